From an optimization exercise on the open Yosys and OpenROAD flow, aimed at small area, a short achievable clock period and few clock cycles per item; shortcuts taken in it are not production practice.
RTL that was checked went through simulation tests only; none was proved equivalent to the original.
Order is by start time. A run may have started before the one above it ended, and the first run may already hold edits.
Not every run is shown, and edits may drop behaviour that the tests do not exercise.
Only the layout flow was run in runs 2 to 11, 14 to 16, 18 to 20, 27 to 30, 32 and 33; the RTL was not checked for function there.

==> design.v <==
module ysyx_23060136_EXU_DIV(
        input                                                       clk	           ,   
        input                                                       rst 	       ,    
        input         [  64-1:0 ]                dividend       ,    
        input         [  64-1:0 ]                divisor	       ,              
        input                                                       div_valid      ,      
        input                                                       divw	       ,      
        input                                                       div_signed     ,   
        output                                                      div_ready      ,  
        output                                                      div_out_valid  ,   
        output        [  64-1:0 ]                quotient       , 
        output        [  64-1:0 ]                remainder  
 );
    wire [63 : 0]  dividend_amend  = divw ? ((div_signed && dividend[31]) ? {32'b0, -dividend[31:0]} : {32'b0, dividend[31:0]}) : 
                                            ((div_signed && dividend[63]) ? -dividend : dividend);
    wire [63 : 0]  divisor_amend   = divw ? ((div_signed && divisor[31])  ? {32'b0, -divisor[31:0]}  : {32'b0, divisor[31:0]}) : 
                                            ((div_signed && divisor[63])  ? -divisor  : divisor);
    logic                                     quotient_signed_amend      ;
    logic                                     remainder_signed_amend     ;
    always_comb begin
        if(divw) begin
            quotient_signed_amend  = div_signed && (dividend[31] ^ divisor[31]) ? 1'b1 : 1'b0   ;
            remainder_signed_amend = div_signed &&  dividend[31] ? 1'b1 : 1'b0                  ;
        end
        else begin
            quotient_signed_amend  = div_signed && (dividend[63] ^ divisor[63]) ? 1'b1 : 1'b0   ;
            remainder_signed_amend = div_signed &&  dividend[63] ? 1'b1 : 1'b0                  ;
        end
    end
    logic                 [ 63:0]          dividend_s                 ;
    logic                 [  127:0]        divisor_s                  ;
    logic                 [   8:0]         shift_times                ;
    logic                                  divider_working            ;
    logic                 [  63:0]         quotient_s                 ;
    always_ff @(posedge clk) begin
        if(rst || div_out_valid) begin
            dividend_s      <= 64'b0    ;
            divisor_s       <= 128'b0   ;
            shift_times     <= 9'b0     ;
            divider_working <= 1'b0     ;
            quotient_s      <= 64'b0    ;
        end
        else if(div_valid && div_ready) begin
            divisor_s       <= divw ? {33'b0, divisor_amend, 31'b0} : {1'b0, divisor_amend, 63'b0} ;
            dividend_s      <= dividend_amend            ;
            shift_times     <= 9'b0                      ;
            divider_working <= 1'b1                      ;
            quotient_s      <= 64'b0                     ;
        end
        else if(divider_working) begin
            if({64'b0, dividend_s} < divisor_s) begin
                divisor_s   <= {1'b0, divisor_s[127 : 1]};
                quotient_s  <= {quotient_s[62 : 0], 1'b0};
            end
            else begin
                dividend_s  <= part_sub[63 : 0]          ;
                divisor_s   <= {1'b0, divisor_s[127 : 1]};
                quotient_s  <= {quotient_s[62:0], 1'b1}  ;
            end
            shift_times     <= shift_times + 1           ;
        end
    end
    wire  [  63:0]   part_sub    =  dividend_s - divisor_s[63 : 0]                                          ;
    assign div_ready              =  ~divider_working                                                       ;
    assign div_out_valid          =  divw      ? (shift_times == 9'd32) : (shift_times == 9'd64)            ;
    assign quotient               =  quotient_signed_amend  ? -quotient_s : quotient_s                      ;
    assign remainder              =  remainder_signed_amend ? -dividend_s : dividend_s                      ;
endmodule
==> run.sh <==
#!/bin/bash
# synth_recipe.tcl (not shown) runs the flow's synth.tcl, then flattens the netlist and writes it again
# the make line also repeats each setting of config.mk as NAME=value (left out here)
make -C /OpenROAD-flow-scripts/flow DESIGN_CONFIG=/design/flow/config.mk WORK_HOME=/design/flow/orfs CLKGATE_MAP_FILE= SYNTH_SCRIPT=/design/flow/synth_recipe.tcl finish
==> config.mk <==
export PLATFORM = sky130hd
export DESIGN_NAME = ysyx_23060136_EXU_DIV
export DESIGN_NICKNAME = ysyx_23060136_EXU_DIV
export VERILOG_FILES = /design/flow/design.v
export SDC_FILE = /design/flow/constraint.sdc
export NUM_CORES = 4
export LEC_CHECK = 0
export CAP_MARGIN = 20
export CORE_MARGIN = 2
export CORE_UTILIZATION = 40
export SLEW_MARGIN = 20
==> constraint.sdc <==
create_clock -name core_clock -period 6.5 [get_ports {clk}]
set_input_delay 1.3000 -clock core_clock [delete_from_list [all_inputs] [get_ports {clk}]]
set_output_delay 1.3000 -clock core_clock [all_outputs]
set_load 0.01 [all_outputs]
==> flow_metrics.env, run 1 <==
export IMPL_drc=0
export IMPL_antenna_cells=0
export IMPL_fin_crit_sh=0.943
export IMPL_clock_fmax_ghz=0.163
export IMPL_die_area_um2=52800
export IMPL_crit_buf_inv=1
export IMPL_drt_initial_drc_count=1932
export IMPL_fin_cells=3574
export IMPL_crit_start="quotient_s[2]$_SDFFE_PP0P_"
export IMPL_ys_flop_type="dfxtp_1"
export IMPL_clk_latency_ns=0.56
export IMPL_required_ns=5.20
export IMPL_hold_start="divisor_s[22]$_SDFFE_PP0P_"
export IMPL_use_met1=0.379
export IMPL_crit_slowest_cell="nor4_1"
export IMPL_vias=21300
export IMPL_synthCells=2734
export IMPL_grt_max_degree=183
export IMPL_avgSynthCellArea_um2=7.46
export IMPL_hold_viol_final=0
export IMPL_final_common_cell="nor2_1"
export IMPL_viasPerCell=5.97
export IMPL_grt_pass1_vias=20000
export IMPL_die_y_um=230
export IMPL_drt_first_pass_iters=6
export IMPL_worstHoldPathType="flop to flop"
export IMPL_synth_seq_area_share=0.260
export IMPL_clkTransAtPathRegs_ns=0.06
export IMPL_grtUsageMet3=0.0538
export IMPL_finish_utilization=0.489
export IMPL_cts_buffers=35
export IMPL_tightest_slew_ns=1.13
export IMPL_path_max_fanout=7
export IMPL_wirelength_um=74800
export IMPL_hold_worst_slack_ns=0.482
export IMPL_ys_seq_elements=265
export IMPL_rsz0062_at_grt="no"
export IMPL_status="complete, no violations"
export IMPL_gr_total_overflow=0
export IMPL_area_growth_pct=20.5
export IMPL_async_flop_share=0
export IMPL_cts_tree="built"
export IMPL_cts_resized_gates=0
export IMPL_finClkSkew_ns=0.0134
export IMPL_yosysWarnings=1
export IMPL_start_kind="flop"
export IMPL_initial_core_util=0.406
export IMPL_synth_edf_count=0
export IMPL_portBuffers=262
export IMPL_pin_count=263
export IMPL_drv_slew=0
export IMPL_cts_hold_buf=0
export IMPL_cp_arrival_ns=4.83
export IMPL_timing_worst_setup_path_type="flop to output pin"
export IMPL_gp_congestion=0.923
export IMPL_antenna_found_initial=0
export IMPL_nNetsFinal=3079
export IMPL_use_met2=0.420
export IMPL_final_cell_mix="nor2_1, dfxtp_1, clkdlybuf4s50_1"
export IMPL_fp_row_count=82
export IMPL_grt_use_total=0.273
export IMPL_fin_tns_setup_ns=0
export IMPL_numClockSinks=265
export IMPL_grt_busiest_layer="met2"
export IMPL_syn_nets=2938
export IMPL_relSlewSlack=0.248
export IMPL_rr_startpoint="dividend_s[0]$_SDFFE_PP0P_"
export IMPL_period_needed_ns=6.13
export IMPL_cts_max_path_buffers=3
export IMPL_cap_violations=0
export IMPL_post_dp_hpwl_um=55800
export IMPL_placed_cells=3510
export IMPL_synth_cell_types=75
export IMPL_htree_num_levels=2
export IMPL_coreArea_um2=50300
export IMPL_grt_pass1_wl_um=116000
export IMPL_netlist_area_um2=20400
export IMPL_root_buffer="clkbuf_16"
export IMPL_cp_end_kind="output pin"
export IMPL_max_stage_delay_ns=0.96
export IMPL_cp_top_family="simple AND/OR/NAND/NOR gates"
export IMPL_setup_viol=0
export IMPL_detail_route_wl_per_cell_um=20.9
export IMPL_layout_drive_gt1_share=0.0427
export IMPL_path_cells="nor4_1 > nand4_1 > or4_1 > nor2_1 > nand3_1 > o21ai_1 > o21ai_0 > xor2_1 > clkdlybuf4s50_1"
export IMPL_die_w_um=230
export IMPL_detail_route_antenna_nets=0
export IMPL_postCtsSetupRepairBufs=0
[registers in the layout, indices dropped and copies added (netlist names)]
signal           flops
divisor_s          127
dividend_s          64
divider_working      1
shift_times          9
quotient_s          64
[metal layers]
metal  part of all wire  vias up
met5                  0        -
met4              0.031        0
met3              0.080      141
met2               0.43      866
met1               0.46    10100
li1                   -    10300
[path summary, 6_finish.rpt]
kind         cells after the start                          end  slack [ns]
max reg2reg                     12  dividend_s[61]$_SDFFE_PP0P_        1.68
max                              9                 quotient[48]        0.37
min reg2reg                      2   divisor_s[21]$_SDFFE_PP0P_        0.48
min                              2   divisor_s[21]$_SDFFE_PP0P_        0.48
[cells in the mapped netlist (all sizes together), types with 78 or more instances]
library cell | n | area (um2)
nand2 | 149 | 559
dfxtp | 265 | 5310
inv | 109 | 409
a221oi | 78 | 689
xor2 | 139 | 1220
xnor2 | 167 | 1460
a21oi | 235 | 1180
nor3 | 127 | 636
o21ai | 148 | 741
nor2 | 351 | 1320
clkbuf | 176 | 661
mux2i | 88 | 881
[worst reg2reg max path: stages, from the launching register on]
cell and delay [ns]:
dfxtp_1 0.40, inv_1 0.10, ha_1 0.24, fa_1 0.39, nand2b_1 0.22, a21oi_1 0.43
o211ai_1 0.25, a211oi_1 0.68, o21ai_0 0.35, a31o_2 0.34, a21oi_4 0.79, a31oi_1 0.23
o221a_2 0.29
[kinds of logic after synthesis]
kind of cell | count (synthesis) | synth area share
xor gates and xnor gates | 306 | 0.131
DFF | 265 | 0.260
buffers and inverters | 297 | 0.0550
muxes | 90 | 0.0443
adders and majority gates | 71 | 0.0439
AOI/OAI and AO/OA | 766 | 0.243
and+or+nand+nor | 939 | 0.222
[final cells by class]
class / instances / area (um2)
fill: 4963 / 25700
inverter: 110 / 413
tap: 672 / 841
clock buffer: 53 / 1030
clock inverter: 11 / 103
multi-input combinational: 2172 / 14000
timing repair buffer: 291 / 2860
sequential: 265 / 5310
[per-stage QoR]
stage	worst slack, ns	cell area (um2)
final	0.371	24600
after global routing	0.0225	24600
after CTS	0.369	24600
after detailed placement	1.01	23400
after global placement	1.00	23400
after floorplan	2.06	20400
Testbench counts, summed over its fixed seeds: cycles 48,288, items 960.
Power of run 1 is not shown: the default activity estimate is doubtful for this run.
==> run 2, diff against run 1 <==
==> design.v (replaced) <==
module ysyx_23060136_EXU_DIV(
        input                 clk           ,
        input                 rst           ,
        input         [63:0]  dividend      ,
        input         [63:0]  divisor       ,
        input                 div_valid     ,
        input                 divw          ,
        input                 div_signed    ,
        output                div_ready     ,
        output                div_out_valid ,
        output        [63:0]  quotient      ,
        output        [63:0]  remainder
 );
    localparam [2:0] S_IDLE  = 3'd0,
                     S_PREP  = 3'd1,
                     S_ALIGN = 3'd2,
                     S_ITER  = 3'd3,
                     S_FIX   = 3'd4,
                     S_DONE  = 3'd5;
    function automatic [6:0] lzc64(input [63:0] x);
        integer i;
        begin
            lzc64 = 7'd64;
            for (i = 0; i < 64; i = i + 1)
                if (x[i]) lzc64 = 7'd63 - i[6:0];
        end
    endfunction
    wire        sa   = div_signed & (divw ? dividend[31] : dividend[63]);
    wire        sb   = div_signed & (divw ? divisor[31]  : divisor[63]);
    wire        qneg = sa ^ sb;
    wire        rneg = sa;
    wire [63:0] a_x  = divw ? {32'b0, dividend[31:0]} : dividend;
    wire [63:0] b_x  = divw ? {32'b0, divisor[31:0]}  : divisor;
    wire [63:0] a_n  = (a_x ^ {64{sa}}) + {63'b0, sa};
    wire [63:0] b_n  = (b_x ^ {64{sb}}) + {63'b0, sb};
    wire [63:0] a_abs = divw ? {32'b0, a_n[31:0]} : a_n;
    wire [63:0] b_abs = divw ? {32'b0, b_n[31:0]} : b_n;
    wire [63:0] a_ext = divw ? {{32{sa}}, dividend[31:0]} : dividend;
    logic [2:0]  state;
    logic [63:0] R, D, Q;
    logic [5:0]  cnt;
    wire [64:0] sub  = {1'b0, R} - {1'b0, D};
    wire        ge   = ~sub[64];
    wire [63:0] r_it = ge ? sub[63:0] : R;
    wire [6:0]  lza  = lzc64(R);
    wire [6:0]  lzb  = lzc64(D);
    wire [6:0]  dd   = lzb - lza;
    wire [63:0] q_ones = divw ? (qneg ? 64'hffffffff00000001 : 64'h00000000ffffffff)
                              : (qneg ? 64'h0000000000000001 : 64'hffffffffffffffff);
    always_ff @(posedge clk) begin
        if (rst) begin
            state <= S_IDLE;
        end
        else begin
            case (state)
            S_IDLE: if (div_valid) begin
                R     <= a_abs;
                D     <= b_abs;
                state <= S_PREP;
            end
            S_PREP: begin
                cnt <= dd[5:0];
                if (lzb[6] || !ge) begin
                    R     <= a_ext;
                    Q     <= lzb[6] ? q_ones : 64'b0;
                    state <= S_DONE;
                end
                else begin
                    if (qneg) R <= sub[63:0];
                    Q     <= {64{qneg}};
                    state <= S_ALIGN;
                end
            end
            S_ALIGN: begin
                D     <= D << cnt;
                state <= S_ITER;
            end
            S_ITER: begin
                Q   <= {Q[62:0], ge ^ qneg};
                cnt <= cnt - 6'd1;
                if (cnt == 6'd0) begin
                    if (rneg) begin
                        R     <= 64'b0;
                        D     <= r_it;
                        state <= S_FIX;
                    end
                    else begin
                        R     <= r_it;
                        state <= S_DONE;
                    end
                end
                else begin
                    R <= r_it;
                    D <= {1'b0, D[63:1]};
                end
            end
            S_FIX: begin
                R     <= sub[63:0];
                state <= S_DONE;
            end
            default: state <= S_IDLE;
            endcase
        end
    end
    assign div_ready     = (state == S_IDLE);
    assign div_out_valid = (state == S_DONE);
    assign quotient      = Q;
    assign remainder     = R;
endmodule
==> flow_metrics.env, run 2 <==
export IMPL_rr_startpoint="D[0]$_DFFE_PP_"
export IMPL_die_w_um=248
export IMPL_synth_top_area_cell="edfxtp_1"
export IMPL_antenna_found_initial=4
export IMPL_die_y_um=248
export IMPL_root_buffer="clkbuf_16"
export IMPL_die_area_um2=61700
export IMPL_crit_slowest_cell="nand2_2"
export IMPL_synthCells=2982
export IMPL_coreArea_um2=59000
export IMPL_netlist_area_um2=23900
export IMPL_postCtsSetupRepairBufs=0
export IMPL_finClkSkew_ns=0.0139
export IMPL_vias=26300
export IMPL_fp_row_count=89
export IMPL_setup_viol=0
export IMPL_worstRegToRegCells=15
export IMPL_cp_arrival_ns=6.05
export IMPL_r2r_slack_ns=0.77
export IMPL_syn_nets=3193
export IMPL_initial_core_util=0.405
export IMPL_wirelength_um=115000
export IMPL_drt_first_pass_iters=9
export IMPL_cts_buffers=27
export IMPL_relSlewSlack=0.278
export IMPL_cts_resized_gates=0
export IMPL_synth_most_common_cell="nand2_1"
export IMPL_yosysWarnings=1
export IMPL_netlist_top_cells_area="edfxtp_1, o21ai_0, xnor2_1"
export IMPL_avgSynthCellArea_um2=8.01
export IMPL_path_max_fanout=35
export IMPL_viasPerCell=6.66
export IMPL_drc=0
export IMPL_clkTransAtPathRegs_ns=0.06
export IMPL_pre_cts_slack_ns=0.542
export IMPL_pin_count=263
export IMPL_ys_seq_elements=201
export IMPL_min_path_cells=1
export IMPL_synth_cell_types=102
export IMPL_final_common_cell="nand2_1"
export IMPL_cts_tree="built"
export IMPL_hold_end="Q[54]$_DFFE_PP_"
export IMPL_reg2reg_to="R[16]$_DFFE_PP_"
export IMPL_ys_flop_type="edfxtp_1"
export IMPL_finalWorstSetupSlack_ns=0.770
export IMPL_post_dp_hpwl_um=89100
export IMPL_numClockSinks=201
export IMPL_hold_worst_slack_ns=0.543
export IMPL_cap_violations=0
export IMPL_worstHoldPathType="flop to flop"
export IMPL_antenna_cells=0
export IMPL_status="complete, no violations"
export IMPL_gp_congestion=1.07
export IMPL_fin_crit_sh=0.882
export IMPL_max_stage_delay_ns=0.62
export IMPL_hold_start="Q[53]$_DFFE_PP_"
export IMPL_cp_end_kind="flop"
export IMPL_cts_max_path_buffers=3
export IMPL_cts_hold_buf=0
export IMPL_drt_initial_drc_count=3671
export IMPL_clock_fmax_ghz=0.175
export IMPL_nNetsFinal=3373
export IMPL_area_growth_pct=18.5
export IMPL_synth_seq_area_share=0.251
export IMPL_synth_edf_count=198
export IMPL_grt_pass1_wl_um=167000
export IMPL_yosysTopAreaCellShare=0.249
export IMPL_final_cell_mix="nand2_1, o21ai_0, nor2_1"
export IMPL_ys_top_cells_by_count="nand2_1, o21ai_0, nor2_1"
export IMPL_htree_num_levels=1
export IMPL_grt_max_degree=77
export IMPL_portBuffers=262
export IMPL_rsz0062_at_grt="no"
export IMPL_timing_worst_setup_path_type="flop to flop"
export IMPL_fin_tns_setup_ns=0
export IMPL_period_needed_ns=5.73
export IMPL_async_flop_share=0
export IMPL_largestRegisters="D x64, Q x64, R x64"
export IMPL_path_cells="ha_1 > inv_1 > fa_1 > a211o_1 > a2111oi_4 > o21bai_2 > o41a_4 > o21a_1 > o2111a_2 > o21ai_2 > nand2_2 > buf_4 > mux2i_1 > a2bb2oi_1 > o21ai_0"
export IMPL_clk_latency_ns=0.60
export IMPL_layout_drive_gt1_share=0.0792
export IMPL_required_ns=6.82
export IMPL_grt_pass1_vias=24700
export IMPL_gr_total_overflow=0
export IMPL_detail_route_wl_per_cell_um=29.2
export IMPL_detail_route_antenna_nets=0
export IMPL_hold_viol_final=0
export IMPL_start_kind="flop"
export IMPL_tightest_slew_ns=1.08
export IMPL_grt_use_total=0.356
export IMPL_drv_slew=0
run 2: worst max-delay path by stage:
stage / slack [ns] / endpoint / from
floorplan: 0.86 / R[0]$_DFFE_PP_ / R[0]$_DFFE_PP_
CTS: 0.80 / R[3]$_DFFE_PP_ / D[0]$_DFFE_PP_
detailed placement: 0.54 / D[60]$_DFFE_PP_ / div_signed
finish: 0.77 / R[16]$_DFFE_PP_ / D[0]$_DFFE_PP_
global route: 0.55 / R[3]$_DFFE_PP_ / D[0]$_DFFE_PP_
global placement: 0.61 / D[60]$_DFFE_PP_ / div_signed
run 2: final cells by class:
class / count / area (um2)
Inverter: 143 / 537
Clock inverter: 17 / 225
Tap cell: 773 / 967
Clock buffer: 30 / 687
Timing Repair Buffer: 338 / 3210
Sequential cell: 201 / 6010
Fill cell: 5863 / 30700
Multi-Input combinational cell: 2451 / 16700
run 2: metrics by stage:
step                utilization  cells  cell area [um2]
global route              0.480   3953            28300
floorplan                     -   2982            23900
detailed placement        0.464   3906            27400
finish                    0.480   3953            28300
CTS                       0.480   3953            28300
global placement          0.464   3906            27400
run 2: critical path, delay by kind of cell, from the launching register on:
kind | cells | cell delay, ns
muxes | 1 | 0.49
buffers and inverters | 2 | 0.57
adders and majority gates | 2 | 0.65
DFF | 1 | 0.57
and+or+nand+nor | 1 | 0.62
AOI/OAI and AO/OA | 9 | 2.50
run 2: cells by family after synthesis:
group,share of synthesized area
AOI/OAI and AO/OA,0.287
xor gates and xnor gates,0.0722
adders and majority gates,0.0415
buffers and inverters,0.0539
DFF,0.251
muxes,0.107
and+or+nand+nor,0.187
run 2: metal layers:
| layer | up-vias | share of wire | track usage |
|---|---|---|---|
| met5 | - | 0.00011 | 0 |
| met4 | 2 | 0.040 | 0.122 |
| met3 | 222 | 0.10 | 0.0731 |
| met2 | 1512 | 0.43 | 0.541 |
| met1 | 12900 | 0.43 | 0.503 |
| li1 | 11700 | - | - |
Power of run 2 is not shown: the default activity estimate is doubtful for this run.
==> run 3, diff against run 2 <==
--- a/config.mk
+++ b/config.mk
@@ -5,7 +5,9 @@
 export SDC_FILE = /design/flow/constraint.sdc
 export NUM_CORES = 4
 export LEC_CHECK = 0
+export ABC_CLOCK_PERIOD_IN_PS = 2000
 export CAP_MARGIN = 20
 export CORE_MARGIN = 2
 export CORE_UTILIZATION = 40
+export SETUP_SLACK_MARGIN = 4.0
 export SLEW_MARGIN = 20
==> flow_metrics.env, run 3 <==
export IMPL_grt_pass1_vias=27300
export IMPL_yosysWarnings=1
export IMPL_viasPerCell=6.76
export IMPL_cap_violations=0
export IMPL_worstRegToRegCells=18
export IMPL_ys_seq_elements=201
export IMPL_die_w_um=248
export IMPL_fin_tns_setup_ns=0
export IMPL_numClockSinks=201
export IMPL_min_path_cells=1
export IMPL_synth_most_common_cell="nand2_1"
export IMPL_ys_flop_type="edfxtp_1"
export IMPL_cts_buffers=27
export IMPL_initial_core_util=0.405
export IMPL_vias=29300
export IMPL_timing_worst_setup_path_type="flop to flop"
export IMPL_fin_crit_sh=0.712
export IMPL_drv_slew=0
export IMPL_cts_max_path_buffers=3
export IMPL_die_y_um=248
export IMPL_htree_num_levels=1
export IMPL_path_max_fanout=8
export IMPL_post_dp_hpwl_um=86500
export IMPL_grt_pass1_wl_um=183000
export IMPL_yosysTopAreaCellShare=0.249
export IMPL_largestRegisters="D x64, Q x64, R x64"
export IMPL_fp_row_count=89
export IMPL_path_cells="buf_6 > inv_4 > ha_4 > inv_2 > fa_2 > a211o_1 > a2111oi_4 > o21bai_2 > o41a_4 > o21a_1 > o2111a_2 > o21a_4 > o21ai_4 > buf_6 > nor2_4 > a221oi_4 > buf_12 > clkbuf_16"
export IMPL_avgSynthCellArea_um2=8.01
export IMPL_hold_viol_final=0
export IMPL_gp_congestion=1.01
export IMPL_status="complete, no violations"
export IMPL_crit_slowest_cell="a2111oi_4"
export IMPL_final_common_cell="nand2_1"
export IMPL_synthCells=2982
export IMPL_grt_use_total=0.390
export IMPL_antenna_found_initial=5
export IMPL_async_flop_share=0
export IMPL_detail_route_antenna_nets=0
export IMPL_cts_tree="built"
export IMPL_period_needed_ns=4.63
export IMPL_finClkSkew_ns=0.0150
export IMPL_tightest_slew_ns=1.18
export IMPL_syn_nets=3193
export IMPL_cp_end_kind="flop"
export IMPL_critPathMostFrequentCell="buf_6"
export IMPL_finalWorstSetupSlack_ns=1.87
export IMPL_pin_count=263
export IMPL_drt_first_pass_iters=11
export IMPL_final_cell_mix="nand2_1, nor2_1, buf_6"
export IMPL_required_ns=6.80
export IMPL_synth_top_area_cell="edfxtp_1"
export IMPL_netlist_area_um2=23900
export IMPL_ys_top_cells_by_count="nand2_1, o21ai_0, nor2_1"
export IMPL_pre_cts_slack_ns=0.777
export IMPL_drc=0
export IMPL_grt_max_degree=77
export IMPL_synth_cell_types=102
export IMPL_coreArea_um2=59000
export IMPL_die_area_um2=61700
export IMPL_max_stage_delay_ns=0.42
export IMPL_clkTransAtPathRegs_ns=0.06
export IMPL_synth_edf_count=198
export IMPL_rsz0062_at_grt="yes"
export IMPL_clk_latency_ns=0.59
export IMPL_nNetsFinal=3746
export IMPL_r2r_slack_ns=1.87
export IMPL_portBuffers=262
export IMPL_netlist_top_cells_area="edfxtp_1, o21ai_0, xnor2_1"
export IMPL_detail_route_wl_per_cell_um=29.6
export IMPL_setup_viol=0
export IMPL_drt_initial_drc_count=4287
export IMPL_area_growth_pct=46.2
export IMPL_clock_fmax_ghz=0.216
export IMPL_cp_arrival_ns=4.93
export IMPL_gr_total_overflow=0
export IMPL_start_kind="flop"
export IMPL_layout_drive_gt1_share=0.290
export IMPL_fill_cells=5179
export IMPL_relSlewSlack=0.209
export IMPL_worstHoldPathType="flop to flop"
export IMPL_synth_seq_area_share=0.251
export IMPL_wirelength_um=128000
export IMPL_root_buffer="clkbuf_16"
-- run 3: per-stage QoR --
step / cells / utilization / hold slack [ns] / area [um2]
global placement: 3892 / 0.466 / 0.524 / 27500
finish: 4332 / 0.592 / 0.541 / 34900
floorplan: 2982 / - / 0.594 / 24300
global route: 4331 / 0.592 / 0.554 / 34900
detailed placement: 3892 / 0.466 / 0.537 / 27500
CTS: 4277 / 0.572 / 0.543 / 33800
-- run 3: logic make-up (layout without fill, tap and decap cells) --
| group | after synthesis | in the layout | synth area share |
|---|---|---|---|
| other cells | 0 | 3 | 0 |
| compound gates | 1027 | 1027 | 0.287 |
| xor+xnor | 197 | 197 | 0.0722 |
| simple gates | 967 | 974 | 0.187 |
| flops | 201 | 201 | 0.251 |
| mux | 182 | 182 | 0.107 |
| fa+ha+maj | 78 | 78 | 0.0415 |
| buf+inv | 330 | 897 | 0.0539 |
-- run 3: layer usage --
layer / wire (um) / vias to the layer above / GRT usage
met3: 15900 / 428 / 0.0959
met4: 7620 / 6 / 0.180
met5: 33 / - / 0
met1: 49600 / 14200 / 0.526
met2: 55100 / 2121 / 0.586
li1: - / 12500 / -
-- run 3: area by class of cell --
| cell class | instances | area [um2] | share of cell area |
|---|---|---|---|
| inverter | 143 | 561 | 0.0160 |
| timing repair buffer | 704 | 7620 | 0.218 |
| sequential | 201 | 6010 | 0.172 |
| tap | 773 | 967 | 0.0277 |
| clock buffer | 36 | 729 | 0.0209 |
| multi-input combinational | 2458 | 18900 | 0.541 |
| clock inverter | 14 | 148 | 0.00423 |
| antenna | 3 | 7.51 | 0.000215 |
-- run 3: worst paths after layout --
kind,startpoint,endpoint
max,R[0]$_DFFE_PP_,R[52]$_DFFE_PP_
min reg2reg,Q[11]$_DFFE_PP_,Q[12]$_DFFE_PP_
max reg2reg,R[0]$_DFFE_PP_,R[52]$_DFFE_PP_
min,Q[11]$_DFFE_PP_,Q[12]$_DFFE_PP_
-- run 3: timing repair --
action                     4_1_cts  5_1_grt
hold buffers                     0        0
setup endpoints to repair      529      397
gates resized for setup       1140      164
pin swaps                       90       78
buffers inserted               302       46
cloned                          33        6
-- run 3: worst max-delay path: cells and delay by family (launching register included) --
kind	cells	cell delay (ns)
buf+inv	6	0.79
flops	1	0.37
compound gates	9	2.65
simple gates	1	0.05
fa+ha+maj	2	0.46
Power of run 3 is not shown: the default activity estimate is doubtful for this run.
==> run 4, diff against run 3 <==
==> design.v (replaced) <==
module ysyx_23060136_EXU_DIV(
        input                 clk           ,
        input                 rst           ,
        input         [63:0]  dividend      ,
        input         [63:0]  divisor       ,
        input                 div_valid     ,
        input                 divw          ,
        input                 div_signed    ,
        output                div_ready     ,
        output                div_out_valid ,
        output        [63:0]  quotient      ,
        output        [63:0]  remainder
 );
    localparam [1:0] S_IDLE  = 2'd0,
                     S_PREP  = 2'd1,
                     S_ITER  = 2'd2,
                     S_DONE  = 2'd3;
    wire        sa_in = div_signed & (divw ? dividend[31] : dividend[63]);
    wire        sb_in = div_signed & (divw ? divisor[31]  : divisor[63]);
    wire        qn_in = sa_in ^ sb_in;
    wire [64:0] a_ext = divw ? {{33{sa_in}}, dividend[31:0]} : {sa_in, dividend};
    wire [65:0] b_ext = divw ? {{34{sb_in}}, divisor[31:0]}  : {{2{sb_in}}, divisor};
    wire [6:0]  lza, lzb;
    ysyx_23060136_EXU_DIV_lzc u_lza (.x(a_ext[63:0] ^ {64{sa_in}}), .z(lza));
    ysyx_23060136_EXU_DIV_lzc u_lzb (.x(b_ext[63:0] ^ {64{sb_in}}), .z(lzb));
    wire [5:0]  lzbc  = lzb[5:0] | {6{lzb[6]}};
    wire        dz_in = lzb[6] & ~sb_in;                     
    wire        a_lt_b = ({1'b0, lzbc} + {6'b0, sa_in}) < lza;    
    wire [5:0]  dd    = lzbc - lza[5:0] + {5'b0, sa_in};
    wire [63:0] q_ones = divw ? (qn_in ? 64'hffffffff00000001 : 64'h00000000ffffffff)
                              : (qn_in ? 64'h0000000000000001 : 64'hffffffffffffffff);
    logic [1:0]  state;
    logic [64:0] R;          
    logic [65:0] D;          
    logic [63:0] Q;
    logic [5:0]  cnt;
    logic        sa, qneg;
    wire        sub  = ~qneg;                
    wire [65:0] x    = {R[64], R};
    wire [65:0] sum;
    ysyx_23060136_EXU_DIV_add u_add (.a(x), .b(D), .cin(sub), .s(sum));
    wire [65:0] cpre = {x[64:0] | D[64:0], sub};
    wire        zero = &(~(x ^ D ^ cpre));
    wire        acc  = sa ? (sum[65] | zero) : ~sum[65];
    wire [65:0] d_sh = (D << cnt) | ({66{sub}} & ~({66{1'b1}} << cnt));
    always_ff @(posedge clk) begin
        if (rst) begin
            state <= S_IDLE;
        end
        else begin
            case (state)
            S_IDLE: if (div_valid) begin
                R     <= a_ext;
                D     <= b_ext ^ {66{~qn_in}};
                Q     <= dz_in ? q_ones : 64'b0;
                cnt   <= dd;
                sa    <= sa_in;
                qneg  <= qn_in;
                state <= (dz_in | a_lt_b) ? S_DONE : S_PREP;
            end
            S_PREP: begin
                D <= d_sh;
                if (acc) begin
                    if (qneg) R <= sum[64:0];
                    Q     <= {64{qneg}};
                    state <= S_ITER;
                end
                else begin
                    state <= S_DONE;
                end
            end
            S_ITER: begin
                if (acc) R <= sum[64:0];
                Q   <= {Q[62:0], acc ^ qneg};
                D   <= {D[65], D[65:1]};
                cnt <= cnt - 6'd1;
                if (cnt == 6'd0) state <= S_DONE;
            end
            default: state <= S_IDLE;
            endcase
        end
    end
    assign div_ready     = (state == S_IDLE);
    assign div_out_valid = (state == S_DONE);
    assign quotient      = Q;
    assign remainder     = R[63:0];
endmodule
module ysyx_23060136_EXU_DIV_add(
        input         [65:0]  a,
        input         [65:0]  b,
        input                 cin,
        output        [65:0]  s
 );
    localparam N = 67;
    wire [N-1:0] g [0:7];
    wire [N-1:0] p [0:7];
    assign g[0] = {a & b, cin};
    assign p[0] = {a ^ b, 1'b0};
    genvar l, i;
    generate
        for (l = 0; l < 7; l = l + 1) begin : lv
            for (i = 0; i < N; i = i + 1) begin : bt
                if ((i >> l) & 1) begin : m
                    localparam integer J = ((i >> l) << l) - 1;
                    assign g[l+1][i] = g[l][i] | (p[l][i] & g[l][J]);
                    assign p[l+1][i] = p[l][i] & p[l][J];
                end
                else begin : t
                    assign g[l+1][i] = g[l][i];
                    assign p[l+1][i] = p[l][i];
                end
            end
        end
    endgenerate
    assign s = p[0][66:1] ^ g[7][65:0];
endmodule
module ysyx_23060136_EXU_DIV_lzc(
        input         [63:0]  x,
        output        [6:0]   z
 );
    wire [31:0]     v1;
    wire [31:0]     c1;
    wire [15:0]     v2;
    wire [15:0][1:0] c2;
    wire [7:0]      v3;
    wire [7:0][2:0] c3;
    wire [3:0]      v4;
    wire [3:0][3:0] c4;
    wire [1:0]      v5;
    wire [1:0][4:0] c5;
    genvar i;
    generate
        for (i = 0; i < 32; i = i + 1) begin : g1
            assign v1[i] = x[2*i+1] | x[2*i];
            assign c1[i] = ~x[2*i+1];
        end
        for (i = 0; i < 16; i = i + 1) begin : g2
            assign v2[i] = v1[2*i+1] | v1[2*i];
            assign c2[i] = v1[2*i+1] ? {1'b0, c1[2*i+1]} : {1'b1, c1[2*i]};
        end
        for (i = 0; i < 8; i = i + 1) begin : g3
            assign v3[i] = v2[2*i+1] | v2[2*i];
            assign c3[i] = v2[2*i+1] ? {1'b0, c2[2*i+1]} : {1'b1, c2[2*i]};
        end
        for (i = 0; i < 4; i = i + 1) begin : g4
            assign v4[i] = v3[2*i+1] | v3[2*i];
            assign c4[i] = v3[2*i+1] ? {1'b0, c3[2*i+1]} : {1'b1, c3[2*i]};
        end
        for (i = 0; i < 2; i = i + 1) begin : g5
            assign v5[i] = v4[2*i+1] | v4[2*i];
            assign c5[i] = v4[2*i+1] ? {1'b0, c4[2*i+1]} : {1'b1, c4[2*i]};
        end
    endgenerate
    assign z = (v5[1] | v5[0]) ? (v5[1] ? {2'b00, c5[1]} : {2'b01, c5[0]}) : 7'd64;
endmodule
--- a/config.mk
+++ b/config.mk
@@ -5,9 +5,8 @@
 export SDC_FILE = /design/flow/constraint.sdc
 export NUM_CORES = 4
 export LEC_CHECK = 0
-export ABC_CLOCK_PERIOD_IN_PS = 2000
 export CAP_MARGIN = 20
 export CORE_MARGIN = 2
 export CORE_UTILIZATION = 40
-export SETUP_SLACK_MARGIN = 4.0
+export SETUP_SLACK_MARGIN = 2.0
 export SLEW_MARGIN = 20
==> flow_metrics.env, run 4 <==
export IMPL_fin_tns_setup_ns=0
export IMPL_detail_route_antenna_nets=0
export IMPL_clock_fmax_ghz=0.211
export IMPL_top_register="D"
export IMPL_synth_edf_count=203
export IMPL_ys_top_cells_by_count="nand2_1, o21ai_0, edfxtp_1"
export IMPL_wirelength_um=106000
export IMPL_layout_drive_gt1_share=0.193
export IMPL_drt_initial_drc_count=3236
export IMPL_path_max_fanout=7
export IMPL_synth_seq_area_share=0.265
export IMPL_netlist_area_um2=23100
export IMPL_async_flop_share=0
export IMPL_yosysTopAreaCellShare=0.264
export IMPL_cts_max_path_buffers=3
export IMPL_cp_end_kind="flop"
export IMPL_grt_use_total=0.340
export IMPL_cts_tree="built"
export IMPL_die_area_um2=59700
export IMPL_post_dp_hpwl_um=78700
export IMPL_die_w_um=244
export IMPL_required_ns=6.81
export IMPL_synth_cell_types=92
export IMPL_hold_viol_final=0
export IMPL_antenna_found_initial=1
export IMPL_area_growth_pct=27.5
export IMPL_rsz0062_at_grt="yes"
export IMPL_numClockSinks=205
export IMPL_drv_slew=0
export IMPL_initial_core_util=0.403
export IMPL_timing_worst_setup_path_type="input pin to flop"
export IMPL_grt_pass1_wl_um=152000
export IMPL_largest_reg_flops=66
export IMPL_clkTransAtPathRegs_ns=0.06
export IMPL_grt_pass1_vias=22400
export IMPL_detail_route_wl_per_cell_um=28.1
export IMPL_finClkSkew_ns=0.0245
export IMPL_status="complete, no violations"
export IMPL_cap_violations=0
export IMPL_synth_top_area_cell="edfxtp_1"
export IMPL_tightest_slew_ns=1.01
export IMPL_gp_congestion=0.998
export IMPL_netlist_top_cells_area="edfxtp_1, ha_1, nand2_1"
export IMPL_finish_utilization=0.514
export IMPL_root_buffer="clkbuf_16"
export IMPL_rr_startpoint="D[39]$_DFFE_PP_"
export IMPL_grt_max_degree=101
export IMPL_r2r_slack_ns=2.09
export IMPL_drc=0
export IMPL_start_kind="input pin"
export IMPL_fin_crit_sh=0.728
export IMPL_cp_arrival_ns=5.04
export IMPL_crit_start="divw"
export IMPL_final_cell_mix="nand2_1, o21ai_0, edfxtp_1"
export IMPL_worstHoldPathType="flop to flop"
export IMPL_viasPerCell=6.37
export IMPL_nNetsFinal=3302
export IMPL_period_needed_ns=4.73
export IMPL_synthCells=2770
export IMPL_avgSynthCellArea_um2=8.34
export IMPL_crit_path_end="cnt[5]$_DFFE_PP_"
export IMPL_largestRegisters="D x66, R x65, Q x64"
export IMPL_coreArea_um2=57400
export IMPL_hold_worst_slack_ns=0.539
export IMPL_drt_first_pass_iters=8
export IMPL_worstRegToRegCells=15
export IMPL_yosysWarnings=2
export IMPL_reg2reg_to="R[47]$_DFFE_PP_"
export IMPL_pin_count=263
export IMPL_portBuffers=262
export IMPL_clk_latency_ns=0.59
export IMPL_ys_flop_type="edfxtp_1"
export IMPL_cts_hold_buf=0
export IMPL_synth_most_common_cell="nand2_1"
export IMPL_die_y_um=244
export IMPL_placed_cells=3620
export IMPL_vias=24100
export IMPL_fin_cells=3787
export IMPL_syn_nets=3068
export IMPL_ys_seq_elements=205
export IMPL_gr_total_overflow=0
export IMPL_fp_row_count=88
export IMPL_relSlewSlack=0.319
export IMPL_htree_num_levels=1
export IMPL_final_common_cell="nand2_1"
export IMPL_cts_buffers=28
export IMPL_setup_viol=0
## run 4: cell types whose count changed in the layout (fill, tap and decap cells not counted), sizes merged, moves of 55 or more
| cell | change |
|---|---|
| buf | -366 |
| ha | +81 |
| nor2 | -84 |
| clkdlybuf4s50 | +55 |
| a21oi | -56 |
## run 4: layout make-up
| class | instances | area [um2] |
|---|---|---|
| fillers | 5397 | 27900 |
| multi-input cells | 2132 | 16600 |
| flip-flops and latches | 205 | 6140 |
| repair buffers | 447 | 4210 |
| well taps | 765 | 957 |
| clock buffers | 31 | 733 |
| inverters | 190 | 724 |
| clock inverters | 16 | 135 |
| diodes | 1 | 2.50 |
## run 4: worst max-delay path, cell delays in order
cell and delay, ns:
buf_12 0.11, mux2_4 0.40, nand2_8 0.16, buf_12 0.11
mux2i_4 0.22, o21ai_2 0.10, buf_4 0.18, o311ai_4 0.33
nand2b_4 0.15, a31oi_4 0.24, nor2_1 0.08, ha_2 0.33
inv_2 0.04, ha_4 0.15, a21o_1 0.19, a21oi_2 0.14
o21bai_1 0.09, a21oi_2 0.19, xnor2_2 0.14, xnor2_1 0.15
xnor2_1 0.14, o21ai_1 0.07
## run 4: timing repair
item	CTS	global route
resized for setup	239	180
cloned	3	0
buffers inserted	57	58
pin swaps	53	81
setup endpoints to repair	199	70
## run 4: how the worst min path moves through the flow
stage,startpoint,cells after the start,to
CTS,Q[51]$_DFFE_PP_,1,Q[52]$_DFFE_PP_
detailed placement,Q[33]$_DFFE_PP_,1,Q[34]$_DFFE_PP_
floorplan,state[1]$_SDFFE_PP0P_,2,state[1]$_SDFFE_PP0P_
global route,Q[51]$_DFFE_PP_,1,Q[52]$_DFFE_PP_
global placement,Q[45]$_DFFE_PP_,1,Q[46]$_DFFE_PP_
finish,Q[51]$_DFFE_PP_,1,Q[52]$_DFFE_PP_
## run 4: metrics by stage
| stage | setup slack, ns | cell area, um2 |
|---|---|---|
| detailed placement | 0.273 | 26200 |
| CTS | 1.68 | 28200 |
| floorplan | 1.46 | 23400 |
| global route | 1.64 | 29500 |
| finish | 1.77 | 29500 |
| global placement | 0.335 | 26200 |
## run 4: kinds of logic (layout without fill, tap and decap cells)
| kind of cell | after synthesis | count (layout) | synth area share |
|---|---|---|---|
| AO/OA/AOI/OAI | 849 | 849 | 0.240 |
| XOR/XNOR | 164 | 164 | 0.0625 |
| adder cells (fa/ha/maj) | 165 | 165 | 0.0919 |
| buffers and inverters | 433 | 684 | 0.0849 |
| flip-flops | 205 | 205 | 0.265 |
| multiplexers | 146 | 146 | 0.0938 |
| other | 0 | 1 | 0 |
| AND/OR/NAND/NOR | 808 | 808 | 0.161 |
## run 4: per-layer routing
metal,track usage,vias up,wire [um]
met1,0.454,11700,42600
met3,0.0735,296,11500
met2,0.519,1548,45600
met5,0.00817,-,64
li1,-,10600,-
met4,0.170,2,6650
Power of run 4 is not shown: the default activity estimate is doubtful for this run.
==> run 5, diff against run 4 <==
--- a/config.mk
+++ b/config.mk
@@ -8,5 +8,4 @@
 export CAP_MARGIN = 20
 export CORE_MARGIN = 2
 export CORE_UTILIZATION = 40
-export SETUP_SLACK_MARGIN = 2.0
 export SLEW_MARGIN = 20
==> flow_metrics.env, run 5 <==
export IMPL_status="complete, no violations"
export IMPL_period_needed_ns=5.89
export IMPL_viasPerCell=6.31
export IMPL_synth_edf_count=203
export IMPL_start_kind="input pin"
export IMPL_die_y_um=244
export IMPL_hold_viol_final=0
export IMPL_reg2reg_to="R[28]$_DFFE_PP_"
export IMPL_gr_total_overflow=0
export IMPL_postCtsSetupRepairBufs=0
export IMPL_antenna_found_initial=0
export IMPL_largestRegisters="D x66, R x65, Q x64"
export IMPL_cts_hold_buf=0
export IMPL_syn_nets=3068
export IMPL_largest_reg_flops=66
export IMPL_ys_seq_elements=205
export IMPL_drt_initial_drc_count=3127
export IMPL_cts_max_path_buffers=3
export IMPL_ys_top_cells_by_count="nand2_1, o21ai_0, edfxtp_1"
export IMPL_drv_slew=0
export IMPL_fp_row_count=88
export IMPL_dpl_cell_area_um2=26200
export IMPL_final_common_cell="nand2_1"
export IMPL_ys_flop_type="edfxtp_1"
export IMPL_nNetsFinal=3202
export IMPL_numClockSinks=205
export IMPL_clkTransAtPathRegs_ns=0.06
export IMPL_portBuffers=262
export IMPL_cts_buffers=27
export IMPL_cts_resized_gates=0
export IMPL_fin_area_um2=27100
export IMPL_yosysWarnings=2
export IMPL_grt_use_total=0.323
export IMPL_final_cell_mix="nand2_1, clkdlybuf4s50_1, o21ai_0"
export IMPL_synthCells=2770
export IMPL_rr_startpoint="D[37]$_DFFE_PP_"
export IMPL_r2r_slack_ns=0.89
export IMPL_root_buffer="clkbuf_16"
export IMPL_fin_crit_sh=0.907
export IMPL_htree_num_levels=1
export IMPL_timing_worst_setup_path_type="input pin to flop"
export IMPL_grt_max_degree=104
export IMPL_synth_cell_types=92
export IMPL_cap_violations=0
export IMPL_grt_pass1_vias=22000
export IMPL_detail_route_antenna_nets=0
export IMPL_drt_first_pass_iters=6
export IMPL_worstRegToRegCells=13
export IMPL_relSlewSlack=0.232
export IMPL_vias=23300
export IMPL_hold_end="Q[29]$_DFFE_PP_"
export IMPL_die_area_um2=59700
export IMPL_synth_top_area_cell="edfxtp_1"
export IMPL_pin_count=263
export IMPL_antenna_cells=0
export IMPL_coreArea_um2=57400
export IMPL_hold_start="Q[28]$_DFFE_PP_"
export IMPL_finClkSkew_ns=0.0453
export IMPL_layout_drive_gt1_share=0.0940
export IMPL_worstHoldPathType="flop to flop"
export IMPL_cp_arrival_ns=6.18
export IMPL_path_max_fanout=12
export IMPL_area_growth_pct=17.1
export IMPL_top_register="D"
export IMPL_wirelength_um=99000
export IMPL_die_w_um=244
export IMPL_netlist_top_cells_area="edfxtp_1, ha_1, nand2_1"
export IMPL_clock_fmax_ghz=0.170
export IMPL_synth_seq_area_share=0.265
export IMPL_detail_route_wl_per_cell_um=26.8
export IMPL_drc=0
export IMPL_tightest_slew_ns=1.14
export IMPL_yosysTopAreaCellShare=0.264
export IMPL_fin_tns_setup_ns=0
export IMPL_avgSynthCellArea_um2=8.34
export IMPL_post_dp_hpwl_um=76600
export IMPL_synth_most_common_cell="nand2_1"
export IMPL_required_ns=6.79
export IMPL_setup_viol=0
export IMPL_rsz0062_at_grt="no"
export IMPL_gp_congestion=1.01
export IMPL_min_path_cells=1
export IMPL_async_flop_share=0
export IMPL_grt_pass1_wl_um=146000
export IMPL_cts_tree="built"
export IMPL_clk_latency_ns=0.60
export IMPL_cp_end_kind="flop"
export IMPL_initial_core_util=0.403
export IMPL_netlist_area_um2=23100
run 5: cell counts after synthesis:
Identical to the previous run, type by type.
run 5: critical path, stage by stage:
cell	delay, ns
clkdlybuf4s50_1	0.44
mux2_2	0.29
nand2_1	0.37
inv_2	0.08
buf_4	0.19
o41ai_1	0.33
o32a_1	0.25
o21ai_1	0.09
a21boi_0	0.71
o31ai_1	0.16
o21ai_1	0.17
ha_1	0.30
ha_1	0.32
a21o_1	0.18
a21oi_1	0.21
o21bai_1	0.09
a21oi_1	0.17
xnor2_1	0.17
xnor2_1	0.16
xnor2_1	0.14
o21ai_1	0.07
run 5: per-stage QoR:
step	util	std cells	setup slack (ns)	hold slack [ns]
floorplan	-	2770	0.344	0.537
global placement	0.456	3640	0.290	0.529
detailed placement	0.456	3640	0.223	0.531
CTS	0.472	3690	0.791	0.546
global route	0.472	3690	0.444	0.561
finish	0.472	3690	0.607	0.546
run 5: area by class of cell:
class	count	area, um2
Tap cell	765	957
Timing Repair Buffer	348	3300
Inverter	190	713
Sequential cell	205	6140
Fill cell	5627	30300
Clock buffer	30	687
Clock inverter	20	205
Multi-Input combinational cell	2132	15100
run 5: worst max-delay path by stage:
stage                    startpoint          endpoint  slack (ns)  depth (start not counted)
detailed placement     dividend[63]  cnt[5]$_DFFE_PP_        0.22                         21
finish                 dividend[63]  cnt[5]$_DFFE_PP_        0.61                         21
global route           dividend[63]  cnt[5]$_DFFE_PP_        0.44                         22
global placement       dividend[31]  cnt[5]$_DFFE_PP_        0.29                         21
CTS                    dividend[31]  cnt[5]$_DFFE_PP_        0.79                         21
floorplan           D[52]$_DFFE_PP_    Q[0]$_DFFE_PP_        0.34                         13
run 5: routing by layer:
metal	routed length (um)	up-vias	global-route usage
met1	41100	11200	0.447
met2	43000	1418	0.495
li1	-	10400	-
met5	0	-	0
met3	10700	230	0.0669
met4	4270	0	0.121
run 5: cells by family (layout without fill, tap and decap cells):
kind of cell | count (synthesis) | after routing | synth area share
compound gates | 849 | 849 | 0.240
simple gates | 808 | 808 | 0.161
buf+inv | 433 | 588 | 0.0849
flops | 205 | 205 | 0.265
fa+ha+maj | 165 | 165 | 0.0919
xor+xnor | 164 | 164 | 0.0625
mux | 146 | 146 | 0.0938
Power of run 5 is not shown: the default activity estimate is doubtful for this run.
==> run 6, diff against run 5 <==
--- a/design.v
+++ b/design.v
@@ -11,10 +11,12 @@
         output        [63:0]  quotient      ,
         output        [63:0]  remainder
  );
-    localparam [1:0] S_IDLE  = 2'd0,
-                     S_PREP  = 2'd1,
-                     S_ITER  = 2'd2,
-                     S_DONE  = 2'd3;
+    localparam [2:0] S_IDLE  = 3'd0,
+                     S_PREP  = 3'd1,
+                     S_ITER  = 3'd2,
+                     S_CORR  = 3'd3,
+                     S_REST  = 3'd4,
+                     S_DONE  = 3'd5;
     wire        sa_in = div_signed & (divw ? dividend[31] : dividend[63]);
     wire        sb_in = div_signed & (divw ? divisor[31]  : divisor[63]);
     wire        qn_in = sa_in ^ sb_in;
@@ -26,59 +28,76 @@
     wire [5:0]  lzbc  = lzb[5:0] | {6{lzb[6]}};
     wire        dz_in = lzb[6] & ~sb_in;                     
     wire        a_lt_b = ({1'b0, lzbc} + {6'b0, sa_in}) < lza;    
-    wire [5:0]  dd    = lzbc - lza[5:0] + {5'b0, sa_in};
     wire [63:0] q_ones = divw ? (qn_in ? 64'hffffffff00000001 : 64'h00000000ffffffff)
                               : (qn_in ? 64'h0000000000000001 : 64'hffffffffffffffff);
-    logic [1:0]  state;
-    logic [64:0] R;          
+    logic [2:0]  state;
+    logic [65:0] R;          
     logic [65:0] D;          
     logic [63:0] Q;
     logic [5:0]  cnt;
+    logic [5:0]  lza_r, lzb_r;
     logic        sa, qneg;
+    logic        ind;        
     wire        sub  = ~qneg;                
-    wire [65:0] x    = {R[64], R};
+    wire [65:0] y    = D ^ {66{~ind}};
+    wire        cin  = sub ^ ~ind;
     wire [65:0] sum;
-    ysyx_23060136_EXU_DIV_add u_add (.a(x), .b(D), .cin(sub), .s(sum));
-    wire [65:0] cpre = {x[64:0] | D[64:0], sub};
-    wire        zero = &(~(x ^ D ^ cpre));
+    ysyx_23060136_EXU_DIV_add u_add (.a(R), .b(y), .cin(cin), .s(sum));
+    wire [65:0] cpre = {R[64:0] | y[64:0], cin};
+    wire        zero = &(~(R ^ y ^ cpre));
     wire        acc  = sa ? (sum[65] | zero) : ~sum[65];
-    wire [65:0] d_sh = (D << cnt) | ({66{sub}} & ~({66{1'b1}} << cnt));
+    wire [5:0]  dd   = lzb_r - lza_r + {5'b0, sa};
+    wire [65:0] d_sh = (D << dd) | ({66{sub}} & ~({66{1'b1}} << dd));
+    wire        last = (cnt == 6'd0);
     always_ff @(posedge clk) begin
         if (rst) begin
             state <= S_IDLE;
         end
         else begin
             case (state)
-            S_IDLE: if (div_valid) begin
-                R     <= a_ext;
-                D     <= b_ext ^ {66{~qn_in}};
-                Q     <= dz_in ? q_ones : 64'b0;
-                cnt   <= dd;
-                sa    <= sa_in;
-                qneg  <= qn_in;
-                state <= (dz_in | a_lt_b) ? S_DONE : S_PREP;
-            end
-            S_PREP: begin
-                D <= d_sh;
-                if (acc) begin
-                    if (qneg) R <= sum[64:0];
-                    Q     <= {64{qneg}};
-                    state <= S_ITER;
-                end
-                else begin
-                    state <= S_DONE;
-                end
-            end
-            S_ITER: begin
-                if (acc) R <= sum[64:0];
-                Q   <= {Q[62:0], acc ^ qneg};
-                D   <= {D[65], D[65:1]};
-                cnt <= cnt - 6'd1;
-                if (cnt == 6'd0) state <= S_DONE;
-            end
+            S_IDLE:  if (div_valid) state <= (dz_in | a_lt_b) ? S_DONE : S_PREP;
+            S_PREP:  state <= acc ? S_ITER : (qneg ? S_REST : S_DONE);
+            S_ITER:  if (last) state <= acc ? S_DONE : S_CORR;
+            S_CORR:  state <= S_DONE;
+            S_REST:  state <= S_DONE;
             default: state <= S_IDLE;
             endcase
         end
+    end
+    always_ff @(posedge clk) begin
+        case (state)
+        S_IDLE: begin
+            R    <= {a_ext[64], a_ext};
+            D    <= b_ext ^ {66{~qn_in}};
+            Q    <= dz_in ? q_ones : 64'b0;
+            lza_r <= lza[5:0];
+            lzb_r <= lzbc;
+            sa   <= sa_in;
+            qneg <= qn_in;
+            ind  <= 1'b1;
+        end
+        S_PREP: begin
+            R <= qneg ? sum : {a_ext[64], a_ext};
+            D   <= d_sh;
+            cnt <= dd;
+            Q   <= {64{qneg}};
+        end
+        S_ITER: begin
+            R   <= sum;
+            ind <= acc;
+            Q   <= {Q[62:0], acc ^ qneg};
+            cnt <= cnt - 6'd1;
+            if (!last) D <= {D[65], D[65:1]};
+        end
+        S_CORR: begin
+            R <= sum;
+        end
+        S_REST: begin
+            R <= {a_ext[64], a_ext};
+            Q <= 64'b0;
+        end
+        default: ;
+        endcase
     end
     assign div_ready     = (state == S_IDLE);
     assign div_out_valid = (state == S_DONE);
--- a/config.mk
+++ b/config.mk
@@ -8,4 +8,5 @@
 export CAP_MARGIN = 20
 export CORE_MARGIN = 2
 export CORE_UTILIZATION = 40
+export SETUP_SLACK_MARGIN = 2.0
 export SLEW_MARGIN = 20
==> flow_metrics.env, run 6 <==
export IMPL_status="complete, no violations"
export IMPL_fill_cells=5702
export IMPL_drv_slew=0
export IMPL_finClkSkew_ns=0.0273
export IMPL_cp_end_kind="flop"
export IMPL_detail_route_wl_per_cell_um=26.8
export IMPL_final_common_cell="nand2_1"
export IMPL_worstHoldPathType="flop to flop"
export IMPL_portBuffers=262
export IMPL_detail_route_antenna_nets=0
export IMPL_grt_max_degree=80
export IMPL_largestRegisters="D x66, R x66, Q x64"
export IMPL_area_growth_pct=22.4
export IMPL_clk_latency_ns=0.62
export IMPL_syn_nets=3234
export IMPL_numClockSinks=220
export IMPL_final_cell_mix="nand2_1, o21ai_0, edfxtp_1"
export IMPL_fin_tns_setup_ns=0
export IMPL_regArea_um2=6580
export IMPL_cts_tree="built"
export IMPL_setup_viol=0
export IMPL_cp_arrival_ns=5.09
export IMPL_netlist_top_cells_area="edfxtp_1, ha_1, o21ai_0"
export IMPL_root_buffer="clkbuf_16"
export IMPL_wirelength_um=104000
export IMPL_die_y_um=249
export IMPL_gr_total_overflow=0
export IMPL_fp_row_count=89
export IMPL_rsz0062_at_grt="yes"
export IMPL_placed_cells=3770
export IMPL_clock_fmax_ghz=0.217
export IMPL_crit_slowest_cell="or3_4"
export IMPL_multi_input_area_um2=16700
export IMPL_drt_initial_drc_count=2962
export IMPL_yosysTopAreaCellShare=0.270
export IMPL_avgSynthCellArea_um2=8.20
export IMPL_post_dp_hpwl_um=79700
export IMPL_path_cells="buf_16 > mux2_4 > buf_6 > a211oi_4 > o22ai_2 > or3_4 > o2111a_2 > buf_4 > o31ai_4 > o211a_1 > ha_4 > nand3_2 > xnor2_1 > ha_1 > a21oi_1 > nor2b_1 > o21ai_1 > a31o_2 > o311a_1 > a211o_1"
export IMPL_ys_seq_elements=220
export IMPL_drt_first_pass_iters=9
export IMPL_grt_use_total=0.318
export IMPL_grt_pass1_vias=22900
export IMPL_vias=24100
export IMPL_synth_edf_count=217
export IMPL_finish_utilization=0.497
export IMPL_drc=0
export IMPL_start_kind="input pin"
export IMPL_synth_seq_area_share=0.273
export IMPL_pin_count=263
export IMPL_period_needed_ns=4.60
export IMPL_synth_cell_types=84
export IMPL_async_flop_share=0
export IMPL_htree_num_levels=1
export IMPL_hold_worst_slack_ns=0.549
export IMPL_cap_violations=0
export IMPL_relSlewSlack=0.206
export IMPL_die_w_um=249
export IMPL_die_area_um2=62200
export IMPL_hold_viol_final=0
export IMPL_initial_core_util=0.406
export IMPL_gp_congestion=1.02
export IMPL_netlist_area_um2=24100
export IMPL_layout_drive_gt1_share=0.130
export IMPL_tightest_slew_ns=1.18
export IMPL_fin_cells=3879
export IMPL_coreArea_um2=59400
export IMPL_synth_top_area_cell="edfxtp_1"
export IMPL_clkTransAtPathRegs_ns=0.06
export IMPL_synth_most_common_cell="nand2_1"
export IMPL_yosysWarnings=2
export IMPL_timing_worst_setup_path_type="input pin to flop"
export IMPL_cts_max_path_buffers=3
export IMPL_antenna_found_initial=5
export IMPL_required_ns=6.99
export IMPL_grt_pass1_wl_um=150000
export IMPL_viasPerCell=6.21
export IMPL_synthCells=2941
export IMPL_max_stage_delay_ns=0.43
export IMPL_cts_buffers=30
export IMPL_ys_flop_type="edfxtp_1"
export IMPL_path_max_fanout=8
export IMPL_ys_top_cells_by_count="nand2_1, o21ai_0, edfxtp_1"
export IMPL_fin_crit_sh=0.708
export IMPL_nNetsFinal=3373
==> run 6: logic make-up (layout without fill, tap and decap cells) <==
logic type | count (synthesis) | count (layout) | share of synthesized area
adder cells (fa/ha/maj) | 160 | 160 | 0.0855
other | 0 | 3 | 0
AND/OR/NAND/NOR | 796 | 796 | 0.153
flip-flops | 220 | 220 | 0.273
buffers and inverters | 460 | 621 | 0.0850
XOR/XNOR | 246 | 247 | 0.0894
AO/OA/AOI/OAI | 926 | 926 | 0.249
multiplexers | 133 | 133 | 0.0656
==> run 6: critical path, delay by kind of cell <==
family / cells / cell delay [ns]
adders and majority gates: 2 / 0.47
AOI/OAI and AO/OA: 10 / 1.76
muxes: 1 / 0.35
and+or+nand+nor: 3 / 0.66
buffers and inverters: 3 / 0.41
xor gates and xnor gates: 1 / 0.14
==> run 6: worst paths after layout <==
path | to | depth (start not counted) | start | slack [ns]
worst max register to register | D[54]$_DFFE_PP_ | 13 | sa$_DFFE_PP_ | 2.03
worst min register to register | Q[9]$_DFFE_PP_ | 1 | Q[8]$_DFFE_PP_ | 0.55
worst min-delay path | Q[9]$_DFFE_PP_ | 1 | Q[8]$_DFFE_PP_ | 0.55
worst max-delay path | state[2]$_SDFFE_PP0P_ | 20 | divw | 1.90
==> run 6: routing by layer <==
metal / part of all wire / vias up / track usage / wire, um
li1: - / 10900 / - / -
met1: 0.41 / 11600 / 0.423 / 42500
met2: 0.45 / 1327 / 0.516 / 47200
met3: 0.098 / 231 / 0.0617 / 10200
met4: 0.039 / 0 / 0.105 / 4040
met5: 0 / - / 0 / 0
==> run 6: repair_timing <==
action | CTS | global route
resized for setup | 160 | 132
pin swaps | 30 | 36
setup endpoints to repair | 126 | 35
hold buffers | 0 | 0
gates cloned | 0 | 3
buffers inserted | 17 | 31
==> run 6: cell type report <==
class / instances / share of cell area
clock inverters: 19 / 0.00678
diodes: 3 / 0.000254
well taps: 773 / 0.0328
repair buffers: 368 / 0.121
clock buffers: 36 / 0.0262
flip-flops and latches: 220 / 0.223
multi-input cells: 2262 / 0.565
inverters: 198 / 0.0253
==> run 6: per-stage QoR <==
step	instance area [um2]	worst slack [ns]
2_1_floorplan	24200	1.72
3_3_place_gp	27000	0.457
3_5_place_dp	27000	0.384
4_1_cts	28500	1.96
5_1_grt	29500	1.80
6_report	29500	1.90
Power of run 6 is left out: the tool's default activity adds up to more than one toggle a clock period on the data nets, which glitch-free logic cannot reach.
==> run 7, diff against run 6 <==
--- a/config.mk
+++ b/config.mk
@@ -8,5 +8,5 @@
 export CAP_MARGIN = 20
 export CORE_MARGIN = 2
 export CORE_UTILIZATION = 40
-export SETUP_SLACK_MARGIN = 2.0
+export SETUP_SLACK_MARGIN = 2.8
 export SLEW_MARGIN = 20
==> flow_metrics.env, run 7 <==
export IMPL_status="complete, no violations"
export IMPL_yosysWarnings=2
export IMPL_yosysTopAreaCellShare=0.270
export IMPL_fin_crit_sh=0.693
export IMPL_gr_total_overflow=0
export IMPL_cts_max_path_buffers=3
export IMPL_detail_route_wl_per_cell_um=27.2
export IMPL_finalWorstSetupSlack_ns=2.00
export IMPL_synth_cell_types=84
export IMPL_wirelength_um=110000
export IMPL_rsz0062_at_grt="yes"
export IMPL_crit_slowest_cell="a2111oi_2"
export IMPL_portBuffers=262
export IMPL_cts_tree="built"
export IMPL_drt_first_pass_iters=6
export IMPL_vias=25400
export IMPL_initial_core_util=0.406
export IMPL_crit_buf_inv=3
export IMPL_drc=0
export IMPL_cp_end_kind="flop"
export IMPL_clkTransAtPathRegs_ns=0.06
export IMPL_cp_arrival_ns=5.03
export IMPL_die_area_um2=62200
export IMPL_syn_nets=3234
export IMPL_synth_seq_area_share=0.273
export IMPL_root_buffer="clkbuf_16"
export IMPL_die_w_um=249
export IMPL_r2r_slack_ns=2.29
export IMPL_pre_cts_slack_ns=0.361
export IMPL_ys_flop_type="edfxtp_1"
export IMPL_timing_worst_setup_path_type="input pin to flop"
export IMPL_netlist_top_cells_area="edfxtp_1, ha_1, o21ai_0"
export IMPL_final_cell_mix="nand2_1, edfxtp_1, clkdlybuf4s50_1"
export IMPL_critPathMostFrequentCell="o31ai_1"
export IMPL_post_dp_hpwl_um=78200
export IMPL_clk_latency_ns=0.60
export IMPL_numClockSinks=220
export IMPL_cp_top_family="compound AO/OA/AOI/OAI gates"
export IMPL_grt_pass1_wl_um=158000
export IMPL_grt_use_total=0.331
export IMPL_drv_slew=0
export IMPL_clock_fmax_ghz=0.222
export IMPL_detail_route_antenna_nets=0
export IMPL_cap_violations=0
export IMPL_start_kind="input pin"
export IMPL_htree_num_levels=1
export IMPL_synth_edf_count=217
export IMPL_cts_buffers=29
export IMPL_relSlewSlack=0.321
export IMPL_synth_most_common_cell="nand2_1"
export IMPL_path_cells="buf_12 > mux2_4 > buf_6 > a2111o_1 > a32oi_1 > o31ai_1 > a2111oi_2 > o31ai_1 > o211a_2 > ha_4 > buf_4 > xor2_1 > ha_1 > or3_1 > a211oi_2 > o311a_1 > a211o_1"
export IMPL_worstHoldPathType="flop to flop"
export IMPL_hold_end="Q[45]$_DFFE_PP_"
export IMPL_path_max_fanout=6
export IMPL_required_ns=7.03
export IMPL_grt_max_degree=79
export IMPL_largestRegisters="D x66, R x66, Q x64"
export IMPL_hold_viol_final=0
export IMPL_synthCells=2941
export IMPL_tightest_slew_ns=1.02
export IMPL_ys_top_cells_by_count="nand2_1, o21ai_0, edfxtp_1"
export IMPL_avgSynthCellArea_um2=8.20
export IMPL_area_growth_pct=43.0
export IMPL_synth_top_area_cell="edfxtp_1"
export IMPL_final_common_cell="nand2_1"
export IMPL_max_stage_delay_ns=0.45
export IMPL_drt_initial_drc_count=3055
export IMPL_pin_count=263
export IMPL_nNetsFinal=3537
export IMPL_grt_pass1_vias=24400
export IMPL_reg2reg_to="Q[0]$_DFFE_PP_"
export IMPL_die_y_um=249
export IMPL_gp_congestion=1.01
export IMPL_coreArea_um2=59400
export IMPL_rr_startpoint="ind$_SDFFCE_PN1P_"
export IMPL_finClkSkew_ns=0.0170
export IMPL_worstRegToRegCells=19
export IMPL_hold_start="Q[44]$_DFFE_PP_"
export IMPL_setup_viol=0
export IMPL_layout_drive_gt1_share=0.299
export IMPL_cts_hold_buf=0
export IMPL_fp_row_count=89
export IMPL_min_path_cells=1
export IMPL_antenna_found_initial=5
export IMPL_period_needed_ns=4.50
export IMPL_netlist_area_um2=24100
export IMPL_async_flop_share=0
export IMPL_viasPerCell=6.30
export IMPL_fin_tns_setup_ns=0
export IMPL_ys_seq_elements=220
run 7: stage by stage:
step	instances	hold slack, ns	cell area [um2]	utilization
2_1_floorplan	2941	0.565	24300	-
3_3_place_gp	3766	0.530	27100	0.456
3_5_place_dp	3766	0.533	27100	0.456
4_1_cts	3962	0.553	32300	0.544
5_1_grt	4037	0.566	34500	0.581
6_report	4037	0.549	34500	0.581
run 7: worst max-delay path by stage:
stage,startpoint,endpoint,slack [ns],depth (start not counted)
after floorplan,divisor[27],state[2]$_SDFFE_PP0P_,1.72,20
after global placement,divisor[31],state[2]$_SDFFE_PP0P_,0.44,20
after detailed placement,divisor[31],state[2]$_SDFFE_PP0P_,0.36,18
after CTS,divisor[25],state[2]$_SDFFE_PP0P_,1.97,18
after global routing,divw,state[2]$_SDFFE_PP0P_,1.85,20
final,divw,state[2]$_SDFFE_PP0P_,2.00,17
run 7: logic make-up after synthesis:
| logic type | share of synthesized area |
|---|---|
| xor+xnor | 0.0894 |
| fa+ha+maj | 0.0855 |
| compound gates | 0.249 |
| buf+inv | 0.0850 |
| flops | 0.273 |
| simple gates | 0.153 |
| mux | 0.0656 |
run 7: layer usage:
| metal | share of wire | track usage |
|---|---|---|
| met1 | 0.40 | 0.442 |
| met5 | 0.00055 | 0 |
| met2 | 0.45 | 0.525 |
| met3 | 0.097 | 0.0669 |
| met4 | 0.046 | 0.133 |
run 7: layout make-up:
cell class,instances,area (um2)
Antenna cell,1,2.50
Clock buffer,36,752
Fill cell,5163,24900
Timing Repair Buffer,531,5460
Clock inverter,14,105
Tap cell,773,967
Sequential cell,220,6580
Inverter,198,764
Multi-Input combinational cell,2264,19900
run 7: timing repair:
| item | in CTS | in global routing |
|---|---|---|
| buffers inserted | 135 | 72 |
| endpoints found under the setup margin | 203 | 184 |
| cloned | 11 | 2 |
| pin swaps | 179 | 234 |
| gates resized for setup | 737 | 409 |
| endpoints found under the hold margin | 0 | 0 |
Power of run 7 is left out for the same reason.
==> run 8, diff against run 7 <==
--- a/design.v
+++ b/design.v
@@ -38,16 +38,16 @@
     logic [5:0]  lza_r, lzb_r;
     logic        sa, qneg;
     logic        ind;        
-    wire        sub  = ~qneg;                
-    wire [65:0] y    = D ^ {66{~ind}};
-    wire        cin  = sub ^ ~ind;
+    wire        sub  = ind ^ qneg;
+    wire [65:0] y    = D ^ {66{sub}};
+    wire        cin  = sub;
     wire [65:0] sum;
     ysyx_23060136_EXU_DIV_add u_add (.a(R), .b(y), .cin(cin), .s(sum));
     wire [65:0] cpre = {R[64:0] | y[64:0], cin};
     wire        zero = &(~(R ^ y ^ cpre));
     wire        acc  = sa ? (sum[65] | zero) : ~sum[65];
     wire [5:0]  dd   = lzb_r - lza_r + {5'b0, sa};
-    wire [65:0] d_sh = (D << dd) | ({66{sub}} & ~({66{1'b1}} << dd));
+    wire [65:0] d_sh = D << dd;
     wire        last = (cnt == 6'd0);
     always_ff @(posedge clk) begin
         if (rst) begin
@@ -68,7 +68,7 @@
         case (state)
         S_IDLE: begin
             R    <= {a_ext[64], a_ext};
-            D    <= b_ext ^ {66{~qn_in}};
+            D    <= b_ext;
             Q    <= dz_in ? q_ones : 64'b0;
             lza_r <= lza[5:0];
             lzb_r <= lzbc;
--- a/config.mk
+++ b/config.mk
@@ -8,5 +8,5 @@
 export CAP_MARGIN = 20
 export CORE_MARGIN = 2
 export CORE_UTILIZATION = 40
-export SETUP_SLACK_MARGIN = 2.8
+export SETUP_SLACK_MARGIN = 2.0
 export SLEW_MARGIN = 20
==> flow_metrics.env, run 8 <==
export IMPL_status="complete, no violations"
export IMPL_critPathMostFrequentCell="ha_4"
export IMPL_final_common_cell="nand2_1"
export IMPL_path_cells="buf_16 > mux2_4 > and2_4 > or3_4 > o31a_1 > nor4_4 > buf_4 > a21boi_4 > o21a_1 > a32oi_4 > ha_4 > ha_4 > nand3_4 > xnor2_2 > ha_1 > nand3_1 > nor2_1 > o21ai_0 > nand3b_1 > a2111o_1 > a21oi_2 > or3_1"
export IMPL_worstHoldPathType="flop to flop"
export IMPL_pin_count=263
export IMPL_die_area_um2=58500
export IMPL_cp_end_kind="flop"
export IMPL_gr_total_overflow=0
export IMPL_netlist_top_cells_area="edfxtp_1, ha_1, xor2_1"
export IMPL_cp_arrival_ns=5.49
export IMPL_fp_row_count=87
export IMPL_numClockSinks=220
export IMPL_clock_fmax_ghz=0.201
export IMPL_largestRegisters="D x66, R x66, Q x64"
export IMPL_coreArea_um2=56200
export IMPL_synth_cell_types=85
export IMPL_reg2reg_to="state[2]$_SDFFE_PP0P_"
export IMPL_synthCells=2719
export IMPL_vias=21900
export IMPL_netlist_area_um2=22600
export IMPL_grt_pass1_wl_um=132000
export IMPL_period_needed_ns=4.97
export IMPL_tightest_slew_ns=1.03
export IMPL_synth_edf_count=217
export IMPL_r2r_slack_ns=2.09
export IMPL_wirelength_um=89800
export IMPL_synth_most_common_cell="nand2_1"
export IMPL_antenna_cells=0
export IMPL_max_stage_delay_ns=0.38
export IMPL_die_y_um=242
export IMPL_final_cell_mix="nand2_1, clkdlybuf4s50_1, o21ai_0"
export IMPL_antenna_found_initial=0
export IMPL_worstRegToRegCells=16
export IMPL_portBuffers=262
export IMPL_timing_worst_setup_path_type="input pin to flop"
export IMPL_post_dp_hpwl_um=67300
export IMPL_area_growth_pct=25.2
export IMPL_crit_slowest_cell="or3_1"
export IMPL_nNetsFinal=3185
export IMPL_rsz0062_at_grt="yes"
export IMPL_synth_top_area_cell="edfxtp_1"
export IMPL_ys_top_cells_by_count="nand2_1, o21ai_0, edfxtp_1"
export IMPL_ys_flop_type="edfxtp_1"
export IMPL_hold_end="Q[31]$_DFFE_PP_"
export IMPL_finClkSkew_ns=0.0533
export IMPL_detail_route_antenna_nets=0
export IMPL_cts_max_path_buffers=3
export IMPL_fin_crit_sh=0.765
export IMPL_hold_start="Q[30]$_DFFE_PP_"
export IMPL_relSlewSlack=0.316
export IMPL_yosysWarnings=2
export IMPL_drc=0
export IMPL_yosysTopAreaCellShare=0.288
export IMPL_drt_initial_drc_count=2316
export IMPL_cts_buffers=30
export IMPL_grt_use_total=0.292
export IMPL_htree_num_levels=1
export IMPL_initial_core_util=0.403
export IMPL_grt_max_degree=84
export IMPL_ys_seq_elements=220
export IMPL_viasPerCell=5.95
export IMPL_min_path_cells=1
export IMPL_syn_nets=3010
export IMPL_clkTransAtPathRegs_ns=0.06
export IMPL_start_kind="input pin"
export IMPL_layout_drive_gt1_share=0.130
export IMPL_drt_first_pass_iters=5
export IMPL_setup_viol=0
export IMPL_hold_viol_final=0
export IMPL_avgSynthCellArea_um2=8.32
export IMPL_cap_violations=0
export IMPL_root_buffer="clkbuf_16"
export IMPL_path_max_fanout=4
export IMPL_clk_latency_ns=0.63
export IMPL_detail_route_wl_per_cell_um=24.4
export IMPL_grt_pass1_vias=20900
export IMPL_cts_tree="built"
export IMPL_fin_tns_setup_ns=0
export IMPL_async_flop_share=0
export IMPL_gp_congestion=0.967
export IMPL_die_w_um=242
export IMPL_rr_startpoint="qneg$_DFFE_PP_"
export IMPL_required_ns=7.02
export IMPL_drv_slew=0
export IMPL_synth_seq_area_share=0.291
==> run 8: changes by cell type in the layout (fill, tap and decap cells not counted), sizes merged, moves of 9 or more <==
cell           before  now
buf               281  106
xnor2             144   56
xor2              103  144
o21ai             280  240
a21oi             188  151
nand2             280  310
a221o              35    7
clkdlybuf4s50     198  222
o221ai              5   25
nor3               69   50
nand3              70   53
a211oi             50   36
o22ai              25   14
o21a               10   19
==> run 8: final cells by class <==
cell class              instances  area (um2)
multi-input cells            2074       15400
inverters                     199         747
flip-flops and latches        220        6580
well taps                     756         946
clock inverters                21         260
fillers                      5458       27800
clock buffers                  35         769
repair buffers                369        3630
==> run 8: kinds of logic (layout without fill, tap and decap cells) <==
logic type      count (synthesis)  count (layout)  share of synthesized area
buf+inv                       426             624                     0.0831
compound gates                803             803                      0.229
fa+ha+maj                     158             158                     0.0897
simple gates                  780             780                      0.158
flops                         220             220                      0.291
mux                           133             133                     0.0728
xor+xnor                      199             200                     0.0770
==> run 8: repair_timing <==
item / 4_1_cts / 5_1_grt
hold buffers: 0 / 0
cloned: 4 / 3
pin swaps: 33 / 30
gates resized for setup: 162 / 99
setup buffers: 30 / 13
endpoints found under the setup margin: 45 / 40
==> run 8: how the worst max path moves through the flow <==
| stage | endpoint | cells past startpoint | startpoint | slack, ns |
|---|---|---|---|---|
| 5_1_grt | state[2]$_SDFFE_PP0P_ | 22 | divw | 1.45 |
| 3_3_place_gp | state[2]$_SDFFE_PP0P_ | 23 | divisor[63] | 0.26 |
| 6_report | state[2]$_SDFFE_PP0P_ | 22 | divw | 1.53 |
| 2_1_floorplan | state[2]$_SDFFE_PP0P_ | 22 | divw | 1.18 |
| 4_1_cts | state[2]$_SDFFE_PP0P_ | 21 | divw | 1.69 |
| 3_5_place_dp | state[2]$_SDFFE_PP0P_ | 22 | div_signed | 0.16 |
==> run 8: metal layers <==
metal	share of wire	global-route usage	vias to the layer above
li1	-	-	10100
met1	0.42	0.393	10600
met2	0.47	0.480	957
met3	0.071	0.0395	178
met4	0.044	0.108	0
met5	0	0	-
==> run 8: worst max-delay path: cells and delay by family <==
kind                     cells  cell delay [ns]
adder cells (fa/ha/maj)      3             0.72
XOR/XNOR                     1             0.15
AND/OR/NAND/NOR              8             1.49
buffers and inverters        2             0.29
multiplexers                 1             0.31
AO/OA/AOI/OAI                7             1.22
==> run 8: through the flow <==
stage | utilization | instances | hold WS [ns] | cell area (um2) | setup slack [ns]
3_5_place_dp | 0.457 | 3568 | 0.536 | 25700 | 0.165
3_3_place_gp | 0.457 | 3568 | 0.527 | 25700 | 0.264
5_1_grt | 0.505 | 3674 | 0.559 | 28300 | 1.45
4_1_cts | 0.492 | 3658 | 0.543 | 27600 | 1.69
6_report | 0.505 | 3674 | 0.539 | 28300 | 1.53
2_1_floorplan | - | 2719 | 0.589 | 22700 | 1.18
Power of run 8 is left out for the same reason.
==> run 9, diff against run 8 <==
--- a/config.mk
+++ b/config.mk
@@ -5,6 +5,7 @@
 export SDC_FILE = /design/flow/constraint.sdc
 export NUM_CORES = 4
 export LEC_CHECK = 0
+export ABC_AREA = 1
 export CAP_MARGIN = 20
 export CORE_MARGIN = 2
 export CORE_UTILIZATION = 40
==> flow_metrics.env, run 9 <==
export IMPL_status="complete, no violations"
export IMPL_grt_pass1_wl_um=136000
export IMPL_die_y_um=246
export IMPL_synthSimpleGateAreaFrac=0.263
export IMPL_largestRegisters="D x66, R x66, Q x64"
export IMPL_timing_worst_setup_path_type="input pin to flop"
export IMPL_synth_adder_area_share=0.0865
export IMPL_hold_start="Q[62]$_DFFE_PP_"
export IMPL_synth_top_area_cell="edfxtp_1"
export IMPL_cap_violations=0
export IMPL_max_stage_delay_ns=0.33
export IMPL_rsz0062_at_grt="yes"
export IMPL_synth_edf_count=217
export IMPL_portBuffers=262
export IMPL_gp_congestion=0.970
export IMPL_antenna_found_initial=2
export IMPL_crit_start="divisor[31]"
export IMPL_grt_use_total=0.295
export IMPL_start_kind="input pin"
export IMPL_cts_buffers=30
export IMPL_vias=24100
export IMPL_rr_startpoint="sa$_DFFE_PP_"
export IMPL_r2r_slack_ns=2.11
export IMPL_netlist_top_cells_area="edfxtp_1, nand2_1, ha_1"
export IMPL_async_flop_share=0
export IMPL_viasPerCell=5.51
export IMPL_synth_compound_area_frac=0.171
export IMPL_area_growth_pct=23.5
export IMPL_synth_most_common_cell="nand2_1"
export IMPL_synthCells=3397
export IMPL_grt_max_degree=83
export IMPL_coreArea_um2=57800
export IMPL_post_dp_hpwl_um=69700
export IMPL_drt_initial_drc_count=2660
export IMPL_clock_fmax_ghz=0.220
export IMPL_crit_slowest_cell="ha_1"
export IMPL_wirelength_um=92800
export IMPL_die_w_um=246
export IMPL_layout_drive_gt1_share=0.120
export IMPL_ys_flop_type="edfxtp_1"
export IMPL_fp_row_count=88
export IMPL_tightest_slew_ns=1.08
export IMPL_hold_viol_final=0
export IMPL_final_common_cell="nand2_1"
export IMPL_htree_num_levels=1
export IMPL_avgSynthCellArea_um2=6.90
export IMPL_die_area_um2=60600
export IMPL_crit_path_end="state[2]$_SDFFE_PP0P_"
export IMPL_path_max_fanout=6
export IMPL_reg2reg_to="D[49]$_DFFE_PP_"
export IMPL_fin_crit_sh=0.701
export IMPL_detail_route_wl_per_cell_um=21.2
export IMPL_netlist_area_um2=23500
export IMPL_setup_viol=0
export IMPL_clk_latency_ns=0.62
export IMPL_numClockSinks=220
export IMPL_relSlewSlack=0.283
export IMPL_crit_buf_inv=6
export IMPL_cp_top_family="simple AND/OR/NAND/NOR gates"
export IMPL_ys_seq_elements=220
export IMPL_crit_cells=32
export IMPL_synth_seq_area_share=0.280
export IMPL_root_buffer="clkbuf_16"
export IMPL_worstRegToRegCells=15
export IMPL_ys_top_cells_by_count="nand2_1, inv_1, o21ai_0"
export IMPL_fin_tns_setup_ns=0
export IMPL_gr_total_overflow=0
export IMPL_cp_end_kind="flop"
export IMPL_grt_pass1_vias=22100
export IMPL_cts_max_path_buffers=3
export IMPL_period_needed_ns=4.55
export IMPL_drc=0
export IMPL_synth_mux_area_frac=0.0166
export IMPL_final_cell_mix="nand2_1, inv_1, o21ai_0"
export IMPL_synth_cell_types=61
export IMPL_cts_tree="built"
export IMPL_yosysTopAreaCellShare=0.278
export IMPL_cp_arrival_ns=5.11
export IMPL_pin_count=263
export IMPL_synth_top_family_by_area="simple AND/OR/NAND/NOR gates"
export IMPL_initial_core_util=0.406
export IMPL_clkTransAtPathRegs_ns=0.06
export IMPL_fill_cells=5784
export IMPL_syn_nets=3688
export IMPL_drt_first_pass_iters=5
export IMPL_nNetsFinal=3873
export IMPL_finClkSkew_ns=0.0365
export IMPL_yosysWarnings=2
export IMPL_hold_worst_slack_ns=0.565
export IMPL_synthXorXnorAreaFrac=0.0534
export IMPL_detail_route_antenna_nets=0
export IMPL_worstHoldPathType="flop to flop"
export IMPL_critPathMostFrequentCell="nand2_1"
export IMPL_required_ns=7.06
export IMPL_antenna_cells=0
export IMPL_drv_slew=0
run 9: cell count changes in the layout (fill, tap and decap cells not counted), moves of 56 or more:
| cell | delta |
|---|---|
| o21ai_0 | +110 |
| a21oi_1 | -56 |
| a21o_1 | -75 |
| inv_1 | +260 |
| nand3_1 | +89 |
| nand2_1 | +581 |
run 9: how the worst min path moves through the flow:
| stage | to | depth (start not counted) |
|---|---|---|
| global route | Q[44]$_DFFE_PP_ | 2 |
| floorplan | D[34]$_DFFE_PP_ | 2 |
| detailed placement | Q[31]$_DFFE_PP_ | 2 |
| global placement | Q[20]$_DFFE_PP_ | 2 |
| CTS | Q[20]$_DFFE_PP_ | 2 |
| finish | Q[63]$_DFFE_PP_ | 2 |
run 9: cell families after synthesis:
| group | after synthesis |
|---|---|
| simple gates | 1448 |
| buf+inv | 715 |
| mux | 39 |
| compound gates | 674 |
| flops | 220 |
| fa+ha+maj | 158 |
| xor+xnor | 143 |
run 9: per-stage QoR:
stage	area [um2]	setup slack (ns)	util	std cells
3_5_place_dp	26300	0.428	0.455	4238
4_1_cts	28000	1.95	0.485	4337
5_1_grt	29000	1.70	0.501	4370
3_3_place_gp	26300	0.384	0.455	4238
6_report	29000	1.95	0.501	4370
2_1_floorplan	23500	1.83	-	3397
run 9: repair_timing:
item | in CTS | in global routing
gates resized for setup | 93 | 143
pin swaps | 33 | 50
buffers inserted | 38 | 31
cloned | 6 | 2
hold buffers | 0 | 0
endpoints found under the setup margin | 24 | 30
run 9: cell type report:
| type | instances | area [um2] | share of cell area |
|---|---|---|---|
| inverter | 484 | 1850 | 0.0639 |
| multi-input combinational | 2464 | 14800 | 0.511 |
| sequential | 220 | 6580 | 0.227 |
| clock inverter | 16 | 179 | 0.00618 |
| timing repair buffer | 379 | 3780 | 0.130 |
| clock buffer | 39 | 805 | 0.0278 |
| tap | 765 | 957 | 0.0330 |
| timing repair inverter | 3 | 27.5 | 0.000950 |
run 9: routing by layer:
layer | track usage | share of wire | vias to the layer above
li1 | - | - | 11500
met1 | 0.410 | 0.42 | 11200
met2 | 0.467 | 0.45 | 1105
met3 | 0.0352 | 0.083 | 224
met4 | 0.113 | 0.044 | 2
met5 | 0 | 0.00016 | -
run 9: worst min-delay path, cell delays in order, from the launching register on:
cell      delay [ns]
edfxtp_1        0.34
nand2_1         0.05
nand3_1         0.07
Power of run 9 is left out for the same reason.
==> run 10, diff against run 9 <==
--- a/design.v
+++ b/design.v
@@ -37,8 +37,8 @@
     logic [5:0]  cnt;
     logic [5:0]  lza_r, lzb_r;
     logic        sa, qneg;
-    logic        ind;        
-    wire        sub  = ind ^ qneg;
+    logic        sub;        
+    logic        early;      
     wire [65:0] y    = D ^ {66{sub}};
     wire        cin  = sub;
     wire [65:0] sum;
@@ -46,6 +46,7 @@
     wire [65:0] cpre = {R[64:0] | y[64:0], cin};
     wire        zero = &(~(R ^ y ^ cpre));
     wire        acc  = sa ? (sum[65] | zero) : ~sum[65];
+    wire        sub_n = acc ^ qneg;
     wire [5:0]  dd   = lzb_r - lza_r + {5'b0, sa};
     wire [65:0] d_sh = D << dd;
     wire        last = (cnt == 6'd0);
@@ -55,8 +56,8 @@
         end
         else begin
             case (state)
-            S_IDLE:  if (div_valid) state <= (dz_in | a_lt_b) ? S_DONE : S_PREP;
-            S_PREP:  state <= acc ? S_ITER : (qneg ? S_REST : S_DONE);
+            S_IDLE:  if (div_valid) state <= S_PREP;
+            S_PREP:  state <= early ? S_IDLE : (acc ? S_ITER : (qneg ? S_REST : S_DONE));
             S_ITER:  if (last) state <= acc ? S_DONE : S_CORR;
             S_CORR:  state <= S_DONE;
             S_REST:  state <= S_DONE;
@@ -74,7 +75,8 @@
             lzb_r <= lzbc;
             sa   <= sa_in;
             qneg <= qn_in;
-            ind  <= 1'b1;
+            sub  <= ~qn_in;
+            early <= dz_in | a_lt_b;
         end
         S_PREP: begin
             R <= qneg ? sum : {a_ext[64], a_ext};
@@ -84,8 +86,8 @@
         end
         S_ITER: begin
             R   <= sum;
-            ind <= acc;
-            Q   <= {Q[62:0], acc ^ qneg};
+            sub <= sub_n;
+            Q   <= {Q[62:0], sub_n};
             cnt <= cnt - 6'd1;
             if (!last) D <= {D[65], D[65:1]};
         end
@@ -100,7 +102,7 @@
         endcase
     end
     assign div_ready     = (state == S_IDLE);
-    assign div_out_valid = (state == S_DONE);
+    assign div_out_valid = (state == S_DONE) | ((state == S_PREP) & early);
     assign quotient      = Q;
     assign remainder     = R[63:0];
 endmodule
--- a/config.mk
+++ b/config.mk
@@ -5,7 +5,6 @@
 export SDC_FILE = /design/flow/constraint.sdc
 export NUM_CORES = 4
 export LEC_CHECK = 0
-export ABC_AREA = 1
 export CAP_MARGIN = 20
 export CORE_MARGIN = 2
 export CORE_UTILIZATION = 40
==> flow_metrics.env, run 10 <==
export IMPL_synth_top_area_cell="edfxtp_1"
export IMPL_ys_top_cells_by_count="nand2_1, edfxtp_1, inv_1"
export IMPL_drv_slew=0
export IMPL_nNetsFinal=3226
export IMPL_gp_congestion=0.972
export IMPL_detail_route_wl_per_cell_um=25.7
export IMPL_synth_adder_area_share=0.0881
export IMPL_die_w_um=245
export IMPL_rsz0062_at_grt="yes"
export IMPL_detail_route_antenna_nets=0
export IMPL_final_common_cell="nand2_1"
export IMPL_viasPerCell=6.11
export IMPL_root_buffer="clkbuf_16"
export IMPL_synthCells=2747
export IMPL_netlist_area_um2=23200
export IMPL_layout_drive_gt1_share=0.150
export IMPL_wirelength_um=95800
export IMPL_netlist_top_cells_area="edfxtp_1, ha_1, mux2i_1"
export IMPL_htree_num_levels=1
export IMPL_cp_arrival_ns=5.11
export IMPL_drt_first_pass_iters=6
export IMPL_path_max_fanout=5
export IMPL_cts_tree="built"
export IMPL_setup_viol=0
export IMPL_vias=22700
export IMPL_cap_violations=0
export IMPL_synthSimpleGateAreaFrac=0.170
export IMPL_largestRegisters="D x66, R x66, Q x64"
export IMPL_numClockSinks=221
export IMPL_fin_crit_sh=0.717
export IMPL_yosysWarnings=2
export IMPL_synth_seq_area_share=0.285
export IMPL_portBuffers=262
export IMPL_tightest_slew_ns=1.08
export IMPL_antenna_cells=0
export IMPL_initial_core_util=0.403
export IMPL_avgSynthCellArea_um2=8.43
export IMPL_start_kind="input pin"
export IMPL_ys_flop_type="edfxtp_1"
export IMPL_fp_row_count=88
export IMPL_synth_compound_area_frac=0.224
export IMPL_cts_max_path_buffers=3
export IMPL_cts_buffers=31
export IMPL_synth_mux_area_frac=0.0793
export IMPL_multi_input_area_um2=16400
export IMPL_grt_pass1_vias=22000
export IMPL_coreArea_um2=57500
export IMPL_final_cell_mix="nand2_1, edfxtp_1, clkdlybuf4s50_1"
export IMPL_synth_top_family_by_area="compound AO/OA/AOI/OAI gates"
export IMPL_relSlewSlack=0.279
export IMPL_grt_max_degree=89
export IMPL_finClkSkew_ns=0.0154
export IMPL_ys_seq_elements=221
export IMPL_pin_count=263
export IMPL_async_flop_share=0
export IMPL_die_y_um=245
export IMPL_grt_pass1_wl_um=141000
export IMPL_yosysTopAreaCellShare=0.283
export IMPL_worstHoldPathType="flop to flop"
export IMPL_die_area_um2=59900
export IMPL_fill_cells=5396
export IMPL_synth_edf_count=218
export IMPL_hold_viol_final=0
export IMPL_fin_tns_setup_ns=0
export IMPL_synth_most_common_cell="nand2_1"
export IMPL_clock_fmax_ghz=0.215
export IMPL_status="complete, no violations"
export IMPL_period_needed_ns=4.66
export IMPL_drt_initial_drc_count=2092
export IMPL_clk_latency_ns=0.63
export IMPL_area_growth_pct=27.4
export IMPL_timing_worst_setup_path_type="input pin to flop"
export IMPL_cp_end_kind="flop"
export IMPL_gr_total_overflow=0
export IMPL_drc=0
export IMPL_regArea_um2=6610
export IMPL_cts_hold_buf=0
export IMPL_synthXorXnorAreaFrac=0.0699
export IMPL_clkTransAtPathRegs_ns=0.06
export IMPL_post_dp_hpwl_um=71400
export IMPL_antenna_found_initial=1
export IMPL_grt_use_total=0.310
export IMPL_synth_cell_types=92
export IMPL_syn_nets=3039
export IMPL_required_ns=6.95
## run 10: final cells by class
| class | instances | area share |
|---|---|---|
| Clock buffer | 36 | 0.0269 |
| Timing Repair Buffer | 373 | 0.125 |
| Sequential cell | 221 | 0.224 |
| Inverter | 206 | 0.0262 |
| Multi-Input combinational cell | 2101 | 0.557 |
| Tap cell | 765 | 0.0324 |
| Clock inverter | 22 | 0.00776 |
## run 10: per-stage QoR
stage	setup slack (ns)	instance area [um2]	utilization	instances	hold WS, ns
after floorplan	1.61	23200	-	2747	0.562
after global placement	0.337	26200	0.456	3606	0.524
after detailed placement	0.242	26200	0.456	3606	0.530
after CTS	1.88	28900	0.503	3702	0.554
after global routing	1.70	29500	0.513	3724	0.572
final	1.84	29500	0.513	3724	0.549
## run 10: final timing paths
path | start | to | slack (ns) | cells after the start
max reg2reg | sub$_DFFE_PP_ | Q[0]$_DFFE_PP_ | 2.10 | 19
max | divisor[49] | early$_DFFE_PP_ | 1.84 | 19
min reg2reg | Q[29]$_DFFE_PP_ | Q[30]$_DFFE_PP_ | 0.55 | 1
min | Q[29]$_DFFE_PP_ | Q[30]$_DFFE_PP_ | 0.55 | 1
## run 10: cell families after synthesis
family,count (synthesis)
AO/OA/AOI/OAI,783
XOR/XNOR,185
adder cells (fa/ha/maj),159
buffers and inverters,427
flip-flops,221
multiplexers,151
AND/OR/NAND/NOR,821
## run 10: worst max-delay path: stages
cell and delay, ns:
dlygate4sd2_1 0.28, or4_4 0.50, o22ai_2 0.14, a21oi_2 0.10, nand2b_4 0.19, nor4_4 0.26, buf_4 0.18, o31ai_4 0.08
buf_4 0.15, o41a_1 0.55, ha_4 0.24, nand3_4 0.07, xnor2_2 0.06, ha_1 0.30, buf_4 0.14, a21o_1 0.16
a21oi_2 0.13, nor2b_1 0.06, o31ai_1 0.21
## run 10: repair_timing
action	4_1_cts	5_1_grt
endpoints found under the hold margin	0	0
pin swaps	37	33
gates cloned	8	1
setup endpoints to repair	104	46
gates resized for setup	235	95
setup buffers	30	21
## run 10: metal layers
layer / vias up / wire length [um] / GRT usage
met1: 11200 / 39200 / 0.407
li1: 10300 / - / -
met2: 992 / 45000 / 0.510
met5: - / 13 / 0
met3: 184 / 6850 / 0.0425
met4: 2 / 4750 / 0.129
Power of run 10 is left out for the same reason.
==> run 11, diff against run 10 <==
--- a/design.v
+++ b/design.v
@@ -121,8 +121,8 @@
     generate
         for (l = 0; l < 7; l = l + 1) begin : lv
             for (i = 0; i < N; i = i + 1) begin : bt
-                if ((i >> l) & 1) begin : m
-                    localparam integer J = ((i >> l) << l) - 1;
+                if (i >= (1 << l)) begin : m
+                    localparam integer J = i - (1 << l);
                     assign g[l+1][i] = g[l][i] | (p[l][i] & g[l][J]);
                     assign p[l+1][i] = p[l][i] & p[l][J];
                 end
==> flow_metrics.env, run 11 <==
export IMPL_drv_slew=0
export IMPL_cts_buffers=31
export IMPL_initial_core_util=0.406
export IMPL_synth_most_common_cell="nand2_1"
export IMPL_path_max_fanout=12
export IMPL_clkTransAtPathRegs_ns=0.06
export IMPL_grt_use_total=0.310
export IMPL_rsz0062_at_grt="yes"
export IMPL_gp_congestion=1.01
export IMPL_final_cell_mix="nand2_1, a21oi_1, clkdlybuf4s50_1"
export IMPL_pre_cts_slack_ns=0.653
export IMPL_syn_nets=3281
export IMPL_finClkSkew_ns=0.0245
export IMPL_pin_count=263
export IMPL_max_stage_delay_ns=0.43
export IMPL_required_ns=6.83
export IMPL_fin_crit_sh=0.698
export IMPL_antenna_found_initial=1
export IMPL_root_buffer="clkbuf_16"
export IMPL_gr_total_overflow=0
export IMPL_path_cells="buf_12 > buf_4 > xor2_2 > inv_1 > ha_4 > xor2_4 > nand4_1 > nor4_1 > nand4_1 > nor4_4 > nor4b_1 > a2111oi_2 > buf_4 > nand2_2 > ha_4 > o31ai_1 > a221oi_1"
export IMPL_start_kind="flop"
export IMPL_finish_utilization=0.508
export IMPL_hold_worst_slack_ns=0.551
export IMPL_setup_viol=0
export IMPL_vias=24000
export IMPL_netlist_top_cells_area="edfxtp_1, ha_1, xor2_1"
export IMPL_detail_route_antenna_nets=0
export IMPL_reg2reg_to="Q[0]$_DFFE_PP_"
export IMPL_clock_fmax_ghz=0.220
export IMPL_grt_pass1_vias=22900
export IMPL_hold_start="Q[27]$_DFFE_PP_"
export IMPL_portBuffers=262
export IMPL_fin_tns_setup_ns=0
export IMPL_drt_first_pass_iters=6
export IMPL_ys_flop_type="edfxtp_1"
export IMPL_wirelength_um=102000
export IMPL_area_growth_pct=25.1
export IMPL_hold_viol_final=0
export IMPL_synth_cell_types=87
export IMPL_fp_row_count=89
export IMPL_worstHoldPathType="flop to flop"
export IMPL_cap_violations=0
export IMPL_crit_slowest_cell="edfxtp_1"
export IMPL_numClockSinks=221
export IMPL_detail_route_wl_per_cell_um=26.2
export IMPL_post_dp_hpwl_um=78400
export IMPL_die_area_um2=62100
export IMPL_drt_initial_drc_count=2441
export IMPL_synth_seq_area_share=0.275
export IMPL_cts_tree="built"
export IMPL_hold_end="Q[28]$_DFFE_PP_"
export IMPL_synthCells=2994
export IMPL_status="complete, no violations"
export IMPL_crit_start="sub$_DFFE_PP_"
export IMPL_ys_seq_elements=221
export IMPL_clk_latency_ns=0.64
export IMPL_htree_num_levels=1
export IMPL_layout_drive_gt1_share=0.139
export IMPL_cp_end_kind="flop"
export IMPL_die_y_um=249
export IMPL_coreArea_um2=59200
export IMPL_grt_max_degree=81
export IMPL_rr_startpoint="sub$_DFFE_PP_"
export IMPL_final_common_cell="nand2_1"
export IMPL_yosysTopAreaCellShare=0.272
export IMPL_period_needed_ns=4.54
export IMPL_min_path_cells=1
export IMPL_avgSynthCellArea_um2=8.03
export IMPL_nNetsFinal=3393
export IMPL_relSlewSlack=0.326
export IMPL_antenna_cells=0
export IMPL_netlist_area_um2=24000
export IMPL_finalWorstSetupSlack_ns=1.96
export IMPL_drc=0
export IMPL_die_w_um=249
export IMPL_synth_top_area_cell="edfxtp_1"
export IMPL_cp_arrival_ns=4.87
export IMPL_ys_top_cells_by_count="nand2_1, a21oi_1, nor2_1"
export IMPL_async_flop_share=0
export IMPL_r2r_slack_ns=1.96
export IMPL_worstRegToRegCells=17
export IMPL_tightest_slew_ns=1.00
export IMPL_largestRegisters="D x66, R x66, Q x64"
export IMPL_yosysWarnings=2
export IMPL_synth_edf_count=218
export IMPL_grt_pass1_wl_um=147000
export IMPL_viasPerCell=6.14
export IMPL_timing_worst_setup_path_type="flop to flop"
export IMPL_cts_max_path_buffers=3
[run 11: layout make-up]
type                    instances  area, um2
clock buffers                  35        791
clock inverters                23        249
fillers                      5643      29200
inverters                     198        752
multi-input cells            2303      17200
flip-flops and latches        221       6610
well taps                     773        967
repair buffers                351       3500
[run 11: routing by layer]
| metal | part of all wire | track usage |
|---|---|---|
| met1 | 0.42 | 0.415 |
| met2 | 0.47 | 0.522 |
| met3 | 0.066 | 0.0344 |
| met4 | 0.041 | 0.0997 |
| met5 | 0 | 0 |
[run 11: worst max-delay path, delay by kind of cell, from the launching register on]
family | cells | cell delay (ns)
XOR/XNOR | 2 | 0.47
buffers and inverters | 4 | 0.72
AND/OR/NAND/NOR | 6 | 1.30
adder cells (fa/ha/maj) | 2 | 0.62
AO/OA/AOI/OAI | 3 | 0.66
flip-flops | 1 | 0.43
[run 11: cells by family after synthesis]
kind of cell             count (synthesis)  share of synthesized area
AO/OA/AOI/OAI                          919                      0.244
XOR/XNOR                               216                     0.0787
adder cells (fa/ha/maj)                154                     0.0805
buffers and inverters                  472                     0.0867
flip-flops                             221                      0.275
multiplexers                           136                     0.0674
AND/OR/NAND/NOR                        876                      0.168
[run 11: repair_timing]
action / 4_1_cts / 5_1_grt
buffers inserted: 6 / 22
hold buffers: 0 / 0
pin swaps: 12 / 29
gates resized for setup: 155 / 190
setup endpoints to repair: 105 / 98
gates cloned: 1 / 3
[run 11: worst max path at each step]
stage                      endpoint  slack [ns]  cells after the start
floorplan           early$_DFFE_PP_        1.80                     18
global placement    early$_DFFE_PP_        0.67                     16
detailed placement  early$_DFFE_PP_        0.65                     16
CTS                  Q[0]$_DFFE_PP_        1.86                     18
global route         Q[0]$_DFFE_PP_        1.79                     17
finish               Q[0]$_DFFE_PP_        1.96                     17
[run 11: through the flow]
stage / std cells / area [um2]
after floorplan: 2994 / 24100
after global placement: 3814 / 26900
after detailed placement: 3814 / 26900
after CTS: 3879 / 28800
after global routing: 3904 / 30100
final: 3904 / 30100
Power of run 11 is left out for the same reason.
==> run 12, diff against run 11 <==
--- a/design.v
+++ b/design.v
@@ -27,7 +27,6 @@
     ysyx_23060136_EXU_DIV_lzc u_lzb (.x(b_ext[63:0] ^ {64{sb_in}}), .z(lzb));
     wire [5:0]  lzbc  = lzb[5:0] | {6{lzb[6]}};
     wire        dz_in = lzb[6] & ~sb_in;                     
-    wire        a_lt_b = ({1'b0, lzbc} + {6'b0, sa_in}) < lza;    
     wire [63:0] q_ones = divw ? (qn_in ? 64'hffffffff00000001 : 64'h00000000ffffffff)
                               : (qn_in ? 64'h0000000000000001 : 64'hffffffffffffffff);
     logic [2:0]  state;
@@ -35,10 +34,11 @@
     logic [65:0] D;          
     logic [63:0] Q;
     logic [5:0]  cnt;
-    logic [5:0]  lza_r, lzb_r;
+    logic [6:0]  lza_r;
+    logic [5:0]  lzb_r;
+    logic        dz;         
     logic        sa, qneg;
     logic        sub;        
-    logic        early;      
     wire [65:0] y    = D ^ {66{sub}};
     wire        cin  = sub;
     wire [65:0] sum;
@@ -47,7 +47,8 @@
     wire        zero = &(~(R ^ y ^ cpre));
     wire        acc  = sa ? (sum[65] | zero) : ~sum[65];
     wire        sub_n = acc ^ qneg;
-    wire [5:0]  dd   = lzb_r - lza_r + {5'b0, sa};
+    wire [5:0]  dd   = lzb_r - lza_r[5:0] + {5'b0, sa};
+    wire        early = dz | (({1'b0, lzb_r} + {6'b0, sa}) < lza_r);
     wire [65:0] d_sh = D << dd;
     wire        last = (cnt == 6'd0);
     always_ff @(posedge clk) begin
@@ -65,37 +66,42 @@
             endcase
         end
     end
+    wire [65:0] a_ld = {a_ext[64], a_ext};
+    always_ff @(posedge clk) begin
+        case (state)
+        S_PREP:         R <= qneg ? sum : a_ld;
+        S_ITER, S_CORR: R <= sum;
+        default:        R <= a_ld;
+        endcase
+    end
+    always_ff @(posedge clk) begin
+        case (state)
+        S_PREP:  D <= d_sh;
+        S_ITER:  D <= last ? b_ext : {D[65], D[65:1]};
+        default: D <= b_ext;
+        endcase
+    end
     always_ff @(posedge clk) begin
         case (state)
         S_IDLE: begin
-            R    <= {a_ext[64], a_ext};
-            D    <= b_ext;
-            Q    <= dz_in ? q_ones : 64'b0;
-            lza_r <= lza[5:0];
+            Q     <= dz_in ? q_ones : 64'b0;
+            lza_r <= lza;
+            dz    <= dz_in;
             lzb_r <= lzbc;
-            sa   <= sa_in;
-            qneg <= qn_in;
-            sub  <= ~qn_in;
-            early <= dz_in | a_lt_b;
+            sa    <= sa_in;
+            qneg  <= qn_in;
+            sub   <= ~qn_in;
         end
         S_PREP: begin
-            R <= qneg ? sum : {a_ext[64], a_ext};
-            D   <= d_sh;
             cnt <= dd;
             Q   <= {64{qneg}};
         end
         S_ITER: begin
-            R   <= sum;
             sub <= sub_n;
             Q   <= {Q[62:0], sub_n};
             cnt <= cnt - 6'd1;
-            if (!last) D <= {D[65], D[65:1]};
-        end
-        S_CORR: begin
-            R <= sum;
         end
         S_REST: begin
-            R <= {a_ext[64], a_ext};
             Q <= 64'b0;
         end
         default: ;
@@ -121,8 +127,8 @@
     generate
         for (l = 0; l < 7; l = l + 1) begin : lv
             for (i = 0; i < N; i = i + 1) begin : bt
-                if (i >= (1 << l)) begin : m
-                    localparam integer J = i - (1 << l);
+                if ((i >> l) & 1) begin : m
+                    localparam integer J = ((i >> l) << l) - 1;
                     assign g[l+1][i] = g[l][i] | (p[l][i] & g[l][J]);
                     assign p[l+1][i] = p[l][i] & p[l][J];
                 end
--- a/config.mk
+++ b/config.mk
@@ -8,5 +8,5 @@
 export CAP_MARGIN = 20
 export CORE_MARGIN = 2
 export CORE_UTILIZATION = 40
-export SETUP_SLACK_MARGIN = 2.0
+export SETUP_SLACK_MARGIN = 2.4
 export SLEW_MARGIN = 20
==> flow_metrics.env, run 12 <==
export IMPL_start_kind="flop"
export IMPL_yosysTopAreaCellShare=0.126
export IMPL_final_common_cell="nand2_1"
export IMPL_portBuffers=262
export IMPL_met3WireLength_um=7510
export IMPL_clkTransAtPathRegs_ns=0.07
export IMPL_viasPerCell=6.02
export IMPL_nNetsFinal=3200
export IMPL_cts_tree="built"
export IMPL_detail_route_antenna_nets=0
export IMPL_numClockSinks=222
export IMPL_finalWorstSetupSlack_ns=2.05
export IMPL_die_y_um=235
export IMPL_placed_cells=3503
export IMPL_pre_cts_slack_ns=1.11
export IMPL_final_cell_mix="nand2_1, clkdlybuf4s50_1, a21oi_1"
export IMPL_htree_num_levels=1
export IMPL_largestRegisters="D x66, R x66, Q x64"
export IMPL_cts_buffers=27
export IMPL_yosysWarnings=2
export IMPL_synth_most_common_cell="nand2_1"
export IMPL_die_area_um2=55000
export IMPL_async_flop_share=0
export IMPL_cp_end_kind="output pin"
export IMPL_gp_congestion=0.963
export IMPL_detail_route_wl_per_cell_um=24.4
export IMPL_met2WireLength_um=40300
export IMPL_drv_slew=0
export IMPL_grt_pass1_vias=20500
export IMPL_drt_initial_drc_count=2154
export IMPL_initial_core_util=0.405
export IMPL_wirelength_met1_um=37600
export IMPL_clock_fmax_ghz=0.225
export IMPL_crit_start="lzb_r[0]$_DFFE_PP_"
export IMPL_fin_cells=3618
export IMPL_tightest_slew_ns=1.05
export IMPL_finClkSkew_ns=0.0265
export IMPL_netlist_area_um2=21300
export IMPL_rsz0062_at_grt="yes"
export IMPL_synth_seq_area_share=0.250
export IMPL_vias=21800
export IMPL_period_needed_ns=4.45
export IMPL_grt_pass1_wl_um=129000
export IMPL_antenna_found_initial=2
export IMPL_ys_top_cells_by_count="nand2_1, a21oi_1, o21ai_0"
export IMPL_clk_latency_ns=0.59
export IMPL_regArea_um2=5330
export IMPL_antenna_cells=0
export IMPL_netlist_top_cells_area="dfxtp_1, edfxtp_1, ha_1"
export IMPL_pin_count=263
export IMPL_die_w_um=235
export IMPL_area_growth_pct=26.4
export IMPL_root_buffer="clkbuf_16"
export IMPL_hold_viol_final=0
export IMPL_ys_flop_type="dfxtp_1"
export IMPL_rr_startpoint="sub$_DFFE_PP_"
export IMPL_cap_violations=0
export IMPL_worstHoldPathType="flop to flop"
export IMPL_cp_arrival_ns=3.15
export IMPL_synth_top_area_cell="dfxtp_1"
export IMPL_layout_drive_gt1_share=0.126
export IMPL_ys_seq_elements=222
export IMPL_wirelength_um=88400
export IMPL_fin_crit_sh=0.684
export IMPL_multi_input_area_um2=15400
export IMPL_grt_use_total=0.300
export IMPL_drc=0
export IMPL_required_ns=5.20
export IMPL_min_path_cells=1
export IMPL_post_dp_hpwl_um=68000
export IMPL_hold_start="Q[37]$_DFFE_PP_"
export IMPL_synthCells=2742
export IMPL_status="complete, no violations"
export IMPL_synth_cell_types=88
export IMPL_syn_nets=3033
export IMPL_fin_tns_setup_ns=0
export IMPL_timing_worst_setup_path_type="flop to output pin"
export IMPL_path_max_fanout=3
export IMPL_drt_first_pass_iters=8
export IMPL_fp_row_count=84
export IMPL_coreArea_um2=52600
export IMPL_grt_max_degree=71
export IMPL_cts_max_path_buffers=3
export IMPL_setup_viol=0
export IMPL_top_layer="met5"
export IMPL_avgSynthCellArea_um2=7.76
export IMPL_worstRegToRegCells=18
export IMPL_fill_cells=5068
export IMPL_gr_total_overflow=0
export IMPL_synth_edf_count=88
export IMPL_relSlewSlack=0.300
-- run 12: cell types whose count changed after synthesis, moves of 14 or more --
cell,change
nand4_1,-20
dfxtp_1,+131
xor2_1,-26
o31ai_1,-16
edfxtp_1,-130
nor3_1,+20
mux2i_1,-34
clkbuf_1,-49
a21oi_1,-14
a211oi_1,+35
nor2_1,-46
nand2_1,-30
a21o_1,-24
-- run 12: critical path: stages (launching register included) --
cell and delay [ns]:
edfxtp_1 0.43, ha_2 0.23, ha_4 0.18, xor2_1 0.15, ha_1 0.28, a21o_1 0.18, a21o_1 0.15, a21o_1 0.16
a21o_1 0.18, a21oi_4 0.26, nor3_4 0.09, nor2_4 0.15, buf_6 0.12
-- run 12: metrics by stage --
stage          utilization  hold WS, ns  cell area (um2)
5_1_grt              0.512        0.571            26900
4_1_cts              0.494        0.555            25900
6_report             0.512        0.551            26900
3_3_place_gp         0.457        0.530            24000
2_1_floorplan            -        0.488            21300
3_5_place_dp         0.457        0.538            24000
-- run 12: timing repair --
item / in CTS / in global routing
setup endpoints to repair: 137 / 122
endpoints found under the hold margin: 0 / 0
setup buffers: 26 / 34
hold buffers: 0 / 0
pin swaps: 39 / 40
gates cloned: 1 / 4
resized for setup: 125 / 107
-- run 12: final timing paths --
kind                          end  slack [ns]
hold / removal    Q[38]$_DFFE_PP_        0.55
hold reg to reg   Q[38]$_DFFE_PP_        0.55
setup / recovery    div_out_valid        2.05
setup reg to reg    sub$_DFFE_PP_        2.15
-- run 12: cell families after synthesis --
group                      Yosys count  share of synthesized area
muxes                               99                     0.0573
adders and majority gates          158                     0.0954
and+or+nand+nor                    815                      0.180
xor gates and xnor gates           197                     0.0811
AOI/OAI and AO/OA                  827                      0.246
buffers and inverters              424                     0.0892
DFF                                222                      0.250
-- run 12: area by class of cell --
cell class,count,share of cell area
clock buffer,29,0.0254
multi-input combinational,2099,0.572
timing repair buffer,364,0.135
tap,688,0.0320
sequential,222,0.198
clock inverter,21,0.0106
inverter,195,0.0273
-- run 12: layer usage --
layer	track usage	vias to the layer above
li1	-	10000
met1	0.410	10600
met2	0.484	1017
met3	0.0496	144
met4	0.0896	2
met5	0	-
Testbench counts for the RTL of run 12, summed over its fixed seeds: cycles 10,303, items 960.
Power of run 12 is left out for the same reason.
==> run 13, diff against run 12 <==
--- a/config.mk
+++ b/config.mk
@@ -8,5 +8,5 @@
 export CAP_MARGIN = 20
 export CORE_MARGIN = 2
 export CORE_UTILIZATION = 40
-export SETUP_SLACK_MARGIN = 2.4
+export SETUP_SLACK_MARGIN = 2.0
 export SLEW_MARGIN = 20
==> flow_metrics.env, run 13 <==
export IMPL_netlist_area_um2=21300
export IMPL_hold_viol_final=0
export IMPL_cts_tree="built"
export IMPL_avgSynthCellArea_um2=7.76
export IMPL_synthCells=2742
export IMPL_die_w_um=235
export IMPL_netlist_top_cells_area="dfxtp_1, edfxtp_1, ha_1"
export IMPL_layout_drive_gt1_share=0.0945
export IMPL_hold_worst_slack_ns=0.545
export IMPL_synth_adder_area_share=0.0954
export IMPL_portBuffers=262
export IMPL_r2r_slack_ns=2.07
export IMPL_synth_mux_area_frac=0.0573
export IMPL_rsz0062_at_grt="yes"
export IMPL_synth_compound_area_frac=0.246
export IMPL_tightest_slew_ns=0.931
export IMPL_regArea_um2=5330
export IMPL_post_dp_hpwl_um=67300
export IMPL_relSlewSlack=0.380
export IMPL_die_y_um=235
export IMPL_antenna_found_initial=1
export IMPL_cts_buffers=28
export IMPL_clkTransAtPathRegs_ns=0.06
export IMPL_drv_slew=0
export IMPL_final_common_cell="nand2_1"
export IMPL_pin_count=263
export IMPL_initial_core_util=0.405
export IMPL_synthXorXnorAreaFrac=0.0811
export IMPL_fp_row_count=84
export IMPL_synth_cell_types=88
export IMPL_yosysWarnings=2
export IMPL_wirelength_um=86100
export IMPL_grt_use_total=0.295
export IMPL_ys_flop_type="dfxtp_1"
export IMPL_setup_viol=0
export IMPL_gp_congestion=0.974
export IMPL_synth_top_family_by_area="compound AO/OA/AOI/OAI gates"
export IMPL_met2WireLength_um=38400
export IMPL_worstHoldPathType="flop to flop"
export IMPL_viasPerCell=5.99
export IMPL_met3WireLength_um=6640
export IMPL_finClkSkew_ns=0.0334
export IMPL_cp_arrival_ns=3.21
export IMPL_required_ns=5.20
export IMPL_final_cell_mix="nand2_1, clkdlybuf4s50_1, a21oi_1"
export IMPL_wirelength_met1_um=37900
export IMPL_yosysTopAreaCellShare=0.126
export IMPL_vias=21400
export IMPL_synth_seq_area_share=0.250
export IMPL_fin_crit_sh=0.694
export IMPL_area_growth_pct=21.5
export IMPL_synth_top_area_cell="dfxtp_1"
export IMPL_period_needed_ns=4.51
export IMPL_numClockSinks=222
export IMPL_async_flop_share=0
export IMPL_clock_fmax_ghz=0.222
export IMPL_finalWorstSetupSlack_ns=1.99
export IMPL_status="complete, no violations"
export IMPL_synth_edf_count=88
export IMPL_coreArea_um2=52600
export IMPL_grt_max_degree=74
export IMPL_cp_end_kind="output pin"
export IMPL_pre_cts_slack_ns=1.29
export IMPL_gr_total_overflow=0
export IMPL_timing_worst_setup_path_type="flop to output pin"
export IMPL_path_max_fanout=2
export IMPL_cap_violations=0
export IMPL_root_buffer="clkbuf_16"
export IMPL_clk_latency_ns=0.60
export IMPL_drt_first_pass_iters=6
export IMPL_drc=0
export IMPL_cts_hold_buf=0
export IMPL_fin_tns_setup_ns=0
export IMPL_htree_num_levels=1
export IMPL_detail_route_wl_per_cell_um=24.1
export IMPL_die_area_um2=55000
export IMPL_drt_initial_drc_count=2164
export IMPL_detail_route_antenna_nets=0
export IMPL_grt_pass1_wl_um=126000
export IMPL_start_kind="flop"
export IMPL_ys_seq_elements=222
export IMPL_nNetsFinal=3147
export IMPL_largestRegisters="D x66, R x66, Q x64"
export IMPL_grt_pass1_vias=19900
export IMPL_synthSimpleGateAreaFrac=0.180
export IMPL_top_layer="met4"
export IMPL_synth_most_common_cell="nand2_1"
export IMPL_fill_cells=5162
export IMPL_cts_max_path_buffers=3
export IMPL_ys_top_cells_by_count="nand2_1, a21oi_1, o21ai_0"
export IMPL_syn_nets=3033
export IMPL_multi_input_area_um2=14900
-- run 13: cell families after synthesis --
kind of cell / count (synthesis)
flops: 222
buf+inv: 424
xor+xnor: 197
compound gates: 827
simple gates: 815
fa+ha+maj: 158
mux: 99
-- run 13: worst max-delay path, cell delays in order, from the launching register on --
cell and delay, ns:
edfxtp_1 0.51, ha_4 0.23, ha_4 0.24, ha_4 0.23, a21o_1 0.17, a21o_1 0.18
a21o_1 0.16, a21o_1 0.16, a21o_1 0.18, a21oi_4 0.20, nor3_4 0.07, nor2_1 0.12
buf_2 0.16
-- run 13: path summary, 6_finish.rpt --
check                     start         endpoint  depth (start not counted)
max          lzb_r[0]$_DFFE_PP_    div_out_valid                         12
min reg2reg     Q[58]$_DFFE_PP_  Q[59]$_DFFE_PP_                          1
max reg2reg       sub$_DFFE_PP_    sub$_DFFE_PP_                         18
min             Q[58]$_DFFE_PP_  Q[59]$_DFFE_PP_                          1
-- run 13: layout make-up --
class | count | share of cell area
multi-input combinational | 2097 | 0.577
clock buffer | 34 | 0.0287
timing repair buffer | 312 | 0.120
sequential | 222 | 0.206
antenna | 1 | 0.0000968
inverter | 195 | 0.0283
clock inverter | 18 | 0.00639
tap | 688 | 0.0333
-- run 13: per-stage QoR --
step	area, um2	utilization	instances
after floorplan	21300	-	2742
after global placement	24000	0.457	3498
after detailed placement	24000	0.457	3498
after CTS	25200	0.480	3559
after global routing	25900	0.492	3566
final	25900	0.492	3567
-- run 13: timing repair --
action                                  in CTS  in global routing
endpoints found under the setup margin      69                 86
gates resized for setup                     39                 88
cloned                                       2                  2
pin swaps                                   22                 16
setup buffers                                7                  4
-- run 13: routing by layer --
layer,GRT usage,up-vias
met2,0.463,943
li1,-,9921
met3,0.0492,132
met5,0,-
met4,0.102,0
met1,0.408,10400
Power of run 13 is left out for the same reason.
==> run 14, diff against run 13 <==
--- a/design.v
+++ b/design.v
@@ -35,7 +35,7 @@
     logic [63:0] Q;
     logic [5:0]  cnt;
     logic [6:0]  lza_r;
-    logic [5:0]  lzb_r;
+    logic [6:0]  lzb_r;      
     logic        dz;         
     logic        sa, qneg;
     logic        sub;        
@@ -47,8 +47,8 @@
     wire        zero = &(~(R ^ y ^ cpre));
     wire        acc  = sa ? (sum[65] | zero) : ~sum[65];
     wire        sub_n = acc ^ qneg;
-    wire [5:0]  dd   = lzb_r - lza_r[5:0] + {5'b0, sa};
-    wire        early = dz | (({1'b0, lzb_r} + {6'b0, sa}) < lza_r);
+    wire [5:0]  dd   = lzb_r[5:0] - lza_r[5:0];
+    wire        early = dz | (lzb_r < lza_r);
     wire [65:0] d_sh = D << dd;
     wire        last = (cnt == 6'd0);
     always_ff @(posedge clk) begin
@@ -87,7 +87,7 @@
             Q     <= dz_in ? q_ones : 64'b0;
             lza_r <= lza;
             dz    <= dz_in;
-            lzb_r <= lzbc;
+            lzb_r <= {1'b0, lzbc} + {6'b0, sa_in};
             sa    <= sa_in;
             qneg  <= qn_in;
             sub   <= ~qn_in;
--- a/config.mk
+++ b/config.mk
@@ -8,5 +8,5 @@
 export CAP_MARGIN = 20
 export CORE_MARGIN = 2
 export CORE_UTILIZATION = 40
-export SETUP_SLACK_MARGIN = 2.0
+export SETUP_SLACK_MARGIN = 1.7
 export SLEW_MARGIN = 20
==> flow_metrics.env, run 14 <==
export IMPL_grt_pass1_wl_um=122000
export IMPL_hold_viol_final=0
export IMPL_grt_max_degree=83
export IMPL_netlist_area_um2=21100
export IMPL_worstHoldPathType="flop to flop"
export IMPL_worstRegToRegCells=17
export IMPL_rsz0062_at_grt="no"
export IMPL_r2r_slack_ns=1.88
export IMPL_finClkSkew_ns=0.0218
export IMPL_avgSynthCellArea_um2=7.80
export IMPL_grt_pass1_vias=19300
export IMPL_async_flop_share=0
export IMPL_relSlewSlack=0.187
export IMPL_cp_end_kind="flop"
export IMPL_drv_slew=0
export IMPL_root_buffer="clkbuf_16"
export IMPL_synth_edf_count=89
export IMPL_cts_buffers=28
export IMPL_setup_viol=0
export IMPL_viasPerCell=5.91
export IMPL_path_max_fanout=12
export IMPL_synth_most_common_cell="nand2_1"
export IMPL_coreArea_um2=52300
export IMPL_ys_seq_elements=223
export IMPL_largestRegisters="D x66, R x66, Q x64"
export IMPL_layout_drive_gt1_share=0.0642
export IMPL_synth_cell_types=83
export IMPL_clk_latency_ns=0.60
export IMPL_ys_flop_type="dfxtp_1"
export IMPL_detail_route_antenna_nets=0
export IMPL_drc=0
export IMPL_initial_core_util=0.403
export IMPL_hold_end="D[36]$_DFF_P_"
export IMPL_clock_fmax_ghz=0.212
export IMPL_fin_tns_setup_ns=0
export IMPL_synthCells=2704
export IMPL_start_kind="input pin"
export IMPL_multi_input_area_um2=14100
export IMPL_yosysTopAreaCellShare=0.127
export IMPL_htree_num_levels=1
export IMPL_cp_arrival_ns=5.17
export IMPL_netlist_top_cells_area="dfxtp_1, edfxtp_1, ha_1"
export IMPL_nNetsFinal=3095
export IMPL_grt_use_total=0.296
export IMPL_final_cell_mix="clkdlybuf4s50_1, nand2_1, a21oi_1"
export IMPL_yosysWarnings=2
export IMPL_drt_first_pass_iters=5
export IMPL_period_needed_ns=4.72
export IMPL_antenna_cells=0
export IMPL_post_dp_hpwl_um=65300
export IMPL_die_area_um2=54600
export IMPL_die_w_um=234
export IMPL_regArea_um2=5360
export IMPL_ys_top_cells_by_count="nand2_1, a21oi_1, inv_1, nor2_1, o21ai_0"
export IMPL_syn_nets=2986
export IMPL_rr_startpoint="sub$_DFFE_PP_"
export IMPL_area_growth_pct=18.6
export IMPL_cts_max_path_buffers=3
export IMPL_cap_violations=0
export IMPL_gp_congestion=1.01
export IMPL_wirelength_um=83600
export IMPL_reg2reg_to="sub$_DFFE_PP_"
export IMPL_drt_initial_drc_count=2011
export IMPL_antenna_found_initial=0
export IMPL_cts_tree="built"
export IMPL_status="complete, no violations"
export IMPL_fin_crit_sh=0.727
export IMPL_die_y_um=234
export IMPL_required_ns=6.95
export IMPL_gr_total_overflow=0
export IMPL_hold_start="D[37]$_DFF_P_"
export IMPL_final_common_cell="clkdlybuf4s50_1"
export IMPL_numClockSinks=223
export IMPL_synth_seq_area_share=0.254
export IMPL_fill_cells=5154
export IMPL_tightest_slew_ns=1.21
export IMPL_fp_row_count=84
export IMPL_timing_worst_setup_path_type="input pin to flop"
export IMPL_detail_route_wl_per_cell_um=23.7
export IMPL_clkTransAtPathRegs_ns=0.07
export IMPL_vias=20800
export IMPL_min_path_cells=2
export IMPL_portBuffers=262
export IMPL_synth_top_area_cell="dfxtp_1"
export IMPL_pin_count=263
==> run 14: changes by cell type after synthesis, sizes merged, moves of 9 or more <==
| cell | delta |
|---|---|
| a21o | +12 |
| a21oi | -16 |
| and3 | -9 |
| ha | -9 |
| mux2i | +23 |
| nand2 | -38 |
| nand3 | -17 |
| nor2 | +19 |
| nor3 | -18 |
| o21ai | -25 |
| o22ai | +23 |
| xnor2 | +9 |
==> run 14: layout make-up <==
type | count | area share
clock buffers | 37 | 0.0294
flip-flops and latches | 223 | 0.214
multi-input cells | 2049 | 0.563
repair buffers | 309 | 0.121
inverters | 202 | 0.0303
well taps | 688 | 0.0344
clock inverters | 14 | 0.00805
==> run 14: stage by stage <==
stage | cells | hold WS, ns | setup WS, ns | cell area [um2] | utilization
after global routing | 3522 | 0.563 | 1.69 | 25000 | 0.478
final | 3522 | 0.551 | 1.78 | 25000 | 0.478
after CTS | 3515 | 0.548 | 1.77 | 24800 | 0.475
after detailed placement | 3461 | 0.538 | 1.16 | 23800 | 0.456
after global placement | 3461 | 0.533 | 1.28 | 23800 | 0.456
after floorplan | 2704 | 0.469 | 1.71 | 21100 | -
==> run 14: routing by layer <==
| layer | vias to the layer above | wire (um) | global-route usage |
|---|---|---|---|
| li1 | 9790 | - | - |
| met1 | 10000 | 36900 | 0.412 |
| met2 | 893 | 37200 | 0.465 |
| met3 | 133 | 6630 | 0.0470 |
| met4 | 0 | 2850 | 0.0955 |
| met5 | - | 0 | 0 |
==> run 14: worst max path at each step <==
stage	start	end	slack, ns
final	dividend[31]	lza_r[3]$_SDFFCE_PN0P_	1.78
after global routing	sub$_DFFE_PP_	sub$_DFFE_PP_	1.69
after CTS	divisor[63]	lzb_r[5]$_DFFE_PP_	1.77
after detailed placement	divisor[63]	lzb_r[5]$_DFFE_PP_	1.16
after global placement	divisor[31]	lzb_r[5]$_DFFE_PP_	1.28
after floorplan	sub$_DFFE_PP_	sub$_DFFE_PP_	1.71
==> run 14: critical path, cell delays in order <==
cell and delay [ns]:
clkdlybuf4s50_1 0.63, and2_1 0.28, o21ai_1 0.11, buf_4 0.25, inv_1 0.11, buf_4 0.22
a31oi_1 0.58, nor2_1 0.20, nand3_1 0.13, nor2_1 0.06, buf_4 0.18, nor3_1 0.57
a31oi_1 0.23, nor2_1 0.16, o21a_1 0.13
==> run 14: repair_timing <==
item                       in CTS  in global routing
pin swaps                       0                  5
cloned                          1                  1
buffers inserted                2                  6
hold buffers                    0                  0
resized for setup               6                 21
setup endpoints to repair       3                 72
==> run 14: logic make-up (layout without fill, tap and decap cells) <==
family,after synthesis,after routing,synth area share
simple gates,759,759,0.166
mux,120,120,0.0676
buf+inv,432,562,0.0901
compound gates,822,822,0.249
fa+ha+maj,149,149,0.0909
xor+xnor,199,199,0.0826
flops,223,223,0.254
Power of run 14 is left out for the same reason.
==> run 15, diff against run 14 <==
--- a/config.mk
+++ b/config.mk
@@ -7,6 +7,6 @@
 export LEC_CHECK = 0
 export CAP_MARGIN = 20
 export CORE_MARGIN = 2
-export CORE_UTILIZATION = 40
-export SETUP_SLACK_MARGIN = 1.7
+export CORE_UTILIZATION = 60
+export SETUP_SLACK_MARGIN = 2.0
 export SLEW_MARGIN = 20
==> flow_metrics.env, run 15 <==
export IMPL_rr_startpoint="sub$_DFFE_PP_"
export IMPL_relSlewSlack=0.299
export IMPL_clkTransAtPathRegs_ns=0.07
export IMPL_drt_initial_drc_count=3378
export IMPL_cts_tree="built"
export IMPL_period_needed_ns=4.66
export IMPL_synth_adder_area_share=0.0909
export IMPL_fin_crit_sh=0.716
export IMPL_vias=22200
export IMPL_layout_drive_gt1_share=0.106
export IMPL_yosysWarnings=2
export IMPL_reg2reg_to="sub$_DFFE_PP_"
export IMPL_worstRegToRegCells=18
export IMPL_rsz0062_at_grt="yes"
export IMPL_largestRegisters="D x66, R x66, Q x64"
export IMPL_synth_top_family_by_area="compound AO/OA/AOI/OAI gates"
export IMPL_drc=0
export IMPL_htree_num_levels=1
export IMPL_clock_fmax_ghz=0.215
export IMPL_synth_mux_area_frac=0.0676
export IMPL_min_path_cells=2
export IMPL_required_ns=6.82
export IMPL_coreArea_um2=34500
export IMPL_synth_edf_count=89
export IMPL_initial_core_util=0.611
export IMPL_gr_total_overflow=0
export IMPL_nNetsFinal=3126
export IMPL_timing_worst_setup_path_type="flop to flop"
export IMPL_grt_pass1_vias=20000
export IMPL_synthXorXnorAreaFrac=0.0826
export IMPL_synth_seq_area_share=0.254
export IMPL_pin_count=263
export IMPL_synth_cell_types=83
export IMPL_die_y_um=191
export IMPL_wirelength_um=82300
export IMPL_area_growth_pct=22.6
export IMPL_final_cell_mix="clkdlybuf4s50_1, nand2_1, a21oi_1"
export IMPL_grt_use_total=0.423
export IMPL_status="complete, no violations"
export IMPL_netlist_top_cells_area="dfxtp_1, edfxtp_1, ha_1"
export IMPL_viasPerCell=6.69
export IMPL_path_max_fanout=5
export IMPL_ys_top_cells_by_count="nand2_1, a21oi_1, inv_1, nor2_1, o21ai_0"
export IMPL_avgSynthCellArea_um2=7.80
export IMPL_grt_pass1_wl_um=119000
export IMPL_setup_viol=0
export IMPL_cts_max_path_buffers=3
export IMPL_fin_tns_setup_ns=0
export IMPL_cp_arrival_ns=4.97
export IMPL_cap_violations=0
export IMPL_synthSimpleGateAreaFrac=0.166
export IMPL_die_area_um2=36700
export IMPL_die_w_um=191
export IMPL_syn_nets=2986
export IMPL_detail_route_antenna_nets=0
export IMPL_drv_slew=0
export IMPL_tightest_slew_ns=1.05
export IMPL_gp_congestion=1.07
export IMPL_netlist_area_um2=21100
export IMPL_hold_start="D[37]$_DFF_P_"
export IMPL_hold_viol_final=0
export IMPL_worstHoldPathType="flop to flop"
export IMPL_post_dp_hpwl_um=59000
export IMPL_synthCells=2704
export IMPL_grt_max_degree=83
export IMPL_yosysTopAreaCellShare=0.127
export IMPL_portBuffers=262
export IMPL_async_flop_share=0
export IMPL_detail_route_wl_per_cell_um=24.8
export IMPL_ys_seq_elements=223
export IMPL_clk_latency_ns=0.57
export IMPL_numClockSinks=223
export IMPL_synth_compound_area_frac=0.249
export IMPL_synth_top_area_cell="dfxtp_1"
export IMPL_final_common_cell="clkdlybuf4s50_1"
export IMPL_fill_cells=2494
export IMPL_cp_end_kind="flop"
export IMPL_ys_flop_type="dfxtp_1"
export IMPL_finClkSkew_ns=0.0267
export IMPL_root_buffer="clkbuf_16"
export IMPL_r2r_slack_ns=1.84
export IMPL_antenna_found_initial=1
export IMPL_drt_first_pass_iters=9
export IMPL_fp_row_count=68
export IMPL_synth_most_common_cell="nand2_1"
export IMPL_cts_hold_buf=0
export IMPL_start_kind="flop"
export IMPL_hold_end="D[36]$_DFF_P_"
export IMPL_cts_buffers=26
-- run 15: changes by cell type in the layout (fill, tap and decap cells not counted), moves of 4 or more --
cell	before	now
buf_4	44	69
clkbuf_1	9	2
clkinv_2	4	8
ha_1	136	112
ha_4	1	26
inv_1	199	190
inv_2	1	9
xor2_1	112	80
xor2_2	9	22
xor2_4	2	21
-- run 15: worst max-delay path by stage --
stage	to	start	slack, ns
floorplan	sub$_DFFE_PP_	sub$_DFFE_PP_	2.00
global placement	lzb_r[5]$_DFFE_PP_	divisor[63]	1.24
detailed placement	lzb_r[5]$_DFFE_PP_	divisor[63]	1.14
CTS	sub$_DFFE_PP_	sub$_DFFE_PP_	1.95
global route	sub$_DFFE_PP_	sub$_DFFE_PP_	1.77
finish	sub$_DFFE_PP_	sub$_DFFE_PP_	1.84
-- run 15: per-layer routing --
metal,track usage,part of all wire,vias up
met1,0.565,0.37,10300
met2,0.644,0.42,1723
li1,-,-,9825
met4,0.207,0.070,4
met5,0,0.00098,-
met3,0.0960,0.13,360
-- run 15: critical path: stages (launching register included) --
cell	delay, ns
edfxtp_1	0.46
buf_8	0.20
clkbuf_16	0.20
xor2_4	0.20
inv_1	0.14
ha_4	0.22
and3_1	0.20
nor3_2	0.19
a21bo_2	0.20
a31oi_4	0.11
o211ai_4	0.31
a211oi_4	0.12
a311oi_4	0.41
a311oi_2	0.18
xnor2_1	0.29
mux2_4	0.36
inv_2	0.06
ha_2	0.26
mux2_2	0.26
-- run 15: cells by family (layout without fill, tap and decap cells) --
family          Yosys count  after routing
flops                   223            223
mux                     120            120
fa+ha+maj               149            149
buf+inv                 432            592
compound gates          822            822
other cells               0              1
xor+xnor                199            199
simple gates            759            759
-- run 15: repair_timing --
action,CTS,global route
setup buffers,16,26
gates resized for setup,84,85
pin swaps,16,21
setup endpoints to repair,75,89
cloned,3,4
-- run 15: final cells by class --
type	count	area, um2	share of cell area
inverters	202	762	0.0295
repair buffers	341	3370	0.130
well taps	455	569	0.0220
flip-flops and latches	223	5360	0.207
multi-input cells	2049	15000	0.579
clock buffers	30	697	0.0269
diodes	1	2.50	0.0000967
clock inverters	18	121	0.00469
repair inverters	1	5.00	0.000193
-- run 15: through the flow --
stage          std cells  hold WS, ns  cell area, um2  setup slack (ns)  utilization
6_report            3320        0.549           25900              1.84        0.749
5_1_grt             3319        0.576           25900              1.77        0.749
4_1_cts             3289        0.540           25100              1.95        0.727
3_5_place_dp        3222        0.534           23500              1.14        0.681
3_3_place_gp        3222        0.525           23500              1.24        0.681
2_1_floorplan       2704        0.469           21100              2.00            -
Power of run 15 is left out for the same reason.
==> run 16, diff against run 15 <==
--- a/config.mk
+++ b/config.mk
@@ -7,6 +7,6 @@
 export LEC_CHECK = 0
 export CAP_MARGIN = 20
 export CORE_MARGIN = 2
-export CORE_UTILIZATION = 60
+export CORE_UTILIZATION = 40
 export SETUP_SLACK_MARGIN = 2.0
 export SLEW_MARGIN = 20
==> flow_metrics.env, run 16 <==
export IMPL_fill_cells=4957
export IMPL_fin_crit_sh=0.690
export IMPL_final_common_cell="nand2_1"
export IMPL_grt_max_degree=82
export IMPL_detail_route_wl_per_cell_um=23.9
export IMPL_portBuffers=262
export IMPL_viasPerCell=5.99
export IMPL_root_buffer="clkbuf_16"
export IMPL_htree_num_levels=1
export IMPL_antenna_cells=0
export IMPL_hold_start="Q[47]$_DFFE_PP_"
export IMPL_setup_viol=0
export IMPL_vias=21300
export IMPL_die_w_um=234
export IMPL_r2r_slack_ns=2.01
export IMPL_synth_edf_count=89
export IMPL_required_ns=6.86
export IMPL_status="complete, no violations"
export IMPL_pin_count=263
export IMPL_relSlewSlack=0.318
export IMPL_crit_slowest_cell="a311oi_2"
export IMPL_antenna_found_initial=0
export IMPL_regArea_um2=5360
export IMPL_largestRegisters="D x66, R x66, Q x64"
export IMPL_period_needed_ns=4.49
export IMPL_cts_hold_buf=0
export IMPL_worstHoldPathType="flop to flop"
export IMPL_gr_total_overflow=0
export IMPL_die_area_um2=54600
export IMPL_grt_pass1_vias=19400
export IMPL_avgSynthCellArea_um2=7.80
export IMPL_final_cell_mix="nand2_1, clkdlybuf4s50_1, a21oi_1"
export IMPL_grt_use_total=0.296
export IMPL_drt_initial_drc_count=2335
export IMPL_clk_latency_ns=0.61
export IMPL_gp_congestion=1.02
export IMPL_drv_slew=0
export IMPL_layout_drive_gt1_share=0.110
export IMPL_min_path_cells=1
export IMPL_worstRegToRegCells=19
export IMPL_nNetsFinal=3130
export IMPL_cp_end_kind="flop"
export IMPL_hold_viol_final=0
export IMPL_rr_startpoint="sub$_DFFE_PP_"
export IMPL_clock_fmax_ghz=0.223
export IMPL_synth_most_common_cell="nand2_1"
export IMPL_fp_row_count=84
export IMPL_synth_seq_area_share=0.254
export IMPL_yosysWarnings=2
export IMPL_wirelength_um=85200
export IMPL_netlist_area_um2=21100
export IMPL_rsz0062_at_grt="yes"
export IMPL_area_growth_pct=25.1
export IMPL_cap_violations=0
export IMPL_tightest_slew_ns=1.02
export IMPL_synthCells=2704
export IMPL_die_y_um=234
export IMPL_post_dp_hpwl_um=66000
export IMPL_cts_max_path_buffers=3
export IMPL_cp_arrival_ns=4.85
export IMPL_clkTransAtPathRegs_ns=0.07
export IMPL_async_flop_share=0
export IMPL_multi_input_area_um2=15000
export IMPL_ys_top_cells_by_count="nand2_1, a21oi_1, inv_1, nor2_1, o21ai_0"
export IMPL_netlist_top_cells_area="dfxtp_1, edfxtp_1, ha_1"
export IMPL_initial_core_util=0.403
export IMPL_detail_route_antenna_nets=0
export IMPL_ys_flop_type="dfxtp_1"
export IMPL_coreArea_um2=52300
export IMPL_synth_top_area_cell="dfxtp_1"
export IMPL_reg2reg_to="sub$_DFFE_PP_"
export IMPL_timing_worst_setup_path_type="flop to flop"
export IMPL_cts_buffers=28
export IMPL_path_cells="buf_12 > buf_12 > xor2_4 > inv_2 > ha_4 > buf_4 > a21oi_1 > nand2_1 > a21oi_1 > a31oi_4 > o211ai_2 > a211oi_2 > a311oi_2 > a311oi_2 > xnor2_1 > mux2_4 > inv_2 > ha_4 > mux2_2"
export IMPL_grt_pass1_wl_um=122000
export IMPL_numClockSinks=223
export IMPL_yosysTopAreaCellShare=0.127
export IMPL_drt_first_pass_iters=5
export IMPL_cts_tree="built"
export IMPL_syn_nets=2986
export IMPL_fin_tns_setup_ns=0
export IMPL_max_stage_delay_ns=0.48
export IMPL_drc=0
export IMPL_hold_end="Q[48]$_DFFE_PP_"
export IMPL_finClkSkew_ns=0.0385
export IMPL_hold_worst_slack_ns=0.550
export IMPL_synth_cell_types=83
export IMPL_path_max_fanout=8
export IMPL_start_kind="flop"
export IMPL_ys_seq_elements=223
run 16: cell counts after synthesis:
No cell type changed its count.
run 16: how the worst max path moves through the flow:
| stage | start | slack [ns] | end |
|---|---|---|---|
| finish | sub$_DFFE_PP_ | 2.01 | sub$_DFFE_PP_ |
| global route | sub$_DFFE_PP_ | 1.84 | sub$_DFFE_PP_ |
| CTS | sub$_DFFE_PP_ | 1.90 | sub$_DFFE_PP_ |
| detailed placement | divisor[63] | 0.94 | Q[61]$_DFFE_PP_ |
| global placement | divisor[63] | 0.99 | Q[32]$_DFFE_PP_ |
| floorplan | sub$_DFFE_PP_ | 2.00 | sub$_DFFE_PP_ |
run 16: through the flow:
step	setup slack (ns)	instance area, um2	utilization	std cells
detailed placement	0.937	23900	0.457	3470
global route	1.84	26400	0.504	3558
floorplan	2.00	21100	-	2704
CTS	1.90	25100	0.479	3530
finish	2.01	26400	0.504	3558
global placement	0.991	23900	0.457	3469
run 16: layer usage:
layer / part of all wire / up-vias / wire (um) / track usage
li1: - / 9834 / - / -
met1: 0.43 / 10300 / 36800 / 0.414
met2: 0.45 / 986 / 38200 / 0.464
met3: 0.082 / 136 / 6980 / 0.0350
met4: 0.038 / 0 / 3200 / 0.110
met5: 0 / - / 0 / 0
run 16: cells by family after synthesis:
| logic type | share of synthesized area |
|---|---|
| muxes | 0.0676 |
| AOI/OAI and AO/OA | 0.249 |
| adders and majority gates | 0.0909 |
| and+or+nand+nor | 0.166 |
| DFF | 0.254 |
| buffers and inverters | 0.0901 |
| xor gates and xnor gates | 0.0826 |
run 16: area by class of cell:
cell class | instances | share of cell area
inverter | 202 | 0.0289
clock buffer | 34 | 0.0289
sequential | 223 | 0.203
clock inverter | 18 | 0.00934
multi-input combinational | 2049 | 0.568
tap | 688 | 0.0326
timing repair buffer | 344 | 0.130
run 16: what timing repair did:
action	CTS	global route
setup endpoints to repair	92	82
gates cloned	0	3
pin swaps	3	29
setup buffers	8	25
resized for setup	25	156
run 16: critical path: cells and delay by family, from the launching register on:
| family | cells | cell delay [ns] |
|---|---|---|
| XOR/XNOR | 2 | 0.45 |
| AND/OR/NAND/NOR | 1 | 0.07 |
| adder cells (fa/ha/maj) | 2 | 0.39 |
| buffers and inverters | 5 | 0.69 |
| multiplexers | 2 | 0.62 |
| flip-flops | 1 | 0.44 |
| AO/OA/AOI/OAI | 7 | 1.53 |
Power of run 16 is left out for the same reason.
==> run 17, diff against run 16 <==
--- a/design.v
+++ b/design.v
@@ -35,7 +35,7 @@
     logic [63:0] Q;
     logic [5:0]  cnt;
     logic [6:0]  lza_r;
-    logic [6:0]  lzb_r;      
+    logic [5:0]  lzb_r;
     logic        dz;         
     logic        sa, qneg;
     logic        sub;        
@@ -47,8 +47,8 @@
     wire        zero = &(~(R ^ y ^ cpre));
     wire        acc  = sa ? (sum[65] | zero) : ~sum[65];
     wire        sub_n = acc ^ qneg;
-    wire [5:0]  dd   = lzb_r[5:0] - lza_r[5:0];
-    wire        early = dz | (lzb_r < lza_r);
+    wire [5:0]  dd   = lzb_r - lza_r[5:0] + {5'b0, sa};
+    wire        early = dz | (({1'b0, lzb_r} + {6'b0, sa}) < lza_r);
     wire [65:0] d_sh = D << dd;
     wire        last = (cnt == 6'd0);
     always_ff @(posedge clk) begin
@@ -87,7 +87,7 @@
             Q     <= dz_in ? q_ones : 64'b0;
             lza_r <= lza;
             dz    <= dz_in;
-            lzb_r <= {1'b0, lzbc} + {6'b0, sa_in};
+            lzb_r <= lzbc;
             sa    <= sa_in;
             qneg  <= qn_in;
             sub   <= ~qn_in;
==> flow/run.sh (new file) <==
#!/bin/bash
# Standard layout, with plain buffers (sky130_fd_sc_hd__buf_1) on the ports
# instead of the delay buffers buffer_ports picks by default.
set -euo pipefail
export BUFFER_PORTS_ARGS="-buffer_cell sky130_fd_sc_hd__buf_1"
bash standard.sh > standard_flow.log 2>&1
==> standard.sh (new file) <==
#!/bin/bash
# synth_recipe.tcl (not shown) runs the flow's synth.tcl, then flattens the netlist and writes it again
# the make line also repeats each setting of config.mk as NAME=value (left out here)
make -C /OpenROAD-flow-scripts/flow DESIGN_CONFIG=/design/flow/config.mk WORK_HOME=/design/flow/orfs CLKGATE_MAP_FILE= SYNTH_SCRIPT=/design/flow/synth_recipe.tcl "${@:-finish}"
removed: run.sh
==> flow_metrics.env, run 17 <==
export IMPL_final_cell_mix="nand2_1, buf_1, a21oi_1"
export IMPL_netlist_area_um2=21300
export IMPL_finClkSkew_ns=0.0293
export IMPL_start_kind="flop"
export IMPL_grt_max_degree=69
export IMPL_hold_end="Q[8]$_DFFE_PP_"
export IMPL_cap_violations=0
export IMPL_min_path_cells=1
export IMPL_coreArea_um2=52600
export IMPL_wirelength_um=85600
export IMPL_drv_slew=0
export IMPL_worstRegToRegCells=12
export IMPL_grt_pass1_vias=19800
export IMPL_fin_cells=3566
export IMPL_crit_buf_inv=2
export IMPL_antenna_found_initial=0
export IMPL_max_stage_delay_ns=0.90
export IMPL_netlist_top_cells_area="dfxtp_1, edfxtp_1, ha_1"
export IMPL_async_flop_share=0
export IMPL_synth_most_common_cell="nand2_1"
export IMPL_fp_row_count=84
export IMPL_placed_cells=3494
export IMPL_drc=0
export IMPL_final_common_cell="nand2_1"
export IMPL_viasPerCell=5.99
export IMPL_wirelength_met1_um=36800
export IMPL_die_area_um2=55000
export IMPL_hold_worst_slack_ns=0.550
export IMPL_required_ns=6.96
export IMPL_met2WireLength_um=38500
export IMPL_path_cells="ha_1 > inv_1 > ha_4 > fa_2 > xor2_4 > buf_4 > o21ai_0 > o21ai_0 > nor2_1 > nor3_1 > a21oi_1 > a221o_1"
export IMPL_fill_cells=5338
export IMPL_synth_cell_types=88
export IMPL_pin_count=263
export IMPL_gr_total_overflow=0
export IMPL_detail_route_wl_per_cell_um=24.0
export IMPL_fin_tns_setup_ns=0
export IMPL_clkTransAtPathRegs_ns=0.06
export IMPL_root_buffer="clkbuf_16"
export IMPL_initial_core_util=0.405
export IMPL_top_layer="met4"
export IMPL_setup_viol=0
export IMPL_synth_seq_area_share=0.250
export IMPL_detail_route_antenna_nets=0
export IMPL_clock_fmax_ghz=0.223
export IMPL_clk_latency_ns=0.60
export IMPL_ys_seq_elements=222
export IMPL_cts_buffers=28
export IMPL_synth_edf_count=88
export IMPL_cts_hold_buf=0
export IMPL_portBuffers=262
export IMPL_cp_top_family="compound AO/OA/AOI/OAI gates"
export IMPL_timing_worst_setup_path_type="flop to flop"
export IMPL_synth_top_area_cell="dfxtp_1"
export IMPL_drt_first_pass_iters=6
export IMPL_die_w_um=235
export IMPL_largestRegisters="D x66, R x66, Q x64"
export IMPL_status="complete, no violations"
export IMPL_gp_congestion=0.986
export IMPL_worstHoldPathType="flop to flop"
export IMPL_synthCells=2742
export IMPL_cp_arrival_ns=4.94
export IMPL_period_needed_ns=4.48
export IMPL_antenna_cells=0
export IMPL_hold_start="Q[7]$_DFFE_PP_"
export IMPL_crit_slowest_cell="xor2_4"
export IMPL_r2r_slack_ns=2.02
export IMPL_cts_tree="built"
export IMPL_cts_max_path_buffers=3
export IMPL_rsz0062_at_grt="yes"
export IMPL_relSlewSlack=0.258
export IMPL_area_growth_pct=13.9
export IMPL_tightest_slew_ns=1.11
export IMPL_layout_drive_gt1_share=0.0910
export IMPL_rr_startpoint="lza_r[0]$_SDFFCE_PN0P_"
export IMPL_ys_top_cells_by_count="nand2_1, a21oi_1, o21ai_0"
export IMPL_avgSynthCellArea_um2=7.76
export IMPL_htree_num_levels=1
export IMPL_grt_pass1_wl_um=125000
export IMPL_nNetsFinal=3147
export IMPL_path_max_fanout=38
export IMPL_yosysTopAreaCellShare=0.126
export IMPL_hold_viol_final=0
export IMPL_cp_end_kind="flop"
export IMPL_ys_flop_type="dfxtp_1"
export IMPL_fin_crit_sh=0.690
export IMPL_post_dp_hpwl_um=66500
export IMPL_critPathMostFrequentCell="o21ai_0"
export IMPL_syn_nets=3033
export IMPL_die_y_um=235
export IMPL_vias=21400
export IMPL_drt_initial_drc_count=2070
export IMPL_numClockSinks=222
export IMPL_reg2reg_to="D[54]$_DFF_P_"
export IMPL_grt_use_total=0.290
export IMPL_met3WireLength_um=7420
export IMPL_yosysWarnings=2
## run 17: cell types whose count changed in the layout (fill, tap and decap cells not counted), sizes merged, moves of 12 or more
| cell | change |
|---|---|
| nand2 | +38 |
| buf | +228 |
| a21o | -12 |
| mux2i | -23 |
| o21ai | +25 |
| nor2 | -19 |
| clkdlybuf4s50 | -253 |
| a21oi | +16 |
| nor3 | +18 |
| o22ai | -23 |
| nand3 | +17 |
## run 17: repair_timing
item	4_1_cts	5_1_grt
pin swaps	4	23
buffers inserted	5	9
gates cloned	1	5
resized for setup	18	98
setup endpoints to repair	75	82
## run 17: worst max-delay path by stage
stage                                 startpoint         endpoint  cells past startpoint
after floorplan                    sub$_DFFE_PP_    sub$_DFFE_PP_                     20
after global placement               divisor[63]  Q[20]$_DFFE_PP_                     13
after detailed placement             divisor[63]  Q[20]$_DFFE_PP_                     13
after CTS                           sa$_DFFE_PP_    div_out_valid                     12
after global routing               sub$_DFFE_PP_    sub$_DFFE_PP_                     18
final                     lza_r[0]$_SDFFCE_PN0P_    D[54]$_DFF_P_                     12
## run 17: cells by family (layout without fill, tap and decap cells)
| kind of cell | count (synthesis) | in the layout | synth area share |
|---|---|---|---|
| xor gates and xnor gates | 197 | 198 | 0.0811 |
| buffers and inverters | 424 | 559 | 0.0892 |
| adders and majority gates | 158 | 158 | 0.0954 |
| DFF | 222 | 222 | 0.250 |
| AOI/OAI and AO/OA | 827 | 827 | 0.246 |
| and+or+nand+nor | 815 | 815 | 0.180 |
| muxes | 99 | 99 | 0.0573 |
## run 17: through the flow
step                      setup WS [ns]  instance area [um2]  utilization
after floorplan                    2.09                21300            -
after global placement             1.45                22300        0.425
after detailed placement           1.32                22300        0.425
after CTS                          2.00                23400        0.446
after global routing               1.93                24200        0.461
final                              2.02                24200        0.461
## run 17: cell type report
type / count / area, um2 / area share
Multi-Input combinational cell: 2097 / 14900 / 0.614
Timing Repair Buffer: 312 / 1480 / 0.0612
Clock buffer: 35 / 800 / 0.0330
Tap cell: 688 / 861 / 0.0355
Sequential cell: 222 / 5330 / 0.220
Inverter: 195 / 732 / 0.0302
Clock inverter: 17 / 163 / 0.00671
## run 17: layer usage
layer / vias to the layer above / global-route usage
met5: - / 0
li1: 9910 / -
met3: 150 / 0.0573
met4: 0 / 0.0817
met2: 956 / 0.465
met1: 10400 / 0.396
Testbench counts for the RTL of run 17, summed over its fixed seeds: cycles 10,303, items 960.
Power of run 17 is left out for the same reason.
==> run 18, diff against run 17 <==
--- a/design.v
+++ b/design.v
@@ -35,7 +35,7 @@
     logic [63:0] Q;
     logic [5:0]  cnt;
     logic [6:0]  lza_r;
-    logic [5:0]  lzb_r;
+    logic [6:0]  lzb_r;      
     logic        dz;         
     logic        sa, qneg;
     logic        sub;        
@@ -47,8 +47,8 @@
     wire        zero = &(~(R ^ y ^ cpre));
     wire        acc  = sa ? (sum[65] | zero) : ~sum[65];
     wire        sub_n = acc ^ qneg;
-    wire [5:0]  dd   = lzb_r - lza_r[5:0] + {5'b0, sa};
-    wire        early = dz | (({1'b0, lzb_r} + {6'b0, sa}) < lza_r);
+    wire [5:0]  dd   = lzb_r[5:0] - lza_r[5:0];
+    wire        early = dz | (lzb_r < lza_r);
     wire [65:0] d_sh = D << dd;
     wire        last = (cnt == 6'd0);
     always_ff @(posedge clk) begin
@@ -87,7 +87,7 @@
             Q     <= dz_in ? q_ones : 64'b0;
             lza_r <= lza;
             dz    <= dz_in;
-            lzb_r <= lzbc;
+            lzb_r <= {1'b0, lzbc} + {6'b0, sa_in};
             sa    <= sa_in;
             qneg  <= qn_in;
             sub   <= ~qn_in;
--- a/config.mk
+++ b/config.mk
@@ -8,5 +8,5 @@
 export CAP_MARGIN = 20
 export CORE_MARGIN = 2
 export CORE_UTILIZATION = 40
-export SETUP_SLACK_MARGIN = 2.0
+export SETUP_SLACK_MARGIN = 2.2
 export SLEW_MARGIN = 20
==> flow_metrics.env, run 18 <==
export IMPL_status="complete, no violations"
export IMPL_portBuffers=262
export IMPL_worstHoldPathType="flop to flop"
export IMPL_grt_use_total=0.301
export IMPL_die_w_um=234
export IMPL_met3WireLength_um=7250
export IMPL_relSlewSlack=0.289
export IMPL_fp_row_count=84
export IMPL_layout_drive_gt1_share=0.106
export IMPL_drv_slew=0
export IMPL_gr_total_overflow=0
export IMPL_cts_buffers=28
export IMPL_fin_crit_sh=0.681
export IMPL_die_y_um=234
export IMPL_htree_num_levels=1
export IMPL_coreArea_um2=52300
export IMPL_drt_initial_drc_count=2442
export IMPL_initial_core_util=0.403
export IMPL_synth_edf_count=89
export IMPL_gp_congestion=0.999
export IMPL_synth_cell_types=83
export IMPL_cts_hold_buf=0
export IMPL_drc=0
export IMPL_final_common_cell="buf_1"
export IMPL_drt_first_pass_iters=6
export IMPL_worstRegToRegCells=18
export IMPL_fin_area_um2=24500
export IMPL_netlist_top_cells_area="dfxtp_1, edfxtp_1, ha_1"
export IMPL_yosysWarnings=2
export IMPL_cp_end_kind="flop"
export IMPL_dpl_cell_area_um2=22300
export IMPL_crit_path_end="sub$_DFFE_PP_"
export IMPL_tightest_slew_ns=1.07
export IMPL_grt_pass1_wl_um=124000
export IMPL_syn_nets=2986
export IMPL_finClkSkew_ns=0.0248
export IMPL_hold_viol_final=0
export IMPL_cap_violations=0
export IMPL_synth_seq_area_share=0.254
export IMPL_timing_worst_setup_path_type="flop to flop"
export IMPL_met2WireLength_um=38000
export IMPL_avgSynthCellArea_um2=7.80
export IMPL_grt_pass1_vias=19500
export IMPL_rsz0062_at_grt="yes"
export IMPL_clock_fmax_ghz=0.226
export IMPL_synth_top_area_cell="dfxtp_1"
export IMPL_antenna_found_initial=1
export IMPL_root_buffer="clkbuf_16"
export IMPL_setup_viol=0
export IMPL_detail_route_antenna_nets=0
export IMPL_detail_route_wl_per_cell_um=24.0
export IMPL_viasPerCell=5.96
export IMPL_area_growth_pct=16.3
export IMPL_pin_count=263
export IMPL_netlist_area_um2=21100
export IMPL_final_cell_mix="buf_1, nand2_1, a21oi_1"
export IMPL_cp_arrival_ns=4.77
export IMPL_clk_latency_ns=0.59
export IMPL_period_needed_ns=4.43
export IMPL_ys_seq_elements=223
export IMPL_top_layer="met4"
export IMPL_wirelength_um=85600
export IMPL_synthCells=2704
export IMPL_fin_tns_setup_ns=0
export IMPL_largestRegisters="D x66, R x66, Q x64"
export IMPL_required_ns=6.84
export IMPL_start_kind="flop"
export IMPL_post_dp_hpwl_um=65800
export IMPL_yosysTopAreaCellShare=0.127
export IMPL_reg2reg_to="sub$_DFFE_PP_"
export IMPL_ys_top_cells_by_count="nand2_1, a21oi_1, inv_1, nor2_1, o21ai_0"
export IMPL_nNetsFinal=3138
export IMPL_rr_startpoint="sub$_DFFE_PP_"
export IMPL_grt_max_degree=83
export IMPL_path_max_fanout=6
export IMPL_crit_start="sub$_DFFE_PP_"
export IMPL_numClockSinks=223
export IMPL_min_path_cells=1
export IMPL_vias=21300
export IMPL_synth_most_common_cell="nand2_1"
export IMPL_ys_flop_type="dfxtp_1"
export IMPL_antenna_cells=0
export IMPL_clkTransAtPathRegs_ns=0.06
export IMPL_r2r_slack_ns=2.07
export IMPL_wirelength_met1_um=37200
export IMPL_cts_max_path_buffers=3
export IMPL_die_area_um2=54600
export IMPL_async_flop_share=0
export IMPL_cts_tree="built"
## run 18: worst min-delay path by stage
stage | from | to | slack (ns)
6_report | Q[28]$_DFFE_PP_ | Q[29]$_DFFE_PP_ | 0.54
5_1_grt | Q[62]$_DFFE_PP_ | Q[63]$_DFFE_PP_ | 0.56
4_1_cts | Q[28]$_DFFE_PP_ | Q[29]$_DFFE_PP_ | 0.54
3_5_place_dp | Q[28]$_DFFE_PP_ | Q[29]$_DFFE_PP_ | 0.53
3_3_place_gp | Q[62]$_DFFE_PP_ | Q[63]$_DFFE_PP_ | 0.53
2_1_floorplan | D[37]$_DFF_P_ | D[36]$_DFF_P_ | 0.47
## run 18: kinds of logic after synthesis
logic type / after synthesis / share of synthesized area
AOI/OAI and AO/OA: 822 / 0.249
xor gates and xnor gates: 199 / 0.0826
adders and majority gates: 149 / 0.0909
buffers and inverters: 432 / 0.0901
DFF: 223 / 0.254
muxes: 120 / 0.0676
and+or+nand+nor: 759 / 0.166
## run 18: cell type report
cell class	instances	area [um2]
timing repair buffer	351	1810
tap	688	861
clock inverter	21	219
multi-input combinational	2049	14800
clock buffer	30	708
inverter	202	762
timing repair inverter	1	5.00
fill	5208	27800
sequential	223	5360
## run 18: per-stage QoR
step	cells	setup slack, ns	utilization	hold WS, ns
floorplan	2704	2.23	-	0.469
global placement	3462	0.966	0.425	0.526
detailed placement	3462	0.983	0.425	0.532
CTS	3552	2.13	0.463	0.542
global route	3565	1.95	0.469	0.562
finish	3565	2.07	0.469	0.541
## run 18: metal layers
layer	up-vias	GRT usage
li1	9846	-
met1	10300	0.415
met2	1018	0.478
met3	134	0.0470
met4	0	0.0969
met5	-	0
## run 18: worst max-delay path, stage by stage, from the launching register on
cell      delay, ns
edfxtp_1       0.43
buf_6          0.16
buf_12         0.15
xor2_4         0.19
inv_1          0.09
ha_4           0.28
nand4_1        0.11
a211oi_1       0.21
a21bo_2        0.28
a31oi_4        0.25
o211ai_4       0.15
a211oi_4       0.33
a311oi_4       0.18
a311oi_2       0.30
xnor2_1        0.19
mux2_4         0.35
inv_2          0.07
ha_4           0.19
mux2_4         0.25
## run 18: repair_timing
action                                 4_1_cts  5_1_grt
setup buffers                               35       13
endpoints found under the hold margin        0        0
pin swaps                                   25       15
setup endpoints to repair                   99       86
gates cloned                                 4        0
gates resized for setup                    108       32
Power of run 18 is left out for the same reason.
==> run 19, diff against run 18 <==
--- a/config.mk
+++ b/config.mk
@@ -8,5 +8,5 @@
 export CAP_MARGIN = 20
 export CORE_MARGIN = 2
 export CORE_UTILIZATION = 40
-export SETUP_SLACK_MARGIN = 2.2
+export SETUP_SLACK_MARGIN = 2.0
 export SLEW_MARGIN = 20
==> flow_metrics.env, run 19 <==
export IMPL_status="complete, no violations"
export IMPL_synth_cell_types=83
export IMPL_synth_top_area_cell="dfxtp_1"
export IMPL_cts_max_path_buffers=3
export IMPL_netlist_top_cells_area="dfxtp_1, edfxtp_1, ha_1"
export IMPL_drt_initial_drc_count=2375
export IMPL_use_met2=0.466
export IMPL_root_buffer="clkbuf_16"
export IMPL_antenna_found_initial=0
export IMPL_fin_cells=3533
export IMPL_syn_nets=2986
export IMPL_drc=0
export IMPL_post_dp_hpwl_um=63800
export IMPL_regArea_um2=5360
export IMPL_synth_edf_count=89
export IMPL_portBuffers=262
export IMPL_dpl_cell_area_um2=22300
export IMPL_detail_route_antenna_nets=0
export IMPL_cts_tree="built"
export IMPL_fin_area_um2=23900
export IMPL_clk_latency_ns=0.59
export IMPL_finalWorstSetupSlack_ns=2.03
export IMPL_synthCells=2704
export IMPL_cp_end_kind="flop"
export IMPL_viasPerCell=5.98
export IMPL_multi_input_area_um2=14500
export IMPL_worstHoldPathType="flop to flop"
export IMPL_pre_cts_slack_ns=1.26
export IMPL_hold_viol_final=0
export IMPL_die_w_um=234
export IMPL_die_y_um=234
export IMPL_die_area_um2=54600
export IMPL_start_kind="flop"
export IMPL_finClkSkew_ns=0.0277
export IMPL_cts_buffers=28
export IMPL_fill_cells=5274
export IMPL_path_max_fanout=6
export IMPL_use_met1=0.405
export IMPL_grt_pass1_vias=19400
export IMPL_coreArea_um2=52300
export IMPL_placed_cells=3465
export IMPL_wirelength_um=81300
export IMPL_synth_seq_area_share=0.254
export IMPL_clock_fmax_ghz=0.223
export IMPL_grtUsageMet3=0.0308
export IMPL_netlist_area_um2=21100
export IMPL_clkTransAtPathRegs_ns=0.06
export IMPL_synth_most_common_cell="nand2_1"
export IMPL_antenna_cells=0
export IMPL_cap_violations=0
export IMPL_vias=21100
export IMPL_rsz0062_at_grt="yes"
export IMPL_grt_max_degree=78
export IMPL_layout_drive_gt1_share=0.0840
export IMPL_setup_viol=0
export IMPL_relSlewSlack=0.277
export IMPL_ys_flop_type="dfxtp_1"
export IMPL_period_needed_ns=4.47
export IMPL_timing_worst_setup_path_type="flop to flop"
export IMPL_grt_busiest_layer="met2"
export IMPL_initial_core_util=0.403
export IMPL_ys_seq_elements=223
export IMPL_detail_route_wl_per_cell_um=23.0
export IMPL_area_growth_pct=13.5
export IMPL_cts_hold_buf=0
export IMPL_required_ns=6.84
export IMPL_fin_crit_sh=0.688
export IMPL_grt_use_total=0.287
export IMPL_pin_count=263
export IMPL_cp_arrival_ns=4.81
export IMPL_ys_top_cells_by_count="nand2_1, a21oi_1, inv_1, nor2_1, o21ai_0"
export IMPL_async_flop_share=0
export IMPL_nNetsFinal=3105
export IMPL_gr_total_overflow=0
export IMPL_final_cell_mix="nand2_1, buf_1, a21oi_1"
export IMPL_fin_tns_setup_ns=0
export IMPL_htree_num_levels=1
export IMPL_tightest_slew_ns=1.08
export IMPL_fp_row_count=84
export IMPL_drt_first_pass_iters=6
export IMPL_gp_congestion=1.02
export IMPL_drv_slew=0
export IMPL_numClockSinks=223
export IMPL_yosysTopAreaCellShare=0.127
export IMPL_largestRegisters="D x66, R x66, Q x64"
export IMPL_yosysWarnings=2
export IMPL_grt_pass1_wl_um=119000
export IMPL_avgSynthCellArea_um2=7.80
-- run 19: changes by cell type in the layout (fill, tap and decap cells not counted), moves of 3 or more --
cell / delta
buf_2: -3
buf_4: -25
buf_8: -3
clkbuf_2: +3
clkbuf_8: +3
clkinv_2: -3
ha_1: +13
ha_2: +3
ha_4: -16
inv_1: +7
inv_2: -6
xor2_1: +8
xor2_2: -7
-- run 19: cells by family after synthesis --
| group | Yosys count | synth area share |
|---|---|---|
| AO/OA/AOI/OAI | 822 | 0.249 |
| XOR/XNOR | 199 | 0.0826 |
| adder cells (fa/ha/maj) | 149 | 0.0909 |
| buffers and inverters | 432 | 0.0901 |
| flip-flops | 223 | 0.254 |
| multiplexers | 120 | 0.0676 |
| AND/OR/NAND/NOR | 759 | 0.166 |
-- run 19: final timing paths --
path	from	endpoint	slack [ns]	cells past startpoint
worst max-delay path	sub$_DFFE_PP_	sub$_DFFE_PP_	2.03	18
worst min-delay path	Q[25]$_DFFE_PP_	Q[26]$_DFFE_PP_	0.55	1
worst max register to register	sub$_DFFE_PP_	sub$_DFFE_PP_	2.03	18
worst min register to register	Q[25]$_DFFE_PP_	Q[26]$_DFFE_PP_	0.55	1
-- run 19: final cells by class --
| type | instances | area share |
|---|---|---|
| repair buffers | 319 | 0.0623 |
| clock inverters | 18 | 0.00962 |
| well taps | 688 | 0.0360 |
| inverters | 202 | 0.0318 |
| multi-input cells | 2049 | 0.605 |
| clock buffers | 34 | 0.0319 |
| flip-flops and latches | 223 | 0.224 |
-- run 19: metrics by stage --
step	utilization	hold slack (ns)
5_1_grt	0.457	0.567
2_1_floorplan	-	0.469
6_report	0.457	0.546
4_1_cts	0.451	0.551
3_3_place_gp	0.425	0.525
3_5_place_dp	0.425	0.537
-- run 19: metal layers --
layer / part of all wire / routed length [um]
met1: 0.44 / 35500
met2: 0.45 / 37000
met5: 0 / 0
met4: 0.025 / 2050
met3: 0.084 / 6810
-- run 19: critical path: stages, from the launching register on --
cell,delay [ns]
edfxtp_1,0.41
buf_12,0.17
buf_16,0.15
xor2_4,0.18
inv_2,0.06
ha_4,0.29
nand4_1,0.16
a211oi_2,0.22
a21bo_2,0.28
a31oi_4,0.27
o211ai_4,0.15
a211oi_4,0.31
a311oi_4,0.16
a311oi_2,0.35
xnor2_2,0.17
mux2_4,0.36
inv_2,0.07
ha_4,0.19
mux2_4,0.25
-- run 19: what timing repair did --
item,in CTS,in global routing
gates cloned,0,1
endpoints found under the setup margin,11,90
pin swaps,6,17
buffers inserted,8,7
resized for setup,39,44
Power of run 19 is left out for the same reason.
==> run 20, diff against run 19 <==
--- a/config.mk
+++ b/config.mk
@@ -8,5 +8,5 @@
 export CAP_MARGIN = 20
 export CORE_MARGIN = 2
 export CORE_UTILIZATION = 40
-export SETUP_SLACK_MARGIN = 2.0
+export SETUP_SLACK_MARGIN = 1.8
 export SLEW_MARGIN = 20
==> flow_metrics.env, run 20 <==
export IMPL_cap_violations=0
export IMPL_cts_buffers=27
export IMPL_grt_pass1_vias=19000
export IMPL_nNetsFinal=3096
export IMPL_netlist_area_um2=21100
export IMPL_post_dp_hpwl_um=64100
export IMPL_synth_seq_area_share=0.254
export IMPL_largestRegisters="D x66, R x66, Q x64"
export IMPL_yosysWarnings=2
export IMPL_synth_most_common_cell="nand2_1"
export IMPL_die_w_um=234
export IMPL_yosysTopAreaCellShare=0.127
export IMPL_avgSynthCellArea_um2=7.80
export IMPL_coreArea_um2=52300
export IMPL_cts_tree="built"
export IMPL_async_flop_share=0
export IMPL_detail_route_wl_per_cell_um=23.5
export IMPL_antenna_found_initial=0
export IMPL_final_cell_mix="buf_1, nand2_1, a21oi_1"
export IMPL_grt_max_degree=78
export IMPL_drc=0
export IMPL_netlist_top_cells_area="dfxtp_1, edfxtp_1, ha_1"
export IMPL_hold_viol_final=0
export IMPL_r2r_slack_ns=1.92
export IMPL_detail_route_antenna_nets=0
export IMPL_die_area_um2=54600
export IMPL_area_growth_pct=12.7
export IMPL_clk_latency_ns=0.59
export IMPL_worstHoldPathType="flop to flop"
export IMPL_cp_arrival_ns=4.92
export IMPL_initial_core_util=0.403
export IMPL_cts_max_path_buffers=3
export IMPL_drt_first_pass_iters=5
export IMPL_drv_slew=0
export IMPL_hold_start="Q[27]$_DFFE_PP_"
export IMPL_min_path_cells=1
export IMPL_fin_tns_setup_ns=0
export IMPL_synth_edf_count=89
export IMPL_path_max_fanout=8
export IMPL_worstRegToRegCells=18
export IMPL_viasPerCell=5.99
export IMPL_fin_crit_sh=0.705
export IMPL_final_common_cell="buf_1"
export IMPL_pin_count=263
export IMPL_fp_row_count=84
export IMPL_drt_initial_drc_count=2616
export IMPL_start_kind="flop"
export IMPL_finish_utilization=0.454
export IMPL_status="complete, no violations"
export IMPL_rsz0062_at_grt="yes"
export IMPL_tightest_slew_ns=1.13
export IMPL_wirelength_um=82900
export IMPL_rr_startpoint="sub$_DFFE_PP_"
export IMPL_gr_total_overflow=0
export IMPL_pre_cts_slack_ns=1.19
export IMPL_finClkSkew_ns=0.0258
export IMPL_cp_end_kind="flop"
export IMPL_grt_pass1_wl_um=120000
export IMPL_gp_congestion=1.03
export IMPL_portBuffers=262
export IMPL_root_buffer="clkbuf_16"
export IMPL_required_ns=6.84
export IMPL_synthCells=2704
export IMPL_synth_cell_types=83
export IMPL_clock_fmax_ghz=0.218
export IMPL_cts_hold_buf=0
export IMPL_relSlewSlack=0.236
export IMPL_clkTransAtPathRegs_ns=0.07
export IMPL_numClockSinks=223
export IMPL_syn_nets=2986
export IMPL_setup_viol=0
export IMPL_period_needed_ns=4.58
export IMPL_timing_worst_setup_path_type="flop to flop"
export IMPL_synth_top_area_cell="dfxtp_1"
export IMPL_vias=21100
export IMPL_grt_use_total=0.290
export IMPL_ys_flop_type="dfxtp_1"
export IMPL_htree_num_levels=1
export IMPL_hold_end="Q[28]$_DFFE_PP_"
export IMPL_finalWorstSetupSlack_ns=1.92
export IMPL_layout_drive_gt1_share=0.0737
export IMPL_ys_top_cells_by_count="nand2_1, a21oi_1, inv_1, nor2_1, o21ai_0"
export IMPL_reg2reg_to="sub$_DFFE_PP_"
export IMPL_ys_seq_elements=223
export IMPL_die_y_um=234
[run 20: cell count changes in the layout (fill, tap and decap cells not counted), moves of 3 or more]
cell       change
buf_1          +4
buf_4          -8
bufinv_16      +4
clkbuf_2       -4
clkbuf_8       -4
clkinv_4       +4
ha_1          +12
ha_2           -3
ha_4           -9
inv_1          +3
inv_2          -4
xor2_4         -3
[run 20: worst max-delay path by stage]
stage / start / end / slack (ns)
finish: sub$_DFFE_PP_ / sub$_DFFE_PP_ / 1.92
global route: sub$_DFFE_PP_ / sub$_DFFE_PP_ / 1.76
CTS: sub$_DFFE_PP_ / sub$_DFFE_PP_ / 1.80
detailed placement: dividend[31] / lza_r[3]$_SDFFCE_PN0P_ / 1.19
global placement: dividend[31] / lza_r[3]$_SDFFCE_PN0P_ / 1.31
floorplan: sub$_DFFE_PP_ / sub$_DFFE_PP_ / 1.86
[run 20: cells by family (layout without fill, tap and decap cells)]
| family | count (synthesis) | count (layout) | synth area share |
|---|---|---|---|
| XOR/XNOR | 199 | 199 | 0.0826 |
| flip-flops | 223 | 223 | 0.254 |
| adder cells (fa/ha/maj) | 149 | 149 | 0.0909 |
| multiplexers | 120 | 120 | 0.0676 |
| buffers and inverters | 432 | 563 | 0.0901 |
| AND/OR/NAND/NOR | 759 | 759 | 0.166 |
| other | 0 | 1 | 0 |
| AO/OA/AOI/OAI | 822 | 822 | 0.249 |
[run 20: worst max-delay path, stage by stage, from the launching register on]
cell	delay, ns
edfxtp_1	0.38
buf_6	0.17
clkbuf_16	0.21
xor2_2	0.19
inv_1	0.10
ha_4	0.31
nand4_1	0.14
a211oi_2	0.17
a21bo_2	0.27
a31oi_4	0.31
o211ai_4	0.14
a211oi_4	0.32
a311oi_4	0.17
a311oi_2	0.32
xnor2_1	0.20
mux2_4	0.35
inv_1	0.06
ha_1	0.23
mux2_2	0.27
[run 20: area by class of cell]
cell class / instances / area [um2]
fill: 5317 / 28600
multi-input combinational: 2049 / 14300
sequential: 223 / 5360
timing repair buffer: 310 / 1440
tap: 688 / 861
inverter: 202 / 762
clock buffer: 28 / 679
clock inverter: 22 / 374
timing repair inverter: 1 / 5.00
antenna: 1 / 2.50
[run 20: timing repair]
action,4_1_cts,5_1_grt
pin swaps,2,8
hold endpoints to repair,0,0
setup endpoints to repair,7,77
setup buffers,3,4
cloned,2,3
resized for setup,12,40
[run 20: per-stage QoR]
step | hold WS (ns) | instances | area (um2)
after global placement | 0.526 | 3461 | 22200
after global routing | 0.575 | 3523 | 23800
final | 0.544 | 3524 | 23800
after CTS | 0.547 | 3516 | 23500
after floorplan | 0.469 | 2704 | 21100
after detailed placement | 0.532 | 3461 | 22200
[run 20: per-layer routing]
layer | GRT usage | vias up | share of wire
li1 | - | 9774 | -
met1 | 0.413 | 10200 | 0.44
met2 | 0.452 | 998 | 0.44
met3 | 0.0382 | 139 | 0.092
met4 | 0.0878 | 0 | 0.032
met5 | 0 | - | 0
Power of run 20 is left out for the same reason.
==> run 21, diff against run 20 <==
--- a/design.v
+++ b/design.v
@@ -33,7 +33,6 @@
     logic [65:0] R;          
     logic [65:0] D;          
     logic [63:0] Q;
-    logic [5:0]  cnt;
     logic [6:0]  lza_r;
     logic [6:0]  lzb_r;      
     logic        dz;         
@@ -50,7 +49,7 @@
     wire [5:0]  dd   = lzb_r[5:0] - lza_r[5:0];
     wire        early = dz | (lzb_r < lza_r);
     wire [65:0] d_sh = D << dd;
-    wire        last = (cnt == 6'd0);
+    wire        last = (lzb_r[5:0] == 6'd0);
     always_ff @(posedge clk) begin
         if (rst) begin
             state <= S_IDLE;
@@ -93,13 +92,13 @@
             sub   <= ~qn_in;
         end
         S_PREP: begin
-            cnt <= dd;
+            lzb_r <= {1'b0, dd};
             Q   <= {64{qneg}};
         end
         S_ITER: begin
             sub <= sub_n;
             Q   <= {Q[62:0], sub_n};
-            cnt <= cnt - 6'd1;
+            lzb_r <= lzb_r - 7'd1;
         end
         S_REST: begin
             Q <= 64'b0;
--- a/config.mk
+++ b/config.mk
@@ -8,5 +8,5 @@
 export CAP_MARGIN = 20
 export CORE_MARGIN = 2
 export CORE_UTILIZATION = 40
-export SETUP_SLACK_MARGIN = 1.8
+export SETUP_SLACK_MARGIN = 2.0
 export SLEW_MARGIN = 20
==> flow_metrics.env, run 21 <==
export IMPL_status="complete, no violations"
export IMPL_grt_pass1_wl_um=119000
export IMPL_hold_viol_final=0
export IMPL_top_layer="met5"
export IMPL_htree_num_levels=1
export IMPL_finClkSkew_ns=0.0267
export IMPL_fin_area_um2=23800
export IMPL_die_y_um=234
export IMPL_netlist_area_um2=21100
export IMPL_clk_latency_ns=0.59
export IMPL_worstHoldPathType="flop to flop"
export IMPL_final_cell_mix="buf_1, nand2_1, o21ai_0"
export IMPL_netlist_top_cells_area="dfxtp_1, edfxtp_1, ha_1"
export IMPL_setup_viol=0
export IMPL_die_area_um2=54700
export IMPL_cts_max_path_buffers=3
export IMPL_drt_first_pass_iters=11
export IMPL_timing_worst_setup_path_type="flop to flop"
export IMPL_tightest_slew_ns=0.950
export IMPL_synth_cell_types=94
export IMPL_drv_slew=0
export IMPL_largestRegisters="D x66, R x66, Q x64"
export IMPL_cap_violations=0
export IMPL_crit_slowest_cell="edfxtp_1"
export IMPL_die_w_um=234
export IMPL_max_stage_delay_ns=0.52
export IMPL_vias=20900
export IMPL_path_cells="buf_4 > clkbuf_16 > xor2_4 > inv_1 > ha_2 > nand4_1 > or3_4 > a2111oi_4 > buf_4 > o21ai_2 > and2_4 > a211oi_4 > mux2i_4 > ha_1 > nand2_1 > nand3_1"
export IMPL_viasPerCell=6.07
export IMPL_numClockSinks=217
export IMPL_met3WireLength_um=7380
export IMPL_cts_buffers=27
export IMPL_gr_total_overflow=0
export IMPL_portBuffers=262
export IMPL_grt_pass1_vias=19500
export IMPL_root_buffer="clkbuf_16"
export IMPL_drt_initial_drc_count=2547
export IMPL_min_path_cells=1
export IMPL_synth_edf_count=83
export IMPL_ys_seq_elements=217
export IMPL_clkTransAtPathRegs_ns=0.06
export IMPL_relSlewSlack=0.366
export IMPL_initial_core_util=0.403
export IMPL_pin_count=263
export IMPL_detail_route_antenna_nets=0
export IMPL_fin_crit_sh=0.681
export IMPL_fin_tns_setup_ns=0
export IMPL_clock_fmax_ghz=0.226
export IMPL_wirelength_um=80900
export IMPL_drc=0
export IMPL_coreArea_um2=52400
export IMPL_required_ns=6.79
export IMPL_cp_arrival_ns=4.71
export IMPL_antenna_found_initial=1
export IMPL_critPathMostFrequentCell="buf_4"
export IMPL_antenna_cells=0
export IMPL_cts_tree="built"
export IMPL_synth_top_area_cell="dfxtp_1"
export IMPL_period_needed_ns=4.42
export IMPL_grt_use_total=0.282
export IMPL_final_common_cell="buf_1"
export IMPL_grt_max_degree=71
export IMPL_path_max_fanout=9
export IMPL_dpl_cell_area_um2=22200
export IMPL_synth_seq_area_share=0.245
export IMPL_fp_row_count=84
export IMPL_async_flop_share=0
export IMPL_start_kind="flop"
export IMPL_wirelength_met1_um=34500
export IMPL_detail_route_wl_per_cell_um=23.5
export IMPL_avgSynthCellArea_um2=8.12
export IMPL_synthCells=2603
export IMPL_yosysTopAreaCellShare=0.127
export IMPL_cp_end_kind="flop"
export IMPL_yosysWarnings=2
export IMPL_rsz0062_at_grt="yes"
export IMPL_met2WireLength_um=35900
export IMPL_layout_drive_gt1_share=0.0934
export IMPL_synth_most_common_cell="nand2_1"
export IMPL_area_growth_pct=12.7
export IMPL_worstRegToRegCells=16
export IMPL_gp_congestion=0.993
export IMPL_ys_flop_type="dfxtp_1"
export IMPL_post_dp_hpwl_um=61400
export IMPL_syn_nets=2885
export IMPL_fill_cells=5310
export IMPL_nNetsFinal=3013
export IMPL_ys_top_cells_by_count="nand2_1, o21ai_0, inv_1"
-- run 21: cell families (layout without fill, tap and decap cells) --
family                     after synthesis  after routing  synth area share
AOI/OAI and AO/OA                      796            798             0.245
and+or+nand+nor                        672            672             0.151
buffers and inverters                  437            584            0.0930
DFF                                    217            217             0.245
xor gates and xnor gates               192            192            0.0796
adders and majority gates              149            149            0.0907
muxes                                  140            140            0.0952
-- run 21: final timing paths --
check	startpoint	end	slack, ns
worst max-delay path	sub$_DFFE_PP_	Q[0]$_DFFE_PP_	2.08
worst min-delay path	Q[36]$_DFFE_PP_	Q[37]$_DFFE_PP_	0.55
worst max register to register	sub$_DFFE_PP_	Q[0]$_DFFE_PP_	2.08
worst min register to register	Q[36]$_DFFE_PP_	Q[37]$_DFFE_PP_	0.55
-- run 21: per-stage QoR --
step            util  hold slack, ns  cells  setup WS (ns)
2_1_floorplan      -           0.500   2603           2.08
3_3_place_gp   0.424           0.527   3371           1.08
3_5_place_dp   0.424           0.534   3371           1.05
4_1_cts        0.443           0.549   3426           1.96
5_1_grt        0.454           0.563   3440           1.92
6_report       0.454           0.545   3440           2.08
-- run 21: final cells by class --
cell class	count	area, um2	share of cell area
Clock inverter	13	153	0.00641
Inverter	221	830	0.0348
Clock buffer	37	743	0.0312
Timing Repair Buffer	313	1510	0.0635
Tap cell	688	861	0.0362
Multi-Input combinational cell	1951	14500	0.610
Sequential cell	217	5170	0.217
-- run 21: worst max-delay path, delay by kind of cell, from the launching register on --
family	cells	cell delay, ns
flip-flops	1	0.52
adder cells (fa/ha/maj)	2	0.66
XOR/XNOR	1	0.19
AND/OR/NAND/NOR	5	0.99
buffers and inverters	4	0.69
AO/OA/AOI/OAI	3	0.69
multiplexers	1	0.38
-- run 21: timing repair --
action / in CTS / in global routing
setup endpoints to repair: 84 / 83
hold buffers: 0 / 0
gates resized for setup: 11 / 72
setup buffers: 4 / 9
pin swaps: 3 / 10
gates cloned: 1 / 5
-- run 21: per-layer routing --
layer | vias to the layer above | global-route usage
li1 | 9614 | -
met1 | 10000 | 0.397
met2 | 1069 | 0.442
met3 | 158 | 0.0375
met4 | 2 | 0.102
met5 | - | 0
Testbench counts for the RTL of run 21, summed over its fixed seeds: cycles 10,303, items 960.
Power of run 21 is not shown: the default activity estimate is doubtful for this run.
==> run 22, diff against run 21 <==
--- a/config.mk
+++ b/config.mk
@@ -10,3 +10,4 @@
 export CORE_UTILIZATION = 40
 export SETUP_SLACK_MARGIN = 2.0
 export SLEW_MARGIN = 20
+export TNS_END_PERCENT = 5
==> flow_metrics.env, run 22 <==
export IMPL_status="complete, no violations"
export IMPL_pin_count=263
export IMPL_hold_end="Q[37]$_DFFE_PP_"
export IMPL_drt_first_pass_iters=9
export IMPL_ys_flop_type="dfxtp_1"
export IMPL_reg2reg_to="sub$_DFFE_PP_"
export IMPL_clk_latency_ns=0.59
export IMPL_hold_start="Q[36]$_DFFE_PP_"
export IMPL_synth_most_common_cell="nand2_1"
export IMPL_min_path_cells=1
export IMPL_htree_num_levels=1
export IMPL_netlist_area_um2=21100
export IMPL_cts_buffers=27
export IMPL_cts_tree="built"
export IMPL_netlist_top_cells_area="dfxtp_1, edfxtp_1, ha_1"
export IMPL_coreArea_um2=52400
export IMPL_initial_core_util=0.403
export IMPL_rsz0062_at_grt="yes"
export IMPL_cp_end_kind="flop"
export IMPL_hold_viol_final=0
export IMPL_fin_crit_sh=0.698
export IMPL_die_area_um2=54700
export IMPL_die_w_um=234
export IMPL_required_ns=6.79
export IMPL_post_dp_hpwl_um=61400
export IMPL_die_y_um=234
export IMPL_ys_seq_elements=217
export IMPL_drc=0
export IMPL_cap_violations=0
export IMPL_synth_top_area_cell="dfxtp_1"
export IMPL_synth_seq_area_share=0.245
export IMPL_async_flop_share=0
export IMPL_detail_route_wl_per_cell_um=23.4
export IMPL_timing_worst_setup_path_type="flop to flop"
export IMPL_syn_nets=2885
export IMPL_fin_tns_setup_ns=0
export IMPL_tightest_slew_ns=0.944
export IMPL_detail_route_antenna_nets=0
export IMPL_synthCells=2603
export IMPL_wirelength_um=80300
export IMPL_portBuffers=262
export IMPL_drv_slew=0
export IMPL_path_max_fanout=17
export IMPL_vias=20900
export IMPL_numClockSinks=217
export IMPL_worstHoldPathType="flop to flop"
export IMPL_r2r_slack_ns=1.96
export IMPL_start_kind="flop"
export IMPL_final_cell_mix="buf_1, nand2_1, o21ai_0"
export IMPL_clkTransAtPathRegs_ns=0.06
export IMPL_cts_max_path_buffers=3
export IMPL_grt_pass1_vias=19500
export IMPL_final_common_cell="buf_1"
export IMPL_worstRegToRegCells=16
export IMPL_grt_pass1_wl_um=119000
export IMPL_area_growth_pct=10.7
export IMPL_ys_top_cells_by_count="nand2_1, o21ai_0, inv_1"
export IMPL_gp_congestion=0.993
export IMPL_synth_edf_count=83
export IMPL_grt_max_degree=71
export IMPL_root_buffer="clkbuf_16"
export IMPL_largestRegisters="D x66, R x66, Q x64"
export IMPL_finClkSkew_ns=0.0250
export IMPL_yosysWarnings=2
export IMPL_viasPerCell=6.08
export IMPL_relSlewSlack=0.369
export IMPL_finalWorstSetupSlack_ns=1.96
export IMPL_pre_cts_slack_ns=1.05
export IMPL_avgSynthCellArea_um2=8.12
export IMPL_antenna_cells=0
export IMPL_period_needed_ns=4.54
export IMPL_antenna_found_initial=1
export IMPL_clock_fmax_ghz=0.220
export IMPL_fp_row_count=84
export IMPL_layout_drive_gt1_share=0.0736
export IMPL_gr_total_overflow=0
export IMPL_grt_use_total=0.282
export IMPL_drt_initial_drc_count=2536
export IMPL_synth_cell_types=94
export IMPL_cp_arrival_ns=4.83
export IMPL_yosysTopAreaCellShare=0.127
export IMPL_setup_viol=0
export IMPL_nNetsFinal=3006
export IMPL_rr_startpoint="sub$_DFFE_PP_"
-- run 22: changes by cell type in the layout (fill, tap and decap cells not counted), moves of 4 or more --
cell / change
buf_4: -4
xor2_2: -21
xor2_1: +25
ha_2: -12
xor2_4: -4
ha_1: +15
-- run 22: worst max-delay path by stage --
stage / startpoint / to / slack (ns)
final: sub$_DFFE_PP_ / sub$_DFFE_PP_ / 1.96
after global routing: sub$_DFFE_PP_ / sub$_DFFE_PP_ / 1.82
after CTS: divw / Q[27]$_DFFE_PP_ / 1.95
after detailed placement: divw / lzb_r[4]$_DFFE_PP_ / 1.05
after global placement: divw / lzb_r[5]$_DFFE_PP_ / 1.08
after floorplan: sub$_DFFE_PP_ / Q[0]$_DFFE_PP_ / 2.08
-- run 22: repair_timing --
action	4_1_cts	5_1_grt
hold buffers	0	0
cloned	1	3
endpoints found under the setup margin	84	83
gates resized for setup	11	10
buffers inserted	4	4
pin swaps	2	3
-- run 22: final cells by class --
class / count / area, um2
Clock buffer: 37 / 743
Timing Repair Buffer: 306 / 1430
Tap cell: 688 / 861
Clock inverter: 13 / 153
Inverter: 221 / 830
Sequential cell: 217 / 5170
Fill cell: 5347 / 29100
Multi-Input combinational cell: 1951 / 14200
-- run 22: kinds of logic after synthesis --
group	count (synthesis)	share of synthesized area
buffers and inverters	437	0.0930
multiplexers	140	0.0952
AND/OR/NAND/NOR	672	0.151
flip-flops	217	0.245
XOR/XNOR	192	0.0796
AO/OA/AOI/OAI	796	0.245
adder cells (fa/ha/maj)	149	0.0907
-- run 22: critical path: stages (launching register included) --
cell	delay (ns)
edfxtp_1	0.52
buf_4	0.21
clkbuf_16	0.19
xor2_1	0.25
inv_1	0.07
ha_1	0.38
nand4_1	0.21
or3_1	0.45
a2111oi_4	0.32
buf_4	0.20
o21ai_2	0.07
and2_4	0.18
a211oi_2	0.34
mux2i_4	0.38
ha_1	0.28
nand2_1	0.09
o21ai_0	0.10
-- run 22: metrics by stage --
step	util	area, um2	std cells	hold WS, ns
floorplan	-	21100	2603	0.500
global placement	0.424	22200	3371	0.527
detailed placement	0.424	22200	3371	0.534
CTS	0.443	23200	3426	0.549
global route	0.446	23400	3433	0.563
finish	0.446	23400	3433	0.547
-- run 22: per-layer routing --
metal	track usage	wire, um
met4	0.102	3220
met1	0.397	34700
met2	0.442	35400
met3	0.0375	6940
met5	0	15
Power of run 22 is not shown: the default activity estimate is doubtful for this run.
==> run 23, diff against run 22 <==
--- a/config.mk
+++ b/config.mk
@@ -8,6 +8,6 @@
 export CAP_MARGIN = 20
 export CORE_MARGIN = 2
 export CORE_UTILIZATION = 40
+export CTS_BUF_LIST = sky130_fd_sc_hd__clkbuf_4 sky130_fd_sc_hd__clkbuf_8
 export SETUP_SLACK_MARGIN = 2.0
 export SLEW_MARGIN = 20
-export TNS_END_PERCENT = 5
==> flow_metrics.env, run 23 <==
export IMPL_avgSynthCellArea_um2=8.12
export IMPL_fp_row_count=84
export IMPL_htree_num_levels=2
export IMPL_wirelength_um=80700
export IMPL_gr_total_overflow=0
export IMPL_required_ns=6.87
export IMPL_viasPerCell=6.05
export IMPL_detail_route_wl_per_cell_um=23.3
export IMPL_root_buffer="clkbuf_8"
export IMPL_grt_pass1_vias=19600
export IMPL_antenna_found_initial=1
export IMPL_synthCells=2603
export IMPL_timing_worst_setup_path_type="flop to flop"
export IMPL_clk_latency_ns=0.65
export IMPL_cap_violations=0
export IMPL_ys_flop_type="dfxtp_1"
export IMPL_synth_edf_count=83
export IMPL_vias=21000
export IMPL_period_needed_ns=4.43
export IMPL_rr_startpoint="sub$_DFFE_PP_"
export IMPL_hold_viol_final=0
export IMPL_ys_top_cells_by_count="nand2_1, o21ai_0, inv_1"
export IMPL_cts_hold_buf=0
export IMPL_rsz0062_at_grt="yes"
export IMPL_gp_congestion=0.993
export IMPL_detail_route_antenna_nets=0
export IMPL_cp_arrival_ns=4.80
export IMPL_pin_count=263
export IMPL_drt_first_pass_iters=6
export IMPL_grt_max_degree=71
export IMPL_finClkSkew_ns=0.0360
export IMPL_die_w_um=234
export IMPL_syn_nets=2885
export IMPL_portBuffers=262
export IMPL_nNetsFinal=3023
export IMPL_post_dp_hpwl_um=61400
export IMPL_numClockSinks=217
export IMPL_clock_fmax_ghz=0.226
export IMPL_yosysWarnings=2
export IMPL_setup_viol=0
export IMPL_coreArea_um2=52400
export IMPL_drv_slew=0
export IMPL_yosysTopAreaCellShare=0.127
export IMPL_ys_seq_elements=217
export IMPL_fin_tns_setup_ns=0
export IMPL_worstHoldPathType="flop to flop"
export IMPL_die_area_um2=54700
export IMPL_crit_start="sub$_DFFE_PP_"
export IMPL_synth_cell_types=94
export IMPL_cts_buffers=43
export IMPL_largestRegisters="D x66, R x66, Q x64"
export IMPL_grt_pass1_wl_um=119000
export IMPL_async_flop_share=0
export IMPL_status="complete, no violations"
export IMPL_fin_crit_sh=0.682
export IMPL_synth_top_area_cell="dfxtp_1"
export IMPL_cts_tree="built"
export IMPL_netlist_top_cells_area="dfxtp_1, edfxtp_1, ha_1"
export IMPL_grt_use_total=0.284
export IMPL_cp_end_kind="flop"
export IMPL_netlist_area_um2=21100
export IMPL_drt_initial_drc_count=2514
export IMPL_final_common_cell="buf_1"
export IMPL_synth_seq_area_share=0.245
export IMPL_die_y_um=234
export IMPL_final_cell_mix="buf_1, nand2_1, o21ai_0"
export IMPL_clkTransAtPathRegs_ns=0.06
export IMPL_initial_core_util=0.403
export IMPL_fill_cells=5341
export IMPL_start_kind="flop"
export IMPL_path_max_fanout=17
export IMPL_area_growth_pct=11.5
export IMPL_hold_start="Q[62]$_DFFE_PP_"
export IMPL_tightest_slew_ns=0.931
export IMPL_cts_max_path_buffers=3
export IMPL_synth_most_common_cell="nand2_1"
export IMPL_relSlewSlack=0.378
export IMPL_drc=0
export IMPL_layout_drive_gt1_share=0.0898
-- run 23: changes by cell type in the layout (fill, tap and decap cells not counted), sizes merged --
cell and delta:
clkbuf +17, diode +1, clkinvlp +2, clkinv +10
-- run 23: cell type report --
| type | count | area, um2 | share of cell area |
|---|---|---|---|
| multi-input cells | 1951 | 14300 | 0.608 |
| flip-flops and latches | 217 | 5170 | 0.220 |
| repair buffers | 307 | 1460 | 0.0619 |
| well taps | 688 | 861 | 0.0365 |
| inverters | 221 | 830 | 0.0352 |
| clock buffers | 53 | 698 | 0.0296 |
| clock inverters | 25 | 223 | 0.00945 |
| diodes | 1 | 2.50 | 0.000106 |
-- run 23: critical path, stage by stage (launching register included) --
cell and delay [ns]:
edfxtp_1 0.41, buf_12 0.16, buf_12 0.16, xor2_1 0.44, inv_1 0.12, ha_1 0.41, nand2_1 0.09, nor3_2 0.20
a41oi_2 0.21, a2111oi_4 0.32, buf_4 0.20, o21ai_2 0.06, and2_4 0.19, a211oi_4 0.29, mux2i_4 0.38, ha_1 0.29
nand2_1 0.09, o21ai_0 0.10
-- run 23: kinds of logic after synthesis --
group	share of synthesized area
compound gates	0.245
buf+inv	0.0930
mux	0.0952
fa+ha+maj	0.0907
flops	0.245
xor+xnor	0.0796
simple gates	0.151
-- run 23: path summary, 6_finish.rpt --
check / cells past startpoint / slack, ns / endpoint
min reg2reg: 1 / 0.52 / Q[63]$_DFFE_PP_
max reg2reg: 17 / 2.07 / sub$_DFFE_PP_
max: 17 / 2.07 / sub$_DFFE_PP_
min: 1 / 0.52 / Q[63]$_DFFE_PP_
-- run 23: what timing repair did --
| item | 4_1_cts | 5_1_grt |
|---|---|---|
| pin swaps | 2 | 4 |
| cloned | 1 | 3 |
| gates resized for setup | 9 | 35 |
| setup endpoints to repair | 86 | 84 |
| setup buffers | 4 | 5 |
-- run 23: stage by stage --
stage	cells	hold slack, ns	util	instance area [um2]	setup WS, ns
2_1_floorplan	2603	0.500	-	21100	2.08
3_3_place_gp	3371	0.527	0.424	22200	1.08
3_5_place_dp	3371	0.534	0.424	22200	1.05
4_1_cts	3454	0.517	0.444	23300	2.01
5_1_grt	3462	0.539	0.449	23600	1.90
6_report	3463	0.524	0.449	23600	2.07
-- run 23: layer usage --
metal  up-vias  GRT usage  routed length [um]
li1       9651          -                   -
met4         2      0.110                3220
met5         -          0                  13
met2      1048      0.439               35700
met1     10100      0.397               34600
met3       157     0.0473                7140
Power of run 23 is not shown: the default activity estimate is doubtful for this run.
==> run 24, diff against run 23 <==
--- a/config.mk
+++ b/config.mk
@@ -9,5 +9,6 @@
 export CORE_MARGIN = 2
 export CORE_UTILIZATION = 40
 export CTS_BUF_LIST = sky130_fd_sc_hd__clkbuf_4 sky130_fd_sc_hd__clkbuf_8
+export GPL_ROUTABILITY_DRIVEN = 0
 export SETUP_SLACK_MARGIN = 2.0
 export SLEW_MARGIN = 20
==> flow_metrics.env, run 24 <==
export IMPL_drc=0
export IMPL_clkTransAtPathRegs_ns=0.06
export IMPL_critPathMostFrequentCell="mux2_2"
export IMPL_layout_drive_gt1_share=0.0878
export IMPL_synthCells=2603
export IMPL_status="complete, no violations"
export IMPL_crit_cells=10
export IMPL_cts_tree="built"
export IMPL_rsz0062_at_grt="yes"
export IMPL_detail_route_antenna_nets=0
export IMPL_ys_flop_type="dfxtp_1"
export IMPL_setup_viol=0
export IMPL_timing_worst_setup_path_type="input pin to flop"
export IMPL_synth_seq_area_share=0.245
export IMPL_start_kind="input pin"
export IMPL_pin_count=263
export IMPL_die_area_um2=54700
export IMPL_synth_mux_area_frac=0.0952
export IMPL_avgSynthCellArea_um2=8.12
export IMPL_area_growth_pct=10.8
export IMPL_detail_route_wl_per_cell_um=22.7
export IMPL_synth_adder_area_share=0.0907
export IMPL_post_dp_hpwl_um=60600
export IMPL_drt_first_pass_iters=13
export IMPL_grt_use_total=0.278
export IMPL_ys_seq_elements=217
export IMPL_cts_hold_buf=0
export IMPL_portBuffers=262
export IMPL_cap_violations=0
export IMPL_htree_num_levels=2
export IMPL_reg2reg_to="sub$_DFFE_PP_"
export IMPL_tightest_slew_ns=1.03
export IMPL_path_cells="clkbuf_2 > mux2_2 > nand2_2 > mux2_2 > nor4b_4 > nand2_1 > nor2_2 > o211ai_2 > o21ai_4 > a21o_1"
export IMPL_required_ns=6.98
export IMPL_numClockSinks=217
export IMPL_synth_cell_types=94
export IMPL_clk_latency_ns=0.64
export IMPL_synth_edf_count=83
export IMPL_drt_initial_drc_count=2811
export IMPL_relSlewSlack=0.315
export IMPL_coreArea_um2=52400
export IMPL_syn_nets=2885
export IMPL_regArea_um2=5170
export IMPL_root_buffer="clkbuf_8"
export IMPL_cts_buffers=42
export IMPL_synth_compound_area_frac=0.245
export IMPL_crit_path_end="Q[40]$_DFFE_PP_"
export IMPL_clock_fmax_ghz=0.224
export IMPL_cp_top_family="simple AND/OR/NAND/NOR gates"
export IMPL_synthXorXnorAreaFrac=0.0796
export IMPL_synth_top_area_cell="dfxtp_1"
export IMPL_pre_cts_slack_ns=1.27
export IMPL_fin_tns_setup_ns=0
export IMPL_cp_end_kind="flop"
export IMPL_dpl_cell_area_um2=22200
export IMPL_yosysTopAreaCellShare=0.127
export IMPL_wirelength_um=78700
export IMPL_async_flop_share=0
export IMPL_r2r_slack_ns=2.13
export IMPL_die_y_um=234
export IMPL_path_max_fanout=32
export IMPL_ys_top_cells_by_count="nand2_1, o21ai_0, inv_1"
export IMPL_period_needed_ns=4.46
export IMPL_gr_total_overflow=0
export IMPL_synthSimpleGateAreaFrac=0.151
export IMPL_die_w_um=234
export IMPL_nNetsFinal=3019
export IMPL_multi_input_area_um2=14200
export IMPL_netlist_top_cells_area="dfxtp_1, edfxtp_1, ha_1"
export IMPL_crit_start="divw"
export IMPL_cts_max_path_buffers=3
export IMPL_initial_core_util=0.403
export IMPL_crit_buf_inv=1
export IMPL_largestRegisters="D x66, R x66, Q x64"
export IMPL_vias=21200
export IMPL_fill_cells=5268
export IMPL_synth_top_family_by_area="compound AO/OA/AOI/OAI gates"
export IMPL_cp_arrival_ns=4.94
export IMPL_synth_most_common_cell="nand2_1"
export IMPL_fin_area_um2=23400
export IMPL_final_common_cell="buf_1"
export IMPL_grt_max_degree=70
export IMPL_finClkSkew_ns=0.0478
export IMPL_netlist_area_um2=21100
export IMPL_finish_utilization=0.446
export IMPL_hold_viol_final=0
export IMPL_antenna_found_initial=2
export IMPL_grt_pass1_vias=19600
export IMPL_worstRegToRegCells=17
export IMPL_finalWorstSetupSlack_ns=2.04
export IMPL_fp_row_count=84
export IMPL_grt_pass1_wl_um=117000
export IMPL_drv_slew=0
export IMPL_worstHoldPathType="flop to flop"
export IMPL_yosysWarnings=2
export IMPL_max_stage_delay_ns=0.70
export IMPL_rr_startpoint="sub$_DFFE_PP_"
export IMPL_fin_crit_sh=0.687
export IMPL_final_cell_mix="buf_1, nand2_1, o21ai_0"
export IMPL_crit_slowest_cell="o21ai_4"
export IMPL_viasPerCell=6.13
run 24: how the worst min path moves through the flow:
stage	cells after the start	startpoint	end	slack, ns
detailed placement	1	Q[43]$_DFFE_PP_	Q[44]$_DFFE_PP_	0.53
CTS	1	Q[62]$_DFFE_PP_	Q[63]$_DFFE_PP_	0.54
floorplan	1	D[64]$_DFF_P_	D[63]$_DFF_P_	0.50
global placement	1	Q[4]$_DFFE_PP_	Q[5]$_DFFE_PP_	0.53
global route	1	Q[62]$_DFFE_PP_	Q[63]$_DFFE_PP_	0.54
finish	1	Q[62]$_DFFE_PP_	Q[63]$_DFFE_PP_	0.54
run 24: routing by layer:
layer | vias to the layer above | GRT usage | part of all wire
met4 | 0 | 0.0854 | 0.032
met2 | 1332 | 0.439 | 0.44
met1 | 10100 | 0.390 | 0.42
li1 | 9642 | - | -
met5 | - | 0 | 0
met3 | 143 | 0.0420 | 0.10
run 24: stage by stage:
step | std cells | hold slack [ns]
final | 3458 | 0.539
after floorplan | 2603 | 0.500
after detailed placement | 3372 | 0.534
after global routing | 3458 | 0.543
after CTS | 3451 | 0.544
after global placement | 3372 | 0.526
run 24: cell families after synthesis:
| logic type | Yosys count |
|---|---|
| mux | 140 |
| compound gates | 796 |
| simple gates | 672 |
| buf+inv | 437 |
| fa+ha+maj | 149 |
| xor+xnor | 192 |
| flops | 217 |
run 24: timing repair:
item	4_1_cts	5_1_grt
gates cloned	1	1
pin swaps	2	2
endpoints found under the setup margin	72	87
buffers inserted	3	4
resized for setup	8	22
run 24: area by class of cell:
type | count | area share
clock buffers | 60 | 0.0321
repair buffers | 306 | 0.0600
multi-input cells | 1949 | 0.608
clock inverters | 15 | 0.00625
diodes | 2 | 0.000214
well taps | 688 | 0.0368
flip-flops and latches | 217 | 0.221
inverters | 221 | 0.0354
Power of run 24 is not shown: the default activity estimate is doubtful for this run.
==> run 25, diff against run 24 <==
--- a/config.mk
+++ b/config.mk
@@ -7,7 +7,7 @@
 export LEC_CHECK = 0
 export CAP_MARGIN = 20
 export CORE_MARGIN = 2
-export CORE_UTILIZATION = 40
+export CORE_UTILIZATION = 48
 export CTS_BUF_LIST = sky130_fd_sc_hd__clkbuf_4 sky130_fd_sc_hd__clkbuf_8
 export GPL_ROUTABILITY_DRIVEN = 0
 export SETUP_SLACK_MARGIN = 2.0
==> flow_metrics.env, run 25 <==
export IMPL_status="complete, no violations"
export IMPL_r2r_slack_ns=2.17
export IMPL_fill_cells=4251
export IMPL_required_ns=6.98
export IMPL_relSlewSlack=0.337
export IMPL_portBuffers=262
export IMPL_grt_pass1_vias=19400
export IMPL_fin_tns_setup_ns=0
export IMPL_cts_buffers=42
export IMPL_gr_total_overflow=0
export IMPL_htree_num_levels=2
export IMPL_fp_row_count=76
export IMPL_drc=0
export IMPL_vias=20800
export IMPL_fin_cells=3358
export IMPL_ys_seq_elements=217
export IMPL_initial_core_util=0.488
export IMPL_timing_worst_setup_path_type="input pin to flop"
export IMPL_synth_most_common_cell="nand2_1"
export IMPL_clk_latency_ns=0.62
export IMPL_cts_hold_buf=0
export IMPL_crit_buf_inv=1
export IMPL_rr_startpoint="sub$_DFFE_PP_"
export IMPL_hold_start="Q[50]$_DFFE_PP_"
export IMPL_min_path_cells=1
export IMPL_worstHoldPathType="flop to flop"
export IMPL_fin_crit_sh=0.678
export IMPL_netlist_top_cells_area="dfxtp_1, edfxtp_1, ha_1"
export IMPL_coreArea_um2=43300
export IMPL_tightest_slew_ns=0.984
export IMPL_clock_fmax_ghz=0.227
export IMPL_clkTransAtPathRegs_ns=0.06
export IMPL_placed_cells=3273
export IMPL_grt_max_degree=86
export IMPL_cp_end_kind="flop"
export IMPL_syn_nets=2885
export IMPL_post_dp_hpwl_um=59300
export IMPL_cts_max_path_buffers=3
export IMPL_setup_viol=0
export IMPL_fin_area_um2=23200
export IMPL_pin_count=263
export IMPL_start_kind="input pin"
export IMPL_nNetsFinal=3022
export IMPL_grt_pass1_wl_um=114000
export IMPL_drv_slew=0
export IMPL_grt_use_total=0.327
export IMPL_path_max_fanout=32
export IMPL_hold_viol_final=0
export IMPL_antenna_found_initial=0
export IMPL_numClockSinks=217
export IMPL_synth_cell_types=94
export IMPL_ys_flop_type="dfxtp_1"
export IMPL_finClkSkew_ns=0.0218
export IMPL_final_cell_mix="buf_1, nand2_1, o21ai_0"
export IMPL_detail_route_antenna_nets=0
export IMPL_regArea_um2=5170
export IMPL_largestRegisters="D x66, R x66, Q x64"
export IMPL_final_common_cell="buf_1"
export IMPL_rsz0062_at_grt="yes"
export IMPL_dpl_cell_area_um2=22100
export IMPL_ys_top_cells_by_count="nand2_1, o21ai_0, inv_1"
export IMPL_crit_slowest_cell="o21ai_4"
export IMPL_avgSynthCellArea_um2=8.12
export IMPL_die_w_um=214
export IMPL_wirelength_um=76700
export IMPL_netlist_area_um2=21100
export IMPL_cts_tree="built"
export IMPL_area_growth_pct=9.88
export IMPL_worstRegToRegCells=16
export IMPL_detail_route_wl_per_cell_um=22.8
export IMPL_yosysTopAreaCellShare=0.127
export IMPL_die_y_um=214
export IMPL_layout_drive_gt1_share=0.0880
export IMPL_cp_top_family="simple AND/OR/NAND/NOR gates"
export IMPL_reg2reg_to="sub$_DFFE_PP_"
export IMPL_yosysWarnings=2
export IMPL_viasPerCell=6.20
export IMPL_synth_seq_area_share=0.245
export IMPL_period_needed_ns=4.41
export IMPL_multi_input_area_um2=14200
export IMPL_antenna_cells=0
export IMPL_max_stage_delay_ns=0.70
export IMPL_synthCells=2603
export IMPL_cp_arrival_ns=4.88
export IMPL_drt_first_pass_iters=8
export IMPL_die_area_um2=45700
export IMPL_synth_top_area_cell="dfxtp_1"
export IMPL_root_buffer="clkbuf_8"
export IMPL_drt_initial_drc_count=2624
export IMPL_cap_violations=0
export IMPL_hold_end="Q[51]$_DFFE_PP_"
export IMPL_async_flop_share=0
export IMPL_path_cells="buf_1 > and2_1 > nand4_1 > a21oi_2 > nand3b_2 > nor4_4 > nand2_1 > nor2_2 > o211ai_2 > o21ai_4 > a21o_1"
export IMPL_synth_edf_count=83
## run 25: cells by family (layout without fill, tap and decap cells)
group	after synthesis	after routing	share of synthesized area
multiplexers	140	140	0.0952
AND/OR/NAND/NOR	672	672	0.151
AO/OA/AOI/OAI	796	796	0.245
XOR/XNOR	192	192	0.0796
flip-flops	217	217	0.245
adder cells (fa/ha/maj)	149	149	0.0907
buffers and inverters	437	607	0.0930
## run 25: cell type report
| cell class | count | share of cell area |
|---|---|---|
| flip-flops and latches | 217 | 0.223 |
| multi-input cells | 1949 | 0.612 |
| clock buffers | 64 | 0.0342 |
| clock inverters | 13 | 0.00415 |
| well taps | 585 | 0.0315 |
| inverters | 221 | 0.0357 |
| repair buffers | 309 | 0.0599 |
## run 25: worst max path at each step
stage | slack [ns] | from | to | cells past startpoint
3_3_place_gp | 1.32 | divw | Q[51]$_DFFE_PP_ | 10
5_1_grt | 1.91 | div_signed | Q[32]$_DFFE_PP_ | 11
2_1_floorplan | 2.08 | sub$_DFFE_PP_ | Q[0]$_DFFE_PP_ | 17
3_5_place_dp | 1.21 | divw | Q[54]$_DFFE_PP_ | 10
4_1_cts | 1.98 | sub$_DFFE_PP_ | sub$_DFFE_PP_ | 15
6_report | 2.09 | div_signed | Q[52]$_DFFE_PP_ | 11
## run 25: metrics by stage
stage / util / hold WS (ns) / setup slack (ns)
after floorplan: - / 0.500 / 2.08
after global placement: 0.511 / 0.527 / 1.32
after detailed placement: 0.511 / 0.536 / 1.21
after CTS: 0.533 / 0.538 / 1.98
after global routing: 0.537 / 0.560 / 1.91
final: 0.537 / 0.545 / 2.09
## run 25: repair_timing
action	CTS	global route
endpoints found under the setup margin	80	81
pin swaps	3	2
gates resized for setup	4	22
setup buffers	5	3
## run 25: routing by layer
metal	part of all wire	vias to the layer above	GRT usage
met5	0	-	0
met4	0.040	0	0.130
met3	0.081	159	0.0442
met2	0.45	1047	0.509
met1	0.43	9994	0.459
li1	-	9630	-
## run 25: worst reg2reg max path: stages, from the launching register on
cell and delay [ns]:
edfxtp_1 0.37, buf_12 0.14, buf_4 0.31, xor2_1 0.36, inv_1 0.08, ha_1 0.39
and4_1 0.30, and3_1 0.20, nand3_1 0.09, o221a_2 0.31, o31a_1 0.26, and2_4 0.16
a211oi_4 0.30, mux2i_4 0.33, ha_1 0.26, nand2_1 0.07, o21ai_0 0.09
Power of run 25 is not shown: the default activity estimate is doubtful for this run.
==> run 26, diff against run 25 <==
--- a/config.mk
+++ b/config.mk
@@ -7,8 +7,7 @@
 export LEC_CHECK = 0
 export CAP_MARGIN = 20
 export CORE_MARGIN = 2
-export CORE_UTILIZATION = 48
-export CTS_BUF_LIST = sky130_fd_sc_hd__clkbuf_4 sky130_fd_sc_hd__clkbuf_8
+export CORE_UTILIZATION = 40
 export GPL_ROUTABILITY_DRIVEN = 0
 export SETUP_SLACK_MARGIN = 2.0
 export SLEW_MARGIN = 20
==> flow_metrics.env, run 26 <==
export IMPL_status="complete, no violations"
export IMPL_detail_route_wl_per_cell_um=23.0
export IMPL_grt_pass1_vias=19500
export IMPL_detail_route_antenna_nets=0
export IMPL_die_w_um=234
export IMPL_die_y_um=234
export IMPL_period_needed_ns=4.41
export IMPL_ys_flop_type="dfxtp_1"
export IMPL_cp_end_kind="flop"
export IMPL_synthCells=2603
export IMPL_coreArea_um2=52400
export IMPL_nNetsFinal=3011
export IMPL_netlist_top_cells_area="dfxtp_1, edfxtp_1, ha_1"
export IMPL_final_cell_mix="buf_1, nand2_1, o21ai_0"
export IMPL_ys_seq_elements=217
export IMPL_drv_slew=0
export IMPL_netlist_area_um2=21100
export IMPL_gr_total_overflow=0
export IMPL_cp_arrival_ns=4.69
export IMPL_drt_first_pass_iters=7
export IMPL_drt_initial_drc_count=2590
export IMPL_cap_violations=0
export IMPL_cts_buffers=26
export IMPL_clk_latency_ns=0.58
export IMPL_cts_max_path_buffers=3
export IMPL_ys_top_cells_by_count="nand2_1, o21ai_0, inv_1"
export IMPL_clkTransAtPathRegs_ns=0.06
export IMPL_tightest_slew_ns=1.04
export IMPL_antenna_found_initial=1
export IMPL_fp_row_count=84
export IMPL_path_max_fanout=17
export IMPL_synth_most_common_cell="nand2_1"
export IMPL_crit_slowest_cell="or3_1"
export IMPL_worstHoldPathType="flop to flop"
export IMPL_finClkSkew_ns=0.0310
export IMPL_final_common_cell="buf_1"
export IMPL_hold_viol_final=0
export IMPL_layout_drive_gt1_share=0.0815
export IMPL_drc=0
export IMPL_required_ns=6.78
export IMPL_cp_top_family="simple AND/OR/NAND/NOR gates"
export IMPL_dpl_cell_area_um2=22200
export IMPL_wirelength_um=79100
export IMPL_vias=21000
export IMPL_root_buffer="clkbuf_16"
export IMPL_fin_area_um2=23500
export IMPL_portBuffers=262
export IMPL_path_cells="buf_4 > buf_4 > clkbuf_16 > xor2_1 > inv_1 > ha_1 > nand4_1 > or3_1 > a2111oi_4 > buf_4 > o21ai_2 > and2_4 > a211oi_4 > mux2i_4 > ha_1 > nand2_1 > nand3_1"
export IMPL_yosysWarnings=2
export IMPL_synth_seq_area_share=0.245
export IMPL_hold_worst_slack_ns=0.544
export IMPL_fin_tns_setup_ns=0
export IMPL_synth_top_area_cell="dfxtp_1"
export IMPL_post_dp_hpwl_um=60600
export IMPL_grt_use_total=0.277
export IMPL_initial_core_util=0.403
export IMPL_fill_cells=5234
export IMPL_largestRegisters="D x66, R x66, Q x64"
export IMPL_pin_count=263
export IMPL_timing_worst_setup_path_type="flop to flop"
export IMPL_die_area_um2=54700
export IMPL_area_growth_pct=11.1
export IMPL_syn_nets=2885
export IMPL_crit_buf_inv=5
export IMPL_critPathMostFrequentCell="buf_4"
export IMPL_rsz0062_at_grt="yes"
export IMPL_synth_edf_count=83
export IMPL_numClockSinks=217
export IMPL_start_kind="flop"
export IMPL_max_stage_delay_ns=0.45
export IMPL_setup_viol=0
export IMPL_cts_tree="built"
export IMPL_grt_max_degree=70
export IMPL_yosysTopAreaCellShare=0.127
export IMPL_viasPerCell=6.12
export IMPL_fin_crit_sh=0.678
export IMPL_avgSynthCellArea_um2=8.12
export IMPL_relSlewSlack=0.305
export IMPL_grt_pass1_wl_um=117000
export IMPL_htree_num_levels=1
export IMPL_finish_utilization=0.447
export IMPL_synth_cell_types=94
export IMPL_async_flop_share=0
export IMPL_clock_fmax_ghz=0.227
## run 26: cell type report
class | count | area, um2 | share of cell area
sequential | 217 | 5170 | 0.221
antenna | 1 | 2.50 | 0.000107
clock inverter | 19 | 181 | 0.00773
timing repair buffer | 312 | 1480 | 0.0632
inverter | 221 | 830 | 0.0353
clock buffer | 29 | 662 | 0.0282
multi-input combinational | 1951 | 14300 | 0.608
tap | 688 | 861 | 0.0367
## run 26: metal layers
metal	global-route usage	up-vias	wire length, um
met5	0	-	0
met4	0.0783	0	2450
met3	0.0345	140	7530
met2	0.440	1187	35300
met1	0.393	10100	33800
li1	-	9635	-
## run 26: path summary, 6_finish.rpt
check | cells past startpoint | end | start | slack, ns
worst max-delay path | 17 | Q[0]$_DFFE_PP_ | sub$_DFFE_PP_ | 2.09
worst min-delay path | 1 | Q[36]$_DFFE_PP_ | Q[35]$_DFFE_PP_ | 0.54
worst max register to register | 17 | Q[0]$_DFFE_PP_ | sub$_DFFE_PP_ | 2.09
worst min register to register | 1 | Q[36]$_DFFE_PP_ | Q[35]$_DFFE_PP_ | 0.54
## run 26: through the flow
stage	setup WS [ns]	std cells
after floorplan	2.08	2603
after global placement	1.33	3372
after global routing	1.97	3437
after detailed placement	1.27	3372
final	2.09	3438
after CTS	2.03	3426
## run 26: kinds of logic (layout without fill, tap and decap cells)
| group | count (synthesis) | in the layout | synth area share |
|---|---|---|---|
| AOI/OAI and AO/OA | 796 | 798 | 0.245 |
| xor gates and xnor gates | 192 | 192 | 0.0796 |
| adders and majority gates | 149 | 149 | 0.0907 |
| buffers and inverters | 437 | 581 | 0.0930 |
| DFF | 217 | 217 | 0.245 |
| muxes | 140 | 140 | 0.0952 |
| other | 0 | 1 | 0 |
| and+or+nand+nor | 672 | 672 | 0.151 |
## run 26: timing repair
item,CTS,global route
setup endpoints to repair,73,81
gates cloned,3,1
pin swaps,4,5
hold endpoints to repair,0,0
setup buffers,3,10
resized for setup,12,23
hold buffers,0,0
Power of run 26 is not shown: the default activity estimate is doubtful for this run.
==> run 27, diff against run 26 <==
--- a/design.v
+++ b/design.v
@@ -38,7 +38,7 @@
     logic        dz;         
     logic        sa, qneg;
     logic        sub;        
-    wire [65:0] y    = D ^ {66{sub}};
+    wire [65:0] y    = D;
     wire        cin  = sub;
     wire [65:0] sum;
     ysyx_23060136_EXU_DIV_add u_add (.a(R), .b(y), .cin(cin), .s(sum));
@@ -48,7 +48,8 @@
     wire        sub_n = acc ^ qneg;
     wire [5:0]  dd   = lzb_r[5:0] - lza_r[5:0];
     wire        early = dz | (lzb_r < lza_r);
-    wire [65:0] d_sh = D << dd;
+    wire [65:0] d_sh = (D << dd) | ({66{sub}} & ~({66{1'b1}} << dd));
+    wire [65:0] d_nx = (last ? (b_ext ^ {66{sub}}) : {D[65], D[65:1]}) ^ {66{sub ^ sub_n}};
     wire        last = (lzb_r[5:0] == 6'd0);
     always_ff @(posedge clk) begin
         if (rst) begin
@@ -76,8 +77,8 @@
     always_ff @(posedge clk) begin
         case (state)
         S_PREP:  D <= d_sh;
-        S_ITER:  D <= last ? b_ext : {D[65], D[65:1]};
-        default: D <= b_ext;
+        S_ITER:  D <= d_nx;
+        default: D <= b_ext ^ {66{~qn_in}};
         endcase
     end
     always_ff @(posedge clk) begin
==> flow_metrics.env, run 27 <==
export IMPL_cp_end_kind="flop"
export IMPL_synth_top_area_cell="dfxtp_1"
export IMPL_hold_worst_slack_ns=0.545
export IMPL_portBuffers=262
export IMPL_start_kind="flop"
export IMPL_path_max_fanout=32
export IMPL_cts_tree="built"
export IMPL_post_dp_hpwl_um=71900
export IMPL_grt_pass1_vias=22000
export IMPL_fp_row_count=89
export IMPL_status="complete, no violations"
export IMPL_initial_core_util=0.405
export IMPL_htree_num_levels=1
export IMPL_drt_initial_drc_count=3270
export IMPL_pin_count=263
export IMPL_rsz0062_at_grt="no"
export IMPL_synth_seq_area_share=0.216
export IMPL_layout_drive_gt1_share=0.0863
export IMPL_clkTransAtPathRegs_ns=0.07
export IMPL_die_y_um=248
export IMPL_top_layer="met5"
export IMPL_wirelength_met1_um=38800
export IMPL_fill_cells=5991
export IMPL_coreArea_um2=59000
export IMPL_finClkSkew_ns=0.0410
export IMPL_yosysTopAreaCellShare=0.113
export IMPL_detail_route_wl_per_cell_um=24.3
export IMPL_required_ns=6.91
export IMPL_netlist_top_cells_area="dfxtp_1, edfxtp_1, xnor2_1"
export IMPL_synth_edf_count=82
export IMPL_cts_buffers=28
export IMPL_met3WireLength_um=8870
export IMPL_timing_worst_setup_path_type="flop to flop"
export IMPL_antenna_found_initial=3
export IMPL_yosysWarnings=2
export IMPL_nNetsFinal=3423
export IMPL_syn_nets=3362
export IMPL_period_needed_ns=4.42
export IMPL_placed_cells=3872
export IMPL_fin_crit_sh=0.680
export IMPL_synth_most_common_cell="nand2_1"
export IMPL_async_flop_share=0
export IMPL_cap_violations=0
export IMPL_numClockSinks=217
export IMPL_finish_utilization=0.446
export IMPL_area_growth_pct=9.99
export IMPL_clock_fmax_ghz=0.226
export IMPL_synth_cell_types=97
export IMPL_drt_first_pass_iters=6
export IMPL_grt_use_total=0.293
export IMPL_hold_viol_final=0
export IMPL_synthCells=3079
export IMPL_cts_max_path_buffers=3
export IMPL_die_w_um=248
export IMPL_largestRegisters="D x66, R x66, Q x64"
export IMPL_cp_arrival_ns=4.83
export IMPL_ys_top_cells_by_count="nand2_1, o21ai_0, a21oi_1"
export IMPL_fin_cells=3936
export IMPL_detail_route_antenna_nets=0
export IMPL_wirelength_um=95500
export IMPL_viasPerCell=6.17
export IMPL_grt_max_degree=81
export IMPL_vias=24300
export IMPL_drv_slew=0
export IMPL_relSlewSlack=0.375
export IMPL_fin_tns_setup_ns=0
export IMPL_clk_latency_ns=0.61
export IMPL_gr_total_overflow=0
export IMPL_cts_hold_buf=0
export IMPL_met2WireLength_um=43100
export IMPL_drc=0
export IMPL_tightest_slew_ns=0.935
export IMPL_grt_pass1_wl_um=141000
export IMPL_setup_viol=0
export IMPL_netlist_area_um2=23900
export IMPL_die_area_um2=61700
export IMPL_final_common_cell="nand2_1"
export IMPL_avgSynthCellArea_um2=7.77
export IMPL_worstHoldPathType="flop to flop"
export IMPL_final_cell_mix="nand2_1, o21ai_0, buf_1"
export IMPL_ys_seq_elements=217
export IMPL_ys_flop_type="dfxtp_1"
export IMPL_root_buffer="clkbuf_16"
run 27: per-stage QoR:
| stage | area [um2] | worst slack, ns |
|---|---|---|
| final | 26300 | 2.08 |
| after global routing | 26300 | 1.99 |
| after CTS | 26100 | 1.86 |
| after detailed placement | 24900 | 1.21 |
| after global placement | 24900 | 1.28 |
| after floorplan | 23900 | 2.12 |
run 27: routing by layer:
metal  global-route usage  up-vias
li1                     -    11100
met4                0.133        4
met1                0.392    11700
met2                0.460     1236
met5                    0        -
met3               0.0521      222
run 27: final cells by class:
cell class / count / area [um2] / share of cell area
repair inverters: 1 / 5.00 / 0.000190
repair buffers: 313 / 1470 / 0.0559
flip-flops and latches: 217 / 5190 / 0.197
clock inverters: 24 / 319 / 0.0121
well taps: 773 / 967 / 0.0368
diodes: 1 / 2.50 / 0.0000952
multi-input cells: 2386 / 16900 / 0.643
inverters: 193 / 728 / 0.0277
clock buffers: 28 / 701 / 0.0266
run 27: kinds of logic (layout without fill, tap and decap cells):
group                    after synthesis  in the layout  share of synthesized area
AO/OA/AOI/OAI                        970            972                      0.264
XOR/XNOR                             308            308                      0.113
adder cells (fa/ha/maj)              150            150                     0.0810
buffers and inverters                478            559                     0.0899
flip-flops                           217            217                      0.216
multiplexers                         120            120                     0.0774
other                                  0              1                          0
AND/OR/NAND/NOR                      836            836                      0.159
run 27: worst max-delay path, stage by stage (launching register included):
cell and delay (ns):
dfxtp_2 0.44, inv_1 0.08, ha_1 0.42, and3_1 0.24, a211o_1 0.29, a221oi_2 0.31
nand2_1 0.21, o21a_2 0.28, a21bo_2 0.24, mux2i_1 0.12, a211o_2 0.46, ha_4 0.39
bufbuf_16 0.42, xnor2_1 0.15, o221ai_1 0.13
run 27: path summary, 6_finish.rpt:
| path | start | to | slack (ns) | cells after the start |
|---|---|---|---|---|
| max reg2reg | D[20]$_DFF_P_ | D[49]$_DFF_P_ | 2.08 | 14 |
| min | Q[27]$_DFFE_PP_ | Q[28]$_DFFE_PP_ | 0.54 | 1 |
| min reg2reg | Q[27]$_DFFE_PP_ | Q[28]$_DFFE_PP_ | 0.54 | 1 |
| max | D[20]$_DFF_P_ | D[49]$_DFF_P_ | 2.08 | 14 |
run 27: what timing repair did:
action / in CTS / in global routing
gates resized for setup: 24 / 40
pin swaps: 3 / 5
endpoints found under the setup margin: 121 / 101
cloned: 3 / 2
buffers inserted: 1 / 5
Power of run 27 is not shown: default switching activity piles up to over one toggle a cycle in this logic, so the estimate is an artifact.
==> run 28, diff against run 27 <==
--- a/design.v
+++ b/design.v
@@ -38,18 +38,19 @@
     logic        dz;         
     logic        sa, qneg;
     logic        sub;        
-    wire [65:0] y    = D;
+    logic        kx;         
+    wire [65:0] y    = D ^ {66{sub}};
     wire        cin  = sub;
     wire [65:0] sum;
     ysyx_23060136_EXU_DIV_add u_add (.a(R), .b(y), .cin(cin), .s(sum));
     wire [65:0] cpre = {R[64:0] | y[64:0], cin};
     wire        zero = &(~(R ^ y ^ cpre));
-    wire        acc  = sa ? (sum[65] | zero) : ~sum[65];
-    wire        sub_n = acc ^ qneg;
+    wire        sub_n = (sum[65] | (zero & sa)) ^ kx;
+    wire        acc   = sub_n ^ qneg;
+    wire        fin   = sub ^ qneg;
     wire [5:0]  dd   = lzb_r[5:0] - lza_r[5:0];
     wire        early = dz | (lzb_r < lza_r);
-    wire [65:0] d_sh = (D << dd) | ({66{sub}} & ~({66{1'b1}} << dd));
-    wire [65:0] d_nx = (last ? (b_ext ^ {66{sub}}) : {D[65], D[65:1]}) ^ {66{sub ^ sub_n}};
+    wire [65:0] d_sh = D << dd;
     wire        last = (lzb_r[5:0] == 6'd0);
     always_ff @(posedge clk) begin
         if (rst) begin
@@ -59,8 +60,8 @@
             case (state)
             S_IDLE:  if (div_valid) state <= S_PREP;
             S_PREP:  state <= early ? S_IDLE : (acc ? S_ITER : (qneg ? S_REST : S_DONE));
-            S_ITER:  if (last) state <= acc ? S_DONE : S_CORR;
-            S_CORR:  state <= S_DONE;
+            S_ITER:  if (last) state <= S_CORR;
+            S_CORR:  state <= fin ? S_IDLE : S_DONE;
             S_REST:  state <= S_DONE;
             default: state <= S_IDLE;
             endcase
@@ -77,8 +78,8 @@
     always_ff @(posedge clk) begin
         case (state)
         S_PREP:  D <= d_sh;
-        S_ITER:  D <= d_nx;
-        default: D <= b_ext ^ {66{~qn_in}};
+        S_ITER:  D <= last ? b_ext : {D[65], D[65:1]};
+        default: D <= b_ext;
         endcase
     end
     always_ff @(posedge clk) begin
@@ -91,6 +92,7 @@
             sa    <= sa_in;
             qneg  <= qn_in;
             sub   <= ~qn_in;
+            kx    <= ~sa_in ^ qn_in;
         end
         S_PREP: begin
             lzb_r <= {1'b0, dd};
@@ -108,7 +110,8 @@
         endcase
     end
     assign div_ready     = (state == S_IDLE);
-    assign div_out_valid = (state == S_DONE) | ((state == S_PREP) & early);
+    assign div_out_valid = (state == S_DONE) | ((state == S_PREP) & early) |
+                           ((state == S_CORR) & fin);
     assign quotient      = Q;
     assign remainder     = R[63:0];
 endmodule
--- a/config.mk
+++ b/config.mk
@@ -8,6 +8,5 @@
 export CAP_MARGIN = 20
 export CORE_MARGIN = 2
 export CORE_UTILIZATION = 40
-export GPL_ROUTABILITY_DRIVEN = 0
 export SETUP_SLACK_MARGIN = 2.0
 export SLEW_MARGIN = 20
==> flow_metrics.env, run 28 <==
export IMPL_htree_num_levels=1
export IMPL_crit_cells=18
export IMPL_drc=0
export IMPL_root_buffer="clkbuf_16"
export IMPL_finClkSkew_ns=0.0177
export IMPL_ys_flop_type="dfxtp_1"
export IMPL_portBuffers=262
export IMPL_gp_congestion=0.997
export IMPL_crit_slowest_cell="edfxtp_1"
export IMPL_multi_input_area_um2=14600
export IMPL_gr_total_overflow=0
export IMPL_setup_viol=0
export IMPL_layout_drive_gt1_share=0.0840
export IMPL_met2WireLength_um=38300
export IMPL_min_path_cells=1
export IMPL_worstHoldPathType="flop to flop"
export IMPL_cts_hold_buf=0
export IMPL_synth_seq_area_share=0.241
export IMPL_status="complete, no violations"
export IMPL_relSlewSlack=0.250
export IMPL_initial_core_util=0.403
export IMPL_drv_slew=0
export IMPL_cts_buffers=27
export IMPL_wirelength_um=84400
export IMPL_die_area_um2=55800
export IMPL_syn_nets=2910
export IMPL_nNetsFinal=3024
export IMPL_netlist_top_cells_area="dfxtp_1, edfxtp_1, ha_1"
export IMPL_clock_fmax_ghz=0.228
export IMPL_period_needed_ns=4.39
export IMPL_yosysTopAreaCellShare=0.124
export IMPL_required_ns=7.01
export IMPL_numClockSinks=218
export IMPL_tightest_slew_ns=1.12
export IMPL_yosysWarnings=2
export IMPL_synth_top_area_cell="dfxtp_1"
export IMPL_drt_initial_drc_count=2364
export IMPL_largestRegisters="D x66, R x66, Q x64"
export IMPL_final_cell_mix="buf_1, nand2_1, inv_1"
export IMPL_max_stage_delay_ns=0.54
export IMPL_fp_row_count=85
export IMPL_clk_latency_ns=0.59
export IMPL_final_common_cell="buf_1"
export IMPL_cp_end_kind="flop"
export IMPL_antenna_found_initial=0
export IMPL_ys_top_cells_by_count="nand2_1, inv_1, o21ai_0"
export IMPL_pin_count=263
export IMPL_met3WireLength_um=6530
export IMPL_path_max_fanout=17
export IMPL_worstRegToRegCells=18
export IMPL_crit_buf_inv=4
export IMPL_regArea_um2=5200
export IMPL_coreArea_um2=53500
export IMPL_vias=21400
export IMPL_rsz0062_at_grt="yes"
export IMPL_synth_cell_types=97
export IMPL_fin_tns_setup_ns=0
export IMPL_detail_route_antenna_nets=0
export IMPL_die_w_um=236
export IMPL_fill_cells=5383
export IMPL_start_kind="flop"
export IMPL_die_y_um=236
export IMPL_synthCells=2628
export IMPL_grt_pass1_vias=19900
export IMPL_cp_arrival_ns=4.90
export IMPL_drt_first_pass_iters=9
export IMPL_hold_viol_final=0
export IMPL_cp_top_family="simple AND/OR/NAND/NOR gates"
export IMPL_cts_max_path_buffers=3
export IMPL_area_growth_pct=10.8
export IMPL_clkTransAtPathRegs_ns=0.07
export IMPL_antenna_cells=0
export IMPL_ys_seq_elements=218
export IMPL_grt_pass1_wl_um=124000
export IMPL_viasPerCell=6.19
export IMPL_path_cells="buf_4 > clkbuf_16 > xor2_1 > inv_1 > ha_1 > nand4_1 > nor2_1 > nand3_1 > o211ai_1 > a31oi_1 > nand2_1 > o211ai_1 > buf_4 > nand2b_1 > xnor2_1 > ha_1 > nand2b_1 > a21oi_1"
export IMPL_timing_worst_setup_path_type="flop to flop"
export IMPL_grt_max_degree=82
export IMPL_cts_tree="built"
export IMPL_detail_route_wl_per_cell_um=24.4
export IMPL_post_dp_hpwl_um=64600
export IMPL_grt_use_total=0.288
export IMPL_wirelength_met1_um=35600
export IMPL_synth_edf_count=84
export IMPL_fin_crit_sh=0.676
export IMPL_async_flop_share=0
export IMPL_synth_most_common_cell="nand2_1"
export IMPL_netlist_area_um2=21600
export IMPL_cap_violations=0
export IMPL_top_layer="met4"
export IMPL_avgSynthCellArea_um2=8.20
-- run 28: per-stage QoR --
step                 util  std cells  hold slack [ns]  area [um2]  setup WS (ns)
floorplan               -       2628            0.508       21600           2.09
CTS                 0.441       3445            0.547       23600           2.00
finish              0.446       3459            0.541       23900           2.11
global placement    0.422       3392            0.522       22600           1.19
detailed placement  0.422       3392            0.531       22600           1.19
global route        0.446       3459            0.554       23900           1.93
-- run 28: area by class of cell --
cell class / count / share of cell area
clock buffers: 36 / 0.0326
clock inverters: 14 / 0.00739
inverters: 220 / 0.0349
multi-input cells: 1964 / 0.610
flip-flops and latches: 218 / 0.218
well taps: 696 / 0.0365
repair buffers: 309 / 0.0603
repair inverters: 2 / 0.000419
-- run 28: worst paths after layout --
path / start / slack [ns] / to
hold reg to reg: Q[20]$_DFFE_PP_ / 0.54 / Q[21]$_DFFE_PP_
hold / removal: Q[20]$_DFFE_PP_ / 0.54 / Q[21]$_DFFE_PP_
setup / recovery: sub$_DFFE_PP_ / 2.11 / state[2]$_SDFFE_PP0P_
setup reg to reg: sub$_DFFE_PP_ / 2.11 / state[2]$_SDFFE_PP0P_
-- run 28: metal layers --
metal | global-route usage | vias to the layer above
met3 | 0.0344 | 198
met4 | 0.117 | 0
met2 | 0.461 | 1090
met5 | 0 | -
met1 | 0.393 | 10400
li1 | - | 9782
-- run 28: kinds of logic (layout without fill, tap and decap cells) --
| family | Yosys count | after routing | synth area share |
|---|---|---|---|
| XOR/XNOR | 174 | 174 | 0.0707 |
| buffers and inverters | 446 | 581 | 0.0941 |
| adder cells (fa/ha/maj) | 149 | 149 | 0.0889 |
| AO/OA/AOI/OAI | 815 | 815 | 0.255 |
| flip-flops | 218 | 218 | 0.241 |
| AND/OR/NAND/NOR | 678 | 678 | 0.151 |
| multiplexers | 148 | 148 | 0.0988 |
-- run 28: repair_timing --
item	CTS	global route
gates cloned	1	4
setup endpoints to repair	10	27
setup buffers	2	10
pin swaps	2	3
gates resized for setup	3	32
Power of run 28 is left out for the same reason.
==> run 29, diff against run 28 <==
--- a/config.mk
+++ b/config.mk
@@ -8,5 +8,6 @@
 export CAP_MARGIN = 20
 export CORE_MARGIN = 2
 export CORE_UTILIZATION = 40
+export GPL_ROUTABILITY_DRIVEN = 0
 export SETUP_SLACK_MARGIN = 2.0
 export SLEW_MARGIN = 20
==> flow_metrics.env, run 29 <==
export IMPL_status="complete, no violations"
export IMPL_grt_max_degree=82
export IMPL_detail_route_antenna_nets=0
export IMPL_netlist_area_um2=21600
export IMPL_hold_viol_final=0
export IMPL_drv_slew=0
export IMPL_async_flop_share=0
export IMPL_synth_edf_count=84
export IMPL_fin_crit_sh=0.683
export IMPL_placed_cells=3390
export IMPL_timing_worst_setup_path_type="input pin to flop"
export IMPL_critPathMostFrequentCell="a21boi_0"
export IMPL_die_w_um=236
export IMPL_fin_cells=3446
export IMPL_initial_core_util=0.403
export IMPL_final_common_cell="buf_1"
export IMPL_required_ns=6.91
export IMPL_root_buffer="clkbuf_16"
export IMPL_detail_route_wl_per_cell_um=23.3
export IMPL_fp_row_count=85
export IMPL_netlist_top_cells_area="dfxtp_1, edfxtp_1, ha_1"
export IMPL_crit_slowest_cell="mux2_2"
export IMPL_cts_hold_buf=0
export IMPL_cap_violations=0
export IMPL_antenna_found_initial=1
export IMPL_pin_count=263
export IMPL_syn_nets=2910
export IMPL_cts_buffers=26
export IMPL_wirelength_um=80400
export IMPL_drt_first_pass_iters=9
export IMPL_ys_top_cells_by_count="nand2_1, inv_1, o21ai_0"
export IMPL_ys_seq_elements=218
export IMPL_fin_tns_setup_ns=0
export IMPL_synthCells=2628
export IMPL_fill_cells=5388
export IMPL_clock_fmax_ghz=0.225
export IMPL_cp_arrival_ns=4.85
export IMPL_tightest_slew_ns=0.915
export IMPL_numClockSinks=218
export IMPL_cts_max_path_buffers=3
export IMPL_coreArea_um2=53500
export IMPL_antenna_cells=0
export IMPL_gr_total_overflow=0
export IMPL_synth_top_area_cell="dfxtp_1"
export IMPL_clkTransAtPathRegs_ns=0.06
export IMPL_worstHoldPathType="flop to flop"
export IMPL_htree_num_levels=1
export IMPL_layout_drive_gt1_share=0.0767
export IMPL_post_dp_hpwl_um=61900
export IMPL_avgSynthCellArea_um2=8.20
export IMPL_grt_use_total=0.273
export IMPL_viasPerCell=6.19
export IMPL_rsz0062_at_grt="yes"
export IMPL_largestRegisters="D x66, R x66, Q x64"
export IMPL_ys_flop_type="dfxtp_1"
export IMPL_period_needed_ns=4.44
export IMPL_hold_worst_slack_ns=0.544
export IMPL_die_y_um=236
export IMPL_drc=0
export IMPL_start_kind="input pin"
export IMPL_grt_pass1_wl_um=119000
export IMPL_finish_utilization=0.442
export IMPL_synth_cell_types=97
export IMPL_drt_initial_drc_count=2485
export IMPL_die_area_um2=55800
export IMPL_path_cells="buf_1 > mux2_2 > nand2_1 > clkinvlp_4 > buf_12 > o311ai_0 > a21boi_0 > o221ai_1 > nand3_1 > a21boi_0 > a2bb2oi_1"
export IMPL_yosysTopAreaCellShare=0.124
export IMPL_grt_pass1_vias=19500
export IMPL_area_growth_pct=9.79
export IMPL_final_cell_mix="buf_1, nand2_1, inv_1"
export IMPL_synth_most_common_cell="nand2_1"
export IMPL_cts_tree="built"
export IMPL_setup_viol=0
export IMPL_max_stage_delay_ns=0.54
export IMPL_synth_seq_area_share=0.241
export IMPL_relSlewSlack=0.390
export IMPL_path_max_fanout=12
export IMPL_clk_latency_ns=0.57
export IMPL_portBuffers=262
export IMPL_nNetsFinal=3012
export IMPL_finClkSkew_ns=0.0151
export IMPL_vias=21300
export IMPL_cp_end_kind="flop"
export IMPL_yosysWarnings=2
run 29: cell counts after synthesis:
Identical to the previous run, type by type.
run 29: final timing paths:
kind / startpoint / to / slack (ns) / cells past startpoint
setup / recovery: dividend[31] / lza_r[0]$_SDFFCE_PN0P_ / 2.06 / 11
hold / removal: Q[7]$_DFFE_PP_ / Q[8]$_DFFE_PP_ / 0.54 / 1
setup reg to reg: sub$_DFFE_PP_ / state[2]$_SDFFE_PP0P_ / 2.19 / 13
hold reg to reg: Q[7]$_DFFE_PP_ / Q[8]$_DFFE_PP_ / 0.54 / 1
run 29: final cells by class:
type,instances,area [um2],area share
inverter,220,833,0.0352
clock buffer,33,687,0.0290
timing repair buffer,298,1360,0.0574
multi-input combinational,1964,14500,0.615
clock inverter,15,156,0.00661
tap,696,871,0.0368
timing repair inverter,2,10.0,0.000423
sequential,218,5200,0.220
run 29: metrics by stage:
stage	setup WS, ns	instance area (um2)
2_1_floorplan	2.09	21600
3_3_place_gp	1.06	22500
3_5_place_dp	0.965	22500
4_1_cts	2.01	23400
5_1_grt	1.95	23700
6_report	2.06	23700
run 29: critical path, delay by kind of cell:
family / cells / cell delay, ns
AOI/OAI and AO/OA: 5 / 1.64
muxes: 1 / 0.54
buffers and inverters: 3 / 0.80
and+or+nand+nor: 2 / 0.54
run 29: repair_timing:
action,CTS,global route
setup buffers,1,4
gates cloned,0,3
endpoints found under the setup margin,80,42
pin swaps,1,1
gates resized for setup,5,39
run 29: logic make-up (layout without fill, tap and decap cells):
family          count (synthesis)  after routing  synth area share
compound gates                815            815             0.255
mux                           148            148            0.0988
fa+ha+maj                     149            149            0.0889
simple gates                  678            678             0.151
buf+inv                       446            568            0.0941
flops                         218            218             0.241
xor+xnor                      174            174            0.0707
run 29: per-layer routing:
metal / global-route usage / vias up / part of all wire
met2: 0.424 / 1246 / 0.44
met1: 0.373 / 10100 / 0.41
met3: 0.0453 / 198 / 0.098
met4: 0.121 / 0 / 0.049
met5: 0 / - / 0
li1: - / 9772 / -
Power of run 29 is left out for the same reason.
==> run 30, diff against run 29 <==
--- a/config.mk
+++ b/config.mk
@@ -9,5 +9,5 @@
 export CORE_MARGIN = 2
 export CORE_UTILIZATION = 40
 export GPL_ROUTABILITY_DRIVEN = 0
-export SETUP_SLACK_MARGIN = 2.0
+export SETUP_SLACK_MARGIN = 2.4
 export SLEW_MARGIN = 20
==> flow_metrics.env, run 30 <==
export IMPL_status="complete, no violations"
export IMPL_cts_tree="built"
export IMPL_ys_flop_type="dfxtp_1"
export IMPL_portBuffers=262
export IMPL_timing_worst_setup_path_type="flop to flop"
export IMPL_synth_seq_area_share=0.241
export IMPL_synthCells=2628
export IMPL_final_cell_mix="buf_1, nand2_1, inv_1"
export IMPL_fin_tns_setup_ns=0
export IMPL_layout_drive_gt1_share=0.132
export IMPL_clkTransAtPathRegs_ns=0.07
export IMPL_worstHoldPathType="flop to flop"
export IMPL_die_area_um2=55800
export IMPL_netlist_area_um2=21600
export IMPL_synth_most_common_cell="nand2_1"
export IMPL_hold_worst_slack_ns=0.544
export IMPL_area_growth_pct=15.7
export IMPL_numClockSinks=218
export IMPL_wirelength_um=82600
export IMPL_cp_end_kind="flop"
export IMPL_crit_slowest_cell="o211ai_1"
export IMPL_drc=0
export IMPL_post_dp_hpwl_um=62900
export IMPL_grt_use_total=0.280
export IMPL_placed_cells=3398
export IMPL_drt_first_pass_iters=10
export IMPL_finish_utilization=0.466
export IMPL_cts_buffers=28
export IMPL_crit_buf_inv=4
export IMPL_start_kind="flop"
export IMPL_gr_total_overflow=0
export IMPL_path_max_fanout=5
export IMPL_grt_max_degree=82
export IMPL_fin_crit_sh=0.638
export IMPL_hold_viol_final=0
export IMPL_yosysTopAreaCellShare=0.124
export IMPL_rsz0062_at_grt="yes"
export IMPL_setup_viol=0
export IMPL_syn_nets=2910
export IMPL_initial_core_util=0.403
export IMPL_finClkSkew_ns=0.0135
export IMPL_fill_cells=5187
export IMPL_multi_input_area_um2=15300
export IMPL_synth_edf_count=84
export IMPL_synth_top_area_cell="dfxtp_1"
export IMPL_fin_cells=3489
export IMPL_fp_row_count=85
export IMPL_detail_route_wl_per_cell_um=23.7
export IMPL_required_ns=7.02
export IMPL_die_y_um=236
export IMPL_vias=21700
export IMPL_detail_route_antenna_nets=0
export IMPL_max_stage_delay_ns=0.48
export IMPL_clock_fmax_ghz=0.241
export IMPL_grt_pass1_wl_um=122000
export IMPL_root_buffer="clkbuf_16"
export IMPL_drt_initial_drc_count=2721
export IMPL_avgSynthCellArea_um2=8.20
export IMPL_tightest_slew_ns=0.895
export IMPL_die_w_um=236
export IMPL_drv_slew=0
export IMPL_period_needed_ns=4.15
export IMPL_viasPerCell=6.22
export IMPL_htree_num_levels=1
export IMPL_relSlewSlack=0.403
export IMPL_yosysWarnings=2
export IMPL_regArea_um2=5200
export IMPL_clk_latency_ns=0.58
export IMPL_cp_top_family="compound AO/OA/AOI/OAI gates"
export IMPL_cts_max_path_buffers=3
export IMPL_antenna_cells=0
export IMPL_cp_arrival_ns=4.67
export IMPL_nNetsFinal=3053
export IMPL_final_common_cell="buf_1"
export IMPL_ys_top_cells_by_count="nand2_1, inv_1, o21ai_0"
export IMPL_grt_pass1_vias=19900
export IMPL_largestRegisters="D x66, R x66, Q x64"
export IMPL_async_flop_share=0
export IMPL_coreArea_um2=53500
export IMPL_path_cells="buf_12 > clkbuf_16 > buf_4 > xor2_1 > ha_1 > a21oi_1 > o21ai_0 > a221oi_2 > o211ai_1 > a31oi_2 > a21o_1 > o211ai_1 > buf_4 > nand2b_4 > xnor2_2 > ha_1 > nand2b_1 > a21oi_2"
export IMPL_netlist_top_cells_area="dfxtp_1, edfxtp_1, ha_1"
export IMPL_ys_seq_elements=218
export IMPL_cap_violations=0
export IMPL_pin_count=263
export IMPL_synth_cell_types=97
export IMPL_antenna_found_initial=0
[run 30: final timing paths]
path,from,to,slack (ns),depth (start not counted)
setup / recovery,sub$_DFFE_PP_,state[2]$_SDFFE_PP0P_,2.35,18
hold / removal,Q[58]$_DFFE_PP_,Q[59]$_DFFE_PP_,0.54,1
setup reg to reg,sub$_DFFE_PP_,state[2]$_SDFFE_PP0P_,2.35,18
hold reg to reg,Q[58]$_DFFE_PP_,Q[59]$_DFFE_PP_,0.54,1
[run 30: layout make-up]
cell class / count / area share
Timing Repair inverter: 2 / 0.000502
Multi-Input combinational cell: 1965 / 0.614
Clock inverter: 20 / 0.00818
Inverter: 220 / 0.0336
Timing Repair Buffer: 336 / 0.0702
Sequential cell: 218 / 0.209
Clock buffer: 32 / 0.0295
Tap cell: 696 / 0.0349
[run 30: what timing repair did]
item,CTS,global route
setup buffers,20,15
resized for setup,38,145
cloned,3,1
hold buffers,0,0
endpoints found under the setup margin,178,120
pin swaps,4,19
[run 30: cell families (layout without fill, tap and decap cells)]
logic type,after synthesis,count (layout),synth area share
mux,148,148,0.0988
xor+xnor,174,174,0.0707
flops,218,218,0.241
fa+ha+maj,149,149,0.0889
buf+inv,446,610,0.0941
simple gates,678,679,0.151
compound gates,815,815,0.255
[run 30: worst register-to-register path, stage by stage (launching register included)]
cell	delay, ns
edfxtp_1	0.47
buf_12	0.18
clkbuf_16	0.17
buf_4	0.16
xor2_1	0.38
ha_1	0.26
a21oi_1	0.07
o21ai_0	0.29
a221oi_2	0.14
o211ai_1	0.48
a31oi_2	0.17
a21o_1	0.20
o211ai_1	0.08
buf_4	0.20
nand2b_4	0.14
xnor2_2	0.11
ha_1	0.28
nand2b_1	0.17
a21oi_2	0.14
[run 30: metrics by stage]
step                      area, um2  setup WS [ns]
after floorplan               21600           2.36
after global placement        22600           1.45
after detailed placement      22600           1.34
after CTS                     24000           2.38
after global routing          24900           2.18
final                         24900           2.35
[run 30: layer usage]
layer / vias to the layer above / routed length (um) / track usage / share of wire
met4: 0 / 3900 / 0.115 / 0.047
met5: - / 0 / 0 / 0
met3: 197 / 7430 / 0.0397 / 0.090
li1: 9817 / - / - / -
met1: 10500 / 34100 / 0.382 / 0.41
met2: 1203 / 37100 / 0.444 / 0.45
Power of run 30 is left out for the same reason.
==> run 31, diff against run 30 <==
--- a/design.v
+++ b/design.v
@@ -38,16 +38,14 @@
     logic        dz;         
     logic        sa, qneg;
     logic        sub;        
-    logic        kx;         
     wire [65:0] y    = D ^ {66{sub}};
     wire        cin  = sub;
     wire [65:0] sum;
     ysyx_23060136_EXU_DIV_add u_add (.a(R), .b(y), .cin(cin), .s(sum));
     wire [65:0] cpre = {R[64:0] | y[64:0], cin};
     wire        zero = &(~(R ^ y ^ cpre));
-    wire        sub_n = (sum[65] | (zero & sa)) ^ kx;
-    wire        acc   = sub_n ^ qneg;
-    wire        fin   = sub ^ qneg;
+    wire        acc  = sa ? (sum[65] | zero) : ~sum[65];
+    wire        sub_n = acc ^ qneg;
     wire [5:0]  dd   = lzb_r[5:0] - lza_r[5:0];
     wire        early = dz | (lzb_r < lza_r);
     wire [65:0] d_sh = D << dd;
@@ -60,8 +58,8 @@
             case (state)
             S_IDLE:  if (div_valid) state <= S_PREP;
             S_PREP:  state <= early ? S_IDLE : (acc ? S_ITER : (qneg ? S_REST : S_DONE));
-            S_ITER:  if (last) state <= S_CORR;
-            S_CORR:  state <= fin ? S_IDLE : S_DONE;
+            S_ITER:  if (last) state <= acc ? S_DONE : S_CORR;
+            S_CORR:  state <= S_DONE;
             S_REST:  state <= S_DONE;
             default: state <= S_IDLE;
             endcase
@@ -92,7 +90,6 @@
             sa    <= sa_in;
             qneg  <= qn_in;
             sub   <= ~qn_in;
-            kx    <= ~sa_in ^ qn_in;
         end
         S_PREP: begin
             lzb_r <= {1'b0, dd};
@@ -110,8 +107,7 @@
         endcase
     end
     assign div_ready     = (state == S_IDLE);
-    assign div_out_valid = (state == S_DONE) | ((state == S_PREP) & early) |
-                           ((state == S_CORR) & fin);
+    assign div_out_valid = (state == S_DONE) | ((state == S_PREP) & early);
     assign quotient      = Q;
     assign remainder     = R[63:0];
 endmodule
--- a/config.mk
+++ b/config.mk
@@ -9,5 +9,5 @@
 export CORE_MARGIN = 2
 export CORE_UTILIZATION = 40
 export GPL_ROUTABILITY_DRIVEN = 0
-export SETUP_SLACK_MARGIN = 2.4
+export SETUP_SLACK_MARGIN = 1.9
 export SLEW_MARGIN = 20
==> flow_metrics.env, run 31 <==
export IMPL_drt_first_pass_iters=8
export IMPL_netlist_area_um2=21100
export IMPL_worstHoldPathType="flop to flop"
export IMPL_nNetsFinal=3003
export IMPL_synth_top_area_cell="dfxtp_1"
export IMPL_max_stage_delay_ns=0.68
export IMPL_htree_num_levels=1
export IMPL_tightest_slew_ns=1.01
export IMPL_yosysTopAreaCellShare=0.127
export IMPL_finish_utilization=0.444
export IMPL_rsz0062_at_grt="yes"
export IMPL_clock_fmax_ghz=0.221
export IMPL_drv_slew=0
export IMPL_vias=21000
export IMPL_path_cells="clkbuf_2 > mux2_2 > nand2_2 > mux2_2 > nor4b_4 > nand2_1 > nor2_2 > o211ai_2 > o21ai_4 > a21o_1"
export IMPL_initial_core_util=0.403
export IMPL_drt_initial_drc_count=2939
export IMPL_grt_pass1_wl_um=115000
export IMPL_path_max_fanout=31
export IMPL_crit_buf_inv=1
export IMPL_coreArea_um2=52400
export IMPL_clkTransAtPathRegs_ns=0.06
export IMPL_grt_max_degree=70
export IMPL_fin_cells=3430
export IMPL_die_area_um2=54700
export IMPL_synth_edf_count=83
export IMPL_cts_tree="built"
export IMPL_wirelength_um=78400
export IMPL_layout_drive_gt1_share=0.0762
export IMPL_period_needed_ns=4.52
export IMPL_pre_cts_slack_ns=1.27
export IMPL_cap_violations=0
export IMPL_netlist_top_cells_area="dfxtp_1, edfxtp_1, ha_1"
export IMPL_synth_cell_types=94
export IMPL_setup_viol=0
export IMPL_post_dp_hpwl_um=60600
export IMPL_clk_latency_ns=0.58
export IMPL_largestRegisters="D x66, R x66, Q x64"
export IMPL_fp_row_count=84
export IMPL_finClkSkew_ns=0.0317
export IMPL_rr_startpoint="sub$_DFFE_PP_"
export IMPL_numClockSinks=217
export IMPL_placed_cells=3372
export IMPL_viasPerCell=6.12
export IMPL_timing_worst_setup_path_type="input pin to flop"
export IMPL_root_buffer="clkbuf_16"
export IMPL_critPathMostFrequentCell="mux2_2"
export IMPL_detail_route_wl_per_cell_um=22.9
export IMPL_syn_nets=2885
export IMPL_final_cell_mix="buf_1, nand2_1, o21ai_0"
export IMPL_relSlewSlack=0.324
export IMPL_synth_most_common_cell="nand2_1"
export IMPL_ys_flop_type="dfxtp_1"
export IMPL_fin_crit_sh=0.695
export IMPL_detail_route_antenna_nets=0
export IMPL_hold_start="Q[35]$_DFFE_PP_"
export IMPL_start_kind="input pin"
export IMPL_gr_total_overflow=0
export IMPL_required_ns=6.92
export IMPL_ys_top_cells_by_count="nand2_1, o21ai_0, inv_1"
export IMPL_synthCells=2603
export IMPL_cts_buffers=26
export IMPL_grt_pass1_vias=19400
export IMPL_die_y_um=234
export IMPL_area_growth_pct=10.2
export IMPL_cp_arrival_ns=4.94
export IMPL_yosysWarnings=2
export IMPL_finalWorstSetupSlack_ns=1.98
export IMPL_ys_seq_elements=217
export IMPL_drc=0
export IMPL_hold_viol_final=0
export IMPL_pin_count=263
export IMPL_cts_max_path_buffers=3
export IMPL_portBuffers=262
export IMPL_antenna_found_initial=2
export IMPL_crit_slowest_cell="o21ai_4"
export IMPL_status="complete, no violations"
export IMPL_cp_top_family="simple AND/OR/NAND/NOR gates"
export IMPL_synth_seq_area_share=0.245
export IMPL_crit_start="divw"
export IMPL_cp_end_kind="flop"
export IMPL_grt_use_total=0.273
export IMPL_die_w_um=234
export IMPL_avgSynthCellArea_um2=8.12
export IMPL_fin_tns_setup_ns=0
export IMPL_async_flop_share=0
export IMPL_final_common_cell="buf_1"
run 31: changes by cell type after synthesis, moves of 8 or more:
| cell | change |
|---|---|
| a211oi_1 | -28 |
| a222oi_1 | +8 |
| a21oi_1 | +14 |
| xnor2_1 | +36 |
| xor2_1 | -18 |
| nand2_1 | +12 |
| o21ai_0 | +32 |
| nor2_1 | -16 |
| nand3_1 | +8 |
run 31: final timing paths:
path | to | slack, ns | cells past startpoint
max reg2reg | sub$_DFFE_PP_ | 2.06 | 14
max | Q[10]$_DFFE_PP_ | 1.98 | 10
min | Q[36]$_DFFE_PP_ | 0.55 | 1
min reg2reg | Q[36]$_DFFE_PP_ | 0.55 | 1
run 31: per-layer routing:
metal | global-route usage | up-vias | share of wire
li1 | - | 9619 | -
met5 | 0 | - | 0
met1 | 0.385 | 9986 | 0.43
met3 | 0.0379 | 130 | 0.097
met2 | 0.430 | 1257 | 0.44
met4 | 0.0847 | 0 | 0.032
run 31: worst register-to-register path, cell delays in order (launching register included):
cell and delay (ns):
edfxtp_1 0.35, buf_4 0.16, buf_6 0.36, xor2_1 0.27
inv_1 0.11, ha_1 0.33, xor2_1 0.32, nand4_1 0.14
nor4_1 0.33, nand4_1 0.19, o41ai_1 0.86, mux2i_4 0.22
ha_1 0.34, nand2_1 0.09, o21ai_0 0.09
run 31: area by class of cell:
class / count / area (um2)
sequential: 217 / 5170
clock inverter: 19 / 181
timing repair buffer: 306 / 1370
clock buffer: 29 / 662
fill: 5247 / 29200
antenna: 1 / 2.50
inverter: 221 / 830
tap: 688 / 861
multi-input combinational: 1949 / 14200
run 31: repair_timing:
item	4_1_cts	5_1_grt
hold endpoints to repair	0	0
endpoints found under the setup margin	63	84
resized for setup	3	19
hold buffers	0	0
setup buffers	2	5
cloned	0	2
pin swaps	2	1
run 31: logic make-up (layout without fill, tap and decap cells):
| family | Yosys count | after routing | share of synthesized area |
|---|---|---|---|
| flops | 217 | 217 | 0.245 |
| mux | 140 | 140 | 0.0952 |
| other cells | 0 | 1 | 0 |
| simple gates | 672 | 672 | 0.151 |
| compound gates | 796 | 796 | 0.245 |
| fa+ha+maj | 149 | 149 | 0.0907 |
| buf+inv | 437 | 575 | 0.0930 |
| xor+xnor | 192 | 192 | 0.0796 |
run 31: stage by stage:
step | cell area [um2] | hold slack [ns]
4_1_cts | 23100 | 0.548
3_5_place_dp | 22200 | 0.534
3_3_place_gp | 22200 | 0.526
2_1_floorplan | 21100 | 0.500
6_report | 23300 | 0.545
5_1_grt | 23300 | 0.559
Testbench counts for the RTL of run 31, summed over its fixed seeds: cycles 10,303, items 960.
Power of run 31 is not shown: the default activity estimate is doubtful for this run.
==> run 32, diff against run 31 <==
--- a/design.v
+++ b/design.v
@@ -38,14 +38,16 @@
     logic        dz;         
     logic        sa, qneg;
     logic        sub;        
+    logic        kx;         
     wire [65:0] y    = D ^ {66{sub}};
     wire        cin  = sub;
     wire [65:0] sum;
     ysyx_23060136_EXU_DIV_add u_add (.a(R), .b(y), .cin(cin), .s(sum));
     wire [65:0] cpre = {R[64:0] | y[64:0], cin};
     wire        zero = &(~(R ^ y ^ cpre));
-    wire        acc  = sa ? (sum[65] | zero) : ~sum[65];
-    wire        sub_n = acc ^ qneg;
+    wire        sub_n = (sum[65] | (zero & sa)) ^ kx;
+    wire        acc   = sub_n ^ qneg;
+    wire        fin   = sub ^ qneg;
     wire [5:0]  dd   = lzb_r[5:0] - lza_r[5:0];
     wire        early = dz | (lzb_r < lza_r);
     wire [65:0] d_sh = D << dd;
@@ -58,8 +60,8 @@
             case (state)
             S_IDLE:  if (div_valid) state <= S_PREP;
             S_PREP:  state <= early ? S_IDLE : (acc ? S_ITER : (qneg ? S_REST : S_DONE));
-            S_ITER:  if (last) state <= acc ? S_DONE : S_CORR;
-            S_CORR:  state <= S_DONE;
+            S_ITER:  if (last) state <= S_CORR;
+            S_CORR:  state <= fin ? S_IDLE : S_DONE;
             S_REST:  state <= S_DONE;
             default: state <= S_IDLE;
             endcase
@@ -90,6 +92,7 @@
             sa    <= sa_in;
             qneg  <= qn_in;
             sub   <= ~qn_in;
+            kx    <= ~sa_in ^ qn_in;
         end
         S_PREP: begin
             lzb_r <= {1'b0, dd};
@@ -107,7 +110,8 @@
         endcase
     end
     assign div_ready     = (state == S_IDLE);
-    assign div_out_valid = (state == S_DONE) | ((state == S_PREP) & early);
+    assign div_out_valid = (state == S_DONE) | ((state == S_PREP) & early) |
+                           ((state == S_CORR) & fin);
     assign quotient      = Q;
     assign remainder     = R[63:0];
 endmodule
--- a/config.mk
+++ b/config.mk
@@ -9,5 +9,5 @@
 export CORE_MARGIN = 2
 export CORE_UTILIZATION = 40
 export GPL_ROUTABILITY_DRIVEN = 0
-export SETUP_SLACK_MARGIN = 1.9
+export SETUP_SLACK_MARGIN = 2.2
 export SLEW_MARGIN = 20
==> flow_metrics.env, run 32 <==
export IMPL_status="complete, no violations"
export IMPL_grt_pass1_wl_um=121000
export IMPL_wirelength_um=81900
export IMPL_async_flop_share=0
export IMPL_max_stage_delay_ns=0.91
export IMPL_required_ns=6.91
export IMPL_ys_top_cells_by_count="nand2_1, inv_1, o21ai_0"
export IMPL_tightest_slew_ns=1.15
export IMPL_cp_top_family="compound AO/OA/AOI/OAI gates"
export IMPL_pin_count=263
export IMPL_timing_worst_setup_path_type="flop to flop"
export IMPL_fin_tns_setup_ns=0
export IMPL_netlist_top_cells_area="dfxtp_1, edfxtp_1, ha_1"
export IMPL_start_kind="flop"
export IMPL_viasPerCell=6.23
export IMPL_die_area_um2=55800
export IMPL_cap_violations=0
export IMPL_yosysWarnings=2
export IMPL_worstHoldPathType="flop to flop"
export IMPL_die_y_um=236
export IMPL_htree_num_levels=1
export IMPL_largestRegisters="D x66, R x66, Q x64"
export IMPL_fin_area_um2=24200
export IMPL_cts_max_path_buffers=3
export IMPL_setup_viol=0
export IMPL_cts_hold_buf=0
export IMPL_portBuffers=262
export IMPL_final_common_cell="buf_1"
export IMPL_antenna_found_initial=0
export IMPL_fp_row_count=85
export IMPL_cts_buffers=26
export IMPL_drc=0
export IMPL_relSlewSlack=0.225
export IMPL_cp_end_kind="flop"
export IMPL_ys_seq_elements=218
export IMPL_detail_route_antenna_nets=0
export IMPL_netlist_area_um2=21600
export IMPL_crit_buf_inv=3
export IMPL_avgSynthCellArea_um2=8.20
export IMPL_synth_edf_count=84
export IMPL_clkTransAtPathRegs_ns=0.06
export IMPL_drt_initial_drc_count=2688
export IMPL_post_dp_hpwl_um=62700
export IMPL_dpl_cell_area_um2=22600
export IMPL_clock_fmax_ghz=0.227
export IMPL_nNetsFinal=3032
export IMPL_hold_viol_final=0
export IMPL_drv_slew=0
export IMPL_initial_core_util=0.403
export IMPL_area_growth_pct=12.4
export IMPL_syn_nets=2910
export IMPL_clk_latency_ns=0.56
export IMPL_synth_cell_types=97
export IMPL_synthCells=2628
export IMPL_crit_slowest_cell="o21ai_0"
export IMPL_finClkSkew_ns=0.0159
export IMPL_cts_tree="built"
export IMPL_synth_seq_area_share=0.241
export IMPL_path_cells="inv_1 > ha_2 > inv_1 > fa_4 > xor2_4 > buf_4 > nor2_1 > o21ai_0 > nor2_1 > a21oi_2 > o211ai_1"
export IMPL_vias=21600
export IMPL_cp_arrival_ns=4.81
export IMPL_ys_flop_type="dfxtp_1"
export IMPL_synth_top_area_cell="dfxtp_1"
export IMPL_final_cell_mix="buf_1, nand2_1, inv_1"
export IMPL_layout_drive_gt1_share=0.102
export IMPL_fin_crit_sh=0.676
export IMPL_rsz0062_at_grt="yes"
export IMPL_drt_first_pass_iters=8
export IMPL_yosysTopAreaCellShare=0.124
export IMPL_finish_utilization=0.453
export IMPL_grt_pass1_vias=19700
export IMPL_grt_max_degree=82
export IMPL_numClockSinks=218
export IMPL_gr_total_overflow=0
export IMPL_synth_most_common_cell="nand2_1"
export IMPL_die_w_um=236
export IMPL_coreArea_um2=53500
export IMPL_root_buffer="clkbuf_16"
export IMPL_grt_use_total=0.279
export IMPL_detail_route_wl_per_cell_um=23.6
export IMPL_period_needed_ns=4.40
export IMPL_path_max_fanout=27
==> run 32: cell types whose count changed in the layout (fill, tap and decap cells not counted), moves of 11 or more <==
cell / change
a211oi_1: +29
xor2_1: -11
a21oi_1: -17
xor2_2: +25
nand2_1: -14
xnor2_1: -36
nor2_1: +15
o21ai_0: -34
==> run 32: cell type report <==
class                      instances  area [um2]
antenna                            1        2.50
inverter                         220         837
timing repair inverter             3        15.0
multi-input combinational       1964       14900
fill                            5241       29300
clock inverter                    15         161
clock buffer                      33         749
timing repair buffer             317        1490
tap                              696         871
sequential                       218        5200
==> run 32: worst reg2reg max path: cells and delay by family (launching register included) <==
kind | cells | cell delay [ns]
adders and majority gates | 2 | 0.79
xor gates and xnor gates | 1 | 0.61
DFF | 1 | 0.42
buffers and inverters | 3 | 0.77
and+or+nand+nor | 2 | 0.27
AOI/OAI and AO/OA | 3 | 1.39
==> run 32: final timing paths <==
kind | startpoint | to | slack (ns) | depth (start not counted)
worst max-delay path | lzb_r[0]$_DFFE_PP_ | D[58]$_DFF_P_ | 2.10 | 11
worst min-delay path | Q[13]$_DFFE_PP_ | Q[14]$_DFFE_PP_ | 0.55 | 1
worst max register to register | lzb_r[0]$_DFFE_PP_ | D[58]$_DFF_P_ | 2.10 | 11
worst min register to register | Q[13]$_DFFE_PP_ | Q[14]$_DFFE_PP_ | 0.55 | 1
==> run 32: per-layer routing <==
layer	wire length, um	GRT usage	vias to the layer above
met2	36700	0.441	1223
met3	7580	0.0380	200
met4	3620	0.110	0
met5	0	0	-
li1	-	-	9786
met1	34000	0.385	10400
==> run 32: cells by family after synthesis <==
group	Yosys count	synth area share
buffers and inverters	446	0.0941
adder cells (fa/ha/maj)	149	0.0889
AND/OR/NAND/NOR	678	0.151
AO/OA/AOI/OAI	815	0.255
multiplexers	148	0.0988
flip-flops	218	0.241
XOR/XNOR	174	0.0707
==> run 32: what timing repair did <==
action	in CTS	in global routing
gates cloned	2	3
pin swaps	2	9
endpoints found under the setup margin	57	44
setup buffers	8	15
gates resized for setup	10	75
==> run 32: per-stage QoR <==
step / hold slack [ns] / instances / setup slack, ns
after detailed placement: 0.536 / 3390 / 1.33
after global placement: 0.523 / 3390 / 1.35
after floorplan: 0.508 / 2628 / 2.23
final: 0.548 / 3467 / 2.10
after CTS: 0.552 / 3448 / 2.19
after global routing: 0.568 / 3466 / 2.09
Power of run 32 is not shown: default switching activity piles up to over one toggle a cycle in this logic, so the estimate is an artifact.
==> run 33, diff against run 32 <==
--- a/config.mk
+++ b/config.mk
@@ -9,5 +9,5 @@
 export CORE_MARGIN = 2
 export CORE_UTILIZATION = 40
 export GPL_ROUTABILITY_DRIVEN = 0
-export SETUP_SLACK_MARGIN = 2.2
+export SETUP_SLACK_MARGIN = 2.6
 export SLEW_MARGIN = 20
==> flow_metrics.env, run 33 <==
export IMPL_largestRegisters="D x66, R x66, Q x64"
export IMPL_ys_flop_type="dfxtp_1"
export IMPL_coreArea_um2=53500
export IMPL_synth_edf_count=84
export IMPL_relSlewSlack=0.380
export IMPL_status="complete, no violations"
export IMPL_detail_route_wl_per_cell_um=24.6
export IMPL_synth_cell_types=97
export IMPL_yosysWarnings=2
export IMPL_drt_first_pass_iters=7
export IMPL_async_flop_share=0
export IMPL_start_kind="flop"
export IMPL_viasPerCell=6.28
export IMPL_clk_latency_ns=0.58
export IMPL_finClkSkew_ns=0.0187
export IMPL_die_w_um=236
export IMPL_final_common_cell="buf_1"
export IMPL_grt_pass1_wl_um=125000
export IMPL_area_growth_pct=22.5
export IMPL_timing_worst_setup_path_type="flop to flop"
export IMPL_synth_top_family_by_area="compound AO/OA/AOI/OAI gates"
export IMPL_synth_adder_area_share=0.0889
export IMPL_syn_nets=2910
export IMPL_synthCells=2628
export IMPL_layout_drive_gt1_share=0.171
export IMPL_cts_buffers=27
export IMPL_finalWorstSetupSlack_ns=2.44
export IMPL_yosysTopAreaCellShare=0.124
export IMPL_fill_cells=4989
export IMPL_pin_count=263
export IMPL_synth_mux_area_frac=0.0988
export IMPL_synthSimpleGateAreaFrac=0.151
export IMPL_setup_viol=0
export IMPL_fin_tns_setup_ns=0
export IMPL_worstHoldPathType="flop to flop"
export IMPL_ys_top_cells_by_count="nand2_1, inv_1, o21ai_0"
export IMPL_pre_cts_slack_ns=1.35
export IMPL_detail_route_antenna_nets=0
export IMPL_cts_tree="built"
export IMPL_portBuffers=262
export IMPL_clock_fmax_ghz=0.246
export IMPL_antenna_found_initial=1
export IMPL_grt_pass1_vias=20500
export IMPL_die_y_um=236
export IMPL_final_cell_mix="buf_1, nand2_1, inv_1"
export IMPL_clkTransAtPathRegs_ns=0.06
export IMPL_cp_arrival_ns=4.56
export IMPL_synth_seq_area_share=0.241
export IMPL_numClockSinks=218
export IMPL_grt_use_total=0.290
export IMPL_drt_initial_drc_count=2712
export IMPL_die_area_um2=55800
export IMPL_synthXorXnorAreaFrac=0.0707
export IMPL_synth_top_area_cell="dfxtp_1"
export IMPL_tightest_slew_ns=0.929
export IMPL_cp_end_kind="flop"
export IMPL_drc=0
export IMPL_netlist_area_um2=21600
export IMPL_avgSynthCellArea_um2=8.20
export IMPL_wirelength_um=86800
export IMPL_grt_max_degree=82
export IMPL_hold_viol_final=0
export IMPL_gr_total_overflow=0
export IMPL_path_max_fanout=8
export IMPL_nNetsFinal=3091
export IMPL_netlist_top_cells_area="dfxtp_1, edfxtp_1, ha_1"
export IMPL_post_dp_hpwl_um=62300
export IMPL_initial_core_util=0.403
export IMPL_fin_crit_sh=0.625
export IMPL_synth_compound_area_frac=0.255
export IMPL_period_needed_ns=4.06
export IMPL_ys_seq_elements=218
export IMPL_rsz0062_at_grt="yes"
export IMPL_cts_max_path_buffers=3
export IMPL_vias=22100
export IMPL_drv_slew=0
export IMPL_synth_most_common_cell="nand2_1"
export IMPL_required_ns=7.00
export IMPL_root_buffer="clkbuf_16"
export IMPL_htree_num_levels=1
export IMPL_fp_row_count=85
export IMPL_cap_violations=0
export IMPL_cts_hold_buf=0
run 33: cell counts after synthesis:
Identical to the previous run, type by type.
run 33: worst paths after layout:
kind	start	endpoint	slack, ns	cells after the start
setup / recovery	sub$_DFFE_PP_	state[2]$_SDFFE_PP0P_	2.44	19
hold / removal	Q[20]$_DFFE_PP_	Q[21]$_DFFE_PP_	0.55	1
hold reg to reg	Q[20]$_DFFE_PP_	Q[21]$_DFFE_PP_	0.55	1
setup reg to reg	sub$_DFFE_PP_	state[2]$_SDFFE_PP0P_	2.44	19
run 33: logic make-up (layout without fill, tap and decap cells):
family / count (synthesis) / in the layout
AOI/OAI and AO/OA: 815 / 815
xor gates and xnor gates: 174 / 174
adders and majority gates: 149 / 149
buffers and inverters: 446 / 646
DFF: 218 / 218
muxes: 148 / 148
other: 0 / 1
and+or+nand+nor: 678 / 680
run 33: timing repair:
item / in CTS / in global routing
pin swaps: 39 / 38
cloned: 10 / 5
gates resized for setup: 214 / 120
endpoints found under the setup margin: 162 / 133
buffers inserted: 44 / 29
run 33: cell type report:
class,instances,area [um2],area share
multi-input cells,1966,16200,0.614
flip-flops and latches,218,5200,0.197
repair buffers,375,2300,0.0871
well taps,696,871,0.0330
inverters,220,833,0.0316
clock buffers,32,724,0.0274
clock inverters,18,262,0.00990
repair inverters,1,5.00,0.000190
diodes,1,2.50,0.0000948
run 33: through the flow:
step                hold WS (ns)  instances   util  area [um2]
finish                     0.546       3527  0.494       26400
global route               0.570       3527  0.494       26400
CTS                        0.547       3492  0.476       25400
detailed placement         0.539       3388  0.422       22600
global placement           0.525       3388  0.422       22600
floorplan                  0.508       2628      -       21700
run 33: critical path, cell delays in order (launching register included):
cell,delay [ns]
edfxtp_1,0.42
buf_8,0.18
buf_12,0.15
buf_16,0.18
xor2_4,0.17
buf_4,0.16
ha_1,0.21
a21oi_2,0.19
o21ai_1,0.13
a221o_1,0.45
o2bb2ai_4,0.19
o2111ai_2,0.23
nand2_1,0.10
o211ai_1,0.22
buf_4,0.19
nand2b_4,0.14
xnor2_2,0.11
ha_1,0.27
nand2b_4,0.15
a21oi_2,0.14
run 33: per-layer routing:
metal	up-vias	global-route usage	wire, um	part of all wire
li1	9926	-	-	-
met1	10600	0.389	35000	0.40
met2	1354	0.466	39200	0.45
met3	238	0.0389	8030	0.093
met4	0	0.130	4580	0.053
met5	-	0	0	0
Power of run 33 is left out for the same reason.
==> run 34, diff against run 33 <==
--- a/design.v
+++ b/design.v
@@ -15,8 +15,7 @@
                      S_PREP  = 3'd1,
                      S_ITER  = 3'd2,
                      S_CORR  = 3'd3,
-                     S_REST  = 3'd4,
-                     S_DONE  = 3'd5;
+                     S_DONE  = 3'd4;
     wire        sa_in = div_signed & (divw ? dividend[31] : dividend[63]);
     wire        sb_in = div_signed & (divw ? divisor[31]  : divisor[63]);
     wire        qn_in = sa_in ^ sb_in;
@@ -39,6 +38,7 @@
     logic        sa, qneg;
     logic        sub;        
     logic        kx;         
+    logic        q0;         
     wire [65:0] y    = D ^ {66{sub}};
     wire        cin  = sub;
     wire [65:0] sum;
@@ -59,10 +59,10 @@
         else begin
             case (state)
             S_IDLE:  if (div_valid) state <= S_PREP;
-            S_PREP:  state <= early ? S_IDLE : (acc ? S_ITER : (qneg ? S_REST : S_DONE));
-            S_ITER:  if (last) state <= S_CORR;
+            S_PREP:  state <= early ? S_IDLE : S_ITER;
+            S_ITER:  if (q0) state <= qneg ? S_DONE : S_IDLE;
+                     else if (last) state <= S_CORR;
             S_CORR:  state <= fin ? S_IDLE : S_DONE;
-            S_REST:  state <= S_DONE;
             default: state <= S_IDLE;
             endcase
         end
@@ -71,7 +71,8 @@
     always_ff @(posedge clk) begin
         case (state)
         S_PREP:         R <= qneg ? sum : a_ld;
-        S_ITER, S_CORR: R <= sum;
+        S_ITER:         R <= q0 ? a_ld : sum;
+        S_CORR:         R <= sum;
         default:        R <= a_ld;
         endcase
     end
@@ -97,21 +98,19 @@
         S_PREP: begin
             lzb_r <= {1'b0, dd};
             Q   <= {64{qneg}};
+            q0  <= ~acc;
         end
         S_ITER: begin
             sub <= sub_n;
-            Q   <= {Q[62:0], sub_n};
+            Q   <= q0 ? 64'b0 : {Q[62:0], sub_n};
             lzb_r <= lzb_r - 7'd1;
-        end
-        S_REST: begin
-            Q <= 64'b0;
         end
         default: ;
         endcase
     end
     assign div_ready     = (state == S_IDLE);
     assign div_out_valid = (state == S_DONE) | ((state == S_PREP) & early) |
-                           ((state == S_CORR) & fin);
+                           ((state == S_ITER) & q0 & ~qneg) | ((state == S_CORR) & fin);
     assign quotient      = Q;
     assign remainder     = R[63:0];
 endmodule
--- a/config.mk
+++ b/config.mk
@@ -9,5 +9,5 @@
 export CORE_MARGIN = 2
 export CORE_UTILIZATION = 40
 export GPL_ROUTABILITY_DRIVEN = 0
-export SETUP_SLACK_MARGIN = 2.6
+export SETUP_SLACK_MARGIN = 2.4
 export SLEW_MARGIN = 20
==> flow_metrics.env, run 34 <==
export IMPL_status="complete, no violations"
export IMPL_coreArea_um2=52600
export IMPL_detail_route_wl_per_cell_um=24.0
export IMPL_avgSynthCellArea_um2=7.86
export IMPL_finish_utilization=0.468
export IMPL_yosysWarnings=2
export IMPL_cts_max_path_buffers=3
export IMPL_numClockSinks=219
export IMPL_htree_num_levels=1
export IMPL_ys_top_cells_by_count="nand2_1, o21ai_0, inv_1"
export IMPL_fin_tns_setup_ns=0
export IMPL_placed_cells=3475
export IMPL_drv_slew=0
export IMPL_required_ns=5.20
export IMPL_path_cells="inv_2 > ha_1 > nor2b_2 > o21ai_2 > a21boi_2 > o21ai_2 > a21boi_1 > o21ai_1 > a21oi_2 > nor2_1 > mux2i_1 > o21ai_1 > buf_4"
export IMPL_grt_use_total=0.289
export IMPL_clock_fmax_ghz=0.243
export IMPL_hold_worst_slack_ns=0.544
export IMPL_fin_cells=3558
export IMPL_post_dp_hpwl_um=65200
export IMPL_initial_core_util=0.405
export IMPL_crit_slowest_cell="edfxtp_1"
export IMPL_relSlewSlack=0.380
export IMPL_timing_worst_setup_path_type="flop to output pin"
export IMPL_rsz0062_at_grt="yes"
export IMPL_crit_start="lza_r[1]$_SDFFCE_PN0P_"
export IMPL_drt_first_pass_iters=10
export IMPL_rr_startpoint="sub$_DFFE_PP_"
export IMPL_netlist_top_cells_area="dfxtp_1, edfxtp_1, ha_1"
export IMPL_synth_seq_area_share=0.246
export IMPL_cts_buffers=26
export IMPL_async_flop_share=0
export IMPL_vias=22000
export IMPL_area_growth_pct=15.4
export IMPL_clkTransAtPathRegs_ns=0.06
export IMPL_yosysTopAreaCellShare=0.126
export IMPL_synth_edf_count=85
export IMPL_netlist_area_um2=21300
export IMPL_cp_top_family="compound AO/OA/AOI/OAI gates"
export IMPL_hold_start="Q[34]$_DFFE_PP_"
export IMPL_die_w_um=235
export IMPL_grt_pass1_vias=20300
export IMPL_final_cell_mix="nand2_1, buf_1, o21ai_0"
export IMPL_largestRegisters="D x66, R x66, Q x64"
export IMPL_grt_pass1_wl_um=125000
export IMPL_nNetsFinal=3133
export IMPL_synthCells=2710
export IMPL_clk_latency_ns=0.57
export IMPL_die_y_um=235
export IMPL_syn_nets=2992
export IMPL_viasPerCell=6.17
export IMPL_period_needed_ns=4.12
export IMPL_grt_max_degree=72
export IMPL_fin_crit_sh=0.633
export IMPL_start_kind="flop"
export IMPL_finClkSkew_ns=0.0128
export IMPL_portBuffers=262
export IMPL_root_buffer="clkbuf_16"
export IMPL_gr_total_overflow=0
export IMPL_ys_flop_type="dfxtp_1"
export IMPL_worstHoldPathType="flop to flop"
export IMPL_setup_viol=0
export IMPL_cp_arrival_ns=2.82
export IMPL_pin_count=263
export IMPL_synth_top_area_cell="dfxtp_1"
export IMPL_fp_row_count=84
export IMPL_drc=0
export IMPL_path_max_fanout=2
export IMPL_antenna_found_initial=1
export IMPL_hold_viol_final=0
export IMPL_drt_initial_drc_count=2926
export IMPL_cts_tree="built"
export IMPL_crit_buf_inv=2
export IMPL_synth_most_common_cell="nand2_1"
export IMPL_die_area_um2=55100
export IMPL_detail_route_antenna_nets=0
export IMPL_max_stage_delay_ns=0.48
export IMPL_cap_violations=0
export IMPL_synth_cell_types=103
export IMPL_layout_drive_gt1_share=0.117
export IMPL_antenna_cells=0
export IMPL_wirelength_um=85200
export IMPL_final_common_cell="nand2_1"
export IMPL_tightest_slew_ns=0.931
export IMPL_cp_end_kind="output pin"
export IMPL_ys_seq_elements=219
## run 34: metal layers
layer  GRT usage  vias to the layer above  routed length, um
met1       0.367                    10500              33300
li1            -                     9909                  -
met5           0                        -                 13
met2       0.458                     1275              38100
met4       0.149                        2               4890
met3      0.0667                      275               8910
## run 34: final timing paths
kind | endpoint | slack (ns) | depth (start not counted)
setup reg to reg | R[54]$_DFF_P_ | 2.43 | 16
hold / removal | Q[35]$_DFFE_PP_ | 0.54 | 1
hold reg to reg | Q[35]$_DFFE_PP_ | 0.54 | 1
setup / recovery | div_out_valid | 2.38 | 13
## run 34: kinds of logic (layout without fill, tap and decap cells)
group	Yosys count	count (layout)	synth area share
and+or+nand+nor	832	832	0.178
AOI/OAI and AO/OA	757	757	0.231
buffers and inverters	442	602	0.0927
DFF	219	219	0.246
xor gates and xnor gates	176	176	0.0727
adders and majority gates	149	149	0.0900
muxes	135	135	0.0902
## run 34: what timing repair did
action | 4_1_cts | 5_1_grt
endpoints found under the setup margin | 152 | 43
resized for setup | 62 | 121
hold buffers | 0 | 0
cloned | 2 | 3
setup buffers | 17 | 14
pin swaps | 13 | 22
## run 34: metrics by stage
stage	instance area, um2	setup slack, ns
CTS	23800	2.34
detailed placement	22400	1.21
floorplan	21300	2.40
global route	24600	2.25
finish	24600	2.38
global placement	22400	1.32
## run 34: worst reg2reg max path, cell delays in order (launching register included)
cell	delay, ns
edfxtp_1	0.47
buf_6	0.20
buf_16	0.16
buf_12	0.16
xor2_4	0.23
inv_1	0.10
ha_4	0.32
nand4_1	0.27
a21oi_2	0.30
nor4_4	0.06
a31oi_4	0.30
buf_4	0.19
o21ai_2	0.08
o21bai_2	0.28
a21boi_1	0.22
o21ba_2	0.28
o311a_1	0.33
## run 34: layout make-up
cell class                 count  area, um2
sequential                   219       5240
clock buffer                  32        713
clock inverter                15        194
tap                          688        861
timing repair inverter         1       5.00
inverter                     217        821
multi-input combinational   2049      14900
fill                        5195      28000
timing repair buffer         337       1790
Testbench counts for the RTL of run 34, summed over its fixed seeds: cycles 10,303, items 960.
Power of run 34 is not shown: the default activity estimate is doubtful for this run.
==> run 35, diff against run 34 <==
--- a/config.mk
+++ b/config.mk
@@ -9,5 +9,5 @@
 export CORE_MARGIN = 2
 export CORE_UTILIZATION = 40
 export GPL_ROUTABILITY_DRIVEN = 0
-export SETUP_SLACK_MARGIN = 2.4
+export SETUP_SLACK_MARGIN = 2.2
 export SLEW_MARGIN = 20
==> flow_metrics.env, run 35 <==
export IMPL_status="complete, no violations"
export IMPL_start_kind="flop"
export IMPL_largestRegisters="D x66, R x66, Q x64"
export IMPL_path_cells="inv_2 > ha_1 > nor2b_1 > o21ai_2 > a21boi_2 > o21ai_1 > a21boi_0 > o21ai_1 > a21oi_1 > nor2_1 > mux2i_1 > o21ai_1 > buf_2"
export IMPL_synth_top_area_cell="dfxtp_1"
export IMPL_yosysTopAreaCellShare=0.126
export IMPL_root_buffer="clkbuf_16"
export IMPL_nNetsFinal=3118
export IMPL_drc=0
export IMPL_yosysWarnings=2
export IMPL_area_growth_pct=10.9
export IMPL_vias=21700
export IMPL_ys_flop_type="dfxtp_1"
export IMPL_fin_tns_setup_ns=0
export IMPL_reg2reg_to="Q[0]$_DFFE_PP_"
export IMPL_crit_slowest_cell="edfxtp_1"
export IMPL_portBuffers=262
export IMPL_cp_end_kind="output pin"
export IMPL_viasPerCell=6.12
export IMPL_htree_num_levels=1
export IMPL_die_w_um=235
export IMPL_coreArea_um2=52600
export IMPL_detail_route_wl_per_cell_um=23.8
export IMPL_final_cell_mix="nand2_1, buf_1, o21ai_0"
export IMPL_finClkSkew_ns=0.0298
export IMPL_final_common_cell="nand2_1"
export IMPL_grt_use_total=0.288
export IMPL_antenna_found_initial=1
export IMPL_grt_max_degree=72
export IMPL_grt_pass1_wl_um=124000
export IMPL_r2r_slack_ns=2.32
export IMPL_crit_path_end="div_out_valid"
export IMPL_wirelength_um=84500
export IMPL_netlist_top_cells_area="dfxtp_1, edfxtp_1, ha_1"
export IMPL_required_ns=5.20
export IMPL_synth_most_common_cell="nand2_1"
export IMPL_numClockSinks=219
export IMPL_fp_row_count=84
export IMPL_setup_viol=0
export IMPL_cts_hold_buf=0
export IMPL_tightest_slew_ns=1.06
export IMPL_hold_viol_final=0
export IMPL_worstRegToRegCells=13
export IMPL_drt_initial_drc_count=3152
export IMPL_clk_latency_ns=0.60
export IMPL_finish_utilization=0.450
export IMPL_drt_first_pass_iters=10
export IMPL_die_y_um=235
export IMPL_synth_cell_types=103
export IMPL_rr_startpoint="sub$_DFFE_PP_"
export IMPL_worstHoldPathType="flop to flop"
export IMPL_relSlewSlack=0.294
export IMPL_syn_nets=2992
export IMPL_period_needed_ns=4.25
export IMPL_cts_tree="built"
export IMPL_drv_slew=0
export IMPL_layout_drive_gt1_share=0.0851
export IMPL_grt_pass1_vias=20000
export IMPL_synth_seq_area_share=0.246
export IMPL_gr_total_overflow=0
export IMPL_avgSynthCellArea_um2=7.86
export IMPL_rsz0062_at_grt="yes"
export IMPL_clock_fmax_ghz=0.235
export IMPL_synthCells=2710
export IMPL_critPathMostFrequentCell="o21ai_1"
export IMPL_detail_route_antenna_nets=0
export IMPL_fin_area_um2=23600
export IMPL_ys_seq_elements=219
export IMPL_dpl_cell_area_um2=22400
export IMPL_synth_edf_count=85
export IMPL_cp_arrival_ns=2.95
export IMPL_min_path_cells=2
export IMPL_antenna_cells=0
export IMPL_timing_worst_setup_path_type="flop to output pin"
export IMPL_cts_buffers=27
export IMPL_netlist_area_um2=21300
export IMPL_max_stage_delay_ns=0.42
export IMPL_die_area_um2=55100
export IMPL_clkTransAtPathRegs_ns=0.08
export IMPL_ys_top_cells_by_count="nand2_1, o21ai_0, inv_1"
export IMPL_fin_crit_sh=0.654
export IMPL_crit_start="lza_r[1]$_SDFFCE_PN0P_"
export IMPL_post_dp_hpwl_um=65600
export IMPL_path_max_fanout=3
export IMPL_async_flop_share=0
export IMPL_cap_violations=0
export IMPL_initial_core_util=0.405
export IMPL_cts_max_path_buffers=3
export IMPL_pin_count=263
run 35: repair_timing:
action / CTS / global route
pin swaps: 1 / 4
gates cloned: 0 / 1
setup buffers: 10 / 9
gates resized for setup: 7 / 33
endpoints found under the setup margin: 27 / 40
run 35: critical path: cells and delay by family, from the launching register on:
kind | cells | cell delay, ns
AO/OA/AOI/OAI | 7 | 0.97
adder cells (fa/ha/maj) | 1 | 0.29
buffers and inverters | 2 | 0.25
AND/OR/NAND/NOR | 2 | 0.25
flip-flops | 1 | 0.42
multiplexers | 1 | 0.16
run 35: worst min path at each step:
| stage | start | endpoint | slack [ns] |
|---|---|---|---|
| after detailed placement | Q[12]$_DFFE_PP_ | Q[13]$_DFFE_PP_ | 0.53 |
| after floorplan | D[26]$_DFF_P_ | D[25]$_DFF_P_ | 0.50 |
| after global routing | Q[57]$_DFFE_PP_ | Q[58]$_DFFE_PP_ | 0.58 |
| after global placement | Q[59]$_DFFE_PP_ | Q[60]$_DFFE_PP_ | 0.52 |
| final | Q[12]$_DFFE_PP_ | Q[13]$_DFFE_PP_ | 0.54 |
| after CTS | Q[12]$_DFFE_PP_ | Q[13]$_DFFE_PP_ | 0.55 |
run 35: cell type report:
cell class	count	area, um2
Fill cell	5294	28900
Multi-Input combinational cell	2049	14300
Sequential cell	219	5240
Timing Repair Buffer	322	1520
Tap cell	688	861
Inverter	217	815
Clock buffer	30	708
Clock inverter	20	174
run 35: metrics by stage:
step	hold WS [ns]	cells	setup slack (ns)
floorplan	0.497	2710	2.24
CTS	0.546	3534	1.98
global placement	0.524	3474	1.47
global route	0.577	3545	2.10
detailed placement	0.530	3474	1.44
finish	0.544	3545	2.25
run 35: layer usage:
metal / vias to the layer above / track usage / share of wire
li1: 9922 / - / -
met1: 10200 / 0.376 / 0.40
met2: 1354 / 0.453 / 0.44
met3: 249 / 0.0578 / 0.10
met4: 0 / 0.146 / 0.059
met5: - / 0 / 0
run 35: cells by family after synthesis:
kind of cell | Yosys count | share of synthesized area
and+or+nand+nor | 832 | 0.178
DFF | 219 | 0.246
adders and majority gates | 149 | 0.0900
muxes | 135 | 0.0902
AOI/OAI and AO/OA | 757 | 0.231
xor gates and xnor gates | 176 | 0.0727
buffers and inverters | 442 | 0.0927
Power of run 35 is not shown: the default activity estimate is doubtful for this run.

==> afterwards: timing with drivers on the ports <==
How much do the figures lean on ideal ports? The routed layouts below were timed once more, with nothing changed but the port constraints.
Step 1 assumes that a clkbuf_16 drives the clock port and a buf_2 every other input.
Step 2 also shifts input and output timing later by t, the mid clock arrival at the registers, as if the neighbouring blocks saw the same clock.
a / b / c = ideal / step 1 / step 2; a / b = the first two.
run	t, ns	setup WS [ns]	cell pins on the clock port's net
run 1	0.609	0.371 / 0.312 / 0.920	1
run 2	0.648	0.770 / 0.770 / 0.294	1
run 3	0.643	1.871 / 1.871 / 1.497	1
run 4	0.647	1.769 / 1.785 / 1.138	1
run 5	0.639	0.607 / 0.648 / 0.009	1
run 6	0.669	1.900 / 1.796 / 1.128	1
run 7	0.647	1.998 / 1.999 / 1.351	1
run 8	0.665	1.529 / 1.428 / 0.763	1
run 9	0.667	1.946 / 1.867 / 1.200	1
run 10	0.677	1.843 / 1.884 / 1.206	1
run 11	0.686	1.961 / 1.961 / 1.444	1
run 12	0.631	2.054 / 1.995 / 1.866	1
run 13	0.649	1.987 / 1.926 / 1.582	1
run 14	0.646	1.777 / 1.812 / 1.166	1
run 15	0.609	1.843 / 1.843 / 1.434	1
run 16	0.649	2.014 / 2.014 / 1.482	1
run 17	0.643	2.017 / 2.017 / 1.653	1
run 18	0.635	2.072 / 2.072 / 1.680	1
run 19	0.631	2.026 / 2.026 / 1.563	1
run 20	0.633	1.915 / 1.915 / 1.374	1
run 21	0.641	2.076 / 2.076 / 1.522	1
run 22	0.641	1.963 / 1.963 / 1.523	1
run 23	0.693	2.069 / 2.069 / 1.530	1
run 24	0.667	2.037 / 1.979 / 1.312	1
run 25	0.654	2.093 / 2.110 / 1.456	1
run 26	0.629	2.093 / 2.093 / 1.501	1
run 27	0.653	2.082 / 2.082 / 1.472	1
run 28	0.637	2.108 / 2.108 / 1.602	1
run 29	0.619	2.058 / 2.082 / 1.463	1
run 30	0.634	2.350 / 2.350 / 1.844	1
run 31	0.625	1.980 / 1.930 / 1.305	1
run 32	0.613	2.104 / 2.104 / 1.799	1
run 33	0.629	2.438 / 2.438 / 2.052	1
run 34	0.619	2.384 / 2.325 / 1.868	1
run 35	0.643	2.250 / 2.193 / 1.688	1
After both steps every run listed still meets setup and hold. The setup slack of run 6, which loses most, moves by -0.104 ns with the drivers and by -0.772 ns with both steps.
